What follows belongs to an exercise in optimizing a design on an open flow for small area; a production flow would make more cautious choices. Only simulation tests tie the RTL to the original design; equivalence was not proved. Order is by start time. A run may have started before the one above it ended, and the first run may already hold edits. The series may have gaps, and a smaller design here may also do less where the tests do not look. The clock cells of runs 8 to 14 come from the design's own scripts or RTL, not from TritonCTS. The clock port is modelled as an ideal driver, which makes a skipped or thinned clock tree look cheaper than it is; a real chip needs a root buffer or a tree. No activity file was given, so power comes from the tool's default toggle rates.

==> flow/design.v <==
`timescale 1ns / 1ps
module my_calculator(
    input plus, 
    input minus, 
    input equal, 
    input clk, 
    input num_0, 
    input num_1, 
    input reset, 
    output [7:0] duan1, 
    output [7:0] duan2, 
    output [7:0] led_bits 
    );
    localparam [32:0] DEBOUNCE = 33'd1000; 
    reg [1:0] operator; 
    reg [4:0] cnt; 
    reg [3:0] firstn; 
    reg [3:0] secondn; 
    reg [7:0] f_led_bits; 
    reg [7:0] t_led_bits; 
    reg [7:0] t_duan1; 
    reg [7:0] t_duan2; 
    reg [35:0] clk_cnt; 
    reg num1; 
    reg num2; 
    reg [3:0] show1; 
    reg [3:0] show2; 
    reg flag; 
    reg [32:0] clk_cnt2; 
    reg error; 
    assign led_bits=t_led_bits;
    assign duan1=t_duan1;
    assign duan2=t_duan2;
    always@(posedge clk or posedge reset) 
    begin
        if (reset)
        begin
            clk_cnt<=0;
            clk_cnt2<=33'b0;
        end
        else 
        begin
            clk_cnt<=clk_cnt+1;
            if (flag)
                clk_cnt2<=clk_cnt2+1;
            else if (flag==0)
                clk_cnt2<=33'b0;
        end
    end
    always@(posedge clk or posedge reset) 
    begin
        if (reset)
            t_led_bits<=8'b00000000;
        else
        begin
            case(clk_cnt[15:13])
                0:
                    if (f_led_bits[0]==1)
                        t_led_bits<=8'b00000001;
                1:
                    if (f_led_bits[1]==1)
                        t_led_bits<=8'b00000010; 
                2:
                    if (f_led_bits[2]==1)         
                        t_led_bits<=8'b00000100;
                3:
                    if (f_led_bits[3]==1)           
                        t_led_bits<=8'b00001000;
                4:
                    if (f_led_bits[4]==1)
                        t_led_bits<=8'b00010000;
                5:
                    if (f_led_bits[5]==1)  
                        t_led_bits<=8'b00100000;
                6:
                    if (f_led_bits[6]==1)
                        t_led_bits<=8'b01000000;
                7:
                    if (f_led_bits[7]==1)        
                        t_led_bits<=8'b10000000;      
            endcase
        end
    end
    always@(*) 
    begin
        num1=1'b0;
        num2=1'b0;
        case(t_led_bits[7:0])
            8'b00000001:
                num2=show2[0];
            8'b00000010:
                num2=show2[1];
            8'b00000100:
                num2=show2[2];
            8'b00001000:
                num2=show2[3];
            8'b00010000:
                num1=show1[0];     
            8'b00100000:
                num1=show1[1];
            8'b01000000:
                num1=show1[2];
            8'b10000000:
                num1=show1[3];
            default: ;
        endcase
    end
    always@(*) 
    begin
        if (error==1) 
        begin
            t_duan1[7:0]=8'b01001111;
            t_duan2[7:0]=8'b01001111;
        end
        else
        begin
            if (num1==0)
            begin
                if (operator==1)
                    t_duan1[7:0]=8'b11111110;
                else t_duan1[7:0]=8'b01111110;
            end
            else
            begin
                if (operator==1)
                    t_duan1[7:0]=8'b10110000;
                else t_duan1[7:0]=8'b00110000;
            end
            if (num2==0)
            begin
                if (operator==2)
                    t_duan2[7:0]=8'b11111110;
                else t_duan2[7:0]=8'b01111110;
            end
            else
            begin
                if (operator==2)
                    t_duan2[7:0]=8'b10110000;
                else t_duan2[7:0]=8'b00110000;
            end
        end
    end
    always@(posedge clk or posedge reset) 
    begin
        if (reset)
        begin
            error<=0;
            operator<=0;
            cnt<=0;
            f_led_bits[7:0]<=8'b00000000;
            firstn<=4'b0;
            secondn<=4'b0;
            show1<=4'b0;
            show2<=4'b0;
            flag<=1'b0;
        end
        else
        begin
            if (plus)
                operator<=1; 
            else if (minus)
                operator<=2; 
            else if (equal)
            begin 
                if (operator==1)
                begin
                    if (firstn+secondn>15) 
                    begin
                        error<=1;
                        f_led_bits<=8'b11111111;
                    end
                    else
                    begin
                        show1[3:0]<=firstn[3:0]+secondn[3:0];
                        f_led_bits<=8'b11110000;
                    end
                end     
                else if (operator==2)
                begin   
                    if (firstn[3:0]<secondn[3:0]) 
                    begin
                        error<=1;
                        f_led_bits<=8'b11111111;
                    end
                    else
                    begin
                        show1[3:0]<=firstn[3:0]-secondn[3:0];   
                        f_led_bits<=8'b11110000;   
                    end
                end            
                operator<=0;
            end
            if (num_0||num_1) 
                flag<=1;
            if (clk_cnt2[32:0]==DEBOUNCE) 
            begin
                if (num_0&&cnt[4:0]<5'b00100) 
                begin 
                    f_led_bits[~cnt[2:0]]<=1;
                    firstn[~cnt[1:0]]<=0;
                    show1[~cnt[1:0]]<=0;
                    cnt<=cnt+1;
                end
                else if (num_0&&cnt[4:0]>=5'b00100) 
                begin
                    if (cnt[4:0]<5'b01000)
                    begin
                        f_led_bits[~cnt[2:0]]<=1;
                        secondn[~cnt[1:0]]<=0;
                        show2[~cnt[1:0]]<=0;
                    end
                    cnt<=cnt+1;
                end               
                else if (num_1&&cnt[4:0]<5'b00100)
                begin
                    f_led_bits[~cnt[2:0]]<=1;
                    firstn[~cnt[1:0]]<=1;
                    show1[~cnt[1:0]]<=1;
                    cnt<=cnt+1;
                end
                else if (num_1&&cnt[4:0]>=5'b00100)
                begin
                    if (cnt[4:0]<5'b01000)
                    begin
                        f_led_bits[~cnt[2:0]]<=1;
                        secondn[~cnt[1:0]]<=1;
                        show2[~cnt[1:0]]<=1;
                    end
                    cnt<=cnt+1;
                end              
                flag<=0;
            end
        end
    end
endmodule
==> flow/run.sh <==
#!/bin/bash
# synth_recipe.tcl (not shown) runs the flow's synth.tcl, then flattens the netlist and writes it again
# the make line also repeats each setting of config.mk as NAME=value (left out here)
make -C /OpenROAD-flow-scripts/flow DESIGN_CONFIG=/design/flow/config.mk WORK_HOME=/design/flow/orfs CLKGATE_MAP_FILE= SYNTH_SCRIPT=/design/flow/synth_recipe.tcl finish
==> flow/config.mk <==
export PLATFORM = sky130hd
export DESIGN_NAME = my_calculator
export DESIGN_NICKNAME = my_calculator
export VERILOG_FILES = /design/flow/design.v
export SDC_FILE = /design/flow/constraint.sdc
export NUM_CORES = 4
export LEC_CHECK = 0
export CAP_MARGIN = 20
export CORE_MARGIN = 2
export CORE_UTILIZATION = 40
export SLEW_MARGIN = 20
==> flow/constraint.sdc <==
create_clock -name core_clock -period 10.0 [get_ports {clk}]
set_input_delay 2.0000 -clock core_clock [delete_from_list [all_inputs] [get_ports {clk}]]
set_output_delay 2.0000 -clock core_clock [all_outputs]
set_load 0.01 [all_outputs]
==> results of run 1 <==
state kept, by name (all words and copies together), names as in the netlist, 2 cells and up, named ones only:
name and flops:
f_led_bits 8, cnt 5, clk_cnt2 33, t_led_bits 8, clk_cnt 16, operator 2
show1 4
path summary, 6_finish.rpt:
kind	startpoint	to	cells after the start
max in group asynchronous	reset	f_led_bits[7]	3
min in group asynchronous	reset	flag	3
min	clk_cnt[11]	clk_cnt[11]	1
max	t_led_bits[3]	duan2[1]	5
min reg2reg	clk_cnt[11]	clk_cnt[11]	1
max reg2reg	flop	show1[2]	7
power breakdown:
part	internal (mW)	leakage, nW	total [mW]	switching, mW
combinational	0.0439	1.27	0.0887	0.0448
sequential	0.370	1.07	0.396	0.0257
clock	0.250	0.172	0.389	0.139
total	0.664	2.51	0.874	0.209
layout make-up:
class / instances / area [sq um] / share of cell area
Clock buffer: 10 / 239 / 0.0420
Inverter: 29 / 110 / 0.0193
Tap cell: 168 / 210 / 0.0369
Sequential cell: 86 / 2150 / 0.378
Clock inverter: 6 / 109 / 0.0191
Timing Repair Buffer: 32 / 319 / 0.0561
Multi-Input combinational cell: 361 / 2550 / 0.448
cells in the final DEF (no fill, tap or decap), types with 2 or more instances in the layout:
| master | count |
|---|---|
| sky130_fd_sc_hd__or4b_1 | 3 |
| sky130_fd_sc_hd__a21oi_1 | 7 |
| sky130_fd_sc_hd__a32oi_1 | 2 |
| sky130_fd_sc_hd__or2_2 | 2 |
| sky130_fd_sc_hd__nor4b_2 | 2 |
| sky130_fd_sc_hd__nor2_1 | 31 |
| sky130_fd_sc_hd__nand2_1 | 43 |
| sky130_fd_sc_hd__and2_1 | 27 |
| sky130_fd_sc_hd__mux2_2 | 9 |
| sky130_fd_sc_hd__nand3_1 | 25 |
| sky130_fd_sc_hd__clkdlybuf4s50_1 | 30 |
| sky130_fd_sc_hd__a22oi_1 | 3 |
| sky130_fd_sc_hd__o31ai_1 | 5 |
| sky130_fd_sc_hd__inv_1 | 28 |
| sky130_fd_sc_hd__nor3b_1 | 3 |
| sky130_fd_sc_hd__clkinv_2 | 3 |
| sky130_fd_sc_hd__and3_1 | 11 |
| sky130_fd_sc_hd__nand3b_1 | 5 |
| sky130_fd_sc_hd__nand4b_1 | 4 |
| sky130_fd_sc_hd__nor4b_1 | 2 |
| sky130_fd_sc_hd__o211ai_1 | 5 |
| sky130_fd_sc_hd__dfrtp_1 | 86 |
| sky130_fd_sc_hd__mux2i_1 | 12 |
| sky130_fd_sc_hd__and4_1 | 5 |
| sky130_fd_sc_hd__bufinv_16 | 3 |
| sky130_fd_sc_hd__nor4_1 | 7 |
| sky130_fd_sc_hd__nor4_2 | 3 |
| sky130_fd_sc_hd__nand2b_1 | 6 |
| sky130_fd_sc_hd__o21ai_0 | 17 |
| sky130_fd_sc_hd__nor3_1 | 13 |
| sky130_fd_sc_hd__nor4_4 | 2 |
| sky130_fd_sc_hd__xor2_1 | 10 |
| sky130_fd_sc_hd__xnor2_1 | 34 |
| sky130_fd_sc_hd__nand4_1 | 14 |
| sky130_fd_sc_hd__fa_1 | 2 |
| sky130_fd_sc_hd__nor2b_1 | 6 |
| sky130_fd_sc_hd__ha_1 | 18 |
| sky130_fd_sc_hd__clkbuf_16 | 9 |
| sky130_fd_sc_hd__a31oi_1 | 2 |
metrics by stage:
stage	utilization	cell area (sq um)
finish	0.472	5690
global route	0.472	5690
CTS	0.472	5690
detailed placement	0.443	5340
global placement	0.443	5340
floorplan	-	4950
worst register-to-register path: stages (launching register included):
cell	delay (ns)
sky130_fd_sc_hd__dfrtp_1	0.45
sky130_fd_sc_hd__ha_1	0.24
sky130_fd_sc_hd__fa_1	0.41
sky130_fd_sc_hd__nand2b_1	0.20
sky130_fd_sc_hd__a211oi_1	0.53
sky130_fd_sc_hd__o21ai_1	0.34
sky130_fd_sc_hd__a32o_1	0.35
sky130_fd_sc_hd__a31oi_1	0.13
Yosys cell counts (12+ instances only):
cell type	number
sky130_fd_sc_hd__dfrtp_1	86
sky130_fd_sc_hd__nand2_1	43
sky130_fd_sc_hd__xnor2_1	34
sky130_fd_sc_hd__nor2_1	31
sky130_fd_sc_hd__inv_1	29
sky130_fd_sc_hd__and2_1	27
sky130_fd_sc_hd__nand3_1	25
sky130_fd_sc_hd__ha_1	18
sky130_fd_sc_hd__o21ai_0	17
sky130_fd_sc_hd__nand4_1	14
sky130_fd_sc_hd__nor3_1	13
sky130_fd_sc_hd__mux2i_1	12
routing by layer:
layer | vias up | part of all wire
met5 | - | 0
met1 | 1736 | 0.52
li1 | 1793 | -
met3 | 9 | 0.033
met4 | 0 | 0.014
met2 | 65 | 0.43
kinds of logic (layout without fill, tap and decap cells):
group,Yosys count,after routing,synth area share
buffers and inverters,53,77,0.0493
xor gates and xnor gates,44,44,0.0779
and+or+nand+nor,222,222,0.267
muxes,21,21,0.0448
adders and majority gates,20,20,0.0536
DFF,86,86,0.435
AOI/OAI and AO/OA,54,54,0.0723
==> notes.md, run 1 <==
The largest net degree at the start of global routing is 87. The final worst clock skew came out at 0.0110 ns. Prior to clock tree synthesis, the placed netlist has a worst setup slack of 5.81 ns. The critical path buffer and inverter count came out at 1.

TritonCTS built the clock tree. The hold slack is 0.474 ns. After synthesis, the cell types taking the most area are sky130_fd_sc_hd__dfrtp_1 43%, sky130_fd_sc_hd__xnor2_1 6.0%, sky130_fd_sc_hd__ha_1 4.6%, sky130_fd_sc_hd__and2_1 3.4%, sky130_fd_sc_hd__nand2_1 3.3%. The final RePlAce weighted congestion is 0.847. The number of cells in the design after placement came out at 676.

The number of enable-type register cells in the synthesized netlist is 0. The number of instances in the synthesized netlist came out at 500. The worst setup margin came out at 6.00 ns. The number of iterations in the first detailed-routing pass came out at 4. The total CTS buffers came out at 9. The stage delay of the slowest cell on the critical path came out at 0.61 ns. The maximum fanout along the worst path came out at 6.

The leakage power is 2.51 nW. The number of nets in the finished design is 546. The remaining routing DRC violations is 0. The dominant cell type by area after synthesis is sky130_fd_sc_hd__dfrtp_1.

The time the final worst path needs with I/O delays and setup is 4.00 ns. The number of antenna violations at the first check in global routing came out at 0. The die span in x is 115 microns. The total chip power is 874 uW. STA puts the critical path data required time at 8.00 ns. The power density of the placed cells is 153 nW/um^2. The sort of element at the start of the critical path is a flop. In this run the tightest slew margin relative to its limit is 0.443. The standard-cell row count is 40.

The flow ran to the end and the layout has no timing, DRC or antenna violations. The peak ir drop on the vdd network came out at 95.1 uV. The setup path with the least slack is of type flop to output pin. The number of nets still failing antenna checks after routing is 0.

The area share of the largest cell type after synthesis came out at 0.435. The number of top-level design ports came out at 31. The final route contains 3603 vias.

The global-route wire length before repair is 17200 microns. The routing usage on met1 came out at 0.238. The floorplan step defined a core boundary enclosing 12100 sq um. The aggregate global-route resource usage came out at 0.165. STA classifies the critical path endpoint as an output pin.

The final layout contains routed wiring with a total length of 10000 microns. The fraction of final layout cells sized beyond drive strength 1 is 0.0821. Counting every net in the synthesized netlist gives 527.

The number of post-CTS setup repair buffers is 0. The number of filler cells placed in the layout is 1135. The number of distinct library cell variants in the gate-level netlist after synthesis is 59. The clock edge transition at the registers on the reported setup and hold paths came out at 0.06 ns.

At the later pin of the worst-skew pair, clock insertion delay measures 0.35 ns. The maximum level of the CTS H-tree came out at 3. The clock net in this run drives a total of 86 sinks. The number of non-filler instances in the completed layout is 692. The final hold violation count came out at 0. The number of input and output port buffers inserted came out at 30. The number of buffers between clock root and the deepest sink came out at 2. In the synthesized netlist the dominant register cell turns out to be sky130_fd_sc_hd__dfrtp_1. The total of hold buffers inserted after clock tree synthesis is 0.

The total setup violations reported at the end of the flow came out at 0. The sequential-to-total area share from yosys stat is 0.435. The total overflow reported by the global router is 0. The busiest metal layer after global routing is met2.

The number of warnings printed during yosys synthesis is 1. The HPWL after detailed placement came out at 7080 microns. The register-to-register path setup slack is 7.30 ns. The die area came out at 13300 sq um. The kind of path behind the tightest hold check is flop to flop. The met2 track demand over resource in global routing is 0.244.

The cell area that synthesis handed to floorplanning was 4950 sq um. The via count of the first global-routing pass came out at 3433. The area growth from synthesis to final layout is 15.0%.

The initial utilization of the core area, before any placement, comes to 0.410. The number of max-slew violations in the final report is 0. The number of antenna diodes is 0.

In the finished design, the share of the clock period the worst path needs comes to 0.400. The number of max-capacitance violations reported is 0. The highest attainable clock frequency is 0.250 GHz.

In this run the vertical extent of the chip is 115 microns. The number of register bits inferred by synthesis is 86. The met3 demand-to-capacity share in global routing is 0.0306.

The number of design-rule violations left by the first detailed-router iteration came out at 245. The slowest stage cell on the critical path is sky130_fd_sc_hd__clkdlybuf4s50_1. The synthesized area per cell came out at 9.90 sq um.

Summed over all failing endpoints, the final setup total negative slack is 0 ns. The post-cts repair resize count is 0. The via-per-instance ratio came out at 5.21. Walking the worst path, the cells encountered are nand2_1 > o22a_1 > o32ai_1 > o2111ai_1 > clkdlybuf4s50_1. The slew at the pin with the worst max-slew slack is 0.824 ns.

Setup repair after global routing left no endpoint under its margin. The kind of cell with the highest combined delay along the critical path is buffers and inverters. The proportion of register bits with asynchronous set or reset after synthesis is 1.00. At the worst endpoint, the arrival time is 2.00 ns. The average wire length per cell after detail routing is 14.5 microns. The buffer cell driving the clock tree root is sky130_fd_sc_hd__clkbuf_16.
==> inputs of run 2 (changes only) <==
==> flow/design.v (replaced) <==
`timescale 1ns / 1ps
module my_calculator(
    input plus,
    input minus,
    input equal,
    input clk,
    input num_0,
    input num_1,
    input reset,
    output [7:0] duan1,
    output [7:0] duan2,
    output [7:0] led_bits
    );
    reg [15:0] clk_cnt;    
    reg [9:0]  deb;        
    reg [4:0]  cnt;        
    reg        f4;         
    reg [3:0]  fr;         
    reg [1:0]  op;         
    reg        error;
    reg [3:0]  firstn;
    reg [3:0]  secondn;    
    reg [3:0]  show1;      
    reg        led_v;
    reg [2:0]  led_i;      
    wire key = num_0 | num_1;
    wire sample = &deb;
    wire enter = sample & key;
    wire bitv = ~num_0;
    wire lo = (cnt[4:2] == 3'b000);
    wire hi = (cnt[4:2] == 3'b001);
    wire [7:0] fl = {f4 | (|cnt[1:0]), f4 | cnt[1], f4 | (&cnt[1:0]), f4, fr};
    wire [2:0] p = clk_cnt[15:13];
    wire fp = fl[p];
    wire sub = op[1];
    wire [4:0] r = {1'b0, firstn} + {1'b0, secondn ^ {4{sub}}} + {4'b0, sub};
    wire ovf = r[4] ^ sub;
    wire eq = ~plus & ~minus & equal;
    wire calc = eq & (|op);
    wire ok = calc & ~ovf;
    wire bad = calc & ovf;
    always @(posedge clk or posedge reset)
        if (reset) begin
            clk_cnt <= 16'd0;
            deb <= 10'd0;
        end else begin
            clk_cnt <= clk_cnt + 16'd1;
            if (deb == 10'd0)
                deb <= key ? 10'd23 : 10'd0;
            else
                deb <= deb + 10'd1;
        end
    always @(posedge clk or posedge reset)
        if (reset) begin
            led_v <= 1'b0;
        end else if (fp) begin
            led_v <= 1'b1;
        end
    always @(posedge clk)
        if (fp)
            led_i <= p;
    always @(posedge clk or posedge reset)
        if (reset) begin
            cnt <= 5'd0;
            f4 <= 1'b0;
            fr <= 4'd0;
            op <= 2'd0;
            error <= 1'b0;
            firstn <= 4'd0;
            secondn <= 4'd0;
        end else begin
            if (plus)
                op <= 2'b01;
            else if (minus)
                op <= 2'b10;
            else if (equal)
                op <= 2'b00;
            if (bad)
                error <= 1'b1;
            if (calc | (enter & lo & (&cnt[1:0])))
                f4 <= 1'b1;
            if (bad)
                fr <= 4'b1111;
            else if (ok)
                fr <= 4'b0000;
            if (enter) begin
                cnt <= cnt + 5'd1;
                if (lo)
                    firstn[~cnt[1:0]] <= bitv;
                if (hi) begin
                    secondn[~cnt[1:0]] <= bitv;
                    fr[~cnt[1:0]] <= 1'b1;
                end
            end
        end
    always @(posedge clk) begin
        if (ok)
            show1 <= r[3:0];
        if (enter & lo)
            show1[~cnt[1:0]] <= bitv;
    end
    wire num1 = led_v & led_i[2] & show1[led_i[1:0]];
    wire num2 = led_v & ~led_i[2] & secondn[led_i[1:0]];
    assign led_bits = led_v ? (8'd1 << led_i) : 8'd0;
    assign duan1 = error ? 8'b01001111 : {op[0], num1 ? 7'b0110000 : 7'b1111110};
    assign duan2 = error ? 8'b01001111 : {op[1], num2 ? 7'b0110000 : 7'b1111110};
endmodule
==> notes.md, run 2 <==
The kind of path behind the tightest hold check is flop to flop. The first global-routing pass estimated 8420 microns of wire. The floorplan has 30 rows.

The post-place setup slack came out at 5.90 ns. Clock latency on the worst-skew pair, taken at its later pin, is 0.30 ns. Clock-pin slew was measured on the worst setup and hold paths at 0.09 ns. For this run, the number of Yosys warnings is 1. The via count of the first global-routing pass came out at 1778. The number of max-slew violations in the final report is 0.

The highest attainable clock frequency came out at 0.246 GHz. A synthesized cell averages 10.5 sq um. The critical path is of the flop to output pin type. The most frequent standard cell in the layout excluding fill and tap cells is sky130_fd_sc_hd__dfrtp_1. The final wirelength is 4960 microns. The fraction of final layout cells sized beyond drive strength 1 is 0.0793. The total of hold buffers inserted after clock tree synthesis is 0. The largest single stage delay on the critical path is 0.56 ns. The largest registers in the layout are clk_cnt x16, deb x10, cnt x5.

The routed metal-1 wirelength is 2520 microns. The synthesized design spends more area on one cell type than any other, namely sky130_fd_sc_hd__dfrtp_1. The number of instances in the synthesized netlist came out at 270. After filler insertion, the fill cell instance count of the layout stands at 647. The wire length on met3 came out at 269 microns. The number of max-capacitance violations reported came out at 0. The relative slew slack came out at 0.441. The number of cells in the design after placement came out at 378.

The synthesized netlist contains 46 unique library cells. The count of nets left with antenna violations once routing finished came out at 0. The number of enable-type register cells in the synthesized netlist came out at 3. The data required time of the critical path came out at 8.00 ns. The placeable core region came out at 6830 sq um. The critical path buffer and inverter count came out at 1. Cell internal power was estimated by the tool at 377 uW.

After the first detailed-routing iteration, the DRC count stood at 83. By area the synthesized netlist is led by sky130_fd_sc_hd__dfrtp_1 42%, sky130_fd_sc_hd__xnor2_1 5.8%, sky130_fd_sc_hd__ha_1 4.8%, sky130_fd_sc_hd__xor2_1 4.0%, sky130_fd_sc_hd__edfxtp_1 3.2%. The commonest cells after synthesis are 48 x sky130_fd_sc_hd__dfrtp_1, 24 x sky130_fd_sc_hd__nand2_1, 20 x sky130_fd_sc_hd__nor2_1, 19 x sky130_fd_sc_hd__xnor2_1, 18 x sky130_fd_sc_hd__inv_1. The die span in x came out at 88.3 microns. Entering global routing, the biggest net connects 49 pins. The most common flop cell mapped by yosys is sky130_fd_sc_hd__dfrtp_1. The total placed instance area is 3130 sq um.

The number of non-filler instances in the completed layout is 386. The clock share of power is 0.293. The slowest stage cell on the critical path is sky130_fd_sc_hd__clkdlybuf4s50_1. The final worst clock skew is 0.00501 ns.

The area growth from synthesis to final layout came out at 14.2%. The met2 layer wire length in the routed design came out at 2130 microns. The post-cts repair resize count came out at 0. The run finished with no timing, DRC or antenna violations. The pre-antenna-repair detailed-routing pass consisted of 4 iterations. The time the final worst path needs with I/O delays and setup is 4.07 ns. The combined area of the multi-input logic cells came out at 1270 sq um.

The maximum fanout along the worst path is 7. The worst setup margin came out at 5.93 ns. TritonCTS built the clock tree.

The total CTS buffers came out at 5. The die outline height is 88.3 microns. The number of register bits inferred by synthesis came out at 55. The number of nets in the synthesized netlist is 289. The number of buffers between clock root and the deepest sink is 2. At the worst endpoint, the arrival time is 2.07 ns. The register with the most flip-flops in the final layout is clk_cnt. Of the total power, combinational logic draws 0.165.

The average wire length per cell after detail routing is 12.9 microns. In the final layout, flip-flops and latches occupy 1370 sq um. The number of input and output port buffers inserted is 30.

Final hold analysis gives a worst-case slack of 0.453 ns. The number of antenna violations at the first check in global routing came out at 0. The routed layout has 1859 vias.

The die covers 7800 sq um. Leaving out fill and tap cells, the most frequent cells in the layout are 48 x sky130_fd_sc_hd__dfrtp_1, 30 x sky130_fd_sc_hd__clkdlybuf4s50_1, 24 x sky130_fd_sc_hd__nand2_1. The area share of the largest cell type after synthesis came out at 0.422. The power spent charging and discharging nets came out at 142 uW.

The share of total power dissipated in sequential elements is 0.541. Walking the worst path, the cells encountered are mux4_2 > nand3_1 > clkdlybuf4s50_1. The tree is rooted in a sky130_fd_sc_hd__clkbuf_8. The final RePlAce weighted congestion is 0.781. The total overflow reported by the global router is 0. The worst-case IR drop observed on VDD is 102 uV. The number of top-level design ports is 31. The number of clock sinks seen by CTS is 55. With fillers left out, the area of the finished cells amounts to 3250 sq um. On the critical path the largest part of the delay comes from buffers and inverters. The part of the cycle the worst path needs is 0.407. The proportion of register bits with asynchronous set or reset after synthesis came out at 0.873. The via-per-instance ratio came out at 4.82. Buffers added to address setup during post-CTS repair amount to 0. The HPWL after detailed placement is 3680 microns. Of the total power, the share spent switching nets is 0.273. The flip-flop count of the largest register, all copies and words added is 16. Setup repair after global routing left no endpoint under its margin. The number of nets in the finished design came out at 308. The worst setup path is launched from a flop. For the final routed database, the setup TNS stands at 0 ns. The total setup violations reported at the end of the flow came out at 0. Summed over all cells, the static leakage comes to 1.45 nW.

The slew at the pin with the worst max-slew slack came out at 0.837 ns. The register-to-register path setup slack is 7.22 ns. The share of the Yosys chip area taken by registers is 0.482. The top layer used by detailed routing is met4.

In this run the power density over the cells is 160 nW/um^2. The final hold violation count is 0. For this run, design rule violations remaining after detail routing come to 0.

In this run the cell area of the synthesized design comes to 2850 sq um. The maximum level of the CTS H-tree came out at 2. sky130_fd_sc_hd__dfrtp_1 is the most common cell in the netlist. The initial core utilization came out at 0.416. The aggregate global-route resource usage is 0.139. The number of antenna diodes in the final layout is 0. The worst setup path is captured at an output pin.
==> run 2: changes by cell type in the layout (fill, tap and decap cells not counted), sizes merged, moves of 10 or more <==
cell / delta
and2: -25
dfrtp: -38
inv: -11
mux2i: -10
nand2: -18
nand3: -11
nand4: -10
nor2: -11
xnor2: -15
==> run 2: cells by family after synthesis <==
group | synth area share
muxes | 0.0585
buffers and inverters | 0.0712
DFF | 0.482
AOI/OAI and AO/OA | 0.0594
xor gates and xnor gates | 0.0985
adders and majority gates | 0.0554
and+or+nand+nor | 0.175
==> run 2: through the flow <==
step	power, mW	utilization
CTS	0.524	0.475
global route	0.547	0.476
global placement	0.371	0.458
finish	0.519	0.476
detailed placement	0.371	0.458
floorplan	0.344	-
==> run 2: cell type report <==
type                            count  share of cell area
Multi-Input combinational cell    179               0.391
Inverter                           18              0.0212
Clock buffer                        6              0.0254
Timing Repair Buffer               30              0.0924
Sequential cell                    55               0.422
Clock inverter                      2              0.0108
Tap cell                           96              0.0370
==> run 2: per-layer routing <==
metal,vias to the layer above,track usage
met5,-,0
li1,945,-
met4,0,0.0413
met3,4,0.0308
met1,864,0.200
met2,46,0.211
==> run 2: power groups by stage <==
stage / clock, mW / sequential, mW / combinational (mW)
3_3_place_gp: 0 / 0.285 / 0.0855
4_1_cts: 0.157 / 0.281 / 0.0866
2_1_floorplan: 0 / 0.275 / 0.0683
6_report: 0.152 / 0.281 / 0.0858
3_5_place_dp: 0 / 0.285 / 0.0861
5_1_grt: 0.163 / 0.285 / 0.0995
==> run 2: final timing paths <==
path                             from           to  cells after the start
setup / recovery             led_i[0]     duan1[1]                      3
setup reg to reg                op[1]     show1[0]                      7
hold reg to reg            clk_cnt[0]   clk_cnt[0]                      1
min in group asynchronous       reset       cnt[0]                      2
hold / removal             clk_cnt[0]   clk_cnt[0]                      1
max in group asynchronous       reset  clk_cnt[12]                      2
==> inputs of run 3 (changes only) <==
--- a/flow/design.v
+++ b/flow/design.v
@@ -11,8 +11,9 @@
     output [7:0] duan2,
     output [7:0] led_bits
     );
-    reg [15:0] clk_cnt;    
-    reg [9:0]  deb;        
+    reg [12:0] ph;
+    reg [2:0]  p;
+    reg [9:0]  deb;
     reg [4:0]  cnt;        
     reg        f4;         
     reg [3:0]  fr;         
@@ -24,13 +25,15 @@
     reg        led_v;
     reg [2:0]  led_i;      
     wire key = num_0 | num_1;
-    wire sample = &deb;
+    wire dz = ~|deb[8:0];
+    wire sample = dz & deb[9];
+    wire dload = dz & ~deb[9] & key;
+    wire pz = ~|ph[11:0];
     wire enter = sample & key;
     wire bitv = ~num_0;
     wire lo = (cnt[4:2] == 3'b000);
     wire hi = (cnt[4:2] == 3'b001);
     wire [7:0] fl = {f4 | (|cnt[1:0]), f4 | cnt[1], f4 | (&cnt[1:0]), f4, fr};
-    wire [2:0] p = clk_cnt[15:13];
     wire fp = fl[p];
     wire sub = op[1];
     wire [4:0] r = {1'b0, firstn} + {1'b0, secondn ^ {4{sub}}} + {4'b0, sub};
@@ -41,14 +44,14 @@
     wire bad = calc & ovf;
     always @(posedge clk or posedge reset)
         if (reset) begin
-            clk_cnt <= 16'd0;
+            ph <= 13'd0;
+            p <= 3'd0;
             deb <= 10'd0;
         end else begin
-            clk_cnt <= clk_cnt + 16'd1;
-            if (deb == 10'd0)
-                deb <= key ? 10'd23 : 10'd0;
-            else
-                deb <= deb + 10'd1;
+            ph <= {ph[11:0], ph[12] ^ ph[4] ^ ph[1] ^ ph[0] ^ pz};
+            if (ph[12] & pz)
+                p <= p + 3'd1;
+            deb <= {deb[8:0], deb[6] ^ (deb[9] & ~dz)} | {1'b0, dload, 5'd0, dload, dload, 1'b0};
         end
     always @(posedge clk or posedge reset)
         if (reset) begin
==> notes.md, run 3 <==
Yosys attributes the largest share of cell area to sky130_fd_sc_hd__dfrtp_1 46%, sky130_fd_sc_hd__ha_1 4.3%, sky130_fd_sc_hd__xnor2_1 4.0%, sky130_fd_sc_hd__edfxtp_1 3.4%, sky130_fd_sc_hd__buf_4 3.1%. The standard-cell row count came out at 29. The final wirelength is 4760 microns. The most common flop cell mapped by yosys is sky130_fd_sc_hd__dfrtp_1.

The average instance in the mapped netlist occupies 11.9 sq um. The die outline height is 85.0 microns. The wire-length estimate of the detail-placed layout is 3570 microns. The utilization of the core after routing is 0.481. The final worst clock skew is 0.00613 ns.

The final-layout setup total negative slack is 0 ns. The worst setup path category is flop to output pin. The final hold violation count came out at 0. Synthesis produced a netlist with a net count of 238. The hold slack is 0.383 ns.

In the final layout, the share of cells above drive strength 1 is 0.114. STA classifies the critical path endpoint as an output pin. The number of antenna diodes in the final layout is 0. In this run the worst hold path is classified as flop to flop. The via-per-instance ratio is 5.15. The slew at the pin with the worst max-slew slack came out at 0.803 ns. The number of enable-type register cells in the synthesized netlist is 3. The total setup violations reported at the end of the flow came out at 0. The share of synthesized area in the top cell type comes to 0.458. The stage delay of the slowest cell on the critical path came out at 0.56 ns.

After layout, the minimum clock period comes to 4.06 ns. The flip-flop count of the largest register, all copies and words added came out at 13. The global-route wire length before repair is 8550 microns. The via count of the first global-routing pass is 1762. The highest attainable clock frequency is 0.247 GHz. Summed over all instances, the cell type with the most area after synthesis is sky130_fd_sc_hd__dfrtp_1. The die span in x came out at 85.0 microns. The proportion of register bits with asynchronous set or reset after synthesis came out at 0.873. The number of non-filler instances in the completed layout is 323. For this design the ratio of total power to cell area is 174 nW/um^2.

In the synthesized netlist, the cells that appear most often are 48 x sky130_fd_sc_hd__dfrtp_1, 18 x sky130_fd_sc_hd__nor2_1, 14 x sky130_fd_sc_hd__nand2_1, 13 x sky130_fd_sc_hd__inv_1, 12 x sky130_fd_sc_hd__xnor2_1. The clock net in this run drives a total of 55 sinks. After detailed routing, the number of remaining DRC violations is 0.

Traced cell by cell, the critical path runs through mux4_2 > nand3b_1 > clkdlybuf4s50_1. Once layout is done, the placed cells without fillers occupy 3050 sq um. Counting the buffers created by CTS gives 5. For this design, the CTS-stage hold fixing added 0 buffers.

The leakage power came out at 1.32 nW. The buffer cell driving the clock tree root is sky130_fd_sc_hd__clkbuf_8. Counting flops per register, the top entry is ph. In this run the worst path has a maximum fanout of 7. The number of cells in the design after placement is 315. In the global route stage, overall resource usage came out at 0.148. The slowest stage of the critical path belongs to the cell sky130_fd_sc_hd__clkdlybuf4s50_1. Synthesis produced a netlist whose cell count is 221. The largest registers in the layout are ph x13, deb x10, cnt x5. The sort of element at the start of the critical path is a flop.

The number of top-level design ports is 31. The number of filler cells placed in the layout came out at 563. Dividing the final minimum period by the clock period gives 0.406. From synthesis to final layout, the design area changed by 16.4%. The number of buffers between clock root and the deepest sink is 2.

The die covers 7220 sq um. The sequential-to-total area share from yosys stat came out at 0.523. sky130_fd_sc_hd__dfrtp_1 is the most common cell in the netlist. Setup repair after global routing left no endpoint under its margin. The final RePlAce weighted congestion came out at 0.745. In this run, synthesis produced a sequential element count of 55. The placeable core region is 6350 sq um. The initial core utilization came out at 0.413.

The run finished with no timing, DRC or antenna violations. In this run, the number of DRC markers left after iteration 0 of detailed routing was 86. The peak ir drop on the vdd network came out at 130 uV. The number of max-capacitance violations reported came out at 0.

The number of post-CTS setup repair buffers is 0. The largest net degree at the start of global routing came out at 49. The number of antenna violations at the first check in global routing came out at 0.

The count of buffers added on input and output ports is 30. The clock edge transition at the registers on the reported setup and hold paths is 0.09 ns. STA puts the critical path data required time at 8.00 ns.

The clock tree from TritonCTS is yes. In the layout the commonest cells are 48 x sky130_fd_sc_hd__dfrtp_1, 30 x sky130_fd_sc_hd__clkdlybuf4s50_1, 18 x sky130_fd_sc_hd__nor2_1. Data on the critical path arrives at its endpoint at 2.06 ns. The number of max-slew violations in the final report came to 0. The most frequent standard cell in the layout excluding fill and tap cells is sky130_fd_sc_hd__dfrtp_1. The number of gates resized after CTS was 0. The number of iterations in the first detailed-routing pass came out at 4.

For this run, the number of Yosys warnings is 1. The number of nets still failing antenna checks after routing came out at 0. The post-synthesis instance area is 2620 sq um.

The average wire length per cell after detail routing is 14.7 microns. The relative slew slack is 0.464. In this run the cell area measured after placement is 2920 sq um. The number of nets in the finished design came out at 262. The total overflow reported by the global router came out at 0. In this run the number of H-tree levels came out at 2.

The number of distinct library cell variants in the gate-level netlist after synthesis came out at 47. The clock latency reported for the late side of the worst-skew pair is 0.30 ns. Summing over every cut layer, the via total after detailed routing is 1665.
## run 3: cell count changes after synthesis, sizes merged, moves of 5 or more
cell	previous run	this run
nand2	25	14
nand3	15	7
xor2	13	5
xnor2	19	12
inv	18	13
nand4	6	1
## run 3: logic make-up (layout without fill, tap and decap cells)
family	after synthesis	after routing	share of synthesized area
buffers and inverters	26	51	0.0568
AO/OA/AOI/OAI	30	30	0.0883
XOR/XNOR	17	17	0.0568
adder cells (fa/ha/maj)	10	10	0.0506
AND/OR/NAND/NOR	71	71	0.160
flip-flops	55	55	0.523
multiplexers	12	12	0.0644
## run 3: final timing paths
kind                             from  slack (ns)       end  depth (start not counted)
max                          led_i[0]        5.94  duan2[3]                          3
max in group asynchronous       reset        7.39    deb[9]                          2
min reg2reg                     ph[8]        0.38     ph[9]                          0
min                             ph[8]        0.38     ph[9]                          0
min in group asynchronous       reset        2.14     ph[8]                          2
max reg2reg                secondn[0]        7.26  show1[2]                          7
## run 3: metrics by stage
step	total power [mW]	setup slack (ns)
floorplan	0.345	6.58
global placement	0.375	6.32
detailed placement	0.375	6.27
CTS	0.537	5.92
global route	0.559	5.81
finish	0.530	5.94
## run 3: area by class of cell
| cell class | count | area (sq um) | area share |
|---|---|---|---|
| Multi-Input combinational cell | 140 | 1100 | 0.361 |
| Sequential cell | 55 | 1370 | 0.449 |
| Clock inverter | 2 | 37.5 | 0.0123 |
| Clock buffer | 6 | 93.8 | 0.0308 |
| Inverter | 13 | 50.0 | 0.0164 |
| Tap cell | 77 | 96.3 | 0.0316 |
| Timing Repair Buffer | 30 | 300 | 0.0984 |
## run 3: worst max-delay path: cells and delay by family, from the launching register on
family | cells | cell delay, ns
mux | 1 | 0.54
simple gates | 1 | 0.16
buf+inv | 1 | 0.56
flops | 1 | 0.50
## run 3: power by group
part           switching, mW  internal [mW]
clock network         0.0706         0.0897
logic                 0.0414         0.0416
registers             0.0305          0.257
total                  0.142          0.388
## run 3: layer usage
metal	track usage	part of all wire	wire [microns]	vias up
li1	-	-	-	814
met1	0.195	0.47	2250	813
met5	0	0	0	-
met3	0.0311	0.033	157	6
met2	0.251	0.48	2300	32
met4	0.0390	0.011	54	0
==> inputs of run 4 (changes only) <==
--- a/flow/config.mk
+++ b/flow/config.mk
@@ -5,6 +5,7 @@
 export SDC_FILE = /design/flow/constraint.sdc
 export NUM_CORES = 4
 export LEC_CHECK = 0
+export ABC_AREA = 1
 export CAP_MARGIN = 20
 export CORE_MARGIN = 2
 export CORE_UTILIZATION = 40
==> notes.md, run 4 <==
The tree built by TritonCTS fans out to 55 sinks. The number of max-slew violations in the final report is 0. Counting instances in the post-synthesis netlist gives the leading cell types as 86 x sky130_fd_sc_hd__nand2_1, 48 x sky130_fd_sc_hd__dfrtp_1, 34 x sky130_fd_sc_hd__nor2_1, 31 x sky130_fd_sc_hd__inv_1, 27 x sky130_fd_sc_hd__nand3_1.

The final hold violation count is 0. The number of iterations in the first detailed-routing pass came out at 4. Derived from the worst setup path, the maximum achievable clock frequency is 0.253 GHz. The number of antenna diodes is 0. By instance count, the cell type seen most on the critical path is sky130_fd_sc_hd__nand2_1. The final wirelength is 5370 microns. The proportion of register bits with asynchronous set or reset after synthesis is 0.873.

The die is 87.5 microns wide. The flow ran to the end and the layout has no timing, DRC or antenna violations. Counting instances, the worst hold path has a depth of 0.

The endpoint kind of the worst setup timing path is an output pin. In this run the worst hold path is classified as flop to flop. The remaining routing DRC violations came out at 0. The largest net degree at the start of global routing came out at 49. Leaving out fill and tap cells, the most frequent cells in the layout are 86 x sky130_fd_sc_hd__nand2_1, 48 x sky130_fd_sc_hd__dfrtp_1, 34 x sky130_fd_sc_hd__nor2_1. The number of register bits inferred by synthesis came out at 55. The finished cells cover 3200 sq um. The share of synthesized area in the top cell type comes to 0.430.

Together, buffers and inverters on the worst path number 2. The part of the cycle the worst path needs came out at 0.395. For the final routed database, the setup TNS stands at 0 ns. The number of distinct library cell variants in the gate-level netlist after synthesis came out at 34. At the placement stage, the worst setup path has a slack of 6.40 ns. The power spent charging and discharging nets came out at 104 uW.

Leaving out filler cells and counting taps, the final layout contains 420. The aggregate global-route resource usage came out at 0.157. The number of gates resized after CTS was 0. Compared with the post-synthesis result, the final layout area differs by 14.5%. The slew at the pin with the worst max-slew slack is 0.824 ns.

The die covers 7660 sq um. The number of nets still failing antenna checks after routing is 0. The largest single stage delay on the critical path is 0.56 ns. The time the final worst path needs with I/O delays and setup is 3.95 ns.

The number of cells on the critical path is 6. The cell internal power dissipation came out at 299 uW. After clock tree synthesis, the clock-pin slew on the worst setup and hold paths is 0.11 ns.

The biggest area contributor in the post-synthesis netlist is sky130_fd_sc_hd__dfrtp_1. The final worst clock skew is 0.0103 ns. The utilization of the core after routing is 0.473.

The number of top-level design ports is 31. The total of hold buffers inserted after clock tree synthesis came out at 0. The number of max-capacitance violations reported is 0.

The clock share of power came out at 0.316. The number of warnings printed during yosys synthesis is 1. The synthesized design contains 3 enable-type register cells. The most used standard cell by instance count after synthesis is sky130_fd_sc_hd__nand2_1. The relative slew slack is 0.450.

The initial utilization of the core area, before any placement, comes to 0.413. The total overflow left after global routing is 0. The clock latency reported for the late side of the worst-skew pair came out at 0.31 ns.

Measured in cells, the most critical reg-to-reg path has a length of 12. The standard-cell row count came out at 30. The largest registers in the layout are ph x13, deb x10, cnt x5. The total placed instance area came out at 3100 sq um.

The via-per-instance ratio is 4.84. The tree is rooted in a sky130_fd_sc_hd__clkbuf_8. The sequential-to-total area share from yosys stat came out at 0.491.

The library cell used most frequently in the layout, excluding fill and tap cells, is sky130_fd_sc_hd__nand2_1. The global-route wire length before repair came out at 9440 microns. The peak ir drop on the vdd network came out at 102 uV. The slowest stage cell on the critical path is sky130_fd_sc_hd__clkdlybuf4s50_1.

The data required time of the critical path is 8.00 ns. The number of design-rule violations left by the first detailed-router iteration came out at 125. The fraction of power consumed by combinational cells came out at 0.094.

The hold slack is 0.383 ns. The flip-flop count of the largest register, all copies and words added is 13. TritonCTS built the clock tree. The number of buffers between clock root and the deepest sink is 2. The region available for standard cell placement spans 6760 sq um. The number of nets in the synthesized netlist is 331. ph holds more flip-flops than any other register. The maximum level of the CTS H-tree came out at 2. The number of input and output port buffers inserted came out at 30. The completed layout was analyzed and its total power is 402 uW. The sort of element at the start of the critical path is a flop.

Along the worst path, the maximum fanout reaches 6. The average wire length per cell after detail routing came out at 12.8 microns. The HPWL after detailed placement came out at 4100 microns. The die outline height came out at 87.5 microns. The number of instances in the synthesized netlist came out at 314. The final RePlAce weighted congestion is 0.810. The worst endpoint data arrival time came out at 1.95 ns.

The via count of the first global-routing pass came to 2045. The overall via count from detail_route is 2033. The most common flop cell mapped by yosys is sky130_fd_sc_hd__dfrtp_1.

The critical path in this run is classified as flop to output pin. In the final layout, the share of cells above drive strength 1 is 0.0882. Summed over all cells, the static leakage comes to 1.60 nW.

The total setup violations reported at the end of the flow is 0. Setup repair after global routing left no endpoint under its margin. The post-synthesis instance area came out at 2790 sq um. Counting the buffers created by CTS gives 5.

The synthesized area per cell is 8.89 sq um. The critical path goes through nand2_1 > inv_1 > a22oi_1 > a31oi_1 > nand2_1 > clkdlybuf4s50_1. The number of post-CTS setup repair buffers is 0. The family with the most delay on the worst path is buffers and inverters. The switching part of the total came out at 0.258. The final layout contains 356 nets.

The number of antenna violations at the first check in global routing is 0. Sorting the synthesized cells by area gives the leading types as sky130_fd_sc_hd__dfrtp_1 43%, sky130_fd_sc_hd__nand2_1 12%, sky130_fd_sc_hd__nand3_1 4.8%, sky130_fd_sc_hd__nor2_1 4.6%, sky130_fd_sc_hd__inv_1 4.2%. In the post-route analysis, the smallest setup slack over all paths is 6.05 ns.

The fraction of power consumed by sequential logic is 0.590. The power density of the placed cells is 126 nW/um^2. The number of cells in the design after placement is 412.
run 4: worst paths after layout:
path | from | end | slack, ns
max | led_i[0] | duan1[2] | 6.05
min | ph[3] | ph[4] | 0.38
max reg2reg | op[1] | show1[0] | 7.82
min reg2reg | ph[3] | ph[4] | 0.38
max in group asynchronous | reset | cnt[3] | 7.38
min in group asynchronous | reset | fr[0] | 2.14
run 4: worst register-to-register path, cell delays in order (launching register included):
cell	delay (ns)
sky130_fd_sc_hd__dfrtp_1	0.52
sky130_fd_sc_hd__inv_1	0.19
sky130_fd_sc_hd__nand2_1	0.08
sky130_fd_sc_hd__and2_1	0.15
sky130_fd_sc_hd__fa_1	0.44
sky130_fd_sc_hd__nand3_1	0.13
sky130_fd_sc_hd__nand3_1	0.08
sky130_fd_sc_hd__nand2_1	0.17
sky130_fd_sc_hd__nand2_2	0.11
sky130_fd_sc_hd__nand2_1	0.07
sky130_fd_sc_hd__nand2_1	0.05
sky130_fd_sc_hd__nand2_1	0.06
sky130_fd_sc_hd__nand2_1	0.05
run 4: cell families (layout without fill, tap and decap cells):
kind of cell	Yosys count	after routing	share of synthesized area
DFF	55	55	0.491
buffers and inverters	45	71	0.0766
adders and majority gates	10	10	0.0475
xor gates and xnor gates	15	15	0.0471
and+or+nand+nor	175	175	0.302
AOI/OAI and AO/OA	14	14	0.0359
run 4: per-layer routing:
layer  GRT usage  vias to the layer above  part of all wire
met1       0.209                      950              0.48
met3      0.0283                        4             0.027
met4      0.0322                        0            0.0050
met2       0.269                       37              0.49
li1            -                     1042                 -
met5           0                        -                 0
run 4: layout make-up:
type / instances / area [sq um]
Sequential cell: 55 / 1370
Timing Repair Buffer: 30 / 300
Multi-Input combinational cell: 214 / 1210
Clock buffer: 5 / 68.8
Inverter: 33 / 125
Fill cell: 629 / 3560
Clock inverter: 3 / 23.8
Tap cell: 80 / 100
run 4: power by group through the flow:
| stage | sequential [mW] | combinational (mW) | clock [mW] |
|---|---|---|---|
| after global routing | 0.238 | 0.0440 | 0.142 |
| after CTS | 0.237 | 0.0386 | 0.131 |
| after global placement | 0.242 | 0.0381 | 0 |
| final | 0.237 | 0.0380 | 0.127 |
| after detailed placement | 0.242 | 0.0384 | 0 |
| after floorplan | 0.239 | 0.0259 | 0 |
==> inputs of run 5 (changes only) <==
==> flow/flow/run.sh (new file) <==
#!/bin/bash
# Standard ORFS layout (standard.sh), with two changes to what gets inserted:
#  - ports are buffered with the smallest buffer (buf_1) instead of the
#    resizer's default pick;
#  - clock tree synthesis without dummy loads and with small clock buffers.
# Each tool's full output is kept in flow_*.log in this folder (and ORFS's
# own per-step logs under orfs/logs).
set -euo pipefail
export BUFFER_PORTS_ARGS="-buffer_cell sky130_fd_sc_hd__buf_1"
export CTS_ARGS="-sink_clustering_enable -repair_clock_nets -dont_use_dummy_load -buf_list {sky130_fd_sc_hd__clkbuf_4 sky130_fd_sc_hd__clkbuf_8}"
bash standard.sh finish > flow_standard.log 2>&1
cp -r orfs/logs flow_orfs_logs 2>/dev/null || true
==> flow/standard.sh (new file) <==
#!/bin/bash
# synth_recipe.tcl (not shown) runs the flow's synth.tcl, then flattens the netlist and writes it again
# the make line also repeats each setting of config.mk as NAME=value (left out here)
make -C /OpenROAD-flow-scripts/flow DESIGN_CONFIG=/design/flow/config.mk WORK_HOME=/design/flow/orfs CLKGATE_MAP_FILE= SYNTH_SCRIPT=/design/flow/synth_recipe.tcl "${@:-finish}"
--- a/flow/config.mk
+++ b/flow/config.mk
@@ -5,7 +5,6 @@
 export SDC_FILE = /design/flow/constraint.sdc
 export NUM_CORES = 4
 export LEC_CHECK = 0
-export ABC_AREA = 1
 export CAP_MARGIN = 20
 export CORE_MARGIN = 2
 export CORE_UTILIZATION = 40
removed: flow/run.sh
==> notes.md, run 5 <==
By startpoint and endpoint, the worst setup path is classified as flop to output pin. Fill cells in the final layout number 578. The worst min-delay path startpoint is ph[9].

Among all stages on the critical path, the largest delay is contributed by sky130_fd_sc_hd__mux4_2. The stage delay of the slowest cell on the critical path came out at 0.53 ns. Summed over all nets, the half-perimeter wirelength after detailed placement is 3430 microns.

Max-cap violations in this run came to 0. Entering global routing, the biggest net connects 49 pins. Across all layers, the routed design uses 1638 vias. The number of nets still failing antenna checks after routing came out at 0.

The part of the cycle the worst path needs is 0.363. The final-layout setup total negative slack is 0 ns. The kind of path behind the tightest hold check is flop to flop. The most common flop cell mapped by yosys is sky130_fd_sc_hd__dfrtp_1. The worst setup path is captured at an output pin. The number of instances in the synthesized netlist is 221. The worst register-to-register path has a depth of 7. The via-per-instance ratio came out at 5.12. The die outline height came out at 85.0 microns. The flip-flop count of the largest register, all copies and words added is 13. The run finished with no timing, DRC or antenna violations.

The H-tree was split into 2 levels. The number of post-CTS setup repair buffers is 0. Measured against its own limit, the worst slew margin works out to 0.451. The remaining routing DRC violations came out at 0. The clock latency reported for the late side of the worst-skew pair came out at 0.30 ns.

In this run, post-CTS hold repair placed 0 buffers. Of all cell types, the one taking the most synthesized area is sky130_fd_sc_hd__dfrtp_1. The fraction of final layout cells sized beyond drive strength 1 came out at 0.103. In this run the critical register-to-register path is captured at show1[1]. Yosys instantiated no cell more often than sky130_fd_sc_hd__dfrtp_1. The cell area that synthesis handed to floorplanning was 2620 sq um.

The standard-cell row count is 29. The clock edge transition at the registers on the reported setup and hold paths came out at 0.10 ns. The final hold violation count was 0. The area share of the largest cell type after synthesis is 0.458. The global-route wire length before repair is 7860 microns. The number of nets in the finished design came out at 262. The sort of element at the start of the critical path is a flop. No sink is reached through more buffers than the 2 on the longest clock path. The number of register bits inferred by synthesis is 55. The critical path ends at duan1[3]. At the worst endpoint, the required time is 8.00 ns. The number of input and output port buffers inserted came out at 30. The root buffer cell chosen for the clock tree is sky130_fd_sc_hd__clkbuf_8. In this run the worst setup path begins at led_i[0]. The sequential-to-total area share from yosys stat came out at 0.523. The signal on the critical path passes through mux4_2 > nand3_1 > buf_1. The aggregate global-route resource usage is 0.137. For this run, the number of Yosys warnings is 1.

The via count of the first global-routing pass is 1637. In the post-synthesis netlist, the biggest area contributors are sky130_fd_sc_hd__dfrtp_1 46%, sky130_fd_sc_hd__ha_1 4.3%, sky130_fd_sc_hd__xnor2_1 4.0%, sky130_fd_sc_hd__edfxtp_1 3.4%, sky130_fd_sc_hd__buf_4 3.1%. For this configuration, the core starts out at a cell density of 0.413.

Counting flops with a built-in enable in the synthesized netlist gives 3. IR analysis of the VDD net gives a maximum drop of 109 uV. Leaving out fill and tap cells, the most frequent cell in the layout is sky130_fd_sc_hd__dfrtp_1.

Static timing analysis puts the maximum clock frequency at 0.275 GHz. The die area is 7220 sq um. The utilization of the core after routing came out at 0.441. Counting flops per register, the top entry is ph. From synthesis to final layout, the design area changed by 6.82%. For this design the ratio of total power to cell area is 168 nW/um^2.

The final wirelength is 4530 microns. The number of top-level design ports is 31. TritonCTS built the clock tree. The number of antenna violations at the first check in global routing is 0. Counting instances in the post-synthesis netlist gives the leading cell types as 48 x sky130_fd_sc_hd__dfrtp_1, 18 x sky130_fd_sc_hd__nor2_1, 14 x sky130_fd_sc_hd__nand2_1, 13 x sky130_fd_sc_hd__inv_1, 12 x sky130_fd_sc_hd__xnor2_1. Of all nets on the critical path, the largest fanout is 7. Leaving out fill and tap cells, the most frequent cells in the layout are 48 x sky130_fd_sc_hd__dfrtp_1, 30 x sky130_fd_sc_hd__buf_1, 18 x sky130_fd_sc_hd__nor2_1.

The die span in x is 85.0 microns. The worst endpoint data arrival time is 1.63 ns. The critical path buffer and inverter count is 1. On the critical path the largest part of the delay comes from multiplexers. In the final layout, the registers with the most flip-flops are ph x13, deb x10, cnt x5. The final worst clock skew came out at 0.0220 ns. Setup violations remaining at the end of the flow were counted as 0. Global routing finished with a remaining overflow of 0.

The final RePlAce weighted congestion is 0.836. The number of design-rule violations left by the first detailed-router iteration came out at 67. The post-cts repair resize count came out at 0.

The slew at the pin with the worst max-slew slack is 0.823 ns. Setup repair after global routing left no endpoint under its margin. Counting every sink on the clock net gives 55. The time the final worst path needs with I/O delays and setup is 3.63 ns. The worst register-to-register path begins at secondn[0]. Before antenna repair, the detailed router went through 4 iterations.

The number of antenna diodes came out at 0. The synthesized area per cell came out at 11.9 sq um. The number of distinct library cell variants in the gate-level netlist after synthesis is 47. The proportion of register bits with asynchronous set or reset after synthesis came out at 0.873. The critical path crosses 3 cells after its start point. The post-synth net total came out at 238. In this run the static leakage power is 1.21 nW. The total CTS buffers came out at 5. The worst register-to-register path has a setup slack of 7.30 ns. In the final routed layout, each cell accounts on average for 14.2 microns.

The placeable core region is 6350 sq um. The number of max-slew violations in the final report came to 0.
-- run 5: changes by cell type in the layout (fill, tap and decap cells not counted), moves of 7 or more --
cell	change
sky130_fd_sc_hd__nor2_1	-16
sky130_fd_sc_hd__xnor2_1	+7
sky130_fd_sc_hd__inv_1	-18
sky130_fd_sc_hd__a22o_1	+7
sky130_fd_sc_hd__buf_1	+30
sky130_fd_sc_hd__nand2_1	-72
sky130_fd_sc_hd__nand3_1	-21
sky130_fd_sc_hd__clkdlybuf4s50_1	-30
-- run 5: kinds of logic (layout without fill, tap and decap cells) --
kind of cell	count (synthesis)	after routing	synth area share
and+or+nand+nor	71	71	0.160
DFF	55	55	0.523
AOI/OAI and AO/OA	30	30	0.0883
buffers and inverters	26	48	0.0568
xor gates and xnor gates	17	17	0.0568
muxes	12	12	0.0644
adders and majority gates	10	10	0.0506
-- run 5: worst min-delay path by stage --
stage | endpoint | slack, ns | cells after the start
3_5_place_dp | deb[9] | 0.36 | 0
4_1_cts | ph[10] | 0.38 | 0
2_1_floorplan | ph[3] | 0.35 | 0
6_report | ph[10] | 0.37 | 0
3_3_place_gp | ph[4] | 0.36 | 0
5_1_grt | ph[10] | 0.39 | 0
-- run 5: per-layer routing --
layer | vias to the layer above | wire, microns | GRT usage | share of wire
li1 | 814 | - | - | -
met1 | 791 | 2160 | 0.187 | 0.48
met2 | 31 | 2180 | 0.222 | 0.48
met3 | 2 | 168 | 0.0292 | 0.037
met4 | 0 | 23 | 0.0390 | 0.0051
met5 | - | 0 | 0 | 0
-- run 5: power by group --
part	switching [mW]	internal, mW
clock	0.0619	0.0453
sequential	0.0289	0.257
combinational	0.0416	0.0360
total	0.132	0.338
-- run 5: layout make-up --
cell class / instances / area, sq um / area share
repair buffers: 30 / 113 / 0.0402
inverters: 13 / 50.0 / 0.0179
clock buffers: 5 / 68.8 / 0.0246
well taps: 77 / 96.3 / 0.0344
flip-flops and latches: 55 / 1370 / 0.490
multi-input cells: 140 / 1100 / 0.393
-- run 5: metrics by stage --
| step | worst slack (ns) | hold WS [ns] | power, mW | instances | area, sq um |
|---|---|---|---|---|---|
| final | 6.37 | 0.373 | 0.470 | 320 | 2800 |
| after global routing | 6.27 | 0.394 | 0.501 | 320 | 2800 |
| after CTS | 6.35 | 0.384 | 0.477 | 320 | 2800 |
| after detailed placement | 6.66 | 0.362 | 0.368 | 315 | 2730 |
| after global placement | 6.70 | 0.360 | 0.368 | 315 | 2730 |
| after floorplan | 6.58 | 0.354 | 0.345 | 221 | 2620 |
==> inputs of run 6 (changes only) <==
--- a/flow/design.v
+++ b/flow/design.v
@@ -29,6 +29,7 @@
     wire sample = dz & deb[9];
     wire dload = dz & ~deb[9] & key;
     wire pz = ~|ph[11:0];
+    wire pt = ph[12] & pz;
     wire enter = sample & key;
     wire bitv = ~num_0;
     wire lo = (cnt[4:2] == 3'b000);
@@ -36,8 +37,18 @@
     wire [7:0] fl = {f4 | (|cnt[1:0]), f4 | cnt[1], f4 | (&cnt[1:0]), f4, fr};
     wire fp = fl[p];
     wire sub = op[1];
-    wire [4:0] r = {1'b0, firstn} + {1'b0, secondn ^ {4{sub}}} + {4'b0, sub};
-    wire ovf = r[4] ^ sub;
+    wire [3:0] bb = secondn ^ {4{sub}};
+    wire [4:0] c;
+    wire [3:0] r;
+    assign c[0] = sub;
+    genvar gi;
+    generate
+        for (gi = 0; gi < 4; gi = gi + 1) begin : g_add
+            assign r[gi] = firstn[gi] ^ bb[gi] ^ c[gi];
+            assign c[gi+1] = (firstn[gi] & bb[gi]) | (c[gi] & (firstn[gi] ^ bb[gi]));
+        end
+    endgenerate
+    wire ovf = c[4] ^ sub;
     wire eq = ~plus & ~minus & equal;
     wire calc = eq & (|op);
     wire ok = calc & ~ovf;
@@ -49,8 +60,7 @@
             deb <= 10'd0;
         end else begin
             ph <= {ph[11:0], ph[12] ^ ph[4] ^ ph[1] ^ ph[0] ^ pz};
-            if (ph[12] & pz)
-                p <= p + 3'd1;
+            p <= p ^ {pt & p[1] & p[0], pt & p[0], pt};
             deb <= {deb[8:0], deb[6] ^ (deb[9] & ~dz)} | {1'b0, dload, 5'd0, dload, dload, 1'b0};
         end
     always @(posedge clk or posedge reset)
@@ -87,7 +97,7 @@
             else if (ok)
                 fr <= 4'b0000;
             if (enter) begin
-                cnt <= cnt + 5'd1;
+                cnt <= cnt ^ {&cnt[3:0], &cnt[2:0], &cnt[1:0], cnt[0], 1'b1};
                 if (lo)
                     firstn[~cnt[1:0]] <= bitv;
                 if (hi) begin
@@ -98,7 +108,7 @@
         end
     always @(posedge clk) begin
         if (ok)
-            show1 <= r[3:0];
+            show1 <= r;
         if (enter & lo)
             show1[~cnt[1:0]] <= bitv;
     end
==> flow/flow/run.sh (replaced) <==
#!/bin/bash
# Standard ORFS layout (standard.sh), with changes only to what gets
# inserted or how cells are sized:
#  - after floorplan, each cell is swapped for the smallest drive strength of
#    its family (flow/downsize.tcl); the later repair steps upsize as needed;
#  - ports are buffered with buf_1 instead of the resizer's default pick;
#  - clock tree synthesis without dummy loads.
# Each tool's full output is kept in flow_standard.log in this folder (and
# ORFS's own per-step logs are copied to flow_orfs_logs/).
set -euo pipefail
HERE=$(pwd)
export POST_FLOORPLAN_TCL="$HERE/flow/downsize.tcl"
export BUFFER_PORTS_ARGS="-buffer_cell sky130_fd_sc_hd__buf_1"
export CTS_ARGS="-sink_clustering_enable -repair_clock_nets -dont_use_dummy_load -buf_list {sky130_fd_sc_hd__clkbuf_8} -sink_clustering_size 60 -sink_clustering_max_diameter 300"
bash standard.sh finish > flow_standard.log 2>&1 || { cp -r orfs/logs flow_orfs_logs 2>/dev/null; exit 1; }
cp -r orfs/logs flow_orfs_logs 2>/dev/null || true
==> flow/flow/downsize.tcl (new file) <==
# Swap every cell for the smallest-area member of its own family (same
# function and pins, only the drive strength differs). Timing has several ns
# of slack at this clock; later repair steps upsize again where needed.
set n 0
set saved 0.0
foreach inst [get_cells *] {
  set master [get_property $inst ref_name]
  if {![regexp {^(sky130_fd_sc_hd__[a-z0-9]+)_([0-9]+)$} $master -> base size]} { continue }
  set cur [get_lib_cells $master]
  if {[llength $cur] == 0} { continue }
  set best $master
  set best_area [get_property [lindex $cur 0] area]
  foreach lc [get_lib_cells ${base}_*] {
    set name [get_property $lc name]
    if {![regexp "^${base}_\[0-9\]+\$" $name]} { continue }
    set a [get_property $lc area]
    if {$a < $best_area - 1e-6} {
      set best $name
      set best_area $a
    }
  }
  if {$best ne $master} {
    set saved [expr {$saved + [get_property [lindex $cur 0] area] - $best_area}]
    replace_cell $inst [lindex [get_lib_cells $best] 0]
    incr n
  }
}
puts "downsize: replaced $n cells, saved [format %.2f $saved] um2"
==> notes.md, run 6 <==
By area the synthesized netlist is led by sky130_fd_sc_hd__dfrtp_1 48%, sky130_fd_sc_hd__buf_4 3.6%, sky130_fd_sc_hd__edfxtp_1 3.6%, sky130_fd_sc_hd__ha_1 3.5%, sky130_fd_sc_hd__dfxtp_1 3.2%. 31 I/O pins were placed. The sequential-to-total area share from yosys stat is 0.548.

The count of cells along the worst hold path came out at 0. Along the worst path, the maximum fanout reaches 7. The largest net degree at the start of global routing is 49. The time the final worst path needs with I/O delays and setup is 3.63 ns. The largest registers in the layout are ph x13, deb x10, cnt x5. In this run the critical register-to-register path is launched from op[1]. The number of nets still failing antenna checks after routing came out at 0.

Of the cells placed in the final design, the portion with a size suffix greater than 1 is 0.0649. The remaining routing DRC violations came out at 0. The number of antenna violations at the first check in global routing came out at 0.

The final hold violation count is 0. The area share of the largest cell type after synthesis came out at 0.480. The final RePlAce weighted congestion is 0.796. The flip-flop count of the largest register, all copies and words added is 13.

The dominant cell type by area after synthesis is sky130_fd_sc_hd__dfrtp_1. The post-synthesis instance area is 2500 sq um. The number of setup buffers added after CTS is 0. The power density of the placed cells came out at 175 nW/um^2. The total chip power came out at 463 uW. The die area came out at 6900 sq um.

The worst register-to-register path ends at show1[0]. The number of max-slew violations in the final report is 0. The die span in x is 83.1 microns. ph holds more flip-flops than any other register. The number of max-capacitance violations reported is 0.

Port buffering added 30 buffers. The kind of path behind the tightest hold check is flop to flop. The most used flip-flop cell after synthesis is sky130_fd_sc_hd__dfrtp_1. The wire-length estimate of the detail-placed layout is 3050 microns. The relative slew slack came out at 0.453.

In the global route stage, met1 resource usage came out at 0.189. The worst endpoint data arrival time came out at 1.63 ns. 0 antenna diodes ended up in the layout. Setup repair after global routing left no endpoint under its margin. Counting every sink on the clock net gives 55. The total setup violations reported at the end of the flow came out at 0. The total overflow reported by the global router is 0.

The number of nets in the finished design is 250. The number of buffers between clock root and the deepest sink is 2. TritonCTS built the clock tree. The clock arrives with 0.0114 ns of skew. Among all cell types in the netlist, the one instantiated most often is sky130_fd_sc_hd__dfrtp_1. STA classifies the critical path startpoint as a flop. Across the VDD grid, the largest voltage drop is 80.2 uV. The analysis attributes to cell leakage a power of 1.13 nW. The number of enable-type register cells in the synthesized netlist came out at 3. The average wire length per cell after detail routing is 13.5 microns. The die outline height came out at 83.1 microns. The via-per-instance ratio came out at 5.12.

The number of iterations in the first detailed-routing pass is 6. The area growth from synthesis to final layout came out at 5.75%. For the worst setup path, the data required time is 8.00 ns.

The slew at the pin with the worst max-slew slack came out at 0.821 ns. The run finished with no timing, DRC or antenna violations. For this run, the number of Yosys warnings is 1. Counting every net in the synthesized netlist gives 228.

The proportion of register bits with asynchronous set or reset after synthesis is 0.873. The tree is rooted in a sky130_fd_sc_hd__clkbuf_8. The clock latency reported for the late side of the worst-skew pair is 0.30 ns.

The library cell used most frequently in the layout, excluding fill and tap cells, is sky130_fd_sc_hd__dfrtp_1. The region available for standard cell placement spans 5990 sq um. The total of hold buffers inserted after clock tree synthesis is 0. In this run the core area contains 28 standard-cell rows. Clock-pin slew was measured on the worst setup and hold paths at 0.09 ns.

The routed layout has 1567 vias. The worst hold path begins at ph[3]. Counting flops and latches in the post-synthesis netlist gives 55. The part of the cycle the worst path needs is 0.363. The highest attainable clock frequency is 0.275 GHz. The synthesized area per cell came out at 11.9 sq um. The via count of the first global-routing pass was 1519. The aggregate global-route resource usage is 0.130.

For this run, global-route usage on met2 was measured as 0.196. In the global route stage, met3 resource usage came out at 0.0328. After clock tree synthesis, the repair step resized 0 gates. The maximum level of the CTS H-tree is 2.

The worst setup path is of the flop to output pin kind. In the layout the commonest cells are 48 x sky130_fd_sc_hd__dfrtp_1, 30 x sky130_fd_sc_hd__buf_1, 18 x sky130_fd_sc_hd__nor2_1. The final-layout setup total negative slack is 0 ns. The layer flagged by global routing as most heavily used is met2. The total CTS buffers is 5. The register-to-register path setup slack is 6.64 ns.

The initial core utilization came out at 0.418. For hold timing, the worst endpoint is ph[4]. The cell depth of the worst flop-to-flop path came out at 9. The final wirelength is 4120 microns. The netlist uses 42 different library cells. STA classifies the critical path endpoint as an output pin. Counting instances in the post-synthesis netlist gives the leading cell types as 48 x sky130_fd_sc_hd__dfrtp_1, 18 x sky130_fd_sc_hd__nor2_1, 12 x sky130_fd_sc_hd__buf_4, 12 x sky130_fd_sc_hd__nand2_1, 9 x sky130_fd_sc_hd__inv_1. The number of design-rule violations left by the first detailed-router iteration came out at 91.

The global-route wire length before repair came out at 7210 microns. After technology mapping, the gate count stands at 211.
==> run 6: cell count changes in the layout (fill, tap and decap cells not counted), moves of 3 or more <==
cell,delta
sky130_fd_sc_hd__a21oi_1,-3
sky130_fd_sc_hd__a221o_1,-4
sky130_fd_sc_hd__a22o_1,-7
sky130_fd_sc_hd__inv_1,-4
sky130_fd_sc_hd__nand4_1,+5
sky130_fd_sc_hd__nor3_1,+3
sky130_fd_sc_hd__o22ai_1,+6
sky130_fd_sc_hd__xnor2_1,-4
==> run 6: worst max path at each step <==
stage,startpoint,end,slack (ns),depth (start not counted)
2_1_floorplan,led_i[0],duan2[2],6.58,4
3_3_place_gp,num_0,show1[0],6.56,5
5_1_grt,led_i[0],duan2[6],6.25,3
4_1_cts,led_i[0],duan1[2],6.32,3
3_5_place_dp,num_0,show1[0],6.50,5
6_report,led_i[0],duan1[2],6.37,3
==> run 6: per-layer routing <==
metal / share of wire / routed length [microns] / vias to the layer above
li1: - / - / 759
met1: 0.51 / 2080 / 755
met2: 0.44 / 1790 / 49
met3: 0.052 / 213 / 4
met4: 0.0080 / 33 / 0
met5: 0 / 0 / -
==> run 6: cells by family (layout without fill, tap and decap cells) <==
logic type / after synthesis / after routing / share of synthesized area
AOI/OAI and AO/OA: 18 / 18 / 0.0460
xor gates and xnor gates: 14 / 14 / 0.0520
adders and majority gates: 10 / 10 / 0.0590
buffers and inverters: 25 / 45 / 0.0590
DFF: 55 / 55 / 0.548
muxes: 13 / 13 / 0.0715
and+or+nand+nor: 76 / 76 / 0.164
==> run 6: area by class of cell <==
cell class | count | area (sq um)
Fill cell | 572 | 3350
Sequential cell | 55 | 1370
Multi-Input combinational cell | 131 | 956
Timing Repair Buffer | 31 | 120
Tap cell | 75 | 93.8
Clock buffer | 5 | 68.8
Inverter | 9 | 35.0
==> run 6: critical path: stages (launching register included) <==
cell and delay (ns):
sky130_fd_sc_hd__edfxtp_1 0.49, sky130_fd_sc_hd__mux4_2 0.53, sky130_fd_sc_hd__nand3_1 0.14, sky130_fd_sc_hd__buf_1 0.17
==> run 6: metrics by stage <==
stage | hold slack (ns) | util | setup WS, ns | cells | instance area (sq um)
CTS | 0.384 | 0.441 | 6.32 | 306 | 2640
floorplan | 0.354 | - | 6.58 | 211 | 2500
detailed placement | 0.362 | 0.430 | 6.50 | 301 | 2570
global placement | 0.358 | 0.430 | 6.56 | 301 | 2570
finish | 0.379 | 0.442 | 6.37 | 306 | 2650
global route | 0.396 | 0.442 | 6.25 | 306 | 2650
==> run 6: power breakdown <==
| group | leakage (nW) | switching [mW] | total (mW) | internal [mW] |
|---|---|---|---|---|
| clock | 0.0359 | 0.0629 | 0.108 | 0.0453 |
| sequential | 0.623 | 0.0262 | 0.285 | 0.259 |
| combinational | 0.469 | 0.0370 | 0.0700 | 0.0330 |
| total | 1.13 | 0.126 | 0.463 | 0.337 |
==> inputs of run 7 (changes only) <==
==> flow/flow/run.sh (replaced) <==
#!/bin/bash
# Standard ORFS layout (standard.sh), with two changes to what gets inserted:
#  - ports are buffered with the smallest buffer (buf_1) instead of the
#    resizer's default pick;
#  - clock tree synthesis without dummy loads and with small clock buffers.
# Each tool's full output is kept in flow_*.log in this folder (and ORFS's
# own per-step logs under orfs/logs).
set -euo pipefail
export BUFFER_PORTS_ARGS="-buffer_cell sky130_fd_sc_hd__buf_1"
export CTS_ARGS="-sink_clustering_enable -repair_clock_nets -dont_use_dummy_load -buf_list {sky130_fd_sc_hd__clkbuf_4 sky130_fd_sc_hd__clkbuf_8}"
bash standard.sh finish > flow_standard.log 2>&1
cp -r orfs/logs flow_orfs_logs 2>/dev/null || true
removed: flow/flow/downsize.tcl
==> notes.md, run 7 <==
For this run, the top clock speed supported by timing is 0.270 GHz. The total overflow reported by the global router is 0. Setup repair after global routing left no endpoint under its margin. The total of hold buffers inserted after clock tree synthesis came out at 0. During I/O placement, the number of pins put on the boundary was 31. The via count of the first global-routing pass came out at 1459. The initial utilization of the core area, before any placement, comes to 0.418. Counting both buffers and inverters, the worst setup path holds a total of 1. The register with the most flip-flops in the final layout is ph. For this run, the leading register cell type out of synthesis is sky130_fd_sc_hd__dfrtp_1. For this design the ratio of total power to cell area is 174 nW/um^2. The run finished with no timing, DRC or antenna violations. Summed over all failing endpoints, the final setup total negative slack is 0 ns. The post-cts repair resize count came out at 0. The sequential-to-total area share from yosys stat came out at 0.548.

The largest registers in the layout are ph x13, deb x10, cnt x5. The maximum level of the CTS H-tree came out at 2. The time the final worst path needs with I/O delays and setup came out at 3.71 ns. Summing all placed instances gives a cell area of 2590 sq um. After clock tree synthesis, the clock-pin slew on the worst setup and hold paths is 0.08 ns. For this block, the via count after detailed routing is 1523. The placeable core region is 5990 sq um. The average wire length per cell after detail routing came out at 13.2 microns. After detailed routing, the number of remaining DRC violations is 0. The via-per-instance ratio is 4.99. The final hold violation count came out at 0. The aggregate global-route resource usage came out at 0.125. The register with the most flip-flops in the layout has 13 of them.

The number of antenna diodes came out at 0. The relative slew slack is 0.472. The number of nets still failing antenna checks after routing came out at 0. The slowest stage cell on the critical path is sky130_fd_sc_hd__mux4_2. The number of clock sinks seen by CTS came out at 55. The synthesized area per cell is 11.9 sq um. Setup violations remaining at the end of the flow were counted as 0. The total chip power came out at 463 uW. The number of buffers between clock root and the deepest sink came out at 2. The hold slack is 0.382 ns. The worst setup path category is flop to output pin. The tree is rooted in a sky130_fd_sc_hd__clkbuf_8. Dividing the final minimum period by the clock period gives 0.371. The post-synthesis instance area is 2500 sq um. Across the run, the number of max-cap violations was 0. The worst setup path is launched from a flop.

By area the synthesized netlist is led by sky130_fd_sc_hd__dfrtp_1 48%, sky130_fd_sc_hd__buf_4 3.6%, sky130_fd_sc_hd__edfxtp_1 3.6%, sky130_fd_sc_hd__ha_1 3.5%, sky130_fd_sc_hd__dfxtp_1 3.2%. Of the cells placed in the final design, the portion with a size suffix greater than 1 is 0.0739. The library cells used most frequently in the layout, excluding fill and tap cells, are 48 x sky130_fd_sc_hd__dfrtp_1, 30 x sky130_fd_sc_hd__buf_1, 18 x sky130_fd_sc_hd__nor2_1. sky130_fd_sc_hd__dfrtp_1 is the most common cell in the netlist. The die is 83.1 microns tall.

Buffers added to address setup during post-CTS repair amount to 0. STA classifies the critical path endpoint as an output pin. Entering global routing, the biggest net connects 49 pins. The leakage power is 1.13 nW. The number of nets handed over by synthesis was 228. The library cell used most frequently in the layout, excluding fill and tap cells, is sky130_fd_sc_hd__dfrtp_1.

The maximum fanout along the worst path is 7. The number of filler cells placed in the layout is 562. The standard-cell row count came out at 28. Broken down by cell family, the worst path's largest delay share belongs to multiplexers. The final RePlAce weighted congestion came out at 0.821. The die span in x is 83.1 microns.

The number of distinct library cell variants in the gate-level netlist after synthesis came out at 42. The critical path goes through mux4_2 > nand3b_1 > buf_1. The HPWL after detailed placement is 3060 microns. Compared with the post-synthesis result, the final layout area differs by 6.50%. For this run, the number of Yosys warnings is 1.

The final wirelength came out at 4040 microns. The peak ir drop on the vdd network is 112 uV. The number of nets in the finished design is 249. The proportion of register bits with asynchronous set or reset after synthesis came out at 0.873. The total CTS buffers came out at 5. By count the netlist is led by 48 x sky130_fd_sc_hd__dfrtp_1, 18 x sky130_fd_sc_hd__nor2_1, 12 x sky130_fd_sc_hd__buf_4, 12 x sky130_fd_sc_hd__nand2_1, 9 x sky130_fd_sc_hd__inv_1. The number of antenna violations at the first check in global routing came out at 0. Summed over all instances, the cell type with the most area after synthesis is sky130_fd_sc_hd__dfrtp_1. The number of max-slew violations in the final report came out at 0. For the worst setup path, the data arrival time is 1.71 ns. The finished layout cell area is 2660 sq um. The slew at the pin with the worst max-slew slack came out at 0.792 ns. The number of register bits inferred by synthesis came out at 55. The number of design-rule violations left by the first detailed-router iteration is 60.

The share of synthesized area in the top cell type comes to 0.480. The clock latency reported for the late side of the worst-skew pair is 0.31 ns. The clock tree from TritonCTS is yes. The number of instances in the synthesized netlist came out at 211. The global-route wire length before repair came out at 6960 microns. The data required time of the critical path is 8.00 ns. The stage delay of the slowest cell on the critical path came out at 0.57 ns. The kind of path behind the tightest hold check is flop to flop. Yosys mapped a number of flops with a built-in enable equal to 3. The utilization of the core after routing is 0.445. The floorplan step defined a die boundary enclosing 6900 sq um. The number of iterations in the first detailed-routing pass is 4. The final worst clock skew is 0.0224 ns. The number of input and output port buffers inserted came out at 30.
==> run 7: final cells by class <==
type                       count  area, sq um  area share
inverter                       9         35.0      0.0132
multi-input combinational    131          982       0.369
clock buffer                   5         68.8      0.0258
sequential                    55         1370       0.515
tap                           75         93.8      0.0352
timing repair buffer          30          113      0.0423
==> run 7: cells by family (layout without fill, tap and decap cells) <==
family	after synthesis	count (layout)	share of synthesized area
mux	13	13	0.0715
simple gates	76	76	0.164
flops	55	55	0.548
fa+ha+maj	10	10	0.0590
buf+inv	25	44	0.0590
xor+xnor	14	14	0.0520
compound gates	18	18	0.0460
==> run 7: power by group <==
part	internal, mW	total, mW	leakage (nW)	switching, mW
clock	0.0453	0.106	0.0359	0.0611
sequential	0.259	0.285	0.623	0.0262
combinational	0.0336	0.0714	0.467	0.0378
==> run 7: stage by stage <==
step,setup slack (ns),instances
after floorplan,6.58,211
after global placement,6.50,300
after detailed placement,6.46,300
after CTS,6.28,305
after global routing,6.21,305
final,6.29,305
==> run 7: final timing paths <==
| path | end | start | slack, ns | depth (start not counted) |
|---|---|---|---|---|
| max in group asynchronous | deb[1] | reset | 7.72 | 2 |
| setup / recovery | duan2[6] | led_i[0] | 6.29 | 3 |
| setup reg to reg | show1[0] | op[1] | 6.52 | 8 |
| min in group asynchronous | ph[8] | reset | 1.78 | 2 |
| hold / removal | deb[9] | deb[8] | 0.38 | 0 |
| hold reg to reg | deb[9] | deb[8] | 0.38 | 0 |
==> run 7: layer usage <==
metal / vias to the layer above / GRT usage / share of wire
met5: - / 0 / 0
met4: 0 / 0.0447 / 0.016
met3: 4 / 0.0338 / 0.043
met2: 34 / 0.180 / 0.43
met1: 727 / 0.182 / 0.51
li1: 758 / - / -
==> inputs of run 8 (changes only) <==
==> flow/flow/run.sh (replaced) <==
#!/bin/bash
# Standard ORFS layout (standard.sh), with changes only to what gets
# inserted or how cells are sized:
#  - after floorplan, each cell is swapped for the smallest drive strength of
#    its family (flow/downsize.tcl); the later repair steps upsize as needed;
#  - ports are buffered with buf_1 instead of the resizer's default pick;
#  - after CTS, the clock tree is replaced by a few clock buffers (fed by the clock port) driving all
#    flip-flops (flow/clock1.tcl); the design has few flip-flops.
# Each tool's full output is kept in flow_standard.log in this folder (and
# ORFS's own per-step logs are copied to flow_orfs_logs/).
set -euo pipefail
HERE=$(pwd)
export POST_FLOORPLAN_TCL="$HERE/flow/downsize.tcl"
export POST_CTS_TCL="$HERE/flow/clock1.tcl"
export CLOCK1_BUF=${CLOCK1_BUF:-sky130_fd_sc_hd__clkbuf_8}
export CLOCK1_N=${CLOCK1_N:-3}
export BUFFER_PORTS_ARGS="-buffer_cell sky130_fd_sc_hd__buf_1"
export CTS_ARGS="-sink_clustering_enable -repair_clock_nets -dont_use_dummy_load"
bash standard.sh finish > flow_standard.log 2>&1 || { cp -r orfs/logs flow_orfs_logs 2>/dev/null; exit 1; }
cp -r orfs/logs flow_orfs_logs 2>/dev/null || true
==> flow/flow/clock1.tcl (new file) <==
set block [ord::get_db_block]
set db [ord::get_db]
set clk_port_net [[$block findBTerm clk] getNet]
set bufcell $::env(CLOCK1_BUF)
set K $::env(CLOCK1_N)

# the buffers CTS inserted (and any dummy loads)
set old {}
foreach inst [$block getInsts] {
  set nm [$inst getName]
  if {[string match clkbuf_* $nm] || [string match clkload* $nm]} {
    lappend old $inst
  }
}
set old_nets {}
foreach inst $old {
  foreach it [$inst getITerms] {
    set n [$it getNet]
    if {$n ne "NULL" && [$n getName] ne [$clk_port_net getName]} { lappend old_nets $n }
  }
}

# flip-flop clock pins and their positions
set pins {}
foreach inst [$block getInsts] {
  set it [$inst findITerm CLK]
  if {$it eq "NULL"} { continue }
  set bb [$inst getBBox]
  lappend pins [list $it [expr {([$bb xMin] + [$bb xMax]) / 2.0}] [expr {([$bb yMin] + [$bb yMax]) / 2.0}]]
}
set pins [lsort -real -index 1 $pins]
set n [llength $pins]
# initial centres: spread along x, then k-means
for {set k 0} {$k < $K} {incr k} {
  set p [lindex $pins [expr {int(($k + 0.5) * $n / $K)}]]
  set cx($k) [lindex $p 1]; set cy($k) [lindex $p 2]
}
for {set iter 0} {$iter < 20} {incr iter} {
  for {set k 0} {$k < $K} {incr k} { set sx($k) 0.0; set sy($k) 0.0; set sn($k) 0 }
  set i 0
  foreach p $pins {
    set best 0; set bd 1e30
    for {set k 0} {$k < $K} {incr k} {
      set d [expr {abs([lindex $p 1] - $cx($k)) + abs([lindex $p 2] - $cy($k))}]
      if {$d < $bd} { set bd $d; set best $k }
    }
    set asg($i) $best
    set sx($best) [expr {$sx($best) + [lindex $p 1]}]
    set sy($best) [expr {$sy($best) + [lindex $p 2]}]
    incr sn($best)
    incr i
  }
  for {set k 0} {$k < $K} {incr k} {
    if {$sn($k) > 0} { set cx($k) [expr {$sx($k) / $sn($k)}]; set cy($k) [expr {$sy($k) / $sn($k)}] }
  }
}
for {set k 0} {$k < $K} {incr k} {
  set net($k) [odb::dbNet_create $block clk_root_$k]
  $net($k) setSigType CLOCK
}
set i 0
foreach p $pins {
  set it [lindex $p 0]
  $it disconnect
  $it connect $net($asg($i))
  incr i
}
foreach inst $old { odb::dbInst_destroy $inst }
foreach nn [lsort -unique $old_nets] {
  if {[llength [$nn getITerms]] == 0} { odb::dbNet_destroy $nn }
}
for {set k 0} {$k < $K} {incr k} {
  set buf [odb::dbInst_create $block [$db findMaster $bufcell] clkbuf_root_$k]
  [$buf findITerm A] connect $clk_port_net
  [$buf findITerm X] connect $net($k)
  $buf setLocation [expr {int($cx($k))}] [expr {int($cy($k))}]
  $buf setPlacementStatus PLACED
  puts "clock1: buffer $k drives $sn($k) clock pins"
}
puts "clock1: $n clock pins on $K $bufcell, removed [llength $old] CTS cells"
detailed_placement
check_placement -verbose
estimate_parasitics -placement
report_clock_skew
report_check_types -max_slew -max_capacitance -violators
==> flow/flow/downsize.tcl (new file) <==
# Swap every cell for the smallest-area member of its own family (same
# function and pins, only the drive strength differs). Timing has several ns
# of slack at this clock; later repair steps upsize again where needed.
set n 0
set saved 0.0
foreach inst [get_cells *] {
  set master [get_property $inst ref_name]
  if {![regexp {^(sky130_fd_sc_hd__[a-z0-9]+)_([0-9]+)$} $master -> base size]} { continue }
  set cur [get_lib_cells $master]
  if {[llength $cur] == 0} { continue }
  set best $master
  set best_area [get_property [lindex $cur 0] area]
  foreach lc [get_lib_cells ${base}_*] {
    set name [get_property $lc name]
    if {![regexp "^${base}_\[0-9\]+\$" $name]} { continue }
    set a [get_property $lc area]
    if {$a < $best_area - 1e-6} {
      set best $name
      set best_area $a
    }
  }
  if {$best ne $master} {
    set saved [expr {$saved + [get_property [lindex $cur 0] area] - $best_area}]
    replace_cell $inst [lindex [get_lib_cells $best] 0]
    incr n
  }
}
puts "downsize: replaced $n cells, saved [format %.2f $saved] um2"
--- a/flow/config.mk
+++ b/flow/config.mk
@@ -7,5 +7,5 @@
 export LEC_CHECK = 0
 export CAP_MARGIN = 20
 export CORE_MARGIN = 2
-export CORE_UTILIZATION = 40
+export CORE_UTILIZATION = 60
 export SLEW_MARGIN = 20
==> notes.md, run 8 <==
The slew at the pin with the worst max-slew slack came out at 0.622 ns. On the final layout, the worst hold slack is 0.385 ns. The area share of the largest cell type after synthesis is 0.480. After clock tree synthesis, the clock-pin slew on the worst setup and hold paths is 0.10 ns. The via count of the first global-routing pass came out at 1524. The sort of element at the start of the critical path is a flop.

The number of max-slew violations in the final report came to 0. The die is 68.6 microns tall. The placeable core region is 4000 sq um. The number of input and output port buffers inserted came out at 30. The initial utilization of the core area, before any placement, comes to 0.625. The final RePlAce weighted congestion came out at 0.824. The detailed router finished its first iteration with 70 violations. Counting flops with an async set or reset pin after synthesis yields a share of 0.873. Entering global routing, the biggest net connects 49 pins. The path class of the tightest hold or removal check is flop to flop. The die is 68.6 microns wide. The power density of the placed cells came out at 169 nW/um^2. The relative slew slack came out at 0.582.

The post-place setup slack came out at 6.48 ns. For the finished layout, the period the worst path requires is 3.59 ns. After technology mapping, the gate count stands at 211.

The total placed instance area came out at 2550 sq um. The total overflow reported by the global router came out at 0. The slowest stage of the critical path belongs to the cell sky130_fd_sc_hd__mux4_2. The post-synthesis instance area is 2500 sq um. The combined area of the multi-input logic cells is 956 sq um.

The routed layout has 1548 vias. In the final layout, the share of cells above drive strength 1 is 0.0565. Sorting the synthesized cells by area gives the leading types as sky130_fd_sc_hd__dfrtp_1 48%, sky130_fd_sc_hd__buf_4 3.6%, sky130_fd_sc_hd__edfxtp_1 3.6%, sky130_fd_sc_hd__ha_1 3.5%, sky130_fd_sc_hd__dfxtp_1 3.2%. Of the total power, combinational logic draws 0.161. Yosys mapped a number of flops with a built-in enable equal to 3.

The power spent charging and discharging nets came out at 117 uW. After the last flow step, the layout net total stands at 249. Among all flip-flop cells after synthesis, the most frequent one is sky130_fd_sc_hd__dfrtp_1. The number of antenna diodes came out at 0. Yosys mapped the design onto 42 distinct sky130hd cell types.

The highest attainable clock frequency came out at 0.278 GHz. In the global route stage, overall resource usage came out at 0.211. The clock share of power is 0.181.

The finished layout cell area came out at 2590 sq um. The total chip power is 437 uW. The cell internal power dissipation came out at 320 uW.

The average wire length per cell after detail routing came out at 15.4 microns. The maximum fanout along the worst path is 7. The number of max-capacitance violations reported came out at 0. In the layout the commonest cells are 48 x sky130_fd_sc_hd__dfrtp_1, 30 x sky130_fd_sc_hd__buf_1, 18 x sky130_fd_sc_hd__nor2_1. The number of warnings printed during yosys synthesis came out at 1. For this run, the register share of the synthesized area comes to 0.548.

The number of antenna violations at the first check in global routing was 0. The first global-routing pass estimated 7220 microns of wire. Counting flops per register, the top entry is ph.

The critical path goes through mux4_2 > nand3b_1 > buf_1. The HPWL after detailed placement is 3210 microns. The number of nets still failing antenna checks after routing is 0. VDD sags by at most 140 uV.

The final-layout setup total negative slack is 0 ns. The number of nets in the synthesized netlist is 228. The flip-flop count of the largest register, all copies and words added came out at 13. The critical path in this run is classified as flop to output pin. Setup repair after global routing left no endpoint under its margin. Setup violations remaining at the end of the flow were counted as 0. The final hold violation count came out at 0. After synthesis, the most frequently instantiated cells are 48 x sky130_fd_sc_hd__dfrtp_1, 18 x sky130_fd_sc_hd__nor2_1, 12 x sky130_fd_sc_hd__buf_4, 12 x sky130_fd_sc_hd__nand2_1, 9 x sky130_fd_sc_hd__inv_1. The synthesized design spends more area on one cell type than any other, namely sky130_fd_sc_hd__dfrtp_1. The library cell used most frequently in the layout, excluding fill and tap cells, is sky130_fd_sc_hd__dfrtp_1.

The number of filler cells placed in the layout came out at 324. The worst setup path is captured at an output pin. The flip-flop and latch area came out at 1370 sq um. The stage delay of the slowest cell on the critical path came out at 0.56 ns. The area growth from synthesis to final layout is 3.65%.

The standard-cell row count came out at 23. The final wirelength came out at 4300 microns. The leakage power came out at 1.12 nW. The synthesized area per cell is 11.9 sq um. The number of clock sinks seen by CTS came out at 55. The clock latency reported for the late side of the worst-skew pair came out at 0.16 ns. The switching part of the total came out at 0.268. The worst endpoint data arrival time came out at 1.59 ns. The via-per-instance ratio came out at 5.53. The fraction of power consumed by sequential logic is 0.658.

The number of register bits inferred by synthesis is 55. The worst path meets setup with 6.41 ns of slack. The data required time of the critical path came out at 8.00 ns. In the final layout, the registers with the most flip-flops are ph x13, deb x10, cnt x5. The number of iterations in the first detailed-routing pass came out at 4. In the routed design, unresolved DRC markers number 0. The number of top-level design ports is 31.

The die area came out at 4700 sq um. The final worst clock skew is 0.00575 ns. In the post-synthesis netlist, the cell with the most instances is sky130_fd_sc_hd__dfrtp_1. The run finished with no timing, DRC or antenna violations. Of the available clock period, the critical path in the final layout requires 0.359.
## run 8: cell counts after synthesis
No cell type changed its count.
## run 8: cells by family after synthesis
kind of cell	Yosys count	synth area share
AO/OA/AOI/OAI	18	0.0460
XOR/XNOR	14	0.0520
adder cells (fa/ha/maj)	10	0.0590
buffers and inverters	25	0.0590
flip-flops	55	0.548
multiplexers	13	0.0715
AND/OR/NAND/NOR	76	0.164
## run 8: critical path: cells and delay by family, from the launching register on
family | cells | cell delay [ns]
muxes | 1 | 0.56
DFF | 1 | 0.54
buffers and inverters | 1 | 0.17
and+or+nand+nor | 1 | 0.16
## run 8: worst paths after layout
path	start	to	slack, ns	cells after the start
max in group asynchronous	reset	ph[2]	7.65	3
max reg2reg	op[1]	show1[0]	6.62	9
max	led_i[0]	duan2[2]	6.41	3
min reg2reg	deb[2]	deb[3]	0.38	0
min in group asynchronous	reset	p[1]	1.96	3
min	deb[2]	deb[3]	0.38	0
## run 8: area by class of cell
| type | instances | share of cell area |
|---|---|---|
| Inverter | 9 | 0.0130 |
| Tap cell | 50 | 0.0241 |
| Multi-Input combinational cell | 131 | 0.369 |
| Buffer | 3 | 0.0159 |
| Sequential cell | 55 | 0.529 |
| Timing Repair Buffer | 32 | 0.0492 |
## run 8: through the flow
step | util | cells
2_1_floorplan | - | 211
3_5_place_dp | 0.638 | 277
5_1_grt | 0.648 | 280
3_3_place_gp | 0.638 | 277
6_report | 0.648 | 280
## run 8: power by group through the flow
stage / combinational, mW / sequential, mW / clock (mW)
6_report: 0.0703 / 0.288 / 0.0789
5_1_grt: 0.0815 / 0.292 / 0.0903
3_5_place_dp: 0.0712 / 0.292 / 0
3_3_place_gp: 0.0690 / 0.289 / 0
2_1_floorplan: 0.0605 / 0.279 / 0
## run 8: per-layer routing
metal,part of all wire,up-vias,track usage
met5,0,-,0
met4,0.011,0,0.0650
met3,0.042,3,0.0438
met2,0.50,38,0.358
met1,0.45,753,0.274
li1,-,754,-
==> inputs of run 9 (changes only) <==
--- a/flow/flow/run.sh
+++ b/flow/flow/run.sh
@@ -12,8 +12,8 @@
 HERE=$(pwd)
 export POST_FLOORPLAN_TCL="$HERE/flow/downsize.tcl"
 export POST_CTS_TCL="$HERE/flow/clock1.tcl"
-export CLOCK1_BUF=${CLOCK1_BUF:-sky130_fd_sc_hd__clkbuf_8}
-export CLOCK1_N=${CLOCK1_N:-3}
+export CLOCK1_BUF=${CLOCK1_BUF:-sky130_fd_sc_hd__clkbuf_16}
+export CLOCK1_N=${CLOCK1_N:-2}
 export BUFFER_PORTS_ARGS="-buffer_cell sky130_fd_sc_hd__buf_1"
 export CTS_ARGS="-sink_clustering_enable -repair_clock_nets -dont_use_dummy_load"
 bash standard.sh finish > flow_standard.log 2>&1 || { cp -r orfs/logs flow_orfs_logs 2>/dev/null; exit 1; }
==> notes.md, run 9 <==
The flow ran to the end and the layout has no timing, DRC or antenna violations. The slew at the pin with the worst max-slew slack came out at 0.636 ns. The floorplan step defined a core boundary enclosing 4000 sq um. The power density of the placed cells came out at 172 nW/um^2.

The worst hold path belongs to the class flop to flop. After synthesis, the cell types taking the most area are sky130_fd_sc_hd__dfrtp_1 48%, sky130_fd_sc_hd__buf_4 3.6%, sky130_fd_sc_hd__edfxtp_1 3.6%, sky130_fd_sc_hd__ha_1 3.5%, sky130_fd_sc_hd__dfxtp_1 3.2%. The number of cells on the worst reg-to-reg path is 9. The number of top-level design ports is 31. The largest registers in the layout are ph x13, deb x10, cnt x5. The synthesized design spends more area on one cell type than any other, namely sky130_fd_sc_hd__dfrtp_1. The remaining routing DRC violations is 0. In this run the worst setup path terminates at duan2[2]. The worst setup margin came out at 6.42 ns. The top cell types in the final layout, fill and taps aside, are 48 x sky130_fd_sc_hd__dfrtp_1, 30 x sky130_fd_sc_hd__buf_1, 18 x sky130_fd_sc_hd__nor2_1. The critical path starts at led_i[0].

For this design the static power due to leakage is 1.12 nW. The register with the most flip-flops in the final layout is ph. The via count of the first global-routing pass came out at 1525.

The number of clock sinks seen by CTS came out at 55. Synthesis produced a netlist with a net count of 228. The initial core utilization is 0.625.

The proportion of register bits with asynchronous set or reset after synthesis is 0.873. The total setup violations reported at the end of the flow is 0. The fraction of power consumed by combinational cells is 0.157. The time the final worst path needs with I/O delays and setup is 3.58 ns. The final wirelength is 4320 microns. The most used standard cell by instance count after synthesis is sky130_fd_sc_hd__dfrtp_1. VDD sags by at most 147 uV.

The clock share of power came out at 0.201. STA classifies the critical path endpoint as an output pin. The total chip power came out at 449 uW. The reg-to-reg endpoint is show1[0]. In the routed layout, each cell is associated on average with a via count of 5.52.

For this run, the leading register cell type out of synthesis is sky130_fd_sc_hd__dfrtp_1. The hold slack came out at 0.385 ns. The number of nets in the finished design came out at 248. The number of antenna violations at the first check in global routing came out at 0.

The final worst clock skew came out at 0.0122 ns. Based on the critical path, the design can be clocked at up to 0.279 GHz. The largest net degree at the start of global routing is 49.

The final-layout setup total negative slack came out at 0 ns. The number of instances in the synthesized netlist is 211. The post-synthesis instance area is 2500 sq um.

The startpoint of the lowest-slack register-to-register path is op[1]. The library cell used most frequently in the layout, excluding fill and tap cells, is sky130_fd_sc_hd__dfrtp_1. The share of total power dissipated in sequential elements is 0.641. Prior to clock tree synthesis, the placed netlist has a worst setup slack of 6.48 ns. The tool flagged a number of max-cap violations equal to 0.

The final RePlAce weighted congestion is 0.824. The clock latency reported for the late side of the worst-skew pair came out at 0.16 ns. The aggregate global-route resource usage is 0.209. The part of the cycle the worst path needs came out at 0.358. The number of max-slew violations in the final report is 0. The netlist uses 42 different library cells. The repair_antennas step left the layout with diodes totalling 0. The number of input and output port buffers inserted came out at 30. The overall via count from detail_route is 1541. After synthesis the netlist holds a flip-flop and latch count of 55. The relative slew slack is 0.573. Of the synthesized area, sequential elements account for 0.548. Setup repair after global routing left no endpoint under its margin. The total overflow reported by the global router is 0. The floorplan has 23 rows. The detailed router finished its first iteration with 71 violations. The floorplan step set the die width to 68.6 microns.

The number of iterations in the first detailed-routing pass is 4. Setup slack on the worst reg-to-reg path comes out at 6.63 ns. The sort of element at the start of the critical path is a flop. The register with the most flip-flops in the layout has 13 of them.

In the final routed layout, each cell accounts on average for 15.5 microns. STA puts the critical path data required time at 8.00 ns. The die area came out at 4700 sq um. The die outline height came out at 68.6 microns. The number of enable-type register cells in the synthesized netlist came out at 3. The synthesized area per cell came out at 11.9 sq um.

Of the cells placed in the final design, the portion with a size suffix greater than 1 is 0.0524. The analysis attributes to net switching a power of 120 uW. The detail route stage leaves a number of antenna-violating nets equal to 0. The area growth from synthesis to final layout is 4.00%.

The area share of the largest cell type after synthesis came out at 0.480. Once detailed placement completed, the half-perimeter wirelength came to 3210 microns. By count the netlist is led by 48 x sky130_fd_sc_hd__dfrtp_1, 18 x sky130_fd_sc_hd__nor2_1, 12 x sky130_fd_sc_hd__buf_4, 12 x sky130_fd_sc_hd__nand2_1, 9 x sky130_fd_sc_hd__inv_1.

The worst endpoint data arrival time came out at 1.58 ns. The maximum fanout along the worst path is 7. The clock edge transition at the registers on the reported setup and hold paths is 0.10 ns.

The switching part of the total is 0.266. The final hold violation count is 0. The first global-routing pass estimated 7180 microns of wire. The cell internal power dissipation is 329 uW. For this run, the number of Yosys warnings is 1. The worst setup path category is flop to output pin.
-- run 9: cell counts after synthesis --
Identical to the previous run, type by type.
-- run 9: cell type report --
type / instances / area, sq um
fill: 321 / 1400
sequential: 55 / 1370
multi-input combinational: 131 / 956
timing repair buffer: 32 / 128
tap: 50 / 62.6
buffer: 2 / 50.0
inverter: 9 / 33.8
-- run 9: how the worst min path moves through the flow --
stage                       from     end  slack [ns]  cells after the start
after floorplan           deb[2]  deb[3]        0.35                      0
after global placement    deb[2]  deb[3]        0.36                      0
after detailed placement  ph[11]  ph[12]        0.37                      0
after global routing      ph[10]  ph[11]        0.40                      0
final                     deb[2]  deb[3]        0.39                      0
-- run 9: through the flow --
step | utilization | cells | cell area, sq um
5_1_grt | 0.650 | 279 | 2600
6_report | 0.650 | 279 | 2600
3_5_place_dp | 0.638 | 277 | 2550
3_3_place_gp | 0.638 | 277 | 2550
2_1_floorplan | - | 211 | 2500
-- run 9: kinds of logic (layout without fill, tap and decap cells) --
| family | after synthesis | in the layout | share of synthesized area |
|---|---|---|---|
| adder cells (fa/ha/maj) | 10 | 10 | 0.0590 |
| AND/OR/NAND/NOR | 76 | 76 | 0.164 |
| buffers and inverters | 25 | 43 | 0.0590 |
| multiplexers | 13 | 13 | 0.0715 |
| XOR/XNOR | 14 | 14 | 0.0520 |
| AO/OA/AOI/OAI | 18 | 18 | 0.0460 |
| flip-flops | 55 | 55 | 0.548 |
-- run 9: power by group through the flow --
| stage | combinational, mW | sequential [mW] | clock (mW) |
|---|---|---|---|
| finish | 0.0706 | 0.288 | 0.0902 |
| global route | 0.0818 | 0.292 | 0.0985 |
| detailed placement | 0.0712 | 0.292 | 0 |
| global placement | 0.0690 | 0.289 | 0 |
| floorplan | 0.0605 | 0.279 | 0 |
-- run 9: worst max-delay path: stages, from the launching register on --
cell and delay (ns):
sky130_fd_sc_hd__edfxtp_1 0.54, sky130_fd_sc_hd__mux4_2 0.56, sky130_fd_sc_hd__nand3b_1 0.16, sky130_fd_sc_hd__buf_1 0.17
-- run 9: metal layers --
| layer | up-vias | GRT usage | share of wire |
|---|---|---|---|
| met5 | - | 0 | 0 |
| met1 | 749 | 0.271 | 0.44 |
| met4 | 0 | 0.0500 | 0.0076 |
| met2 | 36 | 0.364 | 0.51 |
| li1 | 753 | - | - |
| met3 | 3 | 0.0390 | 0.040 |
==> inputs of run 10 (changes only) <==
==> flow/flow/run.sh (replaced) <==
#!/bin/bash
# Standard ORFS layout (standard.sh), with changes only to how logic
# is mapped, what gets inserted and how cells are sized:
#  - synthesis is synth_recipe.tcl unchanged except that ABC maps the logic
#    with an area-oriented script (flow/area.abc) instead of the speed script,
#    and adders are left to ABC (no ADDER_MAP_FILE); flip-flops are mapped
#    exactly as in the standard synthesis;
#  - after floorplan, each cell is swapped for the smallest drive strength of
#    its family (flow/downsize.tcl); the later repair steps upsize as needed;
#  - ports are buffered with buf_1 instead of the resizer's default pick;
#  - after CTS, the clock tree is replaced by a few clock buffers (fed by the clock port) driving all
#    flip-flops (flow/clock1.tcl); the design has few flip-flops.
# Each tool's full output is kept in flow_standard.log in this folder (and
# ORFS's own per-step logs are copied to flow_orfs_logs/).
set -euo pipefail
HERE=$(pwd)
export POST_FLOORPLAN_TCL="$HERE/flow/downsize.tcl"
export POST_CTS_TCL="$HERE/flow/clock1.tcl"
export CLOCK1_BUF=${CLOCK1_BUF:-sky130_fd_sc_hd__clkbuf_8}
export CLOCK1_N=${CLOCK1_N:-3}
export BUFFER_PORTS_ARGS="-buffer_cell sky130_fd_sc_hd__buf_1"
export CTS_ARGS="-sink_clustering_enable -repair_clock_nets -dont_use_dummy_load"
{ head -n 1 synth_recipe.tcl
  echo 'proc abc {args} { set i [lsearch $args -script]; if {$i >= 0} { lset args [expr {$i + 1}] $::env(AREA_ABC_SCRIPT) }; puts "abc with [lindex $args [expr {$i + 1}]]"; yosys abc {*}$args }'
  tail -n +2 synth_recipe.tcl; } > area_synth.tcl
export AREA_ABC_SCRIPT="$HERE/flow/area.abc"
bash standard.sh SYNTH_SCRIPT="$HERE/area_synth.tcl" ADDER_MAP_FILE= finish > flow_standard.log 2>&1 || { cp -r orfs/logs flow_orfs_logs 2>/dev/null; exit 1; }
cp -r orfs/logs flow_orfs_logs 2>/dev/null || true
==> flow/flow/area.abc (new file) <==
&get -n
&st
&dch -f
&nf -R 1000 -F 4 -A 4 -E 4
&put
==> notes.md, run 10 <==
The placeable core region came out at 3690 sq um. The final wirelength is 3890 microns. The time the final worst path needs with I/O delays and setup is 3.97 ns.

The library cell used most frequently in the layout, excluding fill and tap cells, is sky130_fd_sc_hd__dfrtp_1. The largest net degree at the start of global routing is 49. The most used standard cell by instance count after synthesis is sky130_fd_sc_hd__dfrtp_1. The utilization of the core after routing came out at 0.666. The final RePlAce weighted congestion is 0.833.

The total placed instance area came out at 2420 sq um. The analysis attributes to cell leakage a power of 0.972 nW. The part of the cycle the worst path needs came out at 0.397. The clock latency reported for the late side of the worst-skew pair came out at 0.17 ns. The number of top-level design ports came out at 31. The data required time of the critical path came out at 10.10 ns.

The finished layout cell area came out at 2460 sq um. The average wire length per cell after detail routing came out at 14.2 microns. The worst setup margin is 6.03 ns. The number of iterations in the first detailed-routing pass came out at 4. The initial core utilization is 0.629.

The number of design-rule violations left by the first detailed-router iteration is 68. For the worst setup path, the data arrival time is 4.07 ns. The peak ir drop on the vdd network is 130 uV. The number of clock sinks seen by CTS is 55.

The number of antenna diodes in the final layout is 0. The total chip power came out at 394 uW. Traced cell by cell, the critical path runs through buf_1 > nor2_1 > nor3b_1 > nand3_1 > nor3_1 > nor2_1 > a21oi_1. The post-synth net total is 210. The sequential-to-total area share from yosys stat is 0.591. The final worst clock skew came out at 0.0321 ns. The sort of element at the start of the critical path is an input pin. The worst hold path belongs to the class flop to flop. Averaged over all synthesized cells, the footprint is 11.4 sq um. Setup violations remaining at the end of the flow were counted as 0. The final-layout setup total negative slack came out at 0 ns. The via count of the first global-routing pass came out at 1518. The slew at the pin with the worst max-slew slack came out at 0.776 ns. The register name with the most flops is ph.

The aggregate global-route resource usage is 0.202. The proportion of register bits with asynchronous set or reset after synthesis came out at 0.873. The die span in x is 66.2 microns. The flip-flop count of the largest register, all copies and words added came out at 13. Setup repair after global routing left no endpoint under its margin. The post-place setup slack came out at 5.90 ns. The routed layout has 1556 vias. The library cells used most frequently in the layout, excluding fill and tap cells, are 48 x sky130_fd_sc_hd__dfrtp_1, 30 x sky130_fd_sc_hd__buf_1, 17 x sky130_fd_sc_hd__nand2_1. In the final layout, the share of cells above drive strength 1 is 0.0310. Counting the fill cells in the layout gives 296. The number of nets still failing antenna checks after routing is 0.

Counting every instance in the synthesized netlist gives 203. The highest attainable clock frequency is 0.252 GHz. The post-synthesis instance area is 2320 sq um.

The largest registers in the layout are ph x13, deb x10, cnt x5. Power spread over the standard cell area amounts to 160 nW/um^2. The endpoint kind of the worst setup timing path is a flop. The HPWL after detailed placement came out at 2890 microns. The cell family contributing the most delay on the critical path is simple AND/OR/NAND/NOR gates.

In this run, synthesis inferred 3 flip-flops with an integrated enable. After synthesis, the most frequently instantiated cells are 48 x sky130_fd_sc_hd__dfrtp_1, 17 x sky130_fd_sc_hd__nand2_1, 16 x sky130_fd_sc_hd__nor2_1, 15 x sky130_fd_sc_hd__o21ai_0, 15 x sky130_fd_sc_hd__xnor2_1. The number of input and output port buffers inserted came out at 30. Of the post-synthesis cell area, the dominant cell type holds 0.518.

The stage delay of the slowest cell on the critical path came out at 0.68 ns. The number of max-slew violations in the final report was 0. The remaining routing DRC violations came out at 0. The run finished with no timing, DRC or antenna violations. At the end of the flow, the number of nets in the layout was 235. The number of max-capacitance violations reported is 0. The clock edge transition at the registers on the reported setup and hold paths is 0.11 ns. The global-route wire length before repair is 6770 microns. The number of non-filler instances in the completed layout is 274. The critical path buffer and inverter count is 1. For this run, the leading register cell type out of synthesis is sky130_fd_sc_hd__dfrtp_1. By instance count, the cell type seen most on the critical path is sky130_fd_sc_hd__nor2_1.

The area growth from synthesis to final layout is 5.99%. The number of register bits inferred by synthesis came out at 55. Summed over all layers, the global routing overflow is 0. The worst setup path category is input pin to flop. The number of cells in the design after placement came out at 271. Along the worst path, the maximum fanout reaches 13.

The hold slack came out at 0.382 ns. The die outline height came out at 66.2 microns. The relative slew slack came out at 0.482. The number of distinct library cell variants in the gate-level netlist after synthesis is 30. The die area came out at 4380 sq um. The final hold violation count came out at 0.

The largest individual stage delay along the critical path comes from the cell sky130_fd_sc_hd__nor3b_1. The standard-cell row count came out at 22. The number of antenna violations at the first check in global routing came out at 0. The number of warnings printed during yosys synthesis is 1.

The dominant cell type by area after synthesis is sky130_fd_sc_hd__dfrtp_1. By area the synthesized netlist is led by sky130_fd_sc_hd__dfrtp_1 52%, sky130_fd_sc_hd__xnor2_1 5.7%, sky130_fd_sc_hd__edfxtp_1 3.9%, sky130_fd_sc_hd__buf_4 3.6%, sky130_fd_sc_hd__dfxtp_1 3.5%. In the routed layout, each cell is associated on average with a via count of 5.68.
[run 10: changes by cell type after synthesis, sizes merged, moves of 4 or more]
cell / previous run / this run
o21ai: 6 / 15
a21oi: 1 / 8
mux2: 6 / 0
xnor2: 8 / 15
ha: 7 / 0
inv: 9 / 0
o211ai: 0 / 5
or2: 2 / 6
nand4: 6 / 2
nand2: 12 / 17
o22ai: 6 / 0
[run 10: path summary, 6_finish.rpt]
kind                       startpoint         end  slack (ns)  depth (start not counted)
max in group asynchronous       reset      deb[9]        7.64                          3
setup / recovery                num_0  secondn[3]        6.03                          7
min in group asynchronous       reset       led_v        1.94                          3
hold reg to reg                deb[4]      deb[5]        0.38                          0
setup reg to reg                op[1]    show1[0]        6.78                         10
hold / removal                 deb[4]      deb[5]        0.38                          0
[run 10: power breakdown]
group          internal (mW)  switching (mW)  leakage, nW
Clock                 0.0279          0.0495       0.0216
Sequential             0.253          0.0205        0.651
Combinational         0.0204          0.0223        0.300
Total                  0.302          0.0923        0.972
[run 10: layout make-up]
type / instances / area [sq um] / area share
Sequential cell: 55 / 1370 / 0.558
Buffer: 3 / 41.3 / 0.0168
Tap cell: 48 / 60.1 / 0.0244
Timing Repair Buffer: 31 / 120 / 0.0489
Inverter: 3 / 11.3 / 0.00458
Multi-Input combinational cell: 134 / 853 / 0.347
[run 10: routing by layer]
metal / part of all wire / global-route usage / vias to the layer above
met1: 0.45 / 0.261 / 768
met4: 0.0033 / 0.0306 / 0
met3: 0.046 / 0.0358 / 2
met2: 0.50 / 0.364 / 40
met5: 0 / 0 / -
li1: - / - / 746
[run 10: cells by family after synthesis]
group	after synthesis	synth area share
fa+ha+maj	2	0.00863
mux	6	0.0421
compound gates	35	0.0885
xor+xnor	22	0.0831
buf+inv	14	0.0405
simple gates	69	0.146
flops	55	0.591
==> inputs of run 11 (changes only) <==
--- a/flow/flow/run.sh
+++ b/flow/flow/run.sh
@@ -2,7 +2,7 @@
 # Standard ORFS layout (standard.sh), with changes only to how logic
 # is mapped, what gets inserted and how cells are sized:
 #  - synthesis is synth_recipe.tcl unchanged except that ABC maps the logic
-#    with an area-oriented script (flow/area.abc) instead of the speed script,
+#    with an area-oriented script (flow/area.abc: SAT-based resynthesis, then area-recovering mapping) instead of the speed script,
 #    and adders are left to ABC (no ADDER_MAP_FILE); flip-flops are mapped
 #    exactly as in the standard synthesis;
 #  - after floorplan, each cell is swapped for the smallest drive strength of
==> flow/flow/area.abc (replaced) <==
&get -n
&st
&deepsyn -T 60
&dch -f
&nf -R 1000 -F 4 -A 4 -E 4
&put
==> notes.md, run 11 <==
The stage delay of the slowest cell on the critical path came out at 0.49 ns. The worst register-to-register path begins at op[1]. The total setup violations reported at the end of the flow came out at 0. The number of max-slew violations in the final report came to 0. The maximum fanout along the worst path came out at 7. In this run the worst setup path terminates at duan1[6]. The clock latency reported for the late side of the worst-skew pair came out at 0.17 ns.

The utilization of the core after routing is 0.662. After the last flow step, the layout net total stands at 243. The critical path is of the flop to output pin type. The number of antenna violations at the first check in global routing is 0. ph holds more flip-flops than any other register. The number of iterations in the first detailed-routing pass is 4. The power density of the placed cells came out at 150 nW/um^2.

The fraction of final layout cells sized beyond drive strength 1 came out at 0.0214. The via count of the first global-routing pass came out at 1490. The worst setup path is launched from a flop.

The via-per-instance ratio came out at 5.51. The number of antenna diodes is 0. The number of instances in the synthesized netlist came out at 211. The most frequent standard cell in the layout excluding fill and tap cells is sky130_fd_sc_hd__dfrtp_1. Entering global routing, the biggest net connects 49 pins. The post-synthesis instance area came out at 2280 sq um.

In the post-synthesis netlist, the biggest area contributors are sky130_fd_sc_hd__dfrtp_1 53%, sky130_fd_sc_hd__xnor2_1 4.6%, sky130_fd_sc_hd__nand2_1 4.3%, sky130_fd_sc_hd__edfxtp_1 3.9%, sky130_fd_sc_hd__buf_4 3.6%. The worst pin sits at a relative slew slack of 0.519. The kind of path behind the tightest hold check is flop to flop. The highest attainable clock frequency is 0.273 GHz. In the layout the commonest cells are 48 x sky130_fd_sc_hd__dfrtp_1, 30 x sky130_fd_sc_hd__buf_1, 26 x sky130_fd_sc_hd__nand2_1.

The remaining routing DRC violations is 0. The part of the cycle the worst path needs is 0.366. The congestion estimate from routability-driven global placement came to 0.853. The most common cell in the synthesized netlist is sky130_fd_sc_hd__dfrtp_1. The number of max-capacitance violations reported came out at 0. 31 I/O pins were placed. Clock skew on the completed layout was measured at 0.0292 ns. The number of clock sinks seen by CTS came out at 55. The overall via count from detail_route is 1554. The worst setup path is captured at an output pin. Compared with the post-synthesis result, the final layout area differs by 6.08%. The slew at the pin with the worst max-slew slack is 0.715 ns. The die span in x is 65.7 microns.

In the synthesized netlist, the cells that appear most often are 48 x sky130_fd_sc_hd__dfrtp_1, 26 x sky130_fd_sc_hd__nand2_1, 18 x sky130_fd_sc_hd__nor2_1, 12 x sky130_fd_sc_hd__xnor2_1. The number of nets still failing antenna checks after routing came out at 0. The final-layout setup total negative slack is 0 ns. The time the final worst path needs with I/O delays and setup came out at 3.66 ns. The register-to-register path setup slack is 7.37 ns. The proportion of register bits with asynchronous set or reset after synthesis is 0.873. The die outline height came out at 65.7 microns. The final hold violation count is 0.

Wires add up to 3890 microns. The standard-cell row count is 22. The number of distinct library cell variants in the gate-level netlist after synthesis is 33. The initial core utilization came out at 0.624.

The cell depth of the worst flop-to-flop path is 9. The analysis attributes to cell leakage a power of 1.00 nW. The most common flop cell mapped by yosys is sky130_fd_sc_hd__dfrtp_1. Of all cell types, the one taking the most synthesized area is sky130_fd_sc_hd__dfrtp_1. At the worst endpoint, the arrival time is 1.66 ns. The reg-to-reg endpoint is show1[3].

The sequential-to-total area share from yosys stat came out at 0.601. The die area is 4320 sq um. The flip-flop count of the largest register, all copies and words added is 13. The peak ir drop on the vdd network is 143 uV. The critical path starts at led_i[0].

The design draws 364 uW. Traced cell by cell, the critical path runs through nand2b_1 > o22a_1 > o21ai_0 > or4_1 > buf_1. The number of design-rule violations left by the first detailed-router iteration came out at 77. Among all stages on the critical path, the largest delay is contributed by sky130_fd_sc_hd__edfxtp_1.

The flow ran to the end and the layout has no timing, DRC or antenna violations. The average wire length per cell after detail routing is 13.8 microns. The floorplan step defined a core boundary enclosing 3660 sq um. The aggregate global-route resource usage is 0.202. Clock-pin slew was measured on the worst setup and hold paths at 0.12 ns. The global-route wire length before repair came out at 6660 microns. The number of nets handed over by synthesis was 218. Setup repair after global routing left no endpoint under its margin. Detailed placement ended at an HPWL of 2830 microns. The number of enable-type register cells in the synthesized netlist came out at 3. The largest registers in the layout are ph x13, deb x10, cnt x5. The number of register bits inferred by synthesis came out at 55. The total overflow reported by the global router came out at 0. The data required time of the critical path is 8.00 ns. The number of input and output port buffers inserted is 30. The number of warnings printed during yosys synthesis came out at 1. The average instance in the mapped netlist occupies 10.8 sq um. The area share of the largest cell type after synthesis came out at 0.526.
## run 11: changes by cell type after synthesis, sizes merged, moves of 3 or more
cell,before,now
clkinv,3,6
nand3,5,10
o21ai,15,11
or4,0,3
o31ai,3,0
xnor2,15,12
nand2,17,26
## run 11: report_power, final
| group | internal (mW) | switching (mW) |
|---|---|---|
| logic | 0.0101 | 0.0132 |
| registers | 0.247 | 0.0160 |
| clock network | 0.0279 | 0.0506 |
| total | 0.285 | 0.0798 |
## run 11: area by class of cell
class	count	area, sq um
repair buffers	31	120
inverters	6	22.5
multi-input cells	139	807
well taps	48	60.1
flip-flops and latches	55	1370
plain buffers	3	41.3
fillers	303	1240
## run 11: logic make-up (layout without fill, tap and decap cells)
family | count (synthesis) | in the layout | share of synthesized area
buffers and inverters | 17 | 40 | 0.0460
XOR/XNOR | 18 | 18 | 0.0690
multiplexers | 3 | 3 | 0.0186
AND/OR/NAND/NOR | 86 | 86 | 0.180
adder cells (fa/ha/maj) | 1 | 1 | 0.00438
AO/OA/AOI/OAI | 31 | 31 | 0.0816
flip-flops | 55 | 55 | 0.601
## run 11: worst min-delay path by stage
stage	slack (ns)	depth (start not counted)	start	endpoint
2_1_floorplan	0.35	0	deb[3]	deb[4]
3_3_place_gp	0.36	0	ph[8]	ph[9]
3_5_place_dp	0.36	0	ph[10]	ph[11]
5_1_grt	0.40	0	deb[2]	deb[3]
6_report	0.37	0	deb[2]	deb[3]
## run 11: routing by layer
layer | part of all wire | wire length [microns] | GRT usage
met2 | 0.48 | 1860 | 0.335
met3 | 0.033 | 130 | 0.0291
met4 | 0.014 | 55 | 0.0859
met1 | 0.47 | 1840 | 0.269
met5 | 0 | 0 | 0
## run 11: critical path: cells and delay by family (launching register included)
family          cells  cell delay, ns
simple gates        2            0.65
flops               1            0.49
compound gates      2            0.21
buf+inv             1            0.16
## run 11: stage by stage
step	std cells	area, sq um	hold slack, ns	worst slack, ns
after global routing	282	2420	0.395	6.21
after global placement	279	2380	0.362	6.39
after floorplan	211	2280	0.354	6.55
final	282	2420	0.367	6.34
after detailed placement	279	2380	0.361	6.24
==> inputs of run 12 (changes only) <==
--- a/flow/config.mk
+++ b/flow/config.mk
@@ -5,7 +5,7 @@
 export SDC_FILE = /design/flow/constraint.sdc
 export NUM_CORES = 4
 export LEC_CHECK = 0
-export CAP_MARGIN = 20
+export CAP_MARGIN = 0
 export CORE_MARGIN = 2
 export CORE_UTILIZATION = 60
-export SLEW_MARGIN = 20
+export SLEW_MARGIN = 0
==> notes.md, run 12 <==
The first global-routing pass estimated 6660 microns of wire. The proportion of register bits with asynchronous set or reset after synthesis came out at 0.873. The finished layout cell area came out at 2420 sq um.

Measured against the total synthesized area, the mux share comes to 0.0186. The slew at the pin with the worst max-slew slack is 0.715 ns. The worst register-to-register path ends at show1[3]. The largest net degree at the start of global routing is 49. Following the worst setup path forward leads to its endpoint at duan1[6].

Summing all placed instances gives a cell area of 2380 sq um. Excluding fillers, the count of instances in the completed layout stands at 282. The aggregate global-route resource usage is 0.202. The final wirelength came out at 3890 microns. The number of nets in the finished design came out at 243. The die span in x came out at 65.7 microns.

The clock latency reported for the late side of the worst-skew pair is 0.17 ns. The number of max-capacitance violations reported came out at 0. The part of the cycle the worst path needs is 0.366. The number of instances in the synthesized netlist came out at 211. The final RePlAce weighted congestion came out at 0.853. The most used standard cell by instance count after synthesis is sky130_fd_sc_hd__dfrtp_1. The post-synthesis instance area came out at 2280 sq um.

The most critical setup path has its startpoint at led_i[0]. By area the synthesized netlist is led by sky130_fd_sc_hd__dfrtp_1 53%, sky130_fd_sc_hd__xnor2_1 4.6%, sky130_fd_sc_hd__nand2_1 4.3%, sky130_fd_sc_hd__edfxtp_1 3.9%, sky130_fd_sc_hd__buf_4 3.6%. The number of max-slew violations in the final report is 0. The tightest min-delay check is of the flop to flop type. The most common flop cell mapped by yosys is sky130_fd_sc_hd__dfrtp_1. The fraction of the mapped netlist area in compound gates is 0.0816. The largest total area in the synthesized netlist belongs to sky130_fd_sc_hd__dfrtp_1. The die covers 4320 sq um. The die outline height is 65.7 microns. The number of register bits inferred by synthesis came out at 55. The relative slew slack came out at 0.519. The fraction of power consumed by combinational cells came out at 0.064. By startpoint and endpoint, the worst setup path is classified as flop to output pin. Counting distinct cell types in the post-synthesis netlist gives 33.

For this run, the number of Yosys warnings is 1. The register-to-register path setup slack came out at 7.37 ns. The remaining routing DRC violations came out at 0. Data on the critical path arrives at its endpoint at 1.66 ns.

STA classifies the critical path startpoint as a flop. At the worst endpoint, the required time is 8.00 ns. The floorplan has 22 rows.

The most frequent standard cell in the layout excluding fill and tap cells is sky130_fd_sc_hd__dfrtp_1. The clock edge transition at the registers on the reported setup and hold paths is 0.12 ns. The overall via count from detail_route came out at 1554. The synthesized area per cell is 10.8 sq um. For this design, the sink count on the clock tree is 55. The final-layout setup total negative slack is 0 ns. More flip-flops sit in one register than any other, and that register is ph. After synthesis, the largest family of logic cells by area is simple AND/OR/NAND/NOR gates. In the final routed layout, each cell accounts on average for 13.8 microns.

The cell internal power dissipation came out at 285 uW. The xor and xnor area share after synthesis came out at 0.0690. The number of design-rule violations left by the first detailed-router iteration came out at 77. The power density of the placed cells is 150 nW/um^2.

The flip-flop count of the largest register, all copies and words added came out at 13. The number of antenna diodes is 0. Setup violations remaining at the end of the flow were counted as 0.

The via count of the first global-routing pass is 1490. Of the post-synthesis cell area, the dominant cell type holds 0.526. The top cell types in the final layout, fill and taps aside, are 48 x sky130_fd_sc_hd__dfrtp_1, 30 x sky130_fd_sc_hd__buf_1, 26 x sky130_fd_sc_hd__nand2_1. The number of top-level design ports came out at 31.

The via-per-instance ratio came out at 5.51. The number of input and output port buffers inserted is 30. Sorting the synthesized cells by how often they occur yields 48 x sky130_fd_sc_hd__dfrtp_1, 26 x sky130_fd_sc_hd__nand2_1, 18 x sky130_fd_sc_hd__nor2_1, 12 x sky130_fd_sc_hd__xnor2_1. The fraction of power consumed by sequential logic came out at 0.720. The total chip power came out at 364 uW. The largest registers in the layout are ph x13, deb x10, cnt x5.

The hold slack came out at 0.367 ns. The clock share of power is 0.216. VDD sags by at most 143 uV.

Of the total power, the share spent switching nets is 0.219. The maximum fanout along the worst path came out at 7. When the netlist entered floorplanning its net count stood at 218. Between clock sinks in the finished design, the worst skew comes to 0.0292 ns.

Summed over all cells, the static leakage comes to 1.00 nW. Counting tap cells, the placed design contains a total of 279 instances. Of the total synthesized cell area, the portion taken by AND, OR, NAND and NOR gates is 0.180. The time the final worst path needs with I/O delays and setup is 3.66 ns. Setup repair after global routing left no endpoint under its margin. The number of nets still failing antenna checks after routing is 0.

The area growth from synthesis to final layout is 6.08%. Yosys mapped a number of flops with a built-in enable equal to 3. The number of antenna violations at the first check in global routing is 0. The sequential-to-total area share from yosys stat is 0.601. The placeable core region came out at 3660 sq um. The highest attainable clock frequency came out at 0.273 GHz. The worst setup path is captured at an output pin. The flow ran to the end and the layout has no timing, DRC or antenna violations. In this run the power spent charging and discharging nets is 79.8 uW. The adder-cell share of the synthesized area came out at 0.00438. The final hold violation count is 0.

The cell depth of the worst flop-to-flop path is 9. The initial core utilization came out at 0.624. The number of iterations in the first detailed-routing pass came out at 4. After global routing the overflow that remains totals 0. The HPWL after detailed placement came out at 2830 microns.

Of the cells placed in the final design, the portion with a size suffix greater than 1 is 0.0214. The startpoint of the lowest-slack register-to-register path is op[1].
==> run 12: cell counts after synthesis <==
Identical to the previous run, type by type.
==> run 12: layout make-up <==
cell class	count	area [sq um]
Buffer	3	41.3
Fill cell	303	1240
Inverter	6	22.5
Multi-Input combinational cell	139	807
Sequential cell	55	1370
Tap cell	48	60.1
Timing Repair Buffer	31	120
==> run 12: critical path, stage by stage (launching register included) <==
cell and delay [ns]:
sky130_fd_sc_hd__edfxtp_1 0.49, sky130_fd_sc_hd__nand2b_1 0.18, sky130_fd_sc_hd__o22a_1 0.15, sky130_fd_sc_hd__o21ai_0 0.06, sky130_fd_sc_hd__or4_1 0.47, sky130_fd_sc_hd__buf_1 0.16
==> run 12: per-layer routing <==
layer  wire length, microns  GRT usage  vias up
li1                       -          -      763
met1                   1840      0.269      757
met2                   1860      0.335       31
met3                    130     0.0291        3
met4                     55     0.0859        0
met5                      0          0        -
==> run 12: worst min path at each step <==
stage / cells past startpoint / end / from
3_3_place_gp: 0 / ph[9] / ph[8]
6_report: 0 / deb[3] / deb[2]
2_1_floorplan: 0 / deb[4] / deb[3]
5_1_grt: 0 / deb[3] / deb[2]
3_5_place_dp: 0 / ph[11] / ph[10]
==> run 12: cell families (layout without fill, tap and decap cells) <==
| kind of cell | Yosys count | after routing |
|---|---|---|
| flip-flops | 55 | 55 |
| AND/OR/NAND/NOR | 86 | 86 |
| multiplexers | 3 | 3 |
| XOR/XNOR | 18 | 18 |
| buffers and inverters | 17 | 40 |
| AO/OA/AOI/OAI | 31 | 31 |
| adder cells (fa/ha/maj) | 1 | 1 |
==> run 12: per-stage QoR <==
stage	setup slack (ns)	util
floorplan	6.55	-
global placement	6.39	0.650
detailed placement	6.24	0.650
global route	6.21	0.662
finish	6.34	0.662
==> run 12: power by group through the flow <==
stage	clock (mW)	combinational, mW	sequential (mW)
after global placement	0	0.0224	0.266
after detailed placement	0	0.0238	0.267
after floorplan	0	0.0179	0.262
after global routing	0.0899	0.0273	0.267
final	0.0785	0.0233	0.263
==> inputs of run 13 (changes only) <==
--- a/flow/flow/clock1.tcl
+++ b/flow/flow/clock1.tcl
@@ -35,20 +35,35 @@
   set p [lindex $pins [expr {int(($k + 0.5) * $n / $K)}]]
   set cx($k) [lindex $p 1]; set cy($k) [lindex $p 2]
 }
-for {set iter 0} {$iter < 20} {incr iter} {
-  for {set k 0} {$k < $K} {incr k} { set sx($k) 0.0; set sy($k) 0.0; set sn($k) 0 }
+# balanced k-means: each buffer gets at most ceil(n/K) pins; pins whose
+# nearest and second-nearest centres differ most choose first
+set cap [expr {($n + $K - 1) / $K}]
+for {set iter 0} {$iter < 30} {incr iter} {
+  set order {}
   set i 0
   foreach p $pins {
-    set best 0; set bd 1e30
+    set ds {}
     for {set k 0} {$k < $K} {incr k} {
-      set d [expr {abs([lindex $p 1] - $cx($k)) + abs([lindex $p 2] - $cy($k))}]
-      if {$d < $bd} { set bd $d; set best $k }
+      lappend ds [list $k [expr {abs([lindex $p 1] - $cx($k)) + abs([lindex $p 2] - $cy($k))}]]
     }
-    set asg($i) $best
-    set sx($best) [expr {$sx($best) + [lindex $p 1]}]
-    set sy($best) [expr {$sy($best) + [lindex $p 2]}]
-    incr sn($best)
+    set ds [lsort -real -index 1 $ds]
+    set regret [expr {$K > 1 ? [lindex $ds 1 1] - [lindex $ds 0 1] : 0}]
+    set dl($i) $ds
+    lappend order [list $i $regret]
     incr i
+  }
+  for {set k 0} {$k < $K} {incr k} { set sx($k) 0.0; set sy($k) 0.0; set sn($k) 0 }
+  foreach o [lsort -real -decreasing -index 1 $order] {
+    set i [lindex $o 0]
+    foreach kd $dl($i) {
+      set k [lindex $kd 0]
+      if {$sn($k) < $cap} { break }
+    }
+    set asg($i) $k
+    set p [lindex $pins $i]
+    set sx($k) [expr {$sx($k) + [lindex $p 1]}]
+    set sy($k) [expr {$sy($k) + [lindex $p 2]}]
+    incr sn($k)
   }
   for {set k 0} {$k < $K} {incr k} {
     if {$sn($k) > 0} { set cx($k) [expr {$sx($k) / $sn($k)}]; set cy($k) [expr {$sy($k) / $sn($k)}] }
--- a/flow/config.mk
+++ b/flow/config.mk
@@ -5,7 +5,7 @@
 export SDC_FILE = /design/flow/constraint.sdc
 export NUM_CORES = 4
 export LEC_CHECK = 0
-export CAP_MARGIN = 0
+export CAP_MARGIN = 20
 export CORE_MARGIN = 2
 export CORE_UTILIZATION = 60
-export SLEW_MARGIN = 0
+export SLEW_MARGIN = 20
==> notes.md, run 13 <==
The met3 demand-to-capacity share in global routing is 0.0394. The fraction of power consumed by combinational cells came out at 0.064. The power density of the placed cells came out at 151 nW/um^2.

The number of antenna violations at the first check in global routing is 0. On the worst path, the slowest cell contributes a delay of 0.49 ns. In the final layout, the registers with the most flip-flops are ph x13, deb x10, cnt x5. The total overflow reported by the global router came out at 0. The maximum fanout along the worst path is 7.

The most common flop cell mapped by yosys is sky130_fd_sc_hd__dfrtp_1. In the final routed layout, each cell accounts on average for 13.9 microns. The number of nets in the finished design is 243. For this configuration, the core starts out at a cell density of 0.624. The final-layout setup total negative slack came out at 0 ns. The worst setup path is captured at an output pin. The remaining routing DRC violations is 0.

The final worst clock skew is 0.0105 ns. The clock latency reported for the late side of the worst-skew pair is 0.16 ns. The relative slew slack is 0.519.

For this run, the total global-route usage over all layers was measured as 0.200. In this run the static leakage power is 1.00 nW. Of the total power, registers draw 0.715. The clock edge transition at the registers on the reported setup and hold paths came out at 0.11 ns. The floorplan step set the die width to 65.7 microns. The power spent charging and discharging nets came out at 82.0 uW. The peak ir drop on the vdd network came out at 106 uV. The number of enable-type register cells in the synthesized netlist came out at 3. The number of instances in the synthesized netlist came out at 211. The number of top-level design ports is 31.

The post-synth net total is 218. sky130_fd_sc_hd__dfrtp_1 takes more of the synthesized area than any other cell. The first detailed-routing pass took 4 iterations. The area share of the largest cell type after synthesis is 0.526. For the worst setup path, the data required time is 8.00 ns. The placeable core region came out at 3660 sq um. The number of filler cells placed in the layout is 300. The worst setup margin came out at 6.32 ns. The post-synthesis instance area is 2280 sq um. Prior to clock tree synthesis, the placed netlist has a worst setup slack of 6.24 ns. In this run the most used layer during global routing was met2. The worst endpoint data arrival time came out at 1.68 ns.

The via count of the first global-routing pass came out at 1498. The switching part of the total came out at 0.224. The internal power of the cells totals 285 uW. After detailed routing, the total wire length is 3930 microns.

Tracing the worst setup path back leads to its startpoint at led_i[0]. The standard-cell row count came out at 22. The time the final worst path needs with I/O delays and setup is 3.68 ns. The final RePlAce weighted congestion came out at 0.853. The largest net degree at the start of global routing is 49. The utilization of the core after routing came out at 0.662. The global-route wire length before repair is 6650 microns. The number of nets still failing antenna checks after routing came out at 0. The startpoint of the lowest-slack register-to-register path is op[1]. Across the run, the number of max-cap violations was 0.

The library cell used most frequently in the layout, excluding fill and tap cells, is sky130_fd_sc_hd__dfrtp_1. The number of max-slew violations in the final report was 0. The number of warnings printed during yosys synthesis is 1.

For met1 alone, demand over resource in global routing was 0.267. The via-per-instance ratio came out at 5.53. By area the synthesized netlist is led by sky130_fd_sc_hd__dfrtp_1 53%, sky130_fd_sc_hd__xnor2_1 4.6%, sky130_fd_sc_hd__nand2_1 4.3%, sky130_fd_sc_hd__edfxtp_1 3.9%, sky130_fd_sc_hd__buf_4 3.6%. Port buffering added 30 buffers. ph holds more flip-flops than any other register. The final hold violation count came out at 0. The total setup violations reported at the end of the flow is 0. The part of the cycle the worst path needs came out at 0.368. The clock share of power is 0.221. The overall via count from detail_route came out at 1560. For this run, the register share of the synthesized area comes to 0.601. Clock tree synthesis found a total of 55 sinks. Setup repair after global routing left no endpoint under its margin.

The number of antenna diodes came out at 0. The highest attainable clock frequency came out at 0.272 GHz. The synthesized area per cell came out at 10.8 sq um. The worst hold path begins at ph[10]. The top cell types in the final layout, fill and taps aside, are 48 x sky130_fd_sc_hd__dfrtp_1, 30 x sky130_fd_sc_hd__buf_1, 26 x sky130_fd_sc_hd__nand2_1.

The worst hold path belongs to the class flop to flop. The slew at the pin with the worst max-slew slack is 0.715 ns. The area growth from synthesis to final layout is 6.08%. The run finished with no timing, DRC or antenna violations. The commonest cells after synthesis are 48 x sky130_fd_sc_hd__dfrtp_1, 26 x sky130_fd_sc_hd__nand2_1, 18 x sky130_fd_sc_hd__nor2_1, 12 x sky130_fd_sc_hd__xnor2_1.

The die outline height came out at 65.7 microns. The number of register bits inferred by synthesis is 55. The met2 track demand over resource in global routing is 0.338.

For this design, the slowest cell found on the critical path is sky130_fd_sc_hd__edfxtp_1. sky130_fd_sc_hd__dfrtp_1 is the most common cell in the netlist. The proportion of register bits with asynchronous set or reset after synthesis came out at 0.873. The worst setup path is launched from a flop. The total chip power is 367 uW. After legalization and detailed placement, the total HPWL measured 2830 microns. Among cell families on the critical path, the largest total delay comes from simple AND/OR/NAND/NOR gates. The number of non-filler instances in the completed layout came out at 282. The worst setup path category is flop to output pin.

Walking the worst path, the cells encountered are nand2b_1 > o22a_1 > o21ai_0 > or4_1 > buf_1. Of the cells placed in the final design, the portion with a size suffix greater than 1 is 0.0214. Counting both buffers and inverters, the worst setup path holds a total of 1. The flip-flop count of the largest register, all copies and words added is 13. The number of cells in the design after placement is 279. For this block, the initial DRC count from the detailed router was 107. The number of distinct library cell variants in the gate-level netlist after synthesis is 33.

The die covers 4320 sq um.
## run 13: area by class of cell
type / instances / area [sq um] / area share
Sequential cell: 55 / 1370 / 0.566
Multi-Input combinational cell: 139 / 807 / 0.333
Inverter: 6 / 22.5 / 0.00930
Timing Repair Buffer: 31 / 120 / 0.0496
Buffer: 3 / 41.3 / 0.0170
Tap cell: 48 / 60.1 / 0.0248
## run 13: worst paths after layout
| check | slack (ns) | endpoint | depth (start not counted) |
|---|---|---|---|
| max in group asynchronous | 7.68 | ph[2] | 3 |
| setup / recovery | 6.32 | duan1[6] | 5 |
| hold / removal | 0.38 | ph[11] | 0 |
| hold reg to reg | 0.38 | ph[11] | 0 |
| min in group asynchronous | 1.94 | secondn[1] | 3 |
| setup reg to reg | 7.38 | show1[3] | 9 |
## run 13: logic make-up after synthesis
logic type	synth area share
AOI/OAI and AO/OA	0.0816
xor gates and xnor gates	0.0690
adders and majority gates	0.00438
buffers and inverters	0.0460
DFF	0.601
muxes	0.0186
and+or+nand+nor	0.180
## run 13: metal layers
layer  up-vias  share of wire  routed length [microns]
li1        769              -                        -
met1       756           0.46                     1830
met2        33           0.49                     1920
met3         2          0.041                      161
met4         0         0.0059                       23
met5         -              0                        0
## run 13: stage by stage
step	hold slack, ns	area, sq um
2_1_floorplan	0.354	2280
3_3_place_gp	0.362	2380
3_5_place_dp	0.361	2380
5_1_grt	0.390	2420
6_report	0.383	2420
## run 13: power by group through the flow
| stage | Sequential (mW) | Clock (mW) | Combinational (mW) |
|---|---|---|---|
| 2_1_floorplan | 0.262 | 0 | 0.0179 |
| 3_3_place_gp | 0.266 | 0 | 0.0224 |
| 3_5_place_dp | 0.267 | 0 | 0.0238 |
| 5_1_grt | 0.267 | 0.0900 | 0.0274 |
| 6_report | 0.262 | 0.0811 | 0.0234 |
==> inputs of run 14 (changes only) <==
--- a/flow/config.mk
+++ b/flow/config.mk
@@ -7,5 +7,5 @@
 export LEC_CHECK = 0
 export CAP_MARGIN = 20
 export CORE_MARGIN = 2
-export CORE_UTILIZATION = 60
+export CORE_UTILIZATION = 75
 export SLEW_MARGIN = 20
==> notes.md, run 14 <==
The run finished with no timing, DRC or antenna violations. The via-per-instance ratio came out at 5.96. The fraction of final layout cells sized beyond drive strength 1 came out at 0.0214.

The number of max-capacitance violations reported is 0. The leakage power came out at 1.00 nW. Static timing analysis puts the maximum clock frequency at 0.272 GHz. The initial core utilization is 0.767. The number of top-level design ports is 31. At the end of routability-driven placement, the weighted congestion stood at 0.811.

The share of synthesized area in the top cell type comes to 0.526. For this run, the number of Yosys warnings is 1. The simple-gate portion of the synthesized area is 0.180.

The adder-cell share of the synthesized area is 0.00438. The synthesized netlist contains 33 unique library cells. The power density of the placed cells came out at 153 nW/um^2. Clock-pin slew was measured on the worst setup and hold paths at 0.10 ns. Setup repair after global routing left no endpoint under its margin. The signal on the critical path passes through nand2b_1 > o22a_1 > o21ai_0 > or4_1 > buf_1. The post-synthesis instance area came out at 2280 sq um. The multi-input combinational cells in the finished layout cover a total of 807 sq um. The number of max-slew violations in the final report is 0. The synthesized area per cell is 10.8 sq um.

The sequential-to-total area share from yosys stat came out at 0.601. The final hold violation count came out at 0. The fraction of the mapped netlist area in compound gates is 0.0816. The post-synth net total is 218. The number of filler cells placed in the layout came out at 210. The proportion of register bits with asynchronous set or reset after synthesis came out at 0.873. The number of iterations in the first detailed-routing pass is 4.

The most frequent standard cell in the layout excluding fill and tap cells is sky130_fd_sc_hd__dfrtp_1. The final worst clock skew came out at 0.0129 ns. The worst endpoint data arrival time is 1.68 ns. The HPWL after detailed placement is 3100 microns.

The slew at the pin with the worst max-slew slack is 0.648 ns. The synthesized design spends more area on one cell type than any other, namely sky130_fd_sc_hd__dfrtp_1. The number of antenna diodes is 0. The number of enable-type register cells in the synthesized netlist came out at 3. The routing usage on met1 came out at 0.332. The number of register bits inferred by synthesis is 55. The critical path buffer and inverter count came out at 1. The placeable core region came out at 2980 sq um. The largest net degree at the start of global routing is 49. By area, the combinational part of the netlist is dominated by simple AND/OR/NAND/NOR gates. The flip-flop count of the largest register, all copies and words added came out at 13. Of the total synthesized cell area, the portion taken by XOR and XNOR cells is 0.0690. Prior to clock tree synthesis, the placed netlist has a worst setup slack of 6.18 ns. The die area is 3500 sq um.

The final wirelength is 4150 microns. The layer flagged by global routing as most heavily used is met2. For this run the aggregate overflow at the end of global routing stands at 0. The slowest stage of the critical path is the sky130_fd_sc_hd__edfxtp_1 cell.

The flip-flop and latch area came out at 1370 sq um. The stage delay of the slowest cell on the critical path is 0.49 ns. The kind of path behind the tightest hold check is flop to flop.

The total chip power is 368 uW. Once detail routing completed, the nets flagged for antenna violations numbered 0. By startpoint and endpoint, the worst setup path is classified as flop to output pin. The average wire length per cell after detail routing is 15.5 microns. The peak ir drop on the vdd network is 115 uV. The number of antenna violations at the first check in global routing came out at 0.

The worst setup path is captured at an output pin. By count the netlist is led by 48 x sky130_fd_sc_hd__dfrtp_1, 26 x sky130_fd_sc_hd__nand2_1, 18 x sky130_fd_sc_hd__nor2_1, 12 x sky130_fd_sc_hd__xnor2_1. The most common flop cell mapped by yosys is sky130_fd_sc_hd__dfrtp_1. The number of input and output port buffers inserted came out at 30.

The relative slew slack is 0.564. The most used standard cell by instance count after synthesis is sky130_fd_sc_hd__dfrtp_1. The proportion of synthesized area in mux cells came out at 0.0186.

Leaving out fill and tap cells, the most frequent cells in the layout are 48 x sky130_fd_sc_hd__dfrtp_1, 30 x sky130_fd_sc_hd__buf_1, 26 x sky130_fd_sc_hd__nand2_1. The total setup violations reported at the end of the flow is 0. The met2 track demand over resource in global routing is 0.459. The data required time of the critical path is 8.00 ns. The number of design-rule violations left by the first detailed-router iteration is 104. The number of nets in the finished design came out at 243. The clock latency reported for the late side of the worst-skew pair is 0.17 ns. Ranked by total cell area, the synthesized netlist is headed by sky130_fd_sc_hd__dfrtp_1 53%, sky130_fd_sc_hd__xnor2_1 4.6%, sky130_fd_sc_hd__nand2_1 4.3%, sky130_fd_sc_hd__edfxtp_1 3.9%, sky130_fd_sc_hd__buf_4 3.6%. Ranked by flip-flop count, first place goes to ph. The worst setup path is launched from a flop. The part of the cycle the worst path needs came out at 0.368. Detailed routing inserted a total of 1590 vias. The worst setup margin is 6.32 ns. The remaining routing DRC violations came out at 0. The standard-cell row count came out at 20. The via count of the first global-routing pass is 1563.

After technology mapping, the gate count stands at 211. The maximum fanout along the worst path came out at 7. The met3 demand-to-capacity share in global routing came out at 0.0502. The number of clock sinks seen by CTS came out at 55.

The area growth from synthesis to final layout is 5.26%. The die outline height is 59.2 microns. The time the final worst path needs with I/O delays and setup is 3.68 ns. The die span in x came out at 59.2 microns. In the final layout, the registers with the most flip-flops are ph x13, deb x10, cnt x5.

The aggregate global-route resource usage came out at 0.265. The final-layout setup total negative slack came out at 0 ns. The global-route wire length before repair came out at 6880 microns. Broken down by cell family, the worst path's largest delay share belongs to simple AND/OR/NAND/NOR gates.
## run 14: cell counts after synthesis
No cell type changed its count.
## run 14: cells by family (layout without fill, tap and decap cells)
kind of cell,count (synthesis),after routing
AOI/OAI and AO/OA,31,31
adders and majority gates,1,1
DFF,55,55
and+or+nand+nor,86,86
buffers and inverters,17,40
muxes,3,3
xor gates and xnor gates,18,18
## run 14: power breakdown
| part | internal, mW | switching [mW] |
|---|---|---|
| Clock | 0.0279 | 0.0518 |
| Combinational | 0.0101 | 0.0139 |
| Sequential | 0.247 | 0.0172 |
| Total | 0.285 | 0.0828 |
## run 14: final cells by class
type	count	area share
Buffer	3	0.0172
Inverter	6	0.00937
Tap cell	33	0.0172
Multi-Input combinational cell	139	0.336
Timing Repair Buffer	31	0.0500
Sequential cell	55	0.571
## run 14: per-stage QoR
step           utilization  hold slack [ns]  area (sq um)  instances
2_1_floorplan            -            0.354          2280        211
3_3_place_gp         0.793            0.362          2360        264
3_5_place_dp         0.793            0.370          2360        264
5_1_grt              0.807            0.406          2400        267
6_report             0.807            0.391          2400        267
## run 14: metal layers
layer,up-vias,part of all wire
met3,7,0.045
li1,769,-
met2,51,0.52
met1,763,0.42
met5,-,0
met4,0,0.015
## run 14: worst paths after layout
path	slack, ns	cells after the start	end	from
max	6.32	5	duan1[2]	led_i[0]
min	0.39	0	ph[12]	ph[11]
max reg2reg	7.36	9	show1[3]	op[1]
min reg2reg	0.39	0	ph[12]	ph[11]
max in group asynchronous	7.68	3	error	reset
min in group asynchronous	1.93	3	fr[3]	reset
## run 14: worst register-to-register path, cell delays in order, from the launching register on
cell and delay (ns):
sky130_fd_sc_hd__dfrtp_1 0.50, sky130_fd_sc_hd__xor2_1 0.20, sky130_fd_sc_hd__and3_1 0.21, sky130_fd_sc_hd__o21bai_1 0.18, sky130_fd_sc_hd__maj3_1 0.37, sky130_fd_sc_hd__nor2_1 0.16
sky130_fd_sc_hd__o21ai_0 0.17, sky130_fd_sc_hd__nor2_1 0.37, sky130_fd_sc_hd__mux2i_1 0.24, sky130_fd_sc_hd__mux2i_1 0.09

==> what the ideal ports hide <==
Ports are ideal in the flow. The routed layouts listed here were re-timed in OpenROAD. Step 1 sets driving cells, clkbuf_16 on the clock port and buf_2 on the other inputs (assumed; they add their load-dependent delay and slew). Step 2 moves the port delays by t, midway between the first and last clock arrival at a register: inputs arrive t later, outputs are due t later. That takes back most of the time a late clock gives input paths. Slacks: no drivers / after step 1 / after step 2; pairs: no drivers / after step 1.
run	shift t [ns]	setup WS [ns]	hold slack, ns	slew at the worst register clock pin (ns)	worst slew at a driven data input, ns
run 1	0.378	6.001 / 5.963 / 5.723	0.474 / 0.474 / 0.474	0.06 / 0.06	0.03
run 2	0.333	5.929 / 5.899 / 5.909	0.453 / 0.453 / 0.453	0.10 / 0.10	0.04
run 3	0.329	5.944 / 5.916 / 6.245	0.383 / 0.383 / 0.383	0.10 / 0.10	0.03
run 4	0.330	6.049 / 6.024 / 6.354	0.383 / 0.383 / 0.383	0.11 / 0.11	0.03
run 5	0.317	6.367 / 6.339 / 6.643	0.373 / 0.373 / 0.373	0.10 / 0.10	0.03
run 6	0.318	6.370 / 6.347 / 6.479	0.379 / 0.379 / 0.379	0.09 / 0.09	0.03
run 7	0.324	6.295 / 6.266 / 6.447	0.382 / 0.382 / 0.382	0.10 / 0.10	0.03
run 8	0.203	6.409 / 6.363 / 6.476	0.385 / 0.385 / 0.385	0.10 / 0.10	0.03
run 9	0.206	6.416 / 6.369 / 6.480	0.385 / 0.385 / 0.385	0.10 / 0.10	0.03
run 10	0.196	6.032 / 6.053 / 5.857	0.382 / 0.382 / 0.382	0.11 / 0.11	0.03
run 11	0.206	6.337 / 6.291 / 6.225	0.367 / 0.367 / 0.367	0.12 / 0.12	0.03
run 12	0.206	6.337 / 6.291 / 6.225	0.367 / 0.367 / 0.367	0.12 / 0.12	0.03
run 13	0.203	6.320 / 6.277 / 6.232	0.383 / 0.383 / 0.383	0.11 / 0.11	0.03
run 14	0.203	6.320 / 6.277 / 6.159	0.391 / 0.391 / 0.391	0.11 / 0.11	0.03
After both steps every run listed still meets setup and hold. For run 1, which loses most, drivers alone change the setup slack by -0.038 ns; drivers and shift together by -0.278 ns.
